Source: an optimization exercise on an open RTL-to-GDS flow (aim: small area). Production flows keep margins and buffers that such runs may drop. At most, simulation tests tie the RTL to the original design; equivalence was not proved. Runs are listed by start time; runs that overlapped did not see each other's results, and the first one shown may already differ from the original design. Not every run is shown, and edits may drop behaviour that the tests do not exercise. The RTL of runs 4 and 11 was laid out without a check of its function. The clock cells of runs 17 to 22 come from the design's own scripts or RTL, not from TritonCTS. The clock input has no modelled driver; a real chip could not lean on it and would need a root buffer or a full tree.

`design/flow/run.sh`:
```
#!/bin/bash
# synth_recipe.tcl (not shown) runs the flow's synth.tcl, then flattens the netlist and writes it again
# the make line also repeats each setting of config.mk as NAME=value (left out here)
make -C /OpenROAD-flow-scripts/flow DESIGN_CONFIG=/design/flow/config.mk WORK_HOME=/design/flow/orfs CLKGATE_MAP_FILE= SYNTH_SCRIPT=/design/flow/synth_recipe.tcl finish
```
`design/flow/config.mk`:
```
export PLATFORM = sky130hd
export DESIGN_NAME = top
export DESIGN_NICKNAME = top
export VERILOG_FILES = /design/flow/design.v
export SDC_FILE = /design/flow/constraint.sdc
export NUM_CORES = 4
export LEC_CHECK = 0
export CAP_MARGIN = 20
export CORE_MARGIN = 2
export CORE_UTILIZATION = 40
export PLACE_DENSITY = 0.6
export SLEW_MARGIN = 20
```
`design/flow/design.v`:
```
module baud_tick_gen(
	input clk, rst, enable,
	output tick);
parameter clk_freq = 12000000;
parameter baud = 115200;
parameter oversampling = 1;
function integer log2(input integer v); begin log2=0; while(v >> log2) log2 = log2 + 1; end endfunction
localparam acc_width = log2(clk_freq / baud) + 8;  
reg [acc_width:0] acc;
localparam shiftlimiter = log2((baud * oversampling) >> (31 - acc_width));  
localparam inc = ((baud * oversampling << (acc_width - shiftlimiter)) + (clk_freq >> (shiftlimiter + 1))) / (clk_freq >> shiftlimiter);  
always @(posedge clk) if (rst) acc <= 0; else if (enable) acc <= acc[acc_width-1:0] + inc[acc_width:0]; else acc <= inc[acc_width:0];
assign tick = acc[acc_width];
endmodule
module uart_rx(
	input clk,
	input rst,
	input rx,
	output reg rx_ready,
	output reg [7:0] rx_data,  
	output rx_idle,  
	output reg rx_eop  
);
parameter clk_freq = 12000000;
parameter baud = 115200;
parameter oversampling = 8;  
localparam
	IDLE      = 4'b0000,
	BIT_START = 4'b0001,
	BIT0      = 4'b1000,
	BIT1      = 4'b1001,
	BIT2      = 4'b1010,
	BIT3      = 4'b1011,
	BIT4      = 4'b1100,
	BIT5      = 4'b1101,
	BIT6      = 4'b1110,
	BIT7      = 4'b1111,
	BIT_STOP  = 4'b0010;
reg [3:0] rx_state;
wire os_tick;
baud_tick_gen #(clk_freq, baud, oversampling) tickgen(.clk(clk), .rst(rst), .enable(1'b1), .tick(os_tick));
reg [1:0] rx_sync;
always @(posedge clk) if(rst) rx_sync <= 2'b11; else if(os_tick) rx_sync <= {rx_sync[0], rx};
reg [1:0] filter_cnt;
reg rx_bit;
always @(posedge clk)
	if(rst) begin
		filter_cnt <= 2'b11;
		rx_bit <= 1'b1;
	end else if(os_tick) begin
		if((rx_sync[1] == 1'b1) && (filter_cnt != 2'b11)) filter_cnt <= filter_cnt + 1'd1;
		if((rx_sync[1] == 1'b0) && (filter_cnt != 2'b00)) filter_cnt <= filter_cnt - 1'd1;
		if(filter_cnt == 2'b11) rx_bit <= 1'b1;
		else 
		if(filter_cnt == 2'b00) rx_bit <= 1'b0;
	end
function integer log2(input integer v); begin log2 = 0; while(v >> log2) log2 = log2 + 1; end endfunction
localparam l2o = log2(oversampling);
reg [l2o-2:0] os_cnt;
always @(posedge clk) if(rst) os_cnt <= 1'd0; else if(os_tick) os_cnt <= (rx_state == IDLE) ? 1'd0 : os_cnt + 1'd1;
wire sample_now = os_tick && (os_cnt == ((oversampling / 2) - 1));
always @(posedge clk)
	if(rst) rx_state <= IDLE; else
	case(rx_state)
		IDLE:      if(~rx_bit) rx_state <= BIT_START;
		BIT_START: if(sample_now) rx_state <= BIT0;
		BIT0:      if(sample_now) rx_state <= BIT1;
		BIT1:      if(sample_now) rx_state <= BIT2;
		BIT2:      if(sample_now) rx_state <= BIT3;
		BIT3:      if(sample_now) rx_state <= BIT4;
		BIT4:      if(sample_now) rx_state <= BIT5;
		BIT5:      if(sample_now) rx_state <= BIT6;
		BIT6:      if(sample_now) rx_state <= BIT7;
		BIT7:      if(sample_now) rx_state <= BIT_STOP;
		BIT_STOP:  if(sample_now) rx_state <= IDLE;
		default:   rx_state <= IDLE;
	endcase
always @(posedge clk) begin
	if(sample_now && rx_state[3]) begin
		rx_data <= {rx_bit, rx_data[7:1]};
	end
end
always @(posedge clk)
begin
	if(rst) rx_ready <= 1'b0; else
	rx_ready <= (sample_now && (rx_state == BIT_STOP) && rx_bit);  
end
reg [l2o+1:0] gap_cnt;
always @(posedge clk)
	if (rst || rx_state != IDLE) 
		gap_cnt <= 0;
	else
		if(os_tick & ~gap_cnt[l2o+1]) gap_cnt <= gap_cnt + 1'd1;
assign rx_idle = gap_cnt[l2o+1];
always @(posedge clk) if(rst) rx_eop <= 1'b0; else rx_eop <= os_tick & ~gap_cnt[l2o+1] & &gap_cnt[l2o:0];
endmodule
module uart_tx(
	input clk,
	input rst,
	input tx_start,
	input [7:0] tx_data,
	output tx,
	output tx_busy);
parameter clk_freq = 12000000;
parameter baud = 115200;
wire bit_tick;
baud_tick_gen #(clk_freq, baud) tickgen(.clk(clk), .rst(rst), .enable(tx_busy), .tick(bit_tick));
localparam
	IDLE      = 4'b0000,  
	BIT_START = 4'b0100,  
	BIT0      = 4'b1000,  
	BIT1      = 4'b1001,  
	BIT2      = 4'b1010,  
	BIT3      = 4'b1011,  
	BIT4      = 4'b1100,  
	BIT5      = 4'b1101,  
	BIT6      = 4'b1110,  
	BIT7      = 4'b1111,  
	BIT_STOP1 = 4'b0010,  
	BIT_STOP2 = 4'b0011;  
reg [3:0] tx_state;
wire tx_ready = (tx_state == 0);
assign tx_busy = ~tx_ready;
reg [7:0] tx_shift;
always @(posedge clk)
begin
	if (tx_ready & tx_start)
		tx_shift <= tx_data;
	else
	if (tx_state[3] & bit_tick)
		tx_shift <= (tx_shift >> 1);
	case (tx_state)
		IDLE:      if(tx_start) tx_state <= BIT_START;
		BIT_START: if(bit_tick) tx_state <= BIT0;
		BIT0:      if(bit_tick) tx_state <= BIT1;
		BIT1:      if(bit_tick) tx_state <= BIT2;
		BIT2:      if(bit_tick) tx_state <= BIT3;
		BIT3:      if(bit_tick) tx_state <= BIT4;
		BIT4:      if(bit_tick) tx_state <= BIT5;
		BIT5:      if(bit_tick) tx_state <= BIT6;
		BIT6:      if(bit_tick) tx_state <= BIT7;
		BIT7:      if(bit_tick) tx_state <= BIT_STOP1;
		BIT_STOP1: if(bit_tick) tx_state <= BIT_STOP2;
		BIT_STOP2: if(bit_tick) tx_state <= IDLE;
		default:   if(bit_tick) tx_state <= IDLE;
	endcase
	if (rst) begin
		tx_state <= IDLE;
		tx_shift <= 8'b0;
	end
end
assign tx = (tx_state < 4) | (tx_state[3] & tx_shift[0]);
endmodule
module hilotof_io (
    input clock,
    input sys_reset,
    input uart_rx,
    output uart_tx,
    output reg dut_reset,
    output reg [31:0] dut_din,
    output reg dut_din_valid,
    input [31:0] dut_dout,
    output dut_dout_ready,
    input dut_dout_valid
);
    function [4:0] ascii_to_hex;
        input [7:0] i_ascii;
        case(i_ascii)
            "0": ascii_to_hex = 5'h10;
            "1": ascii_to_hex = 5'h11;
            "2": ascii_to_hex = 5'h12;
            "3": ascii_to_hex = 5'h13;
            "4": ascii_to_hex = 5'h14;
            "5": ascii_to_hex = 5'h15;
            "6": ascii_to_hex = 5'h16;
            "7": ascii_to_hex = 5'h17;
            "8": ascii_to_hex = 5'h18;
            "9": ascii_to_hex = 5'h19;
            "A": ascii_to_hex = 5'h1A;
            "B": ascii_to_hex = 5'h1B;
            "C": ascii_to_hex = 5'h1C;
            "D": ascii_to_hex = 5'h1D;
            "E": ascii_to_hex = 5'h1E;
            "F": ascii_to_hex = 5'h1F;
            default: ascii_to_hex = 5'h00;
        endcase
    endfunction
    function [7:0] hex_to_ascii;
        input [3:0] i_ascii;
        case(i_ascii)
            4'h0: hex_to_ascii = "0";
            4'h1: hex_to_ascii = "1";
            4'h2: hex_to_ascii = "2";
            4'h3: hex_to_ascii = "3";
            4'h4: hex_to_ascii = "4";
            4'h5: hex_to_ascii = "5";
            4'h6: hex_to_ascii = "6";
            4'h7: hex_to_ascii = "7";
            4'h8: hex_to_ascii = "8";
            4'h9: hex_to_ascii = "9";
            4'hA: hex_to_ascii = "A";
            4'hB: hex_to_ascii = "B";
            4'hC: hex_to_ascii = "C";
            4'hD: hex_to_ascii = "D";
            4'hE: hex_to_ascii = "E";
            4'hF: hex_to_ascii = "F";
        endcase
    endfunction
    wire uart_rx_valid;
    wire [7:0] uart_rx_data;
    wire [4:0] decoded_rx = ascii_to_hex(uart_rx_data);
    always @(posedge clock)
    begin
        dut_reset <= 1'b0;
        if (uart_rx_valid) begin
            dut_din_valid <= 1'b0;
            if (decoded_rx[4])
                dut_din <= {dut_din[27:0], decoded_rx[3:0]};
            else if (uart_rx_data == "R")
                dut_reset <= 1'b1;
            else if (uart_rx_data == "\r" || uart_rx_data == "\n")
                dut_din_valid <= 1'b1;
        end
        if (sys_reset) begin
            dut_reset <= 1'b1;
            dut_din <= 32'b0;
            dut_din_valid <= 1'b0;
        end
    end
    reg uart_tx_valid;
    reg [7:0] uart_tx_data;
    wire tx_busy;
    reg tx_in_progress;
    reg [11:0] tx_count;
    reg [31:0] tx_shiftreg;
    always @(posedge clock)
    begin
        uart_tx_valid <= 1'b0;
        if (dut_dout_valid && !tx_in_progress) begin
            tx_shiftreg <= dut_dout;
            tx_count <= 4'b0;
            tx_in_progress <= 1'b1;
        end else if (tx_in_progress && !uart_tx_valid && !tx_busy) begin
            if (tx_count < 8) begin
                uart_tx_valid <= 1'b1;
                uart_tx_data <= hex_to_ascii(tx_shiftreg[31:28]);
                tx_shiftreg <= {tx_shiftreg[27:0], 4'b0000};
            end else if (tx_count == 8) begin
                uart_tx_valid <= 1'b1;
                uart_tx_data <= "\r";
            end else if (tx_count == 9) begin
                uart_tx_valid <= 1'b1;
                uart_tx_data <= "\n";
            end else if (&tx_count) begin  
                tx_in_progress <= 1'b0;
            end
            tx_count <= tx_count + 1'b1;
        end
        if (sys_reset) begin
            uart_tx_valid <= 1'b0;
            uart_tx_data <= 8'b0;
            tx_in_progress <= 1'b0;
            tx_count <= 4'b0;
        end
    end
    assign dut_dout_ready = !tx_in_progress;
    uart_rx #(
        .clk_freq(100000000),
        .baud(1000000)
    ) uart_rx_i (
        .clk(clock),
        .rst(sys_reset),
        .rx(uart_rx),
        .rx_ready(uart_rx_valid),
        .rx_data(uart_rx_data)
    );
    uart_tx #(
        .clk_freq(100000000),
        .baud(1000000)
    ) uart_tx_i (
        .clk(clock),
        .rst(sys_reset),
        .tx_start(uart_tx_valid),
        .tx_data(uart_tx_data),
        .tx_busy(tx_busy),
        .tx(uart_tx)
    );
endmodule
module dut(
	input clock, reset,
	input din_valid,
	input [31:0] din,
	input dout_ready,
	output dout_valid,
	output [31:0] dout
);
	assign dout = din[15:0] * din[31:16];
	assign dout_valid = din_valid;
endmodule
module top(
    input clock,
    input rst,
    output uart_tx,
    input uart_rx
);
    wire sys_reset, dut_reset;
    reg [5:0] reset_cnt;
    always @(posedge clock) begin
        if (rst)
            reset_cnt <= 6'd0;
        else
            reset_cnt <= reset_cnt + sys_reset;
    end
    assign sys_reset = !(&reset_cnt);
    wire dut_din_valid, dut_dout_ready, dut_dout_valid;
    wire [31:0] dut_din, dut_dout;
    hilotof_io ctrl_i (
        .clock(clock),
        .sys_reset(sys_reset),
        .uart_tx(uart_tx),
        .uart_rx(uart_rx),
        .dut_reset(dut_reset),
        .dut_din_valid(dut_din_valid),
        .dut_din(dut_din),
        .dut_dout_ready(dut_dout_ready),
        .dut_dout_valid(dut_dout_valid),
        .dut_dout(dut_dout)
    );
    dut dut_i (
        .clock(clock),
        .reset(dut_reset),
        .din_valid(dut_din_valid),
        .din(dut_din),
        .dout_ready(dut_dout_ready),
        .dout_valid(dut_dout_valid),
        .dout(dut_dout)
    );
endmodule
```
`design/flow/constraint.sdc`:
```
create_clock -name core_clock -period 10.0 [get_ports {clock}]
set_input_delay 2.0000 -clock core_clock [delete_from_list [all_inputs] [get_ports {clock}]]
set_output_delay 2.0000 -clock core_clock [all_outputs]
set_load 0.01 [all_outputs]
```
==> results of run 1 <==
## cell type report
cell class	count	area [sq um]
timing repair buffer	10	82.6
sequential	158	3560
fill	3756	21400
multi-input combinational	1253	10500
tap	511	639
clock inverter	13	133
clock buffer	19	433
inverter	256	961
## worst min-delay path: stages (launching register included)
cell                      delay, ns
sky130_fd_sc_hd__dfxtp_1       0.31
sky130_fd_sc_hd__nand2_1       0.05
sky130_fd_sc_hd__a21oi_1       0.05
## per-stage QoR
| step | cells | setup WS (ns) | cell area (sq um) | utilization (%) | hold slack (ns) |
|---|---|---|---|---|---|
| floorplan | 1753 | 3.49 | 15400 | - | 0.424 |
| global placement | 2188 | 2.73 | 15800 | 41.7 | 0.444 |
| detailed placement | 2188 | 2.63 | 15800 | 41.7 | 0.447 |
| CTS | 2220 | 2.61 | 16300 | 43.2 | 0.460 |
| global route | 2220 | 2.19 | 16300 | 43.2 | 0.481 |
| finish | 2220 | 2.55 | 16300 | 43.2 | 0.460 |
## worst min-delay path by stage
| stage | from | end | cells past startpoint |
|---|---|---|---|
| floorplan | ctrl_i.uart_rx_i.rx_data[1] | ctrl_i.uart_rx_i.rx_data[0] | 0 |
| global placement | ctrl_i.uart_rx_i.tickgen.acc[0] | ctrl_i.uart_rx_i.tickgen.acc[0] | 1 |
| detailed placement | register | ctrl_i.uart_tx_data[3] | 2 |
| CTS | ctrl_i.uart_tx_i.tickgen.acc[3] | ctrl_i.uart_tx_i.tickgen.acc[3] | 1 |
| global route | ctrl_i.uart_tx_i.tx_shift[2] | ctrl_i.uart_tx_i.tx_shift[2] | 2 |
| finish | ctrl_i.uart_tx_i.tx_shift[3] | ctrl_i.uart_tx_i.tx_shift[3] | 2 |
## synthesized netlist by cell type, types with 7 or more instances
cell type,instances
sky130_fd_sc_hd__mux2i_1,9
sky130_fd_sc_hd__inv_1,256
sky130_fd_sc_hd__nand4_1,11
sky130_fd_sc_hd__and2_1,130
sky130_fd_sc_hd__buf_2,8
sky130_fd_sc_hd__fa_1,194
sky130_fd_sc_hd__clkbuf_1,68
sky130_fd_sc_hd__o21a_1,9
sky130_fd_sc_hd__nand3_1,17
sky130_fd_sc_hd__dfxtp_1,118
sky130_fd_sc_hd__or3_1,9
sky130_fd_sc_hd__a21o_1,8
sky130_fd_sc_hd__a22oi_1,9
sky130_fd_sc_hd__nand2_1,292
sky130_fd_sc_hd__a21oi_1,93
sky130_fd_sc_hd__xor2_1,27
sky130_fd_sc_hd__nor2_1,98
sky130_fd_sc_hd__xnor2_1,29
sky130_fd_sc_hd__and3_1,11
sky130_fd_sc_hd__nor3_1,18
sky130_fd_sc_hd__buf_1,7
sky130_fd_sc_hd__a211oi_1,8
sky130_fd_sc_hd__nor2b_1,9
sky130_fd_sc_hd__ha_1,117
sky130_fd_sc_hd__o21ai_0,60
sky130_fd_sc_hd__edfxtp_1,40
## routing by layer
metal  part of all wire, %  vias up
met5                     0        -
met4                   2.8        0
met2                    48      209
li1                      -     5469
met3                   3.7       55
met1                    45     5619
## cell families (layout without fill, tap and decap cells)
family                   Yosys count  after routing  synth area share (%)
AO/OA/AOI/OAI                    243            243                  9.97
flip-flops                       158            158                  23.2
multiplexers                      12             12                 0.806
buffers and inverters            342            298                  8.51
XOR/XNOR                          56             56                  3.19
AND/OR/NAND/NOR                  631            631                  19.6
adder cells (fa/ha/maj)          311            311                  34.8
## state kept, by name, summed over array words and instances (netlist names), 2 cells and up, named ones only
| signal | cells |
|---|---|
| ctrl_i.dut_din | 32 |
| ctrl_i.tx_count | 12 |
| ctrl_i.tx_shiftreg | 32 |
| ctrl_i.uart_rx_i.filter_cnt | 2 |
| ctrl_i.uart_rx_i.os_cnt | 3 |
| ctrl_i.uart_rx_i.rx_data | 8 |
| ctrl_i.uart_rx_i.rx_state | 4 |
| ctrl_i.uart_rx_i.rx_sync | 2 |
| ctrl_i.uart_rx_i.tickgen.acc | 16 |
| ctrl_i.uart_tx_data | 6 |
| ctrl_i.uart_tx_i.tickgen.acc | 13 |
| ctrl_i.uart_tx_i.tx_shift | 7 |
| ctrl_i.uart_tx_i.tx_state | 4 |
| reset_cnt | 6 |
==> out/summary.txt, run 1 <==
================================================================================
Core Footprint .................................................... 0.0378 sq mm
Final hold violation count ........................................            0
Worst-margin pin slew .............................................     0.972 ns
Initial core utilization ..........................................        40.7%
Fraction of final layout cells sized beyond drive strength 1 ......        3.98%
Required @ worst endpoint .........................................     10.33 ns
Area enclosed by the die boundary ................................. 0.0400 sq mm
Routability-driven placement congestion ratio .....................        0.847
Die Ht ............................................................       200 um
Beginning of the critical path .................................... ctrl_i.dut_din[25]
Ratio of final minimum period to clock period .....................        74.5%
Met2 track demand over resource in global routing .................        31.8%
Number of nets with antenna violations after routing ..............            0
Post-synthesis async set-or-reset flop share ......................           0%
Path depth of the worst reg2reg path ..............................           23
TritonCTS clock tree ..............................................          yes
Grt ovf ...........................................................            0
Number of antenna violations at the first check in global routing .            0
Cell at the root of the clock tree ................................ sky130_fd_sc_hd__clkbuf_16
Nets in the synthesized netlist ...................................         2067
Most used routing layer in global routing .........................         met2
Synth Cell Area ................................................... 0.0154 sq mm
I/O pin cnt .......................................................            4
Max Clock Freq ....................................................      134 MHz
Distinct cell type count after synthesis ..........................           75
Fraction of post-synthesis cell area in the top cell type by area .        25.3%
Final slew viol count .............................................            0
Clk buf depth .....................................................            2
Reg2reg setup slack ...............................................      2.55 ns
Via count .........................................................        11400
Prevailing post-synth register cell ............................... sky130_fd_sc_hd__dfxtp_1
Dominant cell type by area after synthesis ........................ sky130_fd_sc_hd__fa_1
Kind of cell adding the most delay to the critical path ...........  adder cells
# Max-Cap Violations ..............................................            0
Worst reg2reg startpoint .......................................... ctrl_i.dut_din[25]
Type of the tightest min-delay check ..............................      reg2reg
Total length of routed wires ......................................     35500 um
Number of clock sinks seen by CTS .................................          158
CTS Hold Buffers Added ............................................            0
Average routed wire per standard cell .............................      16.0 um
Area added between synthesis and finish ...........................        6.16%
Most area-consuming cells after synthesis ......................... sky130_fd_sc_hd__fa_1 25%, sky130_fd_sc_hd__dfxtp_1 15%, sky130_fd_sc_hd__ha_1 9.5%
Type of element capturing the critical path .......................     register
Post-synth EDFFs ..................................................           40
Largest net degree at the start of global routing .................           75
Most used cells in the layout excluding fill and tap cells ........ 292 x sky130_fd_sc_hd__nand2_1, 255 x sky130_fd_sc_hd__inv_1, 194 x sky130_fd_sc_hd__fa_1
Post-layout nets ..................................................         2010
Post-synthesis average cell area ..................................   8.77 sq um
HPWL after detailed placement .....................................     26400 um
Number of global-route vias before repair .........................        11600
Count of standard-cell rows .......................................           71
Flip-flop and latch count after synthesis .........................          158
Delay contributed by the slowest stage of the critical path .......      0.96 ns
Total Neg Setup Slack .............................................         0 ns
Status ............................................................ complete, no violations
Die width .........................................................       200 um
Worst slew slack as a fraction of its limit .......................        35.1%
Post_cts resized ..................................................            0
Sequential element share of the synthesized area ..................        23.2%
Critical path depth in cells ......................................           23
Global-route track usage on met3 ..................................        2.47%
Number of buffers inserted by post-CTS setup repair ...............            0
Global-route wire length before repair ............................     59200 um
Startpoint types ..................................................     register
Clock tree skew after final layout ................................    0.0135 ns
Drt first pass iters ..............................................            5
Critical Setup Path Class .........................................      reg2reg
Leading cell type in the layout, fill and taps excluded ........... sky130_fd_sc_hd__nand2_1
Overall routing resource usage ....................................        18.9%
Number of instances in the synthesized netlist ....................         1753
# H-tree levels ...................................................            4
Arrival time of the worst setup path ..............................      7.78 ns
IO Port Bufs ......................................................            3
DRC ...............................................................            0
Yosys warnings ....................................................            6
Met1 layer usage reported by global route .........................        25.3%
Critical path buffers and inverters ...............................            6
Slowest library cell on the worst path ............................ sky130_fd_sc_hd__dfxtp_1
Number of clock buffers inserted by TritonCTS .....................           17
Vias per cell .....................................................         5.11
Worst-path cell chain ............................................. nand2_1 -> fa_1 -> inv_1 -> fa_1 -> inv_1 -> fa_1 -> inv_1 -> fa_1 -> fa_1 -> inv_1 -> fa_1 -> inv_1 -> ha_1 -> nand2_1 -> a2111oi_0 -> o21ba_2 -> o211ai_1 -> and4b_1 -> nor3b_2 -> inv_1 -> ha_1 -> nor2_1 -> o31a_1
Max FO, Critical Path .............................................           18
Number of diodes added for antenna fixing .........................            0
Setup repair after global routing missed its margin ...............        false
Final critical delay including setup and external delays ..........      7.45 ns
Number of DRC markers after the initial detailed-route iteration ..          606
Number of setup violations in the final report ....................            0
Clock-pin slew on the worst setup and hold paths ..................      0.07 ns
Later-pin clock latency in the skew report ........................      0.43 ns
================================================================================
Power of run 1 is not shown: the default activity estimate is doubtful for this run.
==> run 2: changes to the inputs <==
==> design/flow/design.v (replaced) <==
module top(
    input clock,
    input rst,
    output uart_tx,
    input uart_rx
);
    reg [3:0] ph;
    always @(posedge clock) ph <= ph + 1'b1;
    reg [6:0] rt;        
    reg [3:0] rs;        
    reg [7:0] rd;
    reg       valid;
    wire rtick = (rt == 7'd99);
    wire [3:0] hi = rd[7:4];
    wire [3:0] lo = rd[3:0];
    wire is_num = (hi == 4'h3) && (lo <= 4'd9);
    wire is_let = (hi == 4'h4) && (lo >= 4'd1) && (lo <= 4'd6);
    wire is_hex = is_num || is_let;
    wire is_eol = (rd == 8'h0a) || (rd == 8'h0d);
    wire [3:0] dig = rd[6] ? lo + 4'd9 : lo;
    reg [1:0] q;         
    wire win = (rs == 4'd11) && (ph[3:2] == q - 2'd1);
    always @(posedge clock) begin
        if (rst || rs == 4'd0) rt <= 7'd50;
        else if (rtick) rt <= 7'd0;
        else rt <= rt + 1'b1;
        if (rtick && rs >= 4'd2 && rs <= 4'd9) rd <= {uart_rx, rd[7:1]};
        if (rst) rs <= 4'd13;
        else case (rs)
            4'd0:  if (!uart_rx) rs <= 4'd1;
            4'd10: if (ph[1:0] == 2'd3) rs <= is_hex ? 4'd11 : 4'd12;
            4'd11: if (win && ph[1:0] == 2'd3) rs <= 4'd12;
            4'd12: if (uart_rx) rs <= 4'd0;
            4'd13: if (rtick) rs <= 4'd0;
            4'd14, 4'd15: rs <= 4'd0;
            default: if (rtick) rs <= rs + 1'b1;
        endcase
        if (rst) valid <= 1'b0;
        else if (rs == 4'd10 && ph[1:0] == 2'd3) valid <= is_eol;
        if (win && ph[1:0] == 2'd3) q <= q - 2'd1;
    end
    reg [15:0] ra, rb;
    wire clr = (rs == 4'd13);
    wire ain = clr ? 1'b0 : win ? dig[ph[1:0]] : ra[0];
    wire bin = clr ? 1'b0 : win ? ra[0] : rb[0];
    always @(posedge clock) begin
        ra <= {ain, ra[15:1]};
        rb <= {bin, rb[15:1]};
    end
    localparam IDLE = 2'd0, MULT = 2'd1, SEND = 2'd2;
    reg [1:0]  st;
    reg [6:0]  t;
    reg [3:0]  k;
    reg [3:0]  c;
    reg [32:0] p;
    reg        cy, bf;
    reg [3:0]  nib;
    wire [3:0] idx = ph - {q, 2'b00};
    wire mult = (st == MULT);
    wire m31  = (t[4:0] == 5'd31);
    wire load = (k == 4'd0) && (t[6:5] == 2'd0);
    wire last = k[2];
    wire x   = (mult && load) ? (t[4] & rb[0]) : p[0];
    wire ad  = mult && !load && !t[4] && bf && ra[0];
    wire s   = x ^ ad ^ cy;
    wire co  = (x & ad) | (x & cy) | (ad & cy);
    wire pin = (st == IDLE) ? 1'b0 : (mult && m31 && !last) ? 1'b0 : s;
    reg [4:0] dl;
    always @* case (c[2:0])
        3'd0: dl = 5'd29;
        3'd1: dl = 5'd15;
        3'd2: dl = 5'd1;
        3'd3: dl = 5'd20;
        3'd4: dl = 5'd6;
        3'd5: dl = 5'd25;
        3'd6: dl = 5'd11;
        default: dl = 5'd30;
    endcase
    always @(posedge clock) begin
        p  <= {pin, p[32:1]};
        cy <= mult && !m31 && co;
        if (mult && m31) bf <= s;
        if (st == SEND && k == 4'd0 && !c[3] && t == {2'b00, dl}) nib <= p[3:0];
        case (st)
            IDLE: if (valid && idx == 4'd15) begin
                st <= MULT; t <= 7'd0; k <= 4'd0;
            end
            MULT: if (!valid) st <= IDLE;
            else if (last && m31) begin
                st <= SEND; t <= 7'd0; k <= 4'd0; c <= 4'd0;
            end else begin
                t <= t + 1'b1;
                if (t == 7'd127) k <= k + 1'b1;
            end
            default: if (t == 7'd99) begin
                t <= 7'd0;
                if (k == 4'd9) begin
                    k <= 4'd0;
                    c <= c + 1'b1;
                    if (c == 4'd9) st <= IDLE;
                end else k <= k + 1'b1;
            end else t <= t + 1'b1;
        endcase
        if (rst) st <= IDLE;
    end
    wire lt = nib[3] & (nib[2] | nib[1]);
    wire [3:0] nl = lt ? nib + 4'd7 : nib;
    wire [7:0] ch = c[3] ? (c[0] ? 8'h0a : 8'h0d) : {1'b0, lt, ~lt, ~lt, nl};
    wire [3:0] bi = k - 1'b1;
    assign uart_tx = (st != SEND) || (k == 4'd9) || (k != 4'd0 && ch[bi[2:0]]);
endmodule
==> run 2 against run 1 <==
Net effect:
- still clean on timing, DRC and antenna
- die area is 70% lower
- synthesized cell count shrank 77%
- area after synthesis fell by 71%
- register-to-register slack gained 4.9 ns
- cell count decreased by 75%
==> out/summary.txt, run 2 <==
================================================================================
Drt first pass iters ..............................................            4
Worst-margin pin slew .............................................     0.776 ns
Post-synth EDFFs ..................................................           30
Max Clock Freq ....................................................      197 MHz
Ratio of final minimum period to clock period .....................        50.8%
Post_cts resized ..................................................            0
Max FO, Critical Path .............................................            9
Die width .........................................................       110 um
I/O pin cnt .......................................................            4
Setup repair after global routing missed its margin ...............        false
List of most frequent post-synthesis cells ........................ 84 x sky130_fd_sc_hd__dfxtp_1, 31 x sky130_fd_sc_hd__nor2_1, 30 x sky130_fd_sc_hd__edfxtp_1, 25 x sky130_fd_sc_hd__inv_1, 22 x sky130_fd_sc_hd__ha_1
Vias per cell .....................................................         5.08
Number of instances in the synthesized netlist ....................          400
Die Ht ............................................................       110 um
Post-synthesis async set-or-reset flop share ......................           0%
Number of buffers inserted by post-CTS setup repair ...............            0
Number of clock sinks seen by CTS .................................          114
Fraction of post-synthesis cell area in the top cell type by area .        37.7%
Number of clock buffers inserted by TritonCTS .....................           17
TritonCTS clock tree ..............................................          yes
Area added between synthesis and finish ...........................        17.5%
Final slew viol count .............................................            0
Prevailing post-synth register cell ............................... sky130_fd_sc_hd__dfxtp_1
Initial core utilization ..........................................        41.1%
Core Footprint .................................................... 0.0108 sq mm
Status ............................................................ complete, no violations
# H-tree levels ...................................................            4
Most used cells in the layout excluding fill and tap cells ........ 84 x sky130_fd_sc_hd__dfxtp_1, 31 x sky130_fd_sc_hd__nor2_1, 30 x sky130_fd_sc_hd__edfxtp_1
Count of standard-cell rows .......................................           38
Post-synthesis average cell area ..................................   11.1 sq um
Type of element capturing the critical path ....................... primary output
Global-route wire length before repair ............................     13200 um
HPWL after detailed placement .....................................      5180 um
# Max-Cap Violations ..............................................            0
Reg2reg setup slack ...............................................      7.43 ns
Clock tree skew after final layout ................................   0.00569 ns
Number of setup violations in the final report ....................            0
Overall routing resource usage ....................................        14.4%
Number of nets with antenna violations after routing ..............            0
Clk buf depth .....................................................            2
Most area-consuming cells after synthesis ......................... sky130_fd_sc_hd__dfxtp_1 38%, sky130_fd_sc_hd__edfxtp_1 20%, sky130_fd_sc_hd__ha_1 6.2%
Largest net degree at the start of global routing .................           17
Number of diodes added for antenna fixing .........................            0
Final hold violation count ........................................            0
Biggest registers after layout .................................... p (33), ra (16), rb (16)
Via count .........................................................         2864
DRC ...............................................................            0
Distinct cell type count after synthesis ..........................           60
Synth Cell Area ................................................... 0.00446 sq mm
Type of the tightest min-delay check ..............................      reg2reg
Grt ovf ...........................................................            0
Routability-driven placement congestion ratio .....................        0.840
Sequential element share of the synthesized area ..................        58.0%
Arrival time of the worst setup path ..............................      3.08 ns
Number of antenna violations at the first check in global routing .            0
Cell at the root of the clock tree ................................ sky130_fd_sc_hd__clkbuf_8
Required @ worst endpoint .........................................      8.00 ns
Max FFs per register ..............................................           33
Worst slew slack as a fraction of its limit .......................        48.3%
Area enclosed by the die boundary ................................. 0.0120 sq mm
Average routed wire per standard cell .............................      13.5 um
IO Port Bufs ......................................................            3
Biggest register ..................................................            p
Flip-flop and latch count after synthesis .........................          114
Nets in the synthesized netlist ...................................          426
Yosys warnings ....................................................            1
Number of global-route vias before repair .........................         2798
Startpoint types ..................................................     register
Final critical delay including setup and external delays ..........      5.08 ns
Number of DRC markers after the initial detailed-route iteration ..          137
Post-layout nets ..................................................          437
Dominant cell type by area after synthesis ........................ sky130_fd_sc_hd__dfxtp_1
Critical Setup Path Class .........................................      reg2out
Total length of routed wires ......................................      7630 um
Fraction of final layout cells sized beyond drive strength 1 ......        9.20%
Leading cell type in the layout, fill and taps excluded ........... sky130_fd_sc_hd__dfxtp_1
Most frequent cell after synthesis ................................ sky130_fd_sc_hd__dfxtp_1
Later-pin clock latency in the skew report ........................      0.51 ns
Total Neg Setup Slack .............................................         0 ns
Clock-pin slew on the worst setup and hold paths ..................      0.06 ns
CTS Hold Buffers Added ............................................            0
================================================================================
run 2: cell types whose count changed after synthesis, moves of 18 or more:
cell,before,now
sky130_fd_sc_hd__a21oi_1,93,19
sky130_fd_sc_hd__and2_1,130,5
sky130_fd_sc_hd__clkbuf_1,68,9
sky130_fd_sc_hd__dfxtp_1,118,84
sky130_fd_sc_hd__fa_1,194,1
sky130_fd_sc_hd__ha_1,117,22
sky130_fd_sc_hd__inv_1,256,25
sky130_fd_sc_hd__nand2_1,292,18
sky130_fd_sc_hd__nor2_1,98,31
sky130_fd_sc_hd__o21ai_0,60,19
sky130_fd_sc_hd__xor2_1,27,9
run 2: worst max-delay path, stage by stage (launching register included):
cell and delay [ns]:
sky130_fd_sc_hd__edfxtp_1 0.49, sky130_fd_sc_hd__inv_1 0.13, sky130_fd_sc_hd__ha_1 0.42, sky130_fd_sc_hd__nand2b_1 0.11, sky130_fd_sc_hd__o22ai_1 0.08, sky130_fd_sc_hd__a2111o_1 0.41, sky130_fd_sc_hd__a311oi_1 0.28, sky130_fd_sc_hd__o2111ai_1 0.14
sky130_fd_sc_hd__clkdlybuf4s50_1 0.51
run 2: logic make-up (layout without fill, tap and decap cells):
logic type               count (synthesis)  after routing  synth area share (%)
XOR/XNOR                                22             22                  4.63
buffers and inverters                   36             60                  3.09
AND/OR/NAND/NOR                        120            120                  14.4
flip-flops                             114            114                  58.0
adder cells (fa/ha/maj)                 23             23                  6.63
multiplexers                             3              3                 0.674
AO/OA/AOI/OAI                           82             82                  12.6
run 2: per-stage QoR:
stage | hold WS, ns | area [sq um] | std cells | worst slack [ns] | utilization [%]
after detailed placement | 0.312 | 4620 | 532 | 5.47 | 42.6
after global routing | 0.328 | 5240 | 564 | 4.74 | 48.3
after global placement | 0.312 | 4620 | 532 | 5.56 | 42.6
after CTS | 0.325 | 5240 | 564 | 4.92 | 48.3
final | 0.323 | 5240 | 564 | 4.92 | 48.3
after floorplan | 0.310 | 4460 | 400 | 6.04 | -
run 2: worst paths after layout:
path	from	endpoint	cells after the start
max	k[0]	uart_tx	8
min	p[23]	p[22]	0
max reg2reg	k[0]	nib[0]	6
min reg2reg	p[23]	p[22]	0
run 2: layout make-up:
| cell class | instances | area [sq um] |
|---|---|---|
| tap | 140 | 175 |
| clock inverter | 12 | 129 |
| timing repair buffer | 3 | 30.0 |
| clock buffer | 20 | 489 |
| multi-input combinational | 250 | 1740 |
| sequential | 114 | 2580 |
| fill | 989 | 5610 |
| inverter | 25 | 93.8 |
run 2: layer usage:
metal  vias to the layer above  share of wire, %  global-route usage (%)
li1                       1438                 -                       -
met1                      1358                47                    17.8
met2                        53                48                    23.1
met3                        15               3.5                    4.62
met4                         0               1.8                    5.97
met5                         -                 0                       0
Power of run 2 is not shown: the default activity estimate is doubtful for this run.
==> run 3: changes to the inputs <==
--- a/design/flow/config.mk
+++ b/design/flow/config.mk
@@ -9,4 +9,7 @@
 export CORE_MARGIN = 2
 export CORE_UTILIZATION = 40
+export CTS_BUF_LIST = sky130_fd_sc_hd__clkbuf_4
+export CTS_CLUSTER_DIAMETER = 100
+export CTS_CLUSTER_SIZE = 30
 export PLACE_DENSITY = 0.6
 export SLEW_MARGIN = 20
==> run 3 against run 2 <==
Net effect:
- worst hold slack better by 0.0062 ns
- sequential cell count stayed put
- via count is 0.45% lower
- routed wire length is 2.1% lower
- worst setup slack worse by 0.0033 ns
- utilization is 2.5 points lower
- synthesized cell count stayed put
- non-clock buffer count stayed put
- register-to-register slack hardly changed
- sequential share of layout area is 2.7 points higher
- first-iteration DRC count is 7.3% higher
- largest cell class unchanged
==> out/summary.txt, run 3 <==
================================================================================
Status ............................................................ complete, no violations
Type of the tightest min-delay check ..............................      reg2reg
Number of instances in the synthesized netlist ....................          400
Largest net degree at the start of global routing .................           17
Overall routing resource usage ....................................        14.0%
Number of buffers inserted by post-CTS setup repair ...............            0
Nets in the synthesized netlist ...................................          426
Final hold violation count ........................................            0
I/O pin cnt .......................................................            4
Post-synth EDFFs ..................................................           30
Average routed wire per standard cell .............................      13.2 um
Total Neg Setup Slack .............................................         0 ns
Dominant cell type by area after synthesis ........................ sky130_fd_sc_hd__dfxtp_1
Clock tree skew after final layout ................................    0.0158 ns
Synth Cell Area ................................................... 0.00446 sq mm
Vias per cell .....................................................         5.05
Post_cts resized ..................................................            0
Area added between synthesis and finish ...........................        11.4%
Ratio of final minimum period to clock period .....................        50.9%
Number of DRC markers after the initial detailed-route iteration ..          147
Global-route wire length before repair ............................     12900 um
Count of standard-cell rows .......................................           38
Clock-pin slew on the worst setup and hold paths ..................      0.12 ns
Startpoint types ..................................................     register
Number of antenna violations at the first check in global routing .            0
Setup repair after global routing missed its margin ...............        false
Number of setup violations in the final report ....................            0
Leading cell type in the layout, fill and taps excluded ........... sky130_fd_sc_hd__dfxtp_1
Number of nets with antenna violations after routing ..............            0
Drt first pass iters ..............................................            4
Hold path startpoint ..............................................        p[17]
Type of element capturing the critical path ....................... primary output
Post-layout nets ..................................................          437
Count of fill cells added during filler insertion .................         1022
Worst reg2reg startpoint ..........................................         k[0]
Die width .........................................................       110 um
Arrival time of the worst setup path ..............................      3.09 ns
Initial core utilization ..........................................        41.1%
Most used cells in the layout excluding fill and tap cells ........ 84 x sky130_fd_sc_hd__dfxtp_1, 31 x sky130_fd_sc_hd__nor2_1, 30 x sky130_fd_sc_hd__edfxtp_1
Flip-flop and latch count after synthesis .........................          114
# Max-Cap Violations ..............................................            0
Distinct cell type count after synthesis ..........................           60
Area enclosed by the die boundary ................................. 0.0120 sq mm
DRC ...............................................................            0
Fraction of final layout cells sized beyond drive strength 1 ......        9.20%
Final slew viol count .............................................            0
Die Ht ............................................................       110 um
TritonCTS clock tree ..............................................          yes
Sequential element share of the synthesized area ..................        58.0%
Max FO, Critical Path .............................................            9
Core Footprint .................................................... 0.0108 sq mm
Prevailing post-synth register cell ............................... sky130_fd_sc_hd__dfxtp_1
Post-synthesis average cell area ..................................   11.1 sq um
Fraction of post-synthesis cell area in the top cell type by area .        37.7%
Max FFs per register ..............................................           33
Critical Setup Path Class .........................................      reg2out
Max Clock Freq ....................................................      197 MHz
Count of cells along the worst hold path ..........................            0
Yosys warnings ....................................................            1
Path depth of the worst reg2reg path ..............................            7
Grt ovf ...........................................................            0
Number of global-route vias before repair .........................         2766
Number of clock buffers inserted by TritonCTS .....................           17
Total area of multi-input combinational cells ..................... 0.00174 sq mm
HPWL after detailed placement .....................................      5180 um
Required @ worst endpoint .........................................      8.00 ns
Later-pin clock latency in the skew report ........................      0.49 ns
Worst Hold Endpoint ...............................................        p[16]
Clk buf depth .....................................................            2
Final critical delay including setup and external delays ..........      5.09 ns
Most frequent cell after synthesis ................................ sky130_fd_sc_hd__dfxtp_1
Number of diodes added for antenna fixing .........................            0
Worst reg2reg path endpoint .......................................           bf
Cell at the root of the clock tree ................................ sky130_fd_sc_hd__clkbuf_4
Worst slew slack as a fraction of its limit .......................        48.3%
Reg2reg setup slack ...............................................      7.42 ns
Via count .........................................................         2851
Biggest register ..................................................            p
CTS Hold Buffers Added ............................................            0
Worst-margin pin slew .............................................     0.776 ns
Number of clock sinks seen by CTS .................................          114
IO Port Bufs ......................................................            3
Biggest registers after layout .................................... p (33), ra (16), rb (16)
# H-tree levels ...................................................            4
Total length of routed wires ......................................      7470 um
Most area-consuming cells after synthesis ......................... sky130_fd_sc_hd__dfxtp_1 38%, sky130_fd_sc_hd__edfxtp_1 20%, sky130_fd_sc_hd__ha_1 6.2%
Routability-driven placement congestion ratio .....................        0.840
Register area ..................................................... 0.00258 sq mm
Post-synthesis async set-or-reset flop share ......................           0%
List of most frequent post-synthesis cells ........................ 84 x sky130_fd_sc_hd__dfxtp_1, 31 x sky130_fd_sc_hd__nor2_1, 30 x sky130_fd_sc_hd__edfxtp_1, 25 x sky130_fd_sc_hd__inv_1, 22 x sky130_fd_sc_hd__ha_1
================================================================================
## run 3: cell counts after synthesis
Identical to the previous run, type by type.
## run 3: kinds of logic after synthesis
logic type | count (synthesis) | share of synthesized area [%]
XOR/XNOR | 22 | 4.63
buffers and inverters | 36 | 3.09
AND/OR/NAND/NOR | 120 | 14.4
AO/OA/AOI/OAI | 82 | 12.6
flip-flops | 114 | 58.0
multiplexers | 3 | 0.674
adder cells (fa/ha/maj) | 23 | 6.63
## run 3: layer usage
layer / GRT usage [%] / part of all wire (%) / vias up
li1: - / - / 1448
met1: 17.5 / 48 / 1350
met2: 22.2 / 48 / 47
met3: 4.98 / 3.2 / 6
met4: 5.15 / 0.92 / 0
met5: 0 / 0 / -
## run 3: how the worst max path moves through the flow
stage	from	endpoint	depth (start not counted)
global placement	k[0]	uart_tx	8
CTS	k[0]	uart_tx	8
finish	k[0]	uart_tx	8
floorplan	k[0]	uart_tx	8
detailed placement	k[0]	uart_tx	8
global route	k[0]	uart_tx	8
## run 3: worst max-delay path: stages (launching register included)
cell	delay [ns]
sky130_fd_sc_hd__edfxtp_1	0.51
sky130_fd_sc_hd__inv_1	0.13
sky130_fd_sc_hd__ha_1	0.42
sky130_fd_sc_hd__nand2b_1	0.11
sky130_fd_sc_hd__o22ai_1	0.08
sky130_fd_sc_hd__a2111o_1	0.41
sky130_fd_sc_hd__a311oi_1	0.28
sky130_fd_sc_hd__o2111ai_1	0.14
sky130_fd_sc_hd__clkdlybuf4s50_1	0.51
## run 3: area by class of cell
class	count	area share, %
Multi-Input combinational cell	250	35.0
Clock buffer	17	2.57
Sequential cell	114	52.0
Timing Repair Buffer	3	0.605
Tap cell	140	3.53
Inverter	25	1.89
Clock inverter	15	4.41
## run 3: metrics by stage
step	hold slack, ns	cells	setup WS (ns)	utilization, %	area (sq um)
2_1_floorplan	0.310	400	6.04	-	4460
3_3_place_gp	0.312	532	5.56	42.6	4620
3_5_place_dp	0.312	532	5.47	42.6	4620
4_1_cts	0.331	564	4.88	45.8	4960
5_1_grt	0.331	564	4.69	45.8	4960
6_report	0.329	564	4.91	45.8	4960
Power of run 3 is not shown: the default activity estimate is doubtful for this run.
==> run 4: changes to the inputs <==
==> design/flow/design.v (replaced) <==
module top(
    input clock,
    input rst,
    output uart_tx,
    input uart_rx
);
    reg [3:0] ph;
    always @(posedge clock) ph <= ph + 1'b1;
    wire q4 = (ph[1:0] == 2'd3);
    reg [4:0] rt;        
    reg [3:0] rs;        
    reg [7:0] rd;
    reg       valid;
    wire rtick = q4 && (rt == 5'd24);
    wire [3:0] hi = rd[7:4];
    wire [3:0] lo = rd[3:0];
    wire is_num = (hi == 4'h3) && (lo <= 4'd9);
    wire is_let = (hi == 4'h4) && (lo >= 4'd1) && (lo <= 4'd6);
    wire is_hex = is_num || is_let;
    wire is_eol = (rd == 8'h0a) || (rd == 8'h0d);
    reg dbit;
    always @* case (ph[1:0])
        2'd0: dbit = rd[6] ? ~lo[0] : lo[0];
        2'd1: dbit = rd[6] ? (lo[1] ^ lo[0]) : lo[1];
        2'd2: dbit = rd[6] ? (lo[2] ^ (lo[1] & lo[0])) : lo[2];
        default: dbit = rd[6] | lo[3];
    endcase
    reg [1:0] q;         
    wire w   = (ph[3:2] == q - 2'd1);    
    wire win = (rs == 4'd11) && w;
    always @(posedge clock) begin
        if (rst || rs == 4'd0) rt <= 5'd12;
        else if (q4) rt <= (rt == 5'd24) ? 5'd0 : rt + 1'b1;
        if (rtick && rs >= 4'd2 && rs <= 4'd9) rd <= {uart_rx, rd[7:1]};
        if (rst) rs <= 4'd13;
        else case (rs)
            4'd0:  if (!uart_rx) rs <= 4'd1;
            4'd10: if (rtick) rs <= is_hex ? 4'd11 : 4'd0;
            4'd11: if (win && q4) rs <= 4'd0;
            4'd12, 4'd14, 4'd15: rs <= 4'd0;
            4'd13: if (rtick) rs <= 4'd0;
            default: if (rtick) rs <= rs + 1'b1;
        endcase
        if (rst) valid <= 1'b0;
        else if (rs == 4'd10 && rtick) valid <= is_eol;
        if (win && q4) q <= q - 2'd1;
    end
    reg [15:0] ra, rb;
    wire clr = (rs == 4'd13);
    wire ain = clr ? 1'b0 : win ? dbit : ra[0];
    wire bin = clr ? 1'b0 : win ? ra[0] : rb[0];
    always @(posedge clock) begin
        ra <= {ain, ra[15:1]};
        rb <= {bin, rb[15:1]};
    end
    localparam IDLE = 2'd0, MULT = 2'd1, SEND = 2'd2;
    reg [1:0]  st;
    reg [4:0]  t;        
    reg [3:0]  k;
    reg [3:0]  c;
    reg [32:0] p;
    reg        cy, bf;
    reg [3:0]  nib;
    wire mult = (st == MULT);
    wire m31  = q4 && (t[2:0] == 3'd7);
    wire load = (k == 4'd0) && (t[4:3] == 2'd0);
    wire last = k[2];
    wire x   = (mult && load) ? (t[2] & rb[0]) : p[0];
    wire ad  = mult && !load && !t[2] && bf && ra[0];
    wire s   = x ^ ad ^ cy;
    wire co  = (x & ad) | (x & cy) | (ad & cy);
    wire pin = (st == IDLE) ? 1'b0 : (mult && m31 && !last) ? 1'b0 : s;
    reg [4:0] dl;
    always @* case (c[2:0])
        3'd0: dl = 5'd29;
        3'd1: dl = 5'd15;
        3'd2: dl = 5'd1;
        3'd3: dl = 5'd20;
        3'd4: dl = 5'd6;
        3'd5: dl = 5'd25;
        3'd6: dl = 5'd11;
        default: dl = 5'd30;
    endcase
    always @(posedge clock) begin
        p  <= {pin, p[32:1]};
        cy <= mult && !m31 && co;
        if (mult && m31) bf <= s;
        if (st == SEND && k == 4'd0 && !c[3] && {t, ph[1:0]} == {2'b00, dl}) nib <= p[3:0];
        case (st)
            IDLE: if (valid && w && q4) begin
                st <= MULT; t <= 5'd0; k <= 4'd0;
            end
            MULT: if (!valid) st <= IDLE;
            else if (last && m31) begin
                st <= SEND; t <= 5'd0; k <= 4'd0; c <= 4'd0;
            end else if (q4) begin
                t <= t + 1'b1;
                if (t == 5'd31) k <= k + 1'b1;
            end
            default: if (q4) begin
                if (t == 5'd24) begin
                    t <= 5'd0;
                    if (k == 4'd9) begin
                        k <= 4'd0;
                        c <= c + 1'b1;
                        if (c == 4'd9) st <= IDLE;
                    end else k <= k + 1'b1;
                end else t <= t + 1'b1;
            end
        endcase
        if (rst) st <= IDLE;
    end
    wire lt = nib[3] & (nib[2] | nib[1]);
    wire [3:0] nl;
    assign nl[0] = nib[0] ^ lt;
    assign nl[1] = lt ? (nib[1] ~^ nib[0]) : nib[1];
    assign nl[2] = lt ? (nib[2] & (nib[1] | nib[0])) : nib[2];
    assign nl[3] = nib[3] & ~lt;
    wire [7:0] ch = c[3] ? {5'h01, ~c[0], c[0], ~c[0]} : {1'b0, lt, ~lt, ~lt, nl};
    reg fb;
    always @* case (k)
        4'd0: fb = 1'b0;
        4'd1: fb = ch[0];
        4'd2: fb = ch[1];
        4'd3: fb = ch[2];
        4'd4: fb = ch[3];
        4'd5: fb = ch[4];
        4'd6: fb = ch[5];
        4'd7: fb = ch[6];
        4'd8: fb = ch[7];
        default: fb = 1'b1;
    endcase
    assign uart_tx = (st != SEND) || fb;
endmodule
==> design/flow/flow/run.sh (new file) <==
#!/bin/bash
# Standard flow, with clock tree synthesis told not to add dummy balancing loads
# and to use mid-size clock buffers.
set -euo pipefail
export CTS_ARGS="-sink_clustering_enable -repair_clock_nets -dont_use_dummy_load -buf_list sky130_fd_sc_hd__clkbuf_8 -root_buf sky130_fd_sc_hd__clkbuf_8 -sink_clustering_size 30 -sink_clustering_max_diameter 100"
bash standard.sh finish > standard_flow.log 2>&1
==> design/flow/standard.sh (new file) <==
#!/bin/bash
# synth_recipe.tcl (not shown) runs the flow's synth.tcl, then flattens the netlist and writes it again
# the make line also repeats each setting of config.mk as NAME=value (left out here)
make -C /OpenROAD-flow-scripts/flow DESIGN_CONFIG=/design/flow/config.mk WORK_HOME=/design/flow/orfs CLKGATE_MAP_FILE= SYNTH_SCRIPT=/design/flow/synth_recipe.tcl "${@:-finish}"
--- a/design/flow/config.mk
+++ b/design/flow/config.mk
@@ -9,7 +9,4 @@
 export CORE_MARGIN = 2
 export CORE_UTILIZATION = 40
-export CTS_BUF_LIST = sky130_fd_sc_hd__clkbuf_4
-export CTS_CLUSTER_DIAMETER = 100
-export CTS_CLUSTER_SIZE = 30
 export PLACE_DENSITY = 0.6
 export SLEW_MARGIN = 20
removed: design/flow/run.sh
==> run 4 against run 3 <==
Net effect:
- fmax increased by 12%
- worst setup slack improved by 0.56 ns
- critical path depth decreased by 2
- die area decreased by 4.9%
- largest cell class unchanged
==> out/summary.txt, run 4 <==
================================================================================
Initial core utilization ..........................................        41.1%
Number of clock sinks seen by CTS .................................          110
Final hold violation count ........................................            0
Post-layout nets ..................................................          405
Reg2reg setup slack ...............................................      7.30 ns
Most frequent cell after synthesis ................................ sky130_fd_sc_hd__dfxtp_1
Total Neg Setup Slack .............................................         0 ns
Average routed wire per standard cell .............................      13.4 um
Required @ worst endpoint .........................................      8.00 ns
Most area-consuming cells after synthesis ......................... sky130_fd_sc_hd__dfxtp_1 39%, sky130_fd_sc_hd__edfxtp_1 20%, sky130_fd_sc_hd__ha_1 8.3%
Max FFs per register ..............................................           33
Total area of multi-input combinational cells ..................... 0.00160 sq mm
Global-route wire length before repair ............................     11700 um
Total length of routed wires ......................................      6780 um
IO Port Bufs ......................................................            3
Final critical delay including setup and external delays ..........      4.53 ns
Distinct cell type count after synthesis ..........................           53
Routability-driven placement congestion ratio .....................        0.793
Leading cell type in the layout, fill and taps excluded ........... sky130_fd_sc_hd__dfxtp_1
Worst-margin pin slew .............................................     0.930 ns
Type of element capturing the critical path ....................... primary output
Number of buffers inserted by post-CTS setup repair ...............            0
I/O pin cnt .......................................................            4
Arrival time of the worst setup path ..............................      2.53 ns
Vias per cell .....................................................         5.04
# Max-Cap Violations ..............................................            0
Largest net degree at the start of global routing .................           21
Biggest registers after layout .................................... p (33), ra (16), rb (16)
Most used cells in the layout excluding fill and tap cells ........ 82 x sky130_fd_sc_hd__dfxtp_1, 28 x sky130_fd_sc_hd__ha_1, 28 x sky130_fd_sc_hd__edfxtp_1
Prevailing post-synth register cell ............................... sky130_fd_sc_hd__dfxtp_1
Number of setup violations in the final report ....................            0
Yosys warnings ....................................................            1
Post_cts resized ..................................................            0
Ratio of final minimum period to clock period .....................        45.3%
Count of fill cells added during filler insertion .................          986
WHS ...............................................................     0.320 ns
Register area ..................................................... 0.00248 sq mm
Via count .........................................................         2553
Final slew viol count .............................................            0
Biggest register ..................................................            p
Overall routing resource usage ....................................        13.1%
Grt ovf ...........................................................            0
Fraction of post-synthesis cell area in the top cell type by area .        38.8%
CTS Hold Buffers Added ............................................            0
Clock-pin slew on the worst setup and hold paths ..................      0.11 ns
Cell at the root of the clock tree ................................ sky130_fd_sc_hd__clkbuf_8
Area enclosed by the die boundary ................................. 0.0114 sq mm
Drt first pass iters ..............................................            4
Fraction of final layout cells sized beyond drive strength 1 ......        3.23%
Nets in the synthesized netlist ...................................          400
List of most frequent post-synthesis cells ........................ 82 x sky130_fd_sc_hd__dfxtp_1, 28 x sky130_fd_sc_hd__edfxtp_1, 28 x sky130_fd_sc_hd__ha_1, 27 x sky130_fd_sc_hd__nor2_1, 26 x sky130_fd_sc_hd__inv_1
Synth Cell Area ................................................... 0.00423 sq mm
Flip-flop and latch count after synthesis .........................          110
Post-synth EDFFs ..................................................           28
Count of cells along the worst hold path ..........................            0
Clock tree skew after final layout ................................    0.0282 ns
Sequential element share of the synthesized area ..................        58.7%
Clk buf depth .....................................................            2
Later-pin clock latency in the skew report ........................      0.37 ns
Type of the tightest min-delay check ..............................      reg2reg
Number of diodes added for antenna fixing .........................            0
Critical Setup Path Class .........................................      reg2out
Number of clock buffers inserted by TritonCTS .....................            9
Worst slew slack as a fraction of its limit .......................        37.2%
Post-synthesis average cell area ..................................   11.5 sq um
Max Clock Freq ....................................................      221 MHz
Number of instances in the synthesized netlist ....................          368
Die width .........................................................       107 um
Status ............................................................ complete, no violations
HPWL after detailed placement .....................................      4700 um
# H-tree levels ...................................................            3
Dominant cell type by area after synthesis ........................ sky130_fd_sc_hd__dfxtp_1
TritonCTS clock tree ..............................................          yes
Path depth of the worst reg2reg path ..............................            7
Die Ht ............................................................       107 um
Number of global-route vias before repair .........................         2444
DRC ...............................................................            0
Area added between synthesis and finish ...........................        6.60%
Startpoint types ..................................................     register
Max FO, Critical Path .............................................            4
Count of standard-cell rows .......................................           37
Post-synthesis async set-or-reset flop share ......................           0%
Number of DRC markers after the initial detailed-route iteration ..          118
Core Footprint .................................................... 0.0103 sq mm
Number of antenna violations at the first check in global routing .            0
Setup repair after global routing missed its margin ...............        false
Number of nets with antenna violations after routing ..............            0
================================================================================
## run 4: cell count changes in the layout (fill, tap and decap cells not counted), moves of 4 or more
cell                        delta
sky130_fd_sc_hd__a21oi_1       -7
sky130_fd_sc_hd__bufinv_16     -4
sky130_fd_sc_hd__clkbuf_4     -17
sky130_fd_sc_hd__clkbuf_8      +9
sky130_fd_sc_hd__ha_1          +6
sky130_fd_sc_hd__inv_6         -5
sky130_fd_sc_hd__mux2i_1       +4
sky130_fd_sc_hd__nand2b_1      -4
sky130_fd_sc_hd__nand3_1       -6
sky130_fd_sc_hd__nor2_1        -4
sky130_fd_sc_hd__nor2b_1       -4
sky130_fd_sc_hd__o21ai_0       -4
sky130_fd_sc_hd__o21bai_1      -4
## run 4: kinds of logic (layout without fill, tap and decap cells)
group,count (synthesis),after routing,share of synthesized area [%]
xor+xnor,19,19,3.93
mux,7,7,1.66
buf+inv,35,38,3.37
fa+ha+maj,29,29,8.76
flops,110,110,58.7
compound gates,61,61,10.4
simple gates,107,107,13.2
## run 4: final timing paths
| kind | end | from |
|---|---|---|
| hold reg to reg | rb[1] | rb[2] |
| setup reg to reg | nib[0] | c[0] |
| setup / recovery | uart_tx | nib[1] |
| hold / removal | rb[1] | rb[2] |
## run 4: area by class of cell
type,instances,share of cell area [%]
Multi-Input combinational cell,223,35.6
Clock buffer,9,2.75
Timing Repair Buffer,3,0.666
Tap cell,136,3.77
Inverter,26,2.16
Sequential cell,110,55.1
## run 4: worst max-delay path, stage by stage (launching register included)
cell and delay, ns:
sky130_fd_sc_hd__edfxtp_1 0.44, sky130_fd_sc_hd__o21ai_0 0.38, sky130_fd_sc_hd__xnor2_1 0.17, sky130_fd_sc_hd__o211a_1 0.15, sky130_fd_sc_hd__a211oi_1 0.04, sky130_fd_sc_hd__o311ai_0 0.37
sky130_fd_sc_hd__clkdlybuf4s50_1 0.60
## run 4: routing by layer
layer | track usage, % | part of all wire, % | vias to the layer above
met5 | 0 | 0 | -
met4 | 6.68 | 2.0 | 0
met3 | 3.10 | 3.4 | 12
met2 | 19.5 | 43 | 48
met1 | 17.8 | 52 | 1204
li1 | - | - | 1289
## run 4: stage by stage
stage               cells  setup WS (ns)  util (%)  area [sq um]
floorplan             368           6.39         -          4230
global placement      498           5.98      42.7          4380
detailed placement    498           5.88      42.7          4380
CTS                   507           5.44      43.9          4510
global route          507           5.28      43.9          4510
finish                507           5.47      43.9          4510
Power of run 4 is not shown: the default activity estimate is doubtful for this run.
==> run 5: changes to the inputs <==
--- a/design/flow/design.v
+++ b/design/flow/design.v
@@ -32,14 +32,11 @@
         if (rst || rs == 4'd0) rt <= 5'd12;
         else if (q4) rt <= (rt == 5'd24) ? 5'd0 : rt + 1'b1;
-        if (rtick && rs >= 4'd2 && rs <= 4'd9) rd <= {uart_rx, rd[7:1]};
-        if (rst) rs <= 4'd13;
-        else case (rs)
-            4'd0:  if (!uart_rx) rs <= 4'd1;
-            4'd10: if (rtick) rs <= is_hex ? 4'd11 : 4'd0;
-            4'd11: if (win && q4) rs <= 4'd0;
-            4'd12, 4'd14, 4'd15: rs <= 4'd0;
-            4'd13: if (rtick) rs <= 4'd0;
-            default: if (rtick) rs <= rs + 1'b1;
-        endcase
+        if (rtick && rs != 4'd10) rd <= {uart_rx, rd[7:1]};
+        if (rst) rs <= 4'd15;
+        else if (rs == 4'd0) begin
+            if (!uart_rx) rs <= 4'd1;
+        end else if (rs == 4'd11) begin
+            if (win && q4) rs <= 4'd0;
+        end else if (rtick) rs <= (rs == 4'd10) ? (is_hex ? 4'd11 : 4'd0) : rs + 1'b1;
         if (rst) valid <= 1'b0;
         else if (rs == 4'd10 && rtick) valid <= is_eol;
@@ -47,5 +44,5 @@
     end
     reg [15:0] ra, rb;
-    wire clr = (rs == 4'd13);
+    wire clr = (rs == 4'd15);
     wire ain = clr ? 1'b0 : win ? dbit : ra[0];
     wire bin = clr ? 1'b0 : win ? ra[0] : rb[0];
@@ -71,20 +68,9 @@
     wire co  = (x & ad) | (x & cy) | (ad & cy);
     wire pin = (st == IDLE) ? 1'b0 : (mult && m31 && !last) ? 1'b0 : s;
-    reg [4:0] dl;
-    always @* case (c[2:0])
-        3'd0: dl = 5'd29;
-        3'd1: dl = 5'd15;
-        3'd2: dl = 5'd1;
-        3'd3: dl = 5'd20;
-        3'd4: dl = 5'd6;
-        3'd5: dl = 5'd25;
-        3'd6: dl = 5'd11;
-        default: dl = 5'd30;
-    endcase
     always @(posedge clock) begin
         p  <= {pin, p[32:1]};
         cy <= mult && !m31 && co;
         if (mult && m31) bf <= s;
-        if (st == SEND && k == 4'd0 && !c[3] && {t, ph[1:0]} == {2'b00, dl}) nib <= p[3:0];
+        if (st == SEND && k == 4'd0 && !c[3] && t == 5'd7 && ph[1:0] == 2'd1) nib <= p[3:0];
         case (st)
             IDLE: if (valid && w && q4) begin
@@ -99,7 +85,7 @@
             end
             default: if (q4) begin
-                if (t == 5'd24) begin
+                if (t == (k[3] & k[1] ? 5'd12 : 5'd24)) begin    
                     t <= 5'd0;
-                    if (k == 4'd9) begin
+                    if (k == 4'd10) begin
                         k <= 4'd0;
                         c <= c + 1'b1;
==> run 5 against run 4 <==
Net effect:
- area after synthesis shrank 5.4%
- register-to-register slack is essentially flat
- critical path type unchanged
- critical path depth grew 2
- fmax grew 1.8%
- sequential cell count is the same
- global-route usage shrank 1.0 points
- die area shrank 5.2%
- clock skew shrank 0.010 ns
- via count shrank 7.7%
- count of clock-buffer cells in the layout is the same
- first-iteration DRC count shrank 27%
- still clean on timing, DRC and antenna
==> out/summary.txt, run 5 <==
================================================================================
Critical path depth in cells ......................................            8
Initial core utilization ..........................................        41.1%
Worst-margin pin slew .............................................     0.860 ns
Status ............................................................ complete, no violations
Post-place setup slack ............................................      5.94 ns
Critical Setup Path Class .........................................      reg2out
Global-route wire length before repair ............................     10600 um
Area fraction in compound gates after synthesis ...................        9.63%
Xor/xnor share of the synthesized area ............................        3.28%
Final slew viol count .............................................            0
Via count .........................................................         2357
Biggest register ..................................................            p
Number of clock sinks seen by CTS .................................          110
Vias per cell .....................................................         4.93
Post-synth EDFFs ..................................................           28
Number of nets with antenna violations after routing ..............            0
Type of the tightest min-delay check ..............................      reg2reg
CTS Hold Buffers Added ............................................            0
Number of instances in the synthesized netlist ....................          341
Number of setup violations in the final report ....................            0
Dominant cell type by area after synthesis ........................ sky130_fd_sc_hd__dfxtp_1
Clock tree skew after final layout ................................    0.0182 ns
Biggest registers after layout .................................... p (33), ra (16), rb (16)
Final critical delay including setup and external delays ..........      4.45 ns
Synth Area in Simple Gates ........................................        12.6%
Worst slew slack as a fraction of its limit .......................        42.1%
Total length of routed wires ......................................      6210 um
Flip-flop and latch count after synthesis .........................          110
Grt ovf ...........................................................            0
Most area-consuming cells after synthesis ......................... sky130_fd_sc_hd__dfxtp_1 41%, sky130_fd_sc_hd__edfxtp_1 21%, sky130_fd_sc_hd__ha_1 7.5%
Drt first pass iters ..............................................            4
Yosys warnings ....................................................            1
Synth Cell Area ................................................... 0.00400 sq mm
Max FO, Critical Path .............................................            5
Final hold violation count ........................................            0
Type of element capturing the critical path ....................... primary output
Clk buf depth .....................................................            2
Count of standard-cell rows .......................................           36
Average routed wire per standard cell .............................      13.0 um
Worst setup path endpoint .........................................      uart_tx
Number of global-route vias before repair .........................         2337
Path depth of the worst reg2reg path ..............................            5
Leading cell type in the layout, fill and taps excluded ........... sky130_fd_sc_hd__dfxtp_1
Number of clock buffers inserted by TritonCTS .....................            9
Startpoint types ..................................................     register
Number of antenna violations at the first check in global routing .            0
Clock-pin slew on the worst setup and hold paths ..................      0.10 ns
Routability-driven placement congestion ratio .....................        0.811
Prevailing post-synth register cell ............................... sky130_fd_sc_hd__dfxtp_1
HPWL after detailed placement .....................................      4370 um
Worst reg2reg startpoint ..........................................         q[1]
Multiplexer share of the synthesized area .........................        1.38%
Fraction of final layout cells sized beyond drive strength 1 ......        4.06%
Synth Area in Adders ..............................................        8.01%
# Max-Cap Violations ..............................................            0
Kind of cell adding the most delay to the critical path ........... buffers and inverters
Setup repair after global routing missed its margin ...............        false
I/O pin cnt .......................................................            4
Delay contributed by the slowest stage of the critical path .......      0.55 ns
Area added between synthesis and finish ...........................        7.23%
Dominant combinational cell family by area after synthesis ........ simple AND/OR/NAND/NOR gates
Most used cells in the layout excluding fill and tap cells ........ 82 x sky130_fd_sc_hd__dfxtp_1, 28 x sky130_fd_sc_hd__edfxtp_1, 24 x sky130_fd_sc_hd__inv_1, 24 x sky130_fd_sc_hd__ha_1, 23 x sky130_fd_sc_hd__nor2_1
# H-tree levels ...................................................            3
Cell at the root of the clock tree ................................ sky130_fd_sc_hd__clkbuf_8
IO Port Bufs ......................................................            3
Post-synthesis average cell area ..................................   11.7 sq um
Max Clock Freq ....................................................      225 MHz
Number of diodes added for antenna fixing .........................            0
Number of DRC markers after the initial detailed-route iteration ..           86
Most frequent cell after synthesis ................................ sky130_fd_sc_hd__dfxtp_1
Post_cts resized ..................................................            0
Die width .........................................................       104 um
Reg2reg setup slack ...............................................      7.30 ns
Critical path buffers and inverters ...............................            2
TritonCTS clock tree ..............................................          yes
Overall routing resource usage ....................................        12.1%
Required @ worst endpoint .........................................      8.00 ns
Area enclosed by the die boundary ................................. 0.0108 sq mm
DRC ...............................................................            0
Fraction of post-synthesis cell area in the top cell type by area .        41.0%
Max FFs per register ..............................................           33
List of most frequent post-synthesis cells ........................ 82 x sky130_fd_sc_hd__dfxtp_1, 28 x sky130_fd_sc_hd__edfxtp_1, 24 x sky130_fd_sc_hd__ha_1, 24 x sky130_fd_sc_hd__inv_1, 23 x sky130_fd_sc_hd__nor2_1
Sequential element share of the synthesized area ..................        62.1%
Total Neg Setup Slack .............................................         0 ns
Ratio of final minimum period to clock period .....................        44.5%
Post-layout nets ..................................................          375
Die Ht ............................................................       104 um
Distinct cell type count after synthesis ..........................           56
Beginning of the critical path ....................................         k[0]
Worst reg2reg path endpoint .......................................         k[1]
Nets in the synthesized netlist ...................................          369
Slowest library cell on the worst path ............................ sky130_fd_sc_hd__clkdlybuf4s50_1
Core Footprint .................................................... 0.00973 sq mm
Worst-case setup margin in the final layout .......................      5.55 ns
Number of buffers inserted by post-CTS setup repair ...............            0
Largest net degree at the start of global routing .................           18
Later-pin clock latency in the skew report ........................      0.36 ns
Worst-path cell chain ............................................. inv_1 -> ha_1 -> nor2_1 -> a31oi_1 -> o221ai_1 -> and3_1 -> o21ai_0 -> clkdlybuf4s50_1
Arrival time of the worst setup path ..............................      2.45 ns
Post-synthesis async set-or-reset flop share ......................           0%
================================================================================
-- run 5: changes by cell type after synthesis, moves of 3 or more --
cell,previous run,this run
sky130_fd_sc_hd__ha_1,28,24
sky130_fd_sc_hd__mux2i_1,7,4
sky130_fd_sc_hd__xor2_1,10,7
sky130_fd_sc_hd__nor4_1,5,1
sky130_fd_sc_hd__nor2_1,27,23
sky130_fd_sc_hd__a31oi_1,1,6
-- run 5: worst min path at each step --
stage	startpoint	to	slack [ns]	cells after the start
final	p[25]	p[24]	0.31	0
after global routing	p[25]	p[24]	0.33	0
after CTS	p[25]	p[24]	0.31	0
after detailed placement	p[29]	p[28]	0.31	0
after global placement	ra[12]	ra[11]	0.31	0
after floorplan	p[11]	p[10]	0.31	0
-- run 5: cells by family after synthesis --
logic type               Yosys count
AO/OA/AOI/OAI                     57
adder cells (fa/ha/maj)           25
XOR/XNOR                          15
flip-flops                       110
buffers and inverters             32
AND/OR/NAND/NOR                   97
multiplexers                       5
-- run 5: area by class of cell --
type / instances / area (sq um)
inverters: 24 / 90.1
multi-input cells: 199 / 1400
flip-flops and latches: 110 / 2480
well taps: 133 / 166
repair buffers: 3 / 30.0
clock buffers: 9 / 124
fillers: 922 / 5440
-- run 5: worst register-to-register path, cell delays in order (launching register included) --
cell and delay [ns]:
sky130_fd_sc_hd__edfxtp_1 0.43, sky130_fd_sc_hd__xnor2_1 0.30, sky130_fd_sc_hd__mux2i_1 0.44, sky130_fd_sc_hd__o21ai_0 0.14, sky130_fd_sc_hd__a21boi_0 0.71, sky130_fd_sc_hd__and3_1 0.39
-- run 5: through the flow --
step	area [sq um]	util, %	hold WS [ns]	cells
after floorplan	4000	-	0.310	341
after global placement	4170	42.8	0.311	469
after detailed placement	4170	42.8	0.312	469
after CTS	4290	44.1	0.315	478
after global routing	4290	44.1	0.326	478
final	4290	44.1	0.314	478
-- run 5: layer usage --
metal / share of wire (%) / track usage [%]
met1: 49 / 14.9
met2: 47 / 20.2
met3: 3.1 / 3.20
met4: 1.3 / 4.92
met5: 0 / 0
Power of run 5 is not shown: the default activity estimate is doubtful for this run.
==> run 6: changes to the inputs <==
==> design/flow/flow/run.sh (replaced) <==
#!/bin/bash
set -euo pipefail
export CTS_ARGS="-sink_clustering_enable -repair_clock_nets -dont_use_dummy_load -buf_list sky130_fd_sc_hd__clkbuf_8 -root_buf sky130_fd_sc_hd__clkbuf_8 -sink_clustering_size 60 -sink_clustering_max_diameter 300"
bash standard.sh finish > standard_flow.log 2>&1
==> run 6 against run 5 <==
Net effect:
- global-route usage unchanged
- worst setup slack unchanged
- non-clock buffer count did not move
- fmax unchanged
- register-to-register slack is essentially flat
- sequential cell count did not move
- cell area is the same
- clock skew unchanged
- via count unchanged
- worst hold slack is the same
- critical path type unchanged
- area after synthesis is the same
==> out/summary.txt, run 6 <==
================================================================================
Largest net degree at the start of global routing .................           18
Clock tree skew after final layout ................................    0.0182 ns
Count of fill cells added during filler insertion .................          922
Post-layout nets ..................................................          375
Type of element capturing the critical path ....................... primary output
# Max-Cap Violations ..............................................            0
Startpoint types ..................................................     register
Number of global-route vias before repair .........................         2337
Post_cts resized ..................................................            0
Arrival time of the worst setup path ..............................      2.45 ns
Fraction of final layout cells sized beyond drive strength 1 ......        4.06%
Core Footprint .................................................... 0.00973 sq mm
DRC ...............................................................            0
Drt first pass iters ..............................................            4
IO Port Bufs ......................................................            3
Via count .........................................................         2357
Total Neg Setup Slack .............................................         0 ns
Post-synthesis async set-or-reset flop share ......................           0%
Kind of cell adding the most delay to the critical path ........... buffers and inverters
Overall routing resource usage ....................................        12.1%
Ratio of final minimum period to clock period .....................        44.5%
I/O pin cnt .......................................................            4
Average routed wire per standard cell .............................      13.0 um
Placed insts ......................................................          469
Status ............................................................ complete, no violations
Critical Setup Path Class .........................................      reg2out
Required @ worst endpoint .........................................      8.00 ns
Total length of routed wires ......................................      6210 um
Area enclosed by the die boundary ................................. 0.0108 sq mm
Prevailing post-synth register cell ............................... sky130_fd_sc_hd__dfxtp_1
Biggest registers after layout .................................... p (33), ra (16), rb (16)
Leading cell type in the layout, fill and taps excluded ........... sky130_fd_sc_hd__dfxtp_1
Max Clock Freq ....................................................      225 MHz
Grt ovf ...........................................................            0
List of most frequent post-synthesis cells ........................ 82 x sky130_fd_sc_hd__dfxtp_1, 28 x sky130_fd_sc_hd__edfxtp_1, 24 x sky130_fd_sc_hd__ha_1, 24 x sky130_fd_sc_hd__inv_1, 23 x sky130_fd_sc_hd__nor2_1
Setup repair after global routing missed its margin ...............        false
Biggest register ..................................................            p
Worst slew slack as a fraction of its limit .......................        42.1%
Sequential element share of the synthesized area ..................        62.1%
Clk buf depth .....................................................            2
Yosys warnings ....................................................            1
Nets in the synthesized netlist ...................................          369
Number of antenna violations at the first check in global routing .            0
Number of setup violations in the final report ....................            0
Register area ..................................................... 0.00248 sq mm
Most used cells in the layout excluding fill and tap cells ........ 82 x sky130_fd_sc_hd__dfxtp_1, 28 x sky130_fd_sc_hd__edfxtp_1, 24 x sky130_fd_sc_hd__inv_1, 24 x sky130_fd_sc_hd__ha_1, 23 x sky130_fd_sc_hd__nor2_1
Cell at the root of the clock tree ................................ sky130_fd_sc_hd__clkbuf_8
Final cell count without fillers ..................................          478
Initial core utilization ..........................................        41.1%
Number of DRC markers after the initial detailed-route iteration ..           86
Final hold violation count ........................................            0
Most area-consuming cells after synthesis ......................... sky130_fd_sc_hd__dfxtp_1 41%, sky130_fd_sc_hd__edfxtp_1 21%, sky130_fd_sc_hd__ha_1 7.5%
Worst-path cell chain ............................................. inv_1 -> ha_1 -> nor2_1 -> a31oi_1 -> o221ai_1 -> and3_1 -> o21ai_0 -> clkdlybuf4s50_1
TritonCTS clock tree ..............................................          yes
# H-tree levels ...................................................            3
Max FO, Critical Path .............................................            5
Die width .........................................................       104 um
Clock-pin slew on the worst setup and hold paths ..................      0.10 ns
Flip-flop and latch count after synthesis .........................          110
Number of instances in the synthesized netlist ....................          341
Distinct cell type count after synthesis ..........................           56
Most frequent cell after synthesis ................................ sky130_fd_sc_hd__dfxtp_1
Number of nets with antenna violations after routing ..............            0
Max FFs per register ..............................................           33
Delay contributed by the slowest stage of the critical path .......      0.55 ns
Routability-driven placement congestion ratio .....................        0.811
Worst-margin pin slew .............................................     0.860 ns
HPWL after detailed placement .....................................      4370 um
Critical path buffers and inverters ...............................            2
Final slew viol count .............................................            0
Area added between synthesis and finish ...........................        7.23%
Final critical delay including setup and external delays ..........      4.45 ns
Slowest library cell on the worst path ............................ sky130_fd_sc_hd__clkdlybuf4s50_1
Vias per cell .....................................................         4.93
Number of clock buffers inserted by TritonCTS .....................            9
Number of buffers inserted by post-CTS setup repair ...............            0
Fraction of post-synthesis cell area in the top cell type by area .        41.0%
Total area of multi-input combinational cells ..................... 0.00140 sq mm
Type of the tightest min-delay check ..............................      reg2reg
Post-synth EDFFs ..................................................           28
Number of clock sinks seen by CTS .................................          110
Post-synthesis average cell area ..................................   11.7 sq um
Die Ht ............................................................       104 um
Count of standard-cell rows .......................................           36
Synth Cell Area ................................................... 0.00400 sq mm
Dominant cell type by area after synthesis ........................ sky130_fd_sc_hd__dfxtp_1
Later-pin clock latency in the skew report ........................      0.36 ns
Global-route wire length before repair ............................     10600 um
CTS Hold Buffers Added ............................................            0
Number of diodes added for antenna fixing .........................            0
================================================================================
-- run 6: cell counts after synthesis --
No cell type changed its count.
-- run 6: path summary, 6_finish.rpt --
kind,startpoint,slack (ns),cells past startpoint,endpoint
worst max-delay path,k[0],5.55,8,uart_tx
worst min-delay path,p[25],0.31,0,p[24]
worst max register to register,q[1],7.30,5,k[1]
worst min register to register,p[25],0.31,0,p[24]
-- run 6: logic make-up (layout without fill, tap and decap cells) --
group	Yosys count	in the layout	share of synthesized area, %
and+or+nand+nor	97	97	12.6
adders and majority gates	25	25	8.01
buffers and inverters	32	36	3.03
muxes	5	5	1.38
AOI/OAI and AO/OA	57	57	9.63
DFF	110	110	62.1
xor gates and xnor gates	15	15	3.28
-- run 6: area by class of cell --
| class | instances | share of cell area, % |
|---|---|---|
| Tap cell | 133 | 3.88 |
| Timing Repair Buffer | 3 | 0.700 |
| Sequential cell | 110 | 57.9 |
| Inverter | 24 | 2.10 |
| Clock buffer | 9 | 2.89 |
| Multi-Input combinational cell | 199 | 32.6 |
-- run 6: metrics by stage --
step	worst slack, ns	utilization, %	hold slack, ns	instance area (sq um)
4_1_cts	5.53	44.1	0.315	4290
3_3_place_gp	6.04	42.8	0.311	4170
5_1_grt	5.38	44.1	0.326	4290
2_1_floorplan	6.51	-	0.310	4000
3_5_place_dp	5.94	42.8	0.312	4170
6_report	5.55	44.1	0.314	4290
-- run 6: metal layers --
| layer | share of wire (%) | wire length [um] | global-route usage, % |
|---|---|---|---|
| met4 | 1.3 | 78 | 4.92 |
| met5 | 0 | 0 | 0 |
| met3 | 3.1 | 195 | 3.20 |
| met2 | 47 | 2910 | 20.2 |
| met1 | 49 | 3030 | 14.9 |
-- run 6: worst reg2reg max path: cells and delay by family, from the launching register on --
kind	cells	cell delay, ns
AO/OA/AOI/OAI	2	0.85
multiplexers	1	0.44
AND/OR/NAND/NOR	1	0.39
XOR/XNOR	1	0.30
flip-flops	1	0.43
Power of run 6 is not shown: the default activity estimate is doubtful for this run.
==> run 7: changes to the inputs <==
==> design/flow/flow/run.sh (replaced) <==
#!/bin/bash
set -euo pipefail
export CTS_ARGS="-sink_clustering_enable -repair_clock_nets -dont_use_dummy_load -buf_list sky130_fd_sc_hd__clkbuf_8 -root_buf sky130_fd_sc_hd__clkbuf_8 -sink_clustering_size 60 -sink_clustering_max_diameter 300 -sink_clustering_levels 1"
bash standard.sh finish > standard_flow.log 2>&1
==> run 7 against run 6 <==
Net effect:
- still clean on timing, DRC and antenna
- via count unchanged
- non-clock buffer count unchanged
- sequential share of layout area stayed put
- synthesized cell count is the same
- area after synthesis unchanged
- global-route usage is the same
- fmax unchanged
- die area is the same
- cell count is the same
- critical path depth unchanged
- critical path type unchanged
- largest cell class unchanged
- highest routed layer unchanged
==> out/summary.txt, run 7 <==
================================================================================
Status ............................................................ complete, no violations
Register area ..................................................... 0.00248 sq mm
Post-synthesis async set-or-reset flop share ......................           0%
Distinct cell type count after synthesis ..........................           56
Worst-margin pin slew .............................................     0.860 ns
Core Footprint .................................................... 0.00973 sq mm
Fraction of post-synthesis cell area in the top cell type by area .        41.0%
Via count .........................................................         2357
Total area of multi-input combinational cells ..................... 0.00140 sq mm
Synth Area in Adders ..............................................        8.01%
Area fraction in compound gates after synthesis ...................        9.63%
Global-route wire length before repair ............................     10600 um
Final critical delay including setup and external delays ..........      4.45 ns
Core Util, Final ..................................................        44.1%
Post-synthesis average cell area ..................................   11.7 sq um
Post-synth EDFFs ..................................................           28
Number of clock sinks seen by CTS .................................          110
Number of instances in the synthesized netlist ....................          341
Max FO, Critical Path .............................................            5
Post-layout nets ..................................................          375
Die width .........................................................       104 um
Number of global-route vias before repair .........................         2337
Flip-flop and latch count after synthesis .........................          110
Die Ht ............................................................       104 um
Initial core utilization ..........................................        41.1%
Cell at the root of the clock tree ................................ sky130_fd_sc_hd__clkbuf_8
Largest net degree at the start of global routing .................           18
Synth Area in Simple Gates ........................................        12.6%
Worst slew slack as a fraction of its limit .......................        42.1%
Arrival time of the worst setup path ..............................      2.45 ns
Most frequent cell after synthesis ................................ sky130_fd_sc_hd__dfxtp_1
IO Port Bufs ......................................................            3
Final hold violation count ........................................            0
Prevailing post-synth register cell ............................... sky130_fd_sc_hd__dfxtp_1
Slowest library cell on the worst path ............................ sky130_fd_sc_hd__clkdlybuf4s50_1
Dominant combinational cell family by area after synthesis ........ simple AND/OR/NAND/NOR gates
# H-tree levels ...................................................            3
Most used cells in the layout excluding fill and tap cells ........ 82 x sky130_fd_sc_hd__dfxtp_1, 28 x sky130_fd_sc_hd__edfxtp_1, 24 x sky130_fd_sc_hd__inv_1, 24 x sky130_fd_sc_hd__ha_1, 23 x sky130_fd_sc_hd__nor2_1
Biggest registers after layout .................................... p (33), ra (16), rb (16)
# Max-Cap Violations ..............................................            0
Number of DRC markers after the initial detailed-route iteration ..           86
Startpoint types ..................................................     register
Grt ovf ...........................................................            0
Number of buffers inserted by post-CTS setup repair ...............            0
Kind of cell adding the most delay to the critical path ........... buffers and inverters
Xor/xnor share of the synthesized area ............................        3.28%
Sequential element share of the synthesized area ..................        62.1%
Number of nets with antenna violations after routing ..............            0
Type of element capturing the critical path ....................... primary output
Total length of routed wires ......................................      6210 um
Critical path buffers and inverters ...............................            2
Max FFs per register ..............................................           33
Delay contributed by the slowest stage of the critical path .......      0.55 ns
Biggest register ..................................................            p
Critical Setup Path Class .........................................      reg2out
Most area-consuming cells after synthesis ......................... sky130_fd_sc_hd__dfxtp_1 41%, sky130_fd_sc_hd__edfxtp_1 21%, sky130_fd_sc_hd__ha_1 7.5%
Required @ worst endpoint .........................................      8.00 ns
Type of the tightest min-delay check ..............................      reg2reg
Clock tree skew after final layout ................................    0.0182 ns
DRC ...............................................................            0
Clock-pin slew on the worst setup and hold paths ..................      0.10 ns
List of most frequent post-synthesis cells ........................ 82 x sky130_fd_sc_hd__dfxtp_1, 28 x sky130_fd_sc_hd__edfxtp_1, 24 x sky130_fd_sc_hd__ha_1, 24 x sky130_fd_sc_hd__inv_1, 23 x sky130_fd_sc_hd__nor2_1
Drt first pass iters ..............................................            4
Area enclosed by the die boundary ................................. 0.0108 sq mm
Number of antenna violations at the first check in global routing .            0
Number of clock buffers inserted by TritonCTS .....................            9
Overall routing resource usage ....................................        12.1%
Count of fill cells added during filler insertion .................          922
Dominant cell type by area after synthesis ........................ sky130_fd_sc_hd__dfxtp_1
Nets in the synthesized netlist ...................................          369
TritonCTS clock tree ..............................................          yes
Synth Cell Area ................................................... 0.00400 sq mm
Routability-driven placement congestion ratio .....................        0.811
Clk buf depth .....................................................            2
Vias per cell .....................................................         4.93
Fraction of final layout cells sized beyond drive strength 1 ......        4.06%
Final slew viol count .............................................            0
Max Clock Freq ....................................................      225 MHz
Count of standard-cell rows .......................................           36
Multiplexer share of the synthesized area .........................        1.38%
Later-pin clock latency in the skew report ........................      0.36 ns
Worst-path cell chain ............................................. inv_1 -> ha_1 -> nor2_1 -> a31oi_1 -> o221ai_1 -> and3_1 -> o21ai_0 -> clkdlybuf4s50_1
Number of setup violations in the final report ....................            0
Average routed wire per standard cell .............................      13.0 um
I/O pin cnt .......................................................            4
HPWL after detailed placement .....................................      4370 um
CTS Hold Buffers Added ............................................            0
Number of diodes added for antenna fixing .........................            0
Post_cts resized ..................................................            0
Ratio of final minimum period to clock period .....................        44.5%
Yosys warnings ....................................................            1
Total Neg Setup Slack .............................................         0 ns
Leading cell type in the layout, fill and taps excluded ........... sky130_fd_sc_hd__dfxtp_1
Area added between synthesis and finish ...........................        7.23%
Setup repair after global routing missed its margin ...............        false
================================================================================
-- run 7: cell counts after synthesis --
No cell type changed its count.
-- run 7: final timing paths --
path,endpoint,start,slack (ns),depth (start not counted)
min,p[24],p[25],0.31,0
min reg2reg,p[24],p[25],0.31,0
max,uart_tx,k[0],5.55,8
max reg2reg,k[1],q[1],7.30,5
-- run 7: cell type report --
class,count,area share [%]
inverters,24,2.10
flip-flops and latches,110,57.9
multi-input cells,199,32.6
clock buffers,9,2.89
well taps,133,3.88
repair buffers,3,0.700
-- run 7: kinds of logic after synthesis --
group                    Yosys count
buffers and inverters             32
flip-flops                       110
XOR/XNOR                          15
adder cells (fa/ha/maj)           25
AND/OR/NAND/NOR                   97
AO/OA/AOI/OAI                     57
multiplexers                       5
-- run 7: layer usage --
| layer | global-route usage, % | vias to the layer above | routed length, um |
|---|---|---|---|
| met5 | 0 | - | 0 |
| met1 | 14.9 | 1126 | 3030 |
| met3 | 3.20 | 9 | 195 |
| met4 | 4.92 | 0 | 78 |
| met2 | 20.2 | 28 | 2910 |
| li1 | - | 1194 | - |
-- run 7: metrics by stage --
step / hold WS (ns) / cells / instance area (sq um) / worst slack (ns)
floorplan: 0.310 / 341 / 4000 / 6.51
global placement: 0.311 / 469 / 4170 / 6.04
detailed placement: 0.312 / 469 / 4170 / 5.94
CTS: 0.315 / 478 / 4290 / 5.53
global route: 0.326 / 478 / 4290 / 5.38
finish: 0.314 / 478 / 4290 / 5.55
-- run 7: worst reg2reg max path: cells and delay by family (launching register included) --
family / cells / cell delay (ns)
xor+xnor: 1 / 0.30
compound gates: 2 / 0.85
mux: 1 / 0.44
simple gates: 1 / 0.39
flops: 1 / 0.43
Power of run 7 is not shown: the default activity estimate is doubtful for this run.
==> run 8: changes to the inputs <==
==> design/flow/flow/run.sh (replaced) <==
#!/bin/bash
set -euo pipefail
export CTS_ARGS="-repair_clock_nets -dont_use_dummy_load -buf_list sky130_fd_sc_hd__clkbuf_16 -root_buf sky130_fd_sc_hd__clkbuf_16"
bash standard.sh finish > standard_flow.log 2>&1
==> run 8 against run 7 <==
Net effect:
- via count is essentially flat
- fmax grew 0.73%
- sequential share of layout area shrank 1.3 points
- worst hold slack gained 0.0013 ns
- first-iteration DRC count shrank 12%
- area after synthesis is the same
- register-to-register slack is essentially flat
- cell area grew 2.4%
- critical path type unchanged
- critical endpoint unchanged
==> out/summary.txt, run 8 <==
================================================================================
Setup repair after global routing missed its margin ...............        false
Met1 layer usage reported by global route .........................        14.9%
Die width .........................................................       104 um
Count of standard-cell rows .......................................           36
Dominant cell type by area after synthesis ........................ sky130_fd_sc_hd__dfxtp_1
I/O pin cnt .......................................................            4
Synth Cell Area ................................................... 0.00400 sq mm
Most area-consuming cells after synthesis ......................... sky130_fd_sc_hd__dfxtp_1 41%, sky130_fd_sc_hd__edfxtp_1 21%, sky130_fd_sc_hd__ha_1 7.5%
Leading cell type in the layout, fill and taps excluded ........... sky130_fd_sc_hd__dfxtp_1
Count of cells along the worst hold path ..........................            0
Reg2reg setup slack ...............................................      7.30 ns
Number of nets with antenna violations after routing ..............            0
Type of element capturing the critical path ....................... primary output
Ratio of final minimum period to clock period .....................        44.1%
TritonCTS clock tree ..............................................          yes
Number of instances in the synthesized netlist ....................          341
Global-route track usage on met3 ..................................        3.57%
HPWL after detailed placement .....................................      4370 um
Max FO, Critical Path .............................................            5
Arrival time of the worst setup path ..............................      2.41 ns
Worst Hold Endpoint ...............................................        p[24]
Die Ht ............................................................       104 um
Drt first pass iters ..............................................            4
Clk buf depth .....................................................            2
Later-pin clock latency in the skew report ........................      0.34 ns
CTS Hold Buffers Added ............................................            0
# H-tree levels ...................................................            3
Delay contributed by the slowest stage of the critical path .......      0.55 ns
Fraction of post-synthesis cell area in the top cell type by area .        41.0%
Worst reg2reg startpoint ..........................................         q[1]
Vias per cell .....................................................         4.93
Final cell count without fillers ..................................          478
Global-route wire length before repair ............................     10700 um
Fraction of final layout cells sized beyond drive strength 1 ......        4.06%
# Max-Cap Violations ..............................................            0
Grt ovf ...........................................................            0
Final critical delay including setup and external delays ..........      4.41 ns
Average routed wire per standard cell .............................      13.0 um
Final hold violation count ........................................            0
Overall routing resource usage ....................................        12.3%
Cell at the root of the clock tree ................................ sky130_fd_sc_hd__clkbuf_16
Status ............................................................ complete, no violations
Worst reg2reg path endpoint .......................................         k[1]
Most used routing layer in global routing .........................         met2
Max Clock Freq ....................................................      227 MHz
Critical Setup Path Class .........................................      reg2out
Startpoint types ..................................................     register
IO Port Bufs ......................................................            3
Number of setup violations in the final report ....................            0
Area added between synthesis and finish ...........................        9.76%
Required @ worst endpoint .........................................      8.00 ns
Initial core utilization ..........................................        41.1%
List of most frequent post-synthesis cells ........................ 82 x sky130_fd_sc_hd__dfxtp_1, 28 x sky130_fd_sc_hd__edfxtp_1, 24 x sky130_fd_sc_hd__ha_1, 24 x sky130_fd_sc_hd__inv_1, 23 x sky130_fd_sc_hd__nor2_1
Worst slew slack as a fraction of its limit .......................        42.1%
Post-synth EDFFs ..................................................           28
Core Footprint .................................................... 0.00973 sq mm
Number of global-route vias before repair .........................         2348
Final slew viol count .............................................            0
Total Neg Setup Slack .............................................         0 ns
Slowest library cell on the worst path ............................ sky130_fd_sc_hd__clkdlybuf4s50_1
Flip-flop and latch count after synthesis .........................          110
Post-layout nets ..................................................          375
Yosys warnings ....................................................            1
Number of clock buffers inserted by TritonCTS .....................            9
Distinct cell type count after synthesis ..........................           56
Area enclosed by the die boundary ................................. 0.0108 sq mm
Worst-margin pin slew .............................................     0.861 ns
Hold path startpoint ..............................................        p[25]
Post-synthesis average cell area ..................................   11.7 sq um
Clock-pin slew on the worst setup and hold paths ..................      0.07 ns
Routability-driven placement congestion ratio .....................        0.811
Post-synthesis async set-or-reset flop share ......................           0%
Number of buffers inserted by post-CTS setup repair ...............            0
Met2 track demand over resource in global routing .................        20.6%
Most used cells in the layout excluding fill and tap cells ........ 82 x sky130_fd_sc_hd__dfxtp_1, 28 x sky130_fd_sc_hd__edfxtp_1, 24 x sky130_fd_sc_hd__inv_1, 24 x sky130_fd_sc_hd__ha_1, 23 x sky130_fd_sc_hd__nor2_1
Type of the tightest min-delay check ..............................      reg2reg
Clock tree skew after final layout ................................    0.0100 ns
Number of clock sinks seen by CTS .................................          110
Number of antenna violations at the first check in global routing .            0
Sequential element share of the synthesized area ..................        62.1%
Total length of routed wires ......................................      6230 um
Nets in the synthesized netlist ...................................          369
Max FFs per register ..............................................           33
Biggest register ..................................................            p
Placed insts ......................................................          469
Number of DRC markers after the initial detailed-route iteration ..           76
Path depth of the worst reg2reg path ..............................            5
DRC ...............................................................            0
Via count .........................................................         2358
Number of diodes added for antenna fixing .........................            0
Worst-path cell chain ............................................. inv_1 -> ha_1 -> nor2_1 -> a31oi_1 -> o221ai_1 -> and3_1 -> o21ai_0 -> clkdlybuf4s50_1
Prevailing post-synth register cell ............................... sky130_fd_sc_hd__dfxtp_1
Post_cts resized ..................................................            0
Largest net degree at the start of global routing .................           18
Biggest registers after layout .................................... p (33), ra (16), rb (16)
Most frequent cell after synthesis ................................ sky130_fd_sc_hd__dfxtp_1
================================================================================
## run 8: cell counts after synthesis
Identical to the previous run, type by type.
## run 8: worst max-delay path, delay by kind of cell (launching register included)
family	cells	cell delay, ns
AOI/OAI and AO/OA	3	0.44
buffers and inverters	2	0.67
DFF	1	0.46
and+or+nand+nor	2	0.26
adders and majority gates	1	0.25
## run 8: through the flow
step | setup slack [ns] | utilization (%) | cell area (sq um) | hold slack (ns)
after floorplan | 6.51 | - | 4000 | 0.310
after global placement | 6.04 | 42.8 | 4170 | 0.311
after detailed placement | 5.94 | 42.8 | 4170 | 0.312
after CTS | 5.56 | 45.1 | 4390 | 0.315
final | 5.59 | 45.1 | 4390 | 0.315
after global routing | 5.42 | 45.1 | 4390 | 0.328
## run 8: cell families (layout without fill, tap and decap cells)
group	Yosys count	in the layout	share of synthesized area [%]
AO/OA/AOI/OAI	57	57	9.63
adder cells (fa/ha/maj)	25	25	8.01
multiplexers	5	5	1.38
flip-flops	110	110	62.1
XOR/XNOR	15	15	3.28
buffers and inverters	32	36	3.03
AND/OR/NAND/NOR	97	97	12.6
## run 8: layout make-up
class | count | area, sq um
clock buffers | 9 | 225
well taps | 133 | 166
multi-input cells | 199 | 1400
inverters | 24 | 90.1
repair buffers | 3 | 30.0
flip-flops and latches | 110 | 2480
fillers | 918 | 5340
## run 8: worst max path at each step
stage	start	endpoint
floorplan	k[0]	uart_tx
global placement	k[0]	uart_tx
detailed placement	k[0]	uart_tx
CTS	k[0]	uart_tx
global route	k[1]	uart_tx
finish	k[0]	uart_tx
## run 8: routing by layer
layer / wire [um] / vias up
met5: 0 / -
met4: 115 / 0
met3: 190 / 10
met2: 2960 / 24
met1: 2960 / 1130
li1: - / 1194
Power of run 8 is not shown: the default activity estimate is doubtful for this run.
==> run 9: changes to the inputs <==
--- a/design/flow/design.v
+++ b/design/flow/design.v
@@ -6,5 +6,6 @@
 );
     reg [3:0] ph;
-    always @(posedge clock) ph <= ph + 1'b1;
+    wire splice_end;
+    always @(posedge clock) ph <= (ph + 1'b1) | {1'b0, splice_end, 2'b00};
     wire q4 = (ph[1:0] == 2'd3);
     reg [4:0] rt;        
@@ -26,7 +27,7 @@
         default: dbit = rd[6] | lo[3];
     endcase
-    reg [1:0] q;         
-    wire w   = (ph[3:2] == q - 2'd1);    
+    wire w   = (ph[3:2] == 2'd3);    
     wire win = (rs == 4'd11) && w;
+    assign splice_end = win && q4;
     always @(posedge clock) begin
         if (rst || rs == 4'd0) rt <= 5'd12;
@@ -37,9 +38,8 @@
             if (!uart_rx) rs <= 4'd1;
         end else if (rs == 4'd11) begin
-            if (win && q4) rs <= 4'd0;
+            if (splice_end) rs <= 4'd0;
         end else if (rtick) rs <= (rs == 4'd10) ? (is_hex ? 4'd11 : 4'd0) : rs + 1'b1;
         if (rst) valid <= 1'b0;
         else if (rs == 4'd10 && rtick) valid <= is_eol;
-        if (win && q4) q <= q - 2'd1;
     end
     reg [15:0] ra, rb;
==> design/flow/flow/run.sh (replaced) <==
#!/bin/bash
# Standard flow, with clock tree synthesis told not to add dummy balancing loads
# and to use mid-size clock buffers.
set -euo pipefail
export CTS_ARGS="-sink_clustering_enable -repair_clock_nets -dont_use_dummy_load -buf_list sky130_fd_sc_hd__clkbuf_8 -root_buf sky130_fd_sc_hd__clkbuf_8 -sink_clustering_size 30 -sink_clustering_max_diameter 100"
bash standard.sh finish > standard_flow.log 2>&1
==> run 9 against run 8 <==
Net effect:
- critical endpoint unchanged
- sequential cell count fell by 2
- via count fell by 2.2%
- count of clock-buffer cells in the layout unchanged
- worst setup slack improved by 0.064 ns
- cell count down 0.63%
- non-clock buffer count increased by 1
- sequential share of layout area grew 0.91 points
- register-to-register slack improved by 0.15 ns
- synthesized cell count decreased by 1.8%
- critical path depth did not move
==> out/summary.txt, run 9 <==
================================================================================
Cell at the root of the clock tree ................................ sky130_fd_sc_hd__clkbuf_8
Fraction of final layout cells sized beyond drive strength 1 ......        6.43%
Sequential element share of the synthesized area ..................        61.8%
Count of standard-cell rows .......................................           36
Total Neg Setup Slack .............................................         0 ns
IO Port Bufs ......................................................            3
Number of diodes added for antenna fixing .........................            0
Prevailing post-synth register cell ............................... sky130_fd_sc_hd__dfxtp_1
Most area-consuming cells after synthesis ......................... sky130_fd_sc_hd__dfxtp_1 42%, sky130_fd_sc_hd__edfxtp_1 20%, sky130_fd_sc_hd__ha_1 7.7%
Later-pin clock latency in the skew report ........................      0.35 ns
Most used cells in the layout excluding fill and tap cells ........ 82 x sky130_fd_sc_hd__dfxtp_1, 30 x sky130_fd_sc_hd__nor2_1, 26 x sky130_fd_sc_hd__edfxtp_1
Initial core utilization ..........................................        40.7%
Number of clock buffers inserted by TritonCTS .....................            9
Clock-pin slew on the worst setup and hold paths ..................      0.10 ns
Fraction of post-synthesis cell area in the top cell type by area .        41.9%
CTS Hold Buffers Added ............................................            0
Final hold violation count ........................................            0
Max Clock Freq ....................................................      230 MHz
Total length of routed wires ......................................      6260 um
Hold path startpoint ..............................................        ra[2]
Number of global-route vias before repair .........................         2269
Worst reg2reg path endpoint .......................................           bf
Drt first pass iters ..............................................            4
Routability-driven placement congestion ratio .....................        0.860
Critical Setup Path Class .........................................      reg2out
Biggest registers after layout .................................... p (33), ra (16), rb (16)
Area added between synthesis and finish ...........................        7.50%
Post_cts resized ..................................................            0
Path depth of the worst reg2reg path ..............................            7
Reg2reg setup slack ...............................................      7.45 ns
Number of setup violations in the final report ....................            0
Average routed wire per standard cell .............................      13.2 um
List of most frequent post-synthesis cells ........................ 82 x sky130_fd_sc_hd__dfxtp_1, 30 x sky130_fd_sc_hd__nor2_1, 26 x sky130_fd_sc_hd__edfxtp_1, 25 x sky130_fd_sc_hd__inv_1, 24 x sky130_fd_sc_hd__ha_1
Post-layout nets ..................................................          372
Worst-path cell chain ............................................. inv_1 -> ha_1 -> mux2i_1 -> nor2_1 -> a31o_2 -> o41ai_1 -> nand3_1 -> clkdlybuf4s50_1
Beginning of the critical path ....................................         k[0]
Clock tree skew after final layout ................................    0.0218 ns
Max FFs per register ..............................................           33
Clk buf depth .....................................................            2
Largest net degree at the start of global routing .................           20
Leading cell type in the layout, fill and taps excluded ........... sky130_fd_sc_hd__dfxtp_1
DRC ...............................................................            0
Required @ worst endpoint .........................................      8.00 ns
Ratio of final minimum period to clock period .....................        43.5%
# Max-Cap Violations ..............................................            0
Most frequent cell after synthesis ................................ sky130_fd_sc_hd__dfxtp_1
Count of cells along the worst hold path ..........................            0
# H-tree levels ...................................................            3
Yosys warnings ....................................................            1
Final slew viol count .............................................            0
Area enclosed by the die boundary ................................. 0.0106 sq mm
Type of element capturing the critical path ....................... primary output
Number of DRC markers after the initial detailed-route iteration ..          109
Core Util, Final ..................................................        43.7%
Status ............................................................ complete, no violations
Post-synthesis average cell area ..................................   11.7 sq um
Die Ht ............................................................       103 um
Slowest library cell on the worst path ............................ sky130_fd_sc_hd__clkdlybuf4s50_1
Biggest register ..................................................            p
Number of buffers inserted by post-CTS setup repair ...............            0
Number of clock sinks seen by CTS .................................          108
Number of antenna violations at the first check in global routing .            0
Core Footprint .................................................... 0.00964 sq mm
Number of nets with antenna violations after routing ..............            0
Nets in the synthesized netlist ...................................          363
Flip-flop and latch count after synthesis .........................          108
Distinct cell type count after synthesis ..........................           59
Dominant cell type by area after synthesis ........................ sky130_fd_sc_hd__dfxtp_1
Startpoint types ..................................................     register
Final critical delay including setup and external delays ..........      4.35 ns
HPWL after detailed placement .....................................      4380 um
Die width .........................................................       103 um
Worst reg2reg startpoint ..........................................         k[1]
Post-synth EDFFs ..................................................           26
Worst-margin pin slew .............................................     0.708 ns
Arrival time of the worst setup path ..............................      2.35 ns
Type of the tightest min-delay check ..............................      reg2reg
Max FO, Critical Path .............................................            5
Vias per cell .....................................................         4.86
Post-synthesis async set-or-reset flop share ......................           0%
I/O pin cnt .......................................................            4
Worst Hold Endpoint ...............................................        ra[1]
Worst slew slack as a fraction of its limit .......................        52.5%
Count of fill cells added during filler insertion .................          939
Global-route wire length before repair ............................     10500 um
Synth Cell Area ................................................... 0.00392 sq mm
TritonCTS clock tree ..............................................          yes
Via count .........................................................         2307
Number of instances in the synthesized netlist ....................          335
Overall routing resource usage ....................................        13.0%
Setup repair after global routing missed its margin ...............        false
Delay contributed by the slowest stage of the critical path .......      0.50 ns
Grt ovf ...........................................................            0
================================================================================
run 9: cell types whose count changed after synthesis, sizes merged, moves of 2 or more:
cell,previous run,this run
and2,3,1
clkbuf,5,2
edfxtp,28,26
mux2i,4,6
nand2,21,23
nand2b,8,3
nand3,8,13
nand3b,4,2
nor2,23,30
o21bai,2,0
o31ai,2,0
xnor2,8,5
xor2,7,4
run 9: kinds of logic (layout without fill, tap and decap cells):
| group | Yosys count | after routing | synth area share [%] |
|---|---|---|---|
| AO/OA/AOI/OAI | 53 | 53 | 9.44 |
| AND/OR/NAND/NOR | 102 | 102 | 13.6 |
| flip-flops | 108 | 108 | 61.8 |
| adder cells (fa/ha/maj) | 25 | 25 | 8.17 |
| buffers and inverters | 31 | 38 | 3.25 |
| multiplexers | 7 | 7 | 1.82 |
| XOR/XNOR | 9 | 9 | 2.01 |
run 9: per-stage QoR:
stage	hold WS [ns]	std cells	setup slack, ns	instance area [sq um]
floorplan	0.310	335	6.58	3920
global placement	0.311	466	6.08	4090
detailed placement	0.312	466	6.06	4090
CTS	0.311	475	5.66	4220
global route	0.320	475	5.49	4220
finish	0.307	475	5.65	4220
run 9: area by class of cell:
class	count	area, sq um	share of cell area [%]
flip-flops and latches	108	2420	57.4
multi-input cells	196	1370	32.6
well taps	133	166	3.95
clock buffers	9	124	2.94
inverters	25	93.8	2.23
repair buffers	4	37.5	0.890
run 9: layer usage:
metal | wire length (um) | track usage [%] | up-vias
met1 | 3230 | 16.9 | 1107
met3 | 147 | 4.27 | 2
li1 | - | - | 1177
met4 | 35 | 3.64 | 0
met5 | 0 | 0 | -
met2 | 2850 | 20.8 | 21
run 9: worst max-delay path, delay by kind of cell, from the launching register on:
family | cells | cell delay [ns]
AND/OR/NAND/NOR | 2 | 0.17
flip-flops | 1 | 0.43
multiplexers | 1 | 0.14
adder cells (fa/ha/maj) | 1 | 0.22
AO/OA/AOI/OAI | 2 | 0.48
buffers and inverters | 2 | 0.59
run 9: worst max-delay path by stage:
stage                    to  slack, ns  cells past startpoint
floorplan           uart_tx       6.58                      7
global placement    uart_tx       6.08                      8
detailed placement  uart_tx       6.06                      8
CTS                 uart_tx       5.66                      8
global route        uart_tx       5.49                      8
finish              uart_tx       5.65                      8
Power of run 9 is not shown: the default activity estimate is doubtful for this run.
==> run 10: changes to the inputs <==
--- a/design/flow/design.v
+++ b/design/flow/design.v
@@ -58,5 +58,6 @@
     reg [32:0] p;
     reg        cy, bf;
-    reg [3:0]  nib;
+    reg        txo;      
+    reg        lt, cr;   
     wire mult = (st == MULT);
     wire m31  = q4 && (t[2:0] == 3'd7);
@@ -72,5 +73,11 @@
         cy <= mult && !m31 && co;
         if (mult && m31) bf <= s;
-        if (st == SEND && k == 4'd0 && !c[3] && t == 5'd7 && ph[1:0] == 2'd1) nib <= p[3:0];
+        if (tend) begin
+            txo <= nb;
+            if (k == 4'd0) begin
+                lt <= ltn;
+                cr <= p[29] & ltn;
+            end else cr <= (p[29] & lt) | (p[29] & cr) | (lt & cr);
+        end
         case (st)
             IDLE: if (valid && w && q4) begin
@@ -79,5 +86,5 @@
             MULT: if (!valid) st <= IDLE;
             else if (last && m31) begin
-                st <= SEND; t <= 5'd0; k <= 4'd0; c <= 4'd0;
+                st <= SEND; t <= 5'd0; k <= 4'd0; c <= 4'd0; txo <= 1'b0;
             end else if (q4) begin
                 t <= t + 1'b1;
@@ -85,5 +92,5 @@
             end
             default: if (q4) begin
-                if (t == (k[3] & k[1] ? 5'd12 : 5'd24)) begin    
+                if (tend) begin
                     t <= 5'd0;
                     if (k == 4'd10) begin
@@ -97,24 +104,20 @@
         if (rst) st <= IDLE;
     end
-    wire lt = nib[3] & (nib[2] | nib[1]);
-    wire [3:0] nl;
-    assign nl[0] = nib[0] ^ lt;
-    assign nl[1] = lt ? (nib[1] ~^ nib[0]) : nib[1];
-    assign nl[2] = lt ? (nib[2] & (nib[1] | nib[0])) : nib[2];
-    assign nl[3] = nib[3] & ~lt;
-    wire [7:0] ch = c[3] ? {5'h01, ~c[0], c[0], ~c[0]} : {1'b0, lt, ~lt, ~lt, nl};
-    reg fb;
+    wire tend = (st == SEND) && q4 && (t == (k[3] & k[1] ? 5'd12 : 5'd24));
+    wire ltn = p[32] & (p[31] | p[30]);
+    reg nb;
     always @* case (k)
-        4'd0: fb = 1'b0;
-        4'd1: fb = ch[0];
-        4'd2: fb = ch[1];
-        4'd3: fb = ch[2];
-        4'd4: fb = ch[3];
-        4'd5: fb = ch[4];
-        4'd6: fb = ch[5];
-        4'd7: fb = ch[6];
-        4'd8: fb = ch[7];
-        default: fb = 1'b1;
+        4'd0: nb = c[3] ? ~c[0] : p[29] ^ ltn;
+        4'd1: nb = c[3] ?  c[0] : p[29] ^ lt ^ cr;
+        4'd2: nb = c[3] ? ~c[0] : p[29] ^ lt ^ cr;
+        4'd3: nb = c[3] | (p[29] ^ cr);
+        4'd4: nb = ~c[3] & ~lt;
+        4'd5: nb = ~c[3] & ~lt;
+        4'd6: nb = ~c[3] & lt;
+        4'd7: nb = 1'b0;
+        4'd8: nb = 1'b1;
+        4'd9: nb = 1'b1;
+        default: nb = 1'b0;
     endcase
-    assign uart_tx = (st != SEND) || fb;
+    assign uart_tx = (st != SEND) || txo;
 endmodule
==> run 10 against run 9 <==
Net effect:
- via count fell by 1.4%
- global-route usage fell by 0.53 points
- worst setup slack improved by 0.69 ns
==> out/summary.txt, run 10 <==
================================================================================
Worst-path cell chain ............................................. nor2b_1 -> nand2b_1 -> clkdlybuf4s50_1
Number of clock buffers inserted by TritonCTS .....................            9
Area added between synthesis and finish ...........................        7.01%
DRC ...............................................................            0
Average routed wire per standard cell .............................      12.7 um
Worst reg2reg startpoint ..........................................        ph[1]
Number of global-route vias before repair .........................         2174
Number of DRC markers after the initial detailed-route iteration ..           62
# Max-Cap Violations ..............................................            0
Largest net degree at the start of global routing .................           26
Xor/xnor share of the synthesized area ............................        2.00%
Hold path startpoint ..............................................        p[15]
Met1 WL ...........................................................      3080 um
IO Port Bufs ......................................................            3
Count of cells along the worst hold path ..........................            0
Yosys warnings ....................................................            1
Setup repair after global routing missed its margin ...............        false
Dominant cell type by area after synthesis ........................ sky130_fd_sc_hd__dfxtp_1
Global-route wire length before repair ............................     10200 um
Leading cell type in the layout, fill and taps excluded ........... sky130_fd_sc_hd__dfxtp_1
Critical Setup Path Class .........................................      reg2out
Overall routing resource usage ....................................        12.5%
Number of setup violations in the final report ....................            0
Synth Cell Area ................................................... 0.00394 sq mm
Post-synth EDFFs ..................................................           24
Required @ worst endpoint .........................................      8.00 ns
Vias per cell .....................................................         4.87
Clock tree skew after final layout ................................    0.0236 ns
Initial core utilization ..........................................        40.7%
Number of diodes added for antenna fixing .........................            0
Number of buffers inserted by post-CTS setup repair ...............            0
Final critical delay including setup and external delays ..........      3.66 ns
Post-synthesis average cell area ..................................   11.9 sq um
Uppermost metal layer occupied by signal nets .....................         met4
TritonCTS clock tree ..............................................          yes
Most used cells in the layout excluding fill and tap cells ........ 83 x sky130_fd_sc_hd__dfxtp_1, 27 x sky130_fd_sc_hd__nor2_1, 25 x sky130_fd_sc_hd__ha_1
Worst reg2reg path endpoint .......................................         c[3]
Biggest registers after layout .................................... p (33), ra (16), rb (16)
Final slew viol count .............................................            0
Nets in the synthesized netlist ...................................          361
Die Ht ............................................................       103 um
Clk buf depth .....................................................            2
Number of nets with antenna violations after routing ..............            0
Post-layout nets ..................................................          366
Number of instances in the synthesized netlist ....................          331
Final hold violation count ........................................            0
Most area-consuming cells after synthesis ......................... sky130_fd_sc_hd__dfxtp_1 42%, sky130_fd_sc_hd__edfxtp_1 18%, sky130_fd_sc_hd__ha_1 7.9%
Most frequent cell after synthesis ................................ sky130_fd_sc_hd__dfxtp_1
List of most frequent post-synthesis cells ........................ 83 x sky130_fd_sc_hd__dfxtp_1, 27 x sky130_fd_sc_hd__nor2_1, 25 x sky130_fd_sc_hd__ha_1, 24 x sky130_fd_sc_hd__edfxtp_1, 20 x sky130_fd_sc_hd__inv_1
Count of standard-cell rows .......................................           36
Worst-margin pin slew .............................................     0.889 ns
Area fraction in compound gates after synthesis ...................        9.36%
Total Neg Setup Slack .............................................         0 ns
Sequential element share of the synthesized area ..................        60.4%
Slowest library cell on the worst path ............................ sky130_fd_sc_hd__dfxtp_1
Cell at the root of the clock tree ................................ sky130_fd_sc_hd__clkbuf_8
Die width .........................................................       103 um
Path depth of the worst reg2reg path ..............................            4
Clock-pin slew on the worst setup and hold paths ..................      0.11 ns
Later-pin clock latency in the skew report ........................      0.37 ns
Worst Hold Endpoint ...............................................        p[14]
Type of the tightest min-delay check ..............................      reg2reg
Multiplexer share of the synthesized area .........................        2.44%
Routability-driven placement congestion ratio .....................        0.825
Grt ovf ...........................................................            0
Area enclosed by the die boundary ................................. 0.0107 sq mm
Fraction of post-synthesis cell area in the top cell type by area .        42.1%
I/O pin cnt .......................................................            4
Reg2reg setup slack ...............................................      7.48 ns
Number of clock sinks seen by CTS .................................          107
Total length of routed wires ......................................      5950 um
Critical path buffers and inverters ...............................            1
Status ............................................................ complete, no violations
Kind of cell adding the most delay to the critical path ...........   flip-flops
Number of antenna violations at the first check in global routing .            0
Startpoint types ..................................................     register
Post-synthesis async set-or-reset flop share ......................           0%
Via count .........................................................         2274
Prevailing post-synth register cell ............................... sky130_fd_sc_hd__dfxtp_1
Core Footprint .................................................... 0.00968 sq mm
Synth Area in Simple Gates ........................................        13.8%
Core Util, Final ..................................................        43.6%
Ratio of final minimum period to clock period .....................        36.6%
Drt first pass iters ..............................................            4
Synth Area in Adders ..............................................        8.95%
Max Clock Freq ....................................................      274 MHz
Worst slew slack as a fraction of its limit .......................        40.7%
Dominant combinational cell family by area after synthesis ........ simple AND/OR/NAND/NOR gates
Max FO, Critical Path .............................................           13
Arrival time of the worst setup path ..............................      1.66 ns
Max FFs per register ..............................................           33
Biggest register ..................................................            p
# H-tree levels ...................................................            3
Flip-flop and latch count after synthesis .........................          107
Wire length on met3 ...............................................       170 um
WL met2 ...........................................................      2620 um
Distinct cell type count after synthesis ..........................           55
CTS Hold Buffers Added ............................................            0
Post_cts resized ..................................................            0
Delay contributed by the slowest stage of the critical path .......      0.52 ns
Type of element capturing the critical path ....................... primary output
Fraction of final layout cells sized beyond drive strength 1 ......        5.39%
HPWL after detailed placement .....................................      4140 um
================================================================================
-- run 10: cell count changes after synthesis, moves of 3 or more --
cell,previous run,this run
sky130_fd_sc_hd__o21ai_0,14,8
sky130_fd_sc_hd__a211o_1,1,4
sky130_fd_sc_hd__inv_1,25,20
sky130_fd_sc_hd__and4_1,0,3
sky130_fd_sc_hd__mux2_2,1,5
sky130_fd_sc_hd__nand2_1,23,16
sky130_fd_sc_hd__a21oi_1,10,7
sky130_fd_sc_hd__o21a_1,1,5
sky130_fd_sc_hd__nand3b_1,2,6
sky130_fd_sc_hd__and3b_1,0,3
sky130_fd_sc_hd__nor2_1,30,27
sky130_fd_sc_hd__a31oi_1,5,1
-- run 10: worst register-to-register path, delay by kind of cell, from the launching register on --
family	cells	cell delay [ns]
fa+ha+maj	1	0.76
compound gates	2	0.73
flops	1	0.38
simple gates	1	0.31
-- run 10: per-stage QoR --
stage	std cells	hold WS, ns	instance area (sq um)	setup slack, ns
floorplan	331	0.310	3940	7.42
global placement	458	0.311	4100	6.71
detailed placement	458	0.312	4100	6.72
CTS	467	0.306	4220	6.34
global route	467	0.295	4220	6.22
finish	467	0.306	4220	6.34
-- run 10: cell type report --
type | instances | area (sq um)
inverter | 20 | 75.1
sequential | 107 | 2380
tap | 133 | 166
timing repair buffer | 3 | 30.0
clock buffer | 9 | 124
multi-input combinational | 195 | 1440
fill | 905 | 5460
-- run 10: cells by family (layout without fill, tap and decap cells) --
| logic type | after synthesis | after routing |
|---|---|---|
| flip-flops | 107 | 107 |
| multiplexers | 9 | 9 |
| AND/OR/NAND/NOR | 100 | 100 |
| AO/OA/AOI/OAI | 50 | 50 |
| XOR/XNOR | 9 | 9 |
| buffers and inverters | 29 | 32 |
| adder cells (fa/ha/maj) | 27 | 27 |
-- run 10: how the worst max path moves through the flow --
stage / endpoint / startpoint / cells after the start / slack, ns
2_1_floorplan: uart_tx / st[0] / 2 / 7.42
3_3_place_gp: uart_tx / st[1] / 3 / 6.71
3_5_place_dp: uart_tx / st[1] / 3 / 6.72
4_1_cts: uart_tx / st[1] / 3 / 6.34
5_1_grt: uart_tx / st[1] / 3 / 6.22
6_report: uart_tx / st[1] / 3 / 6.34
-- run 10: per-layer routing --
metal  global-route usage (%)  vias up
met1                     17.2     1082
met2                     18.3       22
met4                     4.55        0
met3                     4.03       10
met5                        0        -
li1                         -     1160
Power of run 10 is not shown: the default activity estimate is doubtful for this run.
==> run 11: changes to the inputs <==
--- a/design/flow/design.v
+++ b/design/flow/design.v
@@ -13,5 +13,5 @@
     reg [7:0] rd;
     reg       valid;
-    wire rtick = q4 && (rt == 5'd24);
+    wire rtick = q4 && (rt == 5'd16);    
     wire [3:0] hi = rd[7:4];
     wire [3:0] lo = rd[3:0];
@@ -31,6 +31,6 @@
     assign splice_end = win && q4;
     always @(posedge clock) begin
-        if (rst || rs == 4'd0) rt <= 5'd12;
-        else if (q4) rt <= (rt == 5'd24) ? 5'd0 : rt + 1'b1;
+        if (rst || rs == 4'd0) rt <= 5'd3;                   
+        else if (q4) rt <= (rt == 5'd16) ? 5'd11 : {rt[3:0], rt[4] ^ rt[2]};    
         if (rtick && rs != 4'd10) rd <= {uart_rx, rd[7:1]};
         if (rst) rs <= 4'd15;
==> design/flow/flow/run.sh (replaced) <==
#!/bin/bash
# Standard flow with two changes:
#  - synthesis and repair do not use the half/full adder cells (the platform's
#    don't-use list plus ha/fa), so Yosys's extract_fa does not turn small
#    decoders into half-adder cells;
#  - clock tree synthesis adds no dummy balancing loads and uses mid-size buffers.
set -euo pipefail
DU=$(sed -n '/export DONT_USE_CELLS += /,/^$/p' "$FLOW_HOME/platforms/sky130hd/config.mk" | tr -d '\\' | sed 's/export DONT_USE_CELLS += //' | tr '\n' ' ' | tr -s ' ')
export CTS_ARGS="-sink_clustering_enable -repair_clock_nets -dont_use_dummy_load -buf_list sky130_fd_sc_hd__clkbuf_8 -root_buf sky130_fd_sc_hd__clkbuf_8 -sink_clustering_size 30 -sink_clustering_max_diameter 100"
bash standard.sh "DONT_USE_CELLS=$DU sky130_fd_sc_hd__ha_1 sky130_fd_sc_hd__fa_1" finish > standard_flow.log 2>&1
==> run 11 against run 10 <==
Net effect:
- sequential share of layout area rose by 4.0 points
- non-clock buffer count stayed put
- area after synthesis shrank 5.7%
- register-to-register slack better by 0.04 ns
- highest routed layer unchanged
==> out/summary.txt, run 11 <==
================================================================================
Status ............................................................ complete, no violations
Nets in the synthesized netlist ...................................          324
Number of clock sinks seen by CTS .................................          107
Area enclosed by the die boundary ................................. 0.0101 sq mm
Kind of cell adding the most delay to the critical path ...........   flip-flops
Prevailing post-synth register cell ............................... sky130_fd_sc_hd__dfxtp_1
Delay contributed by the slowest stage of the critical path .......      0.52 ns
Initial core utilization ..........................................        40.8%
Clock-pin slew on the worst setup and hold paths ..................      0.09 ns
Cell at the root of the clock tree ................................ sky130_fd_sc_hd__clkbuf_8
Total Neg Setup Slack .............................................         0 ns
Overall routing resource usage ....................................        13.3%
Yosys warnings ....................................................            1
Sequential element share of the synthesized area ..................        64.1%
Routability-driven placement congestion ratio .....................        0.800
Final critical delay including setup and external delays ..........      3.74 ns
Startpoint types ..................................................     register
Type of the tightest min-delay check ..............................      reg2reg
Critical Setup Path Class .........................................      reg2out
Worst-path cell chain ............................................. nand2b_1 -> or2_2 -> clkdlybuf4s50_1
Die Ht ............................................................       100 um
Post_cts resized ..................................................            0
Final hold violation count ........................................            0
Drt first pass iters ..............................................            4
Biggest registers after layout .................................... p (33), ra (16), rb (16)
Later-pin clock latency in the skew report ........................      0.36 ns
Max FFs per register ..............................................           33
Setup repair after global routing missed its margin ...............        false
Total length of routed wires ......................................      6030 um
Area added between synthesis and finish ...........................        6.02%
# H-tree levels ...................................................            3
Post-layout nets ..................................................          327
Number of nets with antenna violations after routing ..............            0
Clock tree skew after final layout ................................    0.0188 ns
Most frequent cell after synthesis ................................ sky130_fd_sc_hd__dfxtp_1
Most used cells in the layout excluding fill and tap cells ........ 83 x sky130_fd_sc_hd__dfxtp_1, 33 x sky130_fd_sc_hd__nor2_1, 26 x sky130_fd_sc_hd__nand2_1
Via count .........................................................         2272
Worst-margin pin slew .............................................     0.703 ns
Critical path buffers and inverters ...............................            1
DRC ...............................................................            0
Dominant cell type by area after synthesis ........................ sky130_fd_sc_hd__dfxtp_1
Post-synthesis async set-or-reset flop share ......................           0%
Biggest register ..................................................            p
Post-place setup slack ............................................      6.63 ns
Vias per cell .....................................................         5.25
Core Footprint .................................................... 0.00911 sq mm
Number of antenna violations at the first check in global routing .            0
Number of setup violations in the final report ....................            0
Number of clock buffers inserted by TritonCTS .....................            9
Average routed wire per standard cell .............................      13.9 um
Number of global-route vias before repair .........................         2185
Final slew viol count .............................................            0
Synth Cell Area ................................................... 0.00372 sq mm
Worst-case setup margin in the final layout .......................      6.26 ns
Number of diodes added for antenna fixing .........................            0
Required @ worst endpoint .........................................      8.00 ns
Largest net degree at the start of global routing .................           19
List of most frequent post-synthesis cells ........................ 83 x sky130_fd_sc_hd__dfxtp_1, 33 x sky130_fd_sc_hd__nor2_1, 26 x sky130_fd_sc_hd__nand2_1, 24 x sky130_fd_sc_hd__edfxtp_1, 14 x sky130_fd_sc_hd__a21oi_1
Arrival time of the worst setup path ..............................      1.74 ns
Number of buffers inserted by post-CTS setup repair ...............            0
Count of standard-cell rows .......................................           35
HPWL after detailed placement .....................................      4090 um
CTS Hold Buffers Added ............................................            0
WHS ...............................................................     0.313 ns
Max Clock Freq ....................................................      267 MHz
Worst slew slack as a fraction of its limit .......................        52.7%
Number of DRC markers after the initial detailed-route iteration ..           85
Fraction of final layout cells sized beyond drive strength 1 ......        7.14%
Ratio of final minimum period to clock period .....................        37.4%
# Max-Cap Violations ..............................................            0
Flip-flop and latch count after synthesis .........................          107
Clk buf depth .....................................................            2
Core Util, Final ..................................................        43.3%
Grt ovf ...........................................................            0
Most area-consuming cells after synthesis ......................... sky130_fd_sc_hd__dfxtp_1 45%, sky130_fd_sc_hd__edfxtp_1 19%, sky130_fd_sc_hd__nor2_1 3.3%
IO Port Bufs ......................................................            3
Slowest library cell on the worst path ............................ sky130_fd_sc_hd__dfxtp_1
Type of element capturing the critical path ....................... primary output
Number of instances in the synthesized netlist ....................          321
TritonCTS clock tree ..............................................          yes
I/O pin cnt .......................................................            4
Max FO, Critical Path .............................................           12
Leading cell type in the layout, fill and taps excluded ........... sky130_fd_sc_hd__dfxtp_1
Post-synth EDFFs ..................................................           24
Distinct cell type count after synthesis ..........................           63
Die width .........................................................       100 um
Post-synthesis average cell area ..................................   11.6 sq um
Global-route wire length before repair ............................     10400 um
Fraction of post-synthesis cell area in the top cell type by area .        44.7%
================================================================================
-- run 11: cell count changes after synthesis, sizes merged, moves of 6 or more --
cell   before  now
a21oi       7   14
ha         25    0
inv        20   11
nand2      16   27
nor2       27   33
nor2b       8    2
nor4        2    8
xor2        4   10
-- run 11: path summary, 6_finish.rpt --
check                           startpoint  cells past startpoint  slack (ns)      end
worst max register to register       ph[0]                      5        7.52     c[2]
worst min register to register       p[20]                      0        0.31    p[19]
worst max-delay path                 st[1]                      3        6.26  uart_tx
worst min-delay path                 p[20]                      0        0.31    p[19]
-- run 11: stage by stage --
stage / area [sq um] / cells
5_1_grt: 3940 / 433
3_3_place_gp: 3820 / 424
3_5_place_dp: 3820 / 424
4_1_cts: 3940 / 433
2_1_floorplan: 3720 / 321
6_report: 3940 / 433
-- run 11: cells by family after synthesis --
| group | count (synthesis) | synth area share, % |
|---|---|---|
| AOI/OAI and AO/OA | 59 | 11.5 |
| xor gates and xnor gates | 17 | 4.01 |
| DFF | 107 | 64.1 |
| muxes | 1 | 0.269 |
| buffers and inverters | 22 | 2.96 |
| adders and majority gates | 2 | 0.572 |
| and+or+nand+nor | 113 | 16.6 |
-- run 11: routing by layer --
layer | global-route usage (%) | up-vias | wire length [um]
li1 | - | 1142 | -
met1 | 17.4 | 1079 | 2860
met2 | 20.5 | 42 | 2820
met3 | 4.18 | 9 | 245
met4 | 5.48 | 0 | 108
met5 | 0 | - | 0
-- run 11: layout make-up --
type                    count  area, sq um
multi-input cells         192         1220
flip-flops and latches    107         2380
inverters                  11         41.3
well taps                 111          139
fillers                   864         5170
clock buffers               9          124
repair buffers              3         30.0
Power of run 11 is not shown: the default activity estimate is doubtful for this run.
==> run 12: changes to the inputs <==
--- a/design/flow/design.v
+++ b/design/flow/design.v
@@ -58,6 +58,5 @@
     reg [32:0] p;
     reg        cy, bf;
-    reg        txo;      
-    reg        lt, cr;   
+    reg [3:0]  nib;
     wire mult = (st == MULT);
     wire m31  = q4 && (t[2:0] == 3'd7);
@@ -73,11 +72,5 @@
         cy <= mult && !m31 && co;
         if (mult && m31) bf <= s;
-        if (tend) begin
-            txo <= nb;
-            if (k == 4'd0) begin
-                lt <= ltn;
-                cr <= p[29] & ltn;
-            end else cr <= (p[29] & lt) | (p[29] & cr) | (lt & cr);
-        end
+        if (st == SEND && k == 4'd0 && !c[3] && t == 5'd7 && ph[1:0] == 2'd1) nib <= p[3:0];
         case (st)
             IDLE: if (valid && w && q4) begin
@@ -86,5 +79,5 @@
             MULT: if (!valid) st <= IDLE;
             else if (last && m31) begin
-                st <= SEND; t <= 5'd0; k <= 4'd0; c <= 4'd0; txo <= 1'b0;
+                st <= SEND; t <= 5'd0; k <= 4'd0; c <= 4'd0;
             end else if (q4) begin
                 t <= t + 1'b1;
@@ -92,5 +85,5 @@
             end
             default: if (q4) begin
-                if (tend) begin
+                if (t == (k[3] & k[1] ? 5'd12 : 5'd24)) begin    
                     t <= 5'd0;
                     if (k == 4'd10) begin
@@ -104,20 +97,24 @@
         if (rst) st <= IDLE;
     end
-    wire tend = (st == SEND) && q4 && (t == (k[3] & k[1] ? 5'd12 : 5'd24));
-    wire ltn = p[32] & (p[31] | p[30]);
-    reg nb;
+    wire lt = nib[3] & (nib[2] | nib[1]);
+    wire [3:0] nl;
+    assign nl[0] = nib[0] ^ lt;
+    assign nl[1] = lt ? (nib[1] ~^ nib[0]) : nib[1];
+    assign nl[2] = lt ? (nib[2] & (nib[1] | nib[0])) : nib[2];
+    assign nl[3] = nib[3] & ~lt;
+    wire [7:0] ch = c[3] ? {5'h01, ~c[0], c[0], ~c[0]} : {1'b0, lt, ~lt, ~lt, nl};
+    reg fb;
     always @* case (k)
-        4'd0: nb = c[3] ? ~c[0] : p[29] ^ ltn;
-        4'd1: nb = c[3] ?  c[0] : p[29] ^ lt ^ cr;
-        4'd2: nb = c[3] ? ~c[0] : p[29] ^ lt ^ cr;
-        4'd3: nb = c[3] | (p[29] ^ cr);
-        4'd4: nb = ~c[3] & ~lt;
-        4'd5: nb = ~c[3] & ~lt;
-        4'd6: nb = ~c[3] & lt;
-        4'd7: nb = 1'b0;
-        4'd8: nb = 1'b1;
-        4'd9: nb = 1'b1;
-        default: nb = 1'b0;
+        4'd0: fb = 1'b0;
+        4'd1: fb = ch[0];
+        4'd2: fb = ch[1];
+        4'd3: fb = ch[2];
+        4'd4: fb = ch[3];
+        4'd5: fb = ch[4];
+        4'd6: fb = ch[5];
+        4'd7: fb = ch[6];
+        4'd8: fb = ch[7];
+        default: fb = 1'b1;
     endcase
-    assign uart_tx = (st != SEND) || txo;
+    assign uart_tx = (st != SEND) || fb;
 endmodule
==> run 12 against run 11 <==
Net effect:
- synthesized cell count is 2.2% lower
- register-to-register slack better by 0.22 ns
- critical endpoint unchanged
- clock skew is 0.026 ns higher
- area after synthesis down 2.2%
- largest cell class unchanged
- critical path depth is 3 higher
- critical path type unchanged
- cell count decreased by 2.3%
==> out/summary.txt, run 12 <==
================================================================================
Number of buffers inserted by post-CTS setup repair ...............            0
Core Footprint .................................................... 0.00876 sq mm
Largest net degree at the start of global routing .................           23
Die Ht ............................................................      99.3 um
Required @ worst endpoint .........................................      8.00 ns
Total length of routed wires ......................................      5800 um
Post_cts resized ..................................................            0
Fraction of post-synthesis cell area in the top cell type by area .        45.2%
Post-synth EDFFs ..................................................           26
Status ............................................................ complete, no violations
# H-tree levels ...................................................            3
Final cell count without fillers ..................................          423
Biggest registers after layout .................................... p (33), ra (16), rb (16)
Biggest register ..................................................            p
Count of standard-cell rows .......................................           34
Type of the tightest min-delay check ..............................      reg2reg
DRC ...............................................................            0
Post-place setup slack ............................................      5.82 ns
Clk buf depth .....................................................            2
Number of instances in the synthesized netlist ....................          314
Distinct cell type count after synthesis ..........................           53
Number of clock buffers inserted by TritonCTS .....................            9
Post-synthesis average cell area ..................................   11.6 sq um
Post-layout nets ..................................................          320
Most frequent cell after synthesis ................................ sky130_fd_sc_hd__dfxtp_1
Type of element capturing the critical path ....................... primary output
Placed insts ......................................................          414
Die width .........................................................      99.3 um
Cell at the root of the clock tree ................................ sky130_fd_sc_hd__clkbuf_8
I/O pin cnt .......................................................            4
Max FO, Critical Path .............................................           13
Final critical delay including setup and external delays ..........      4.56 ns
Count of fill cells added during filler insertion .................          834
Number of antenna violations at the first check in global routing .            0
Number of DRC markers after the initial detailed-route iteration ..           75
Number of clock sinks seen by CTS .................................          108
Area added between synthesis and finish ...........................        6.61%
Via count .........................................................         2253
Fraction of final layout cells sized beyond drive strength 1 ......        4.76%
Number of nets with antenna violations after routing ..............            0
Worst slew slack as a fraction of its limit .......................        55.8%
Worst-path cell chain ............................................. or4_1 -> o31ai_1 -> a221oi_1 -> nor3b_1 -> a311o_1 -> clkdlybuf4s50_1
Average routed wire per standard cell .............................      13.7 um
Initial core utilization ..........................................        41.5%
Worst-margin pin slew .............................................     0.657 ns
Later-pin clock latency in the skew report ........................      0.36 ns
Ratio of final minimum period to clock period .....................        45.6%
Area enclosed by the die boundary ................................. 0.00987 sq mm
Sequential element share of the synthesized area ..................        66.6%
Max Clock Freq ....................................................      219 MHz
Synth Cell Area ................................................... 0.00363 sq mm
Number of global-route vias before repair .........................         2136
Arrival time of the worst setup path ..............................      2.56 ns
Yosys warnings ....................................................            1
HPWL after detailed placement .....................................      3990 um
Worst-case setup margin in the final layout .......................      5.44 ns
Grt ovf ...........................................................            0
Final slew viol count .............................................            0
Global-route wire length before repair ............................      9870 um
CTS Hold Buffers Added ............................................            0
Most used cells in the layout excluding fill and tap cells ........ 82 x sky130_fd_sc_hd__dfxtp_1, 28 x sky130_fd_sc_hd__nor2_1, 26 x sky130_fd_sc_hd__nand2_1, 26 x sky130_fd_sc_hd__edfxtp_1, 15 x sky130_fd_sc_hd__a21oi_1
Vias per cell .....................................................         5.33
TritonCTS clock tree ..............................................          yes
Drt first pass iters ..............................................            4
Setup repair after global routing missed its margin ...............        false
Kind of cell adding the most delay to the critical path ........... simple AND/OR/NAND/NOR gates
Max FFs per register ..............................................           33
Leading cell type in the layout, fill and taps excluded ........... sky130_fd_sc_hd__dfxtp_1
List of most frequent post-synthesis cells ........................ 82 x sky130_fd_sc_hd__dfxtp_1, 28 x sky130_fd_sc_hd__nor2_1, 26 x sky130_fd_sc_hd__edfxtp_1, 26 x sky130_fd_sc_hd__nand2_1, 15 x sky130_fd_sc_hd__a21oi_1
Flip-flop and latch count after synthesis .........................          108
Routability-driven placement congestion ratio .....................        0.781
Startpoint types ..................................................     register
Delay contributed by the slowest stage of the critical path .......      0.57 ns
Clock tree skew after final layout ................................    0.0450 ns
WHS ...............................................................     0.296 ns
Critical Setup Path Class .........................................      reg2out
Prevailing post-synth register cell ............................... sky130_fd_sc_hd__dfxtp_1
IO Port Bufs ......................................................            3
Clock-pin slew on the worst setup and hold paths ..................      0.11 ns
Total Neg Setup Slack .............................................         0 ns
# Max-Cap Violations ..............................................            0
Critical path buffers and inverters ...............................            1
Dominant cell type by area after synthesis ........................ sky130_fd_sc_hd__dfxtp_1
Overall routing resource usage ....................................        12.5%
Slowest library cell on the worst path ............................ sky130_fd_sc_hd__edfxtp_1
Nets in the synthesized netlist ...................................          317
Post-synthesis async set-or-reset flop share ......................           0%
Final hold violation count ........................................            0
Most area-consuming cells after synthesis ......................... sky130_fd_sc_hd__dfxtp_1 45%, sky130_fd_sc_hd__edfxtp_1 21%, sky130_fd_sc_hd__nor2_1 2.9%
Number of diodes added for antenna fixing .........................            0
Number of setup violations in the final report ....................            0
================================================================================
run 12: worst register-to-register path, cell delays in order (launching register included):
cell and delay (ns):
sky130_fd_sc_hd__edfxtp_1 0.60, sky130_fd_sc_hd__and4b_1 0.26, sky130_fd_sc_hd__a21oi_1 0.06, sky130_fd_sc_hd__o21ai_0 0.56, sky130_fd_sc_hd__nand2_1 0.10, sky130_fd_sc_hd__a21oi_1 0.36
run 12: final timing paths:
path          from  endpoint  slack [ns]  depth (start not counted)
max           k[1]   uart_tx        5.44                          6
min          p[30]     p[29]        0.30                          0
max reg2reg   k[1]      k[0]        7.74                          5
min reg2reg  p[30]     p[29]        0.30                          0
run 12: final cells by class:
cell class,instances,area [sq um],area share [%]
timing repair buffer,3,30.0,0.775
multi-input combinational,189,1140,29.4
inverter,6,22.5,0.581
sequential,108,2420,62.5
tap,108,135,3.49
clock buffer,9,124,3.20
run 12: logic make-up (layout without fill, tap and decap cells):
family	after synthesis	count (layout)	share of synthesized area (%)
compound gates	56	56	10.0
xor+xnor	16	16	3.86
fa+ha+maj	1	1	0.275
buf+inv	17	18	1.96
flops	108	108	66.6
mux	3	3	0.895
simple gates	113	113	16.4
run 12: per-layer routing:
layer	share of wire, %	up-vias	global-route usage, %
li1	-	1123	-
met1	50	1082	16.9
met2	45	44	19.1
met3	4.4	4	4.01
met4	0.72	0	4.21
met5	0	-	0
run 12: per-stage QoR:
stage | utilization (%) | area [sq um]
after floorplan | - | 3630
after global placement | 42.8 | 3750
after detailed placement | 42.8 | 3750
after CTS | 44.2 | 3870
after global routing | 44.2 | 3870
final | 44.2 | 3870
Power of run 12 is not shown: the default activity estimate is doubtful for this run.
==> run 13: changes to the inputs <==
--- a/design/flow/design.v
+++ b/design/flow/design.v
@@ -9,9 +9,11 @@
     always @(posedge clock) ph <= (ph + 1'b1) | {1'b0, splice_end, 2'b00};
     wire q4 = (ph[1:0] == 2'd3);
-    reg [4:0] rt;        
+    wire w   = (ph[3:2] == 2'd3);    
+    reg [2:0] rt;        
     reg [3:0] rs;        
     reg [7:0] rd;
     reg       valid;
-    wire rtick = q4 && (rt == 5'd16);    
+    wire q16   = w && q4;
+    wire rtick = q16 && (rt == {1'b1, rs[1:0] == 2'd2, rs[1:0] != 2'd2});
     wire [3:0] hi = rd[7:4];
     wire [3:0] lo = rd[3:0];
@@ -27,10 +29,9 @@
         default: dbit = rd[6] | lo[3];
     endcase
-    wire w   = (ph[3:2] == 2'd3);    
     wire win = (rs == 4'd11) && w;
     assign splice_end = win && q4;
     always @(posedge clock) begin
-        if (rst || rs == 4'd0) rt <= 5'd3;                   
-        else if (q4) rt <= (rt == 5'd16) ? 5'd11 : {rt[3:0], rt[4] ^ rt[2]};    
+        if (rst || rs == 4'd0) rt <= 3'd3;
+        else if (q16) rt <= rtick ? 3'd0 : rt + 1'b1;
         if (rtick && rs != 4'd10) rd <= {uart_rx, rd[7:1]};
         if (rst) rs <= 4'd15;
==> design/flow/flow/run.sh (replaced) <==
#!/bin/bash
# Standard flow with these changes:
#  - synthesis: the standard flow's own script (synth_recipe.tcl), but ABC maps the logic with
#    an area-oriented script (flow/abc_area.script: one choice-network pass and
#    &nf with relaxed delay), and the half/full adder cells are left out (added
#    to the platform's don't-use list) so Yosys's extract_fa does not turn small
#    decoders into half-adder cells;
#  - clock tree synthesis adds no dummy balancing loads and uses mid-size buffers.
# Every tool's output stays in the ORFS logs under orfs/logs; make's own output
# goes to standard_flow.log.
set -euo pipefail
HERE=$(pwd)
DU=$(sed -n '/export DONT_USE_CELLS += /,/^$/p' "$FLOW_HOME/platforms/sky130hd/config.mk" | tr -d '\\' | sed 's/export DONT_USE_CELLS += //' | tr '\n' ' ' | tr -s ' ')
{
  echo 'proc abc {args} {'
  echo '  set i [lsearch -exact $args -script]'
  echo '  if {$i >= 0} { lset args [expr {$i + 1}] $::env(MY_ABC_SCRIPT) }'
  echo '  yosys abc {*}$args'
  echo '}'
  cat synth_recipe.tcl
} > my_synth.tcl
export MY_ABC_SCRIPT="$HERE/flow/abc_area.script"
export CTS_ARGS="-sink_clustering_enable -repair_clock_nets -dont_use_dummy_load -buf_list sky130_fd_sc_hd__clkbuf_8 -root_buf sky130_fd_sc_hd__clkbuf_8 -sink_clustering_size 30 -sink_clustering_max_diameter 100"
bash standard.sh "DONT_USE_CELLS=$DU sky130_fd_sc_hd__ha_1 sky130_fd_sc_hd__fa_1" "SYNTH_SCRIPT=$HERE/my_synth.tcl" finish > standard_flow.log 2>&1
==> design/flow/flow/abc_area.script (new file) <==
&get -n
&st
&dch
&nf -R 1000
&put
==> run 13 against run 12 <==
Net effect:
- global-route usage rose by 0.75 points
- cell count down 4.5%
- fmax fell by 0.82%
- utilization rose by 0.74 points
- cell area is 4.2% lower
- via count is 6.5% lower
- count of clock-buffer cells in the layout did not move
- clock skew down 0.019 ns
- first-iteration DRC count up 25%
- non-clock buffer count stayed put
- critical endpoint unchanged
- synthesized cell count decreased by 8.6%
==> out/summary.txt, run 13 <==
================================================================================
Status ............................................................ complete, no violations
Most used cells in the layout excluding fill and tap cells ........ 80 x sky130_fd_sc_hd__dfxtp_1, 30 x sky130_fd_sc_hd__nor2_1, 26 x sky130_fd_sc_hd__edfxtp_1
Count of cells along the worst hold path ..........................            0
Post-synthesis async set-or-reset flop share ......................           0%
Post-synthesis average cell area ..................................   11.9 sq um
Later-pin clock latency in the skew report ........................      0.36 ns
Final non-filler cell area ........................................ 0.00371 sq mm
Count of fill cells added during filler insertion .................          792
Slowest library cell on the worst path ............................ sky130_fd_sc_hd__o21ai_0
Register area ..................................................... 0.00238 sq mm
Worst-margin pin slew .............................................     0.936 ns
Nets in the synthesized netlist ...................................          290
Critical path buffers and inverters ...............................            1
Total length of routed wires ......................................      5330 um
Worst slew slack as a fraction of its limit .......................        37.2%
Met2 track demand over resource in global routing .................        20.2%
Ratio of final minimum period to clock period .....................        46.0%
Overall routing resource usage ....................................        13.3%
Met1 layer usage reported by global route .........................        17.3%
Arrival time of the worst setup path ..............................      2.60 ns
Count of standard-cell rows .......................................           33
Number of instances in the synthesized netlist ....................          287
Biggest register ..................................................            p
Initial core utilization ..........................................        41.5%
HPWL after detailed placement .....................................      3540 um
Number of global-route vias before repair .........................         2019
Core Footprint .................................................... 0.00826 sq mm
CTS Hold Buffers Added ............................................            0
Final slew viol count .............................................            0
Number of clock buffers inserted by TritonCTS .....................            9
# Max-Cap Violations ..............................................            0
Prevailing post-synth register cell ............................... sky130_fd_sc_hd__dfxtp_1
Clock-pin slew on the worst setup and hold paths ..................      0.10 ns
TritonCTS clock tree ..............................................          yes
I/O pin cnt .......................................................            4
Setup repair after global routing missed its margin ...............        false
Clock tree skew after final layout ................................    0.0256 ns
Core Util, Final ..................................................        45.0%
Yosys warnings ....................................................            1
# H-tree levels ...................................................            3
Clk buf depth .....................................................            2
Number of setup violations in the final report ....................            0
Type of the tightest min-delay check ..............................      reg2reg
Number of buffers inserted by post-CTS setup repair ...............            0
Critical Setup Path Class .........................................      reg2out
Sequential element share of the synthesized area ..................        69.5%
Die width .........................................................      96.6 um
Area added between synthesis and finish ...........................        8.32%
Total Neg Setup Slack .............................................         0 ns
Total area of multi-input combinational cells ..................... 0.00104 sq mm
Post-synth EDFFs ..................................................           26
Global-route wire length before repair ............................      9360 um
Synth Cell Area ................................................... 0.00343 sq mm
Most used routing layer in global routing .........................         met2
Flip-flop and latch count after synthesis .........................          106
Post_cts resized ..................................................            0
List of most frequent post-synthesis cells ........................ 80 x sky130_fd_sc_hd__dfxtp_1, 30 x sky130_fd_sc_hd__nor2_1, 26 x sky130_fd_sc_hd__edfxtp_1, 22 x sky130_fd_sc_hd__a21oi_1, 16 x sky130_fd_sc_hd__o21ai_0
Most frequent cell after synthesis ................................ sky130_fd_sc_hd__dfxtp_1
Most area-consuming cells after synthesis ......................... sky130_fd_sc_hd__dfxtp_1 47%, sky130_fd_sc_hd__edfxtp_1 23%, sky130_fd_sc_hd__nor2_1 3.3%
Delay contributed by the slowest stage of the critical path .......      0.48 ns
Post-layout nets ..................................................          304
Grt ovf ...........................................................            0
Drt first pass iters ..............................................            4
Average routed wire per standard cell .............................      13.2 um
Number of nets with antenna violations after routing ..............            0
IO Port Bufs ......................................................            3
Kind of cell adding the most delay to the critical path ........... compound AO/OA/AOI/OAI gates
Cell at the root of the clock tree ................................ sky130_fd_sc_hd__clkbuf_8
Die Ht ............................................................      96.6 um
Startpoint types ..................................................     register
Number of clock sinks seen by CTS .................................          106
Critical path depth in cells ......................................            9
Fraction of final layout cells sized beyond drive strength 1 ......        3.01%
Routability-driven placement congestion ratio .....................        0.758
Number of antenna violations at the first check in global routing .            0
Dominant cell type by area after synthesis ........................ sky130_fd_sc_hd__dfxtp_1
Max FO, Critical Path .............................................            5
Biggest registers after layout .................................... p (33), ra (16), rb (16)
Area enclosed by the die boundary ................................. 0.00932 sq mm
Required @ worst endpoint .........................................      8.00 ns
Worst-path cell chain ............................................. o21ai_0 -> nor3_1 -> nor2_1 -> a21oi_1 -> nand4b_1 -> nand4b_1 -> a211oi_1 -> o21ai_0 -> clkdlybuf4s50_1
Path depth of the worst reg2reg path ..............................            6
Type of element capturing the critical path ....................... primary output
Number of DRC markers after the initial detailed-route iteration ..           94
Leading cell type in the layout, fill and taps excluded ........... sky130_fd_sc_hd__dfxtp_1
Distinct cell type count after synthesis ..........................           35
Largest net degree at the start of global routing .................           20
Via count .........................................................         2107
Number of diodes added for antenna fixing .........................            0
Global-route track usage on met3 ..................................        4.89%
DRC ...............................................................            0
Placed cell area .................................................. 0.00359 sq mm
Max Clock Freq ....................................................      217 MHz
Final hold violation count ........................................            0
Vias per cell .....................................................         5.22
Final critical delay including setup and external delays ..........      4.60 ns
Max FFs per register ..............................................           33
Fraction of post-synthesis cell area in the top cell type by area .        46.7%
================================================================================
==> run 13: worst reg2reg max path: stages (launching register included) <==
cell and delay (ns):
sky130_fd_sc_hd__edfxtp_1 0.54, sky130_fd_sc_hd__or3_1 0.45, sky130_fd_sc_hd__nor4_1 0.55, sky130_fd_sc_hd__a21boi_0 0.21, sky130_fd_sc_hd__a41oi_1 0.29, sky130_fd_sc_hd__xor2_1 0.20
sky130_fd_sc_hd__nor3b_1 0.24
==> run 13: path summary, 6_finish.rpt <==
| kind | startpoint | endpoint | slack (ns) |
|---|---|---|---|
| setup / recovery | nib[2] | uart_tx | 5.40 |
| hold / removal | p[17] | p[16] | 0.31 |
| setup reg to reg | k[1] | p[32] | 7.43 |
| hold reg to reg | p[17] | p[16] | 0.31 |
==> run 13: cell type report <==
class / instances / share of cell area, %
tap: 105 / 3.54
multi-input combinational: 179 / 27.9
inverter: 2 / 0.202
sequential: 106 / 64.2
clock buffer: 9 / 3.34
timing repair buffer: 3 / 0.809
==> run 13: per-layer routing <==
layer / routed length [um] / up-vias
li1: - / 1064
met1: 2730 / 1012
met2: 2360 / 21
met3: 175 / 10
met4: 62 / 0
met5: 0 / -
==> run 13: cell families after synthesis <==
kind of cell    count (synthesis)  share of synthesized area [%]
simple gates                  106                           16.2
buf+inv                         2                          0.219
mux                             2                          0.584
flops                         106                           69.5
compound gates                 57                           9.86
xor+xnor                       14                           3.58
==> run 13: per-stage QoR <==
step | setup slack [ns] | hold slack [ns] | std cells
final | 5.40 | 0.313 | 404
after CTS | 5.40 | 0.318 | 404
after floorplan | 6.44 | 0.310 | 287
after global placement | 5.91 | 0.311 | 395
after detailed placement | 5.81 | 0.312 | 395
after global routing | 5.11 | 0.319 | 404
Power of run 13 is not shown: the default activity estimate is doubtful for this run.
==> run 14: changes to the inputs <==
--- a/design/flow/flow/run.sh
+++ b/design/flow/flow/run.sh
@@ -6,4 +6,5 @@
 #    to the platform's don't-use list) so Yosys's extract_fa does not turn small
 #    decoders into half-adder cells;
+#  - the port buffers are the smallest buffer, buf_1;
 #  - clock tree synthesis adds no dummy balancing loads and uses mid-size buffers.
 # Every tool's output stays in the ORFS logs under orfs/logs; make's own output
@@ -21,4 +22,5 @@
 } > my_synth.tcl
 export MY_ABC_SCRIPT="$HERE/flow/abc_area.script"
+export BUFFER_PORTS_ARGS="-buffer_cell sky130_fd_sc_hd__buf_1"
 export CTS_ARGS="-sink_clustering_enable -repair_clock_nets -dont_use_dummy_load -buf_list sky130_fd_sc_hd__clkbuf_8 -root_buf sky130_fd_sc_hd__clkbuf_8 -sink_clustering_size 30 -sink_clustering_max_diameter 100"
 bash standard.sh "DONT_USE_CELLS=$DU sky130_fd_sc_hd__ha_1 sky130_fd_sc_hd__fa_1" "SYNTH_SCRIPT=$HERE/my_synth.tcl" finish > standard_flow.log 2>&1
==> run 14 against run 13 <==
Net effect:
- global-route usage decreased by 0.54 points
- fmax increased by 8.4%
- area after synthesis did not move
- cell area down 0.51%
- via count fell by 0.24%
- clock skew fell by 0.010 ns
- count of clock-buffer cells in the layout did not move
- sequential cell count stayed put
- worst setup slack better by 0.36 ns
- non-clock buffer count unchanged
- die area stayed put
==> out/summary.txt, run 14 <==
================================================================================
Clk buf depth .....................................................            2
Post-synthesis async set-or-reset flop share ......................           0%
Final slew viol count .............................................            0
Critical path buffers and inverters ...............................            1
Post-synthesis average cell area ..................................   11.9 sq um
Sequential element share of the synthesized area ..................        69.5%
Clock tree skew after final layout ................................    0.0154 ns
Slowest library cell on the worst path ............................ sky130_fd_sc_hd__o21ai_0
Yosys warnings ....................................................            1
Type of element capturing the critical path ....................... primary output
Biggest register ..................................................            p
Total length of routed wires ......................................      5220 um
Via count .........................................................         2102
List of most frequent post-synthesis cells ........................ 80 x sky130_fd_sc_hd__dfxtp_1, 30 x sky130_fd_sc_hd__nor2_1, 26 x sky130_fd_sc_hd__edfxtp_1, 22 x sky130_fd_sc_hd__a21oi_1, 16 x sky130_fd_sc_hd__o21ai_0
Clock-pin slew on the worst setup and hold paths ..................      0.09 ns
Core Footprint .................................................... 0.00826 sq mm
Synth Cell Area ................................................... 0.00343 sq mm
Die width .........................................................      96.6 um
Grt ovf ...........................................................            0
Ratio of final minimum period to clock period .....................        42.4%
# H-tree levels ...................................................            3
Post-place setup slack ............................................      6.17 ns
Fraction of post-synthesis cell area in the top cell type by area .        46.7%
Average routed wire per standard cell .............................      12.9 um
Most area-consuming cells after synthesis ......................... sky130_fd_sc_hd__dfxtp_1 47%, sky130_fd_sc_hd__edfxtp_1 23%, sky130_fd_sc_hd__nor2_1 3.3%
Number of clock buffers inserted by TritonCTS .....................            9
Required @ worst endpoint .........................................      8.00 ns
Count of standard-cell rows .......................................           33
Kind of cell adding the most delay to the critical path ........... compound AO/OA/AOI/OAI gates
Leading cell type in the layout, fill and taps excluded ........... sky130_fd_sc_hd__dfxtp_1
Max FFs per register ..............................................           33
Final non-filler cell area ........................................ 0.00369 sq mm
Final critical delay including setup and external delays ..........      4.24 ns
Nets in the synthesized netlist ...................................          290
Final hold violation count ........................................            0
Number of setup violations in the final report ....................            0
Post-synth EDFFs ..................................................           26
Type of the tightest min-delay check ..............................      reg2reg
CTS Hold Buffers Added ............................................            0
Largest net degree at the start of global routing .................           18
Initial core utilization ..........................................        41.5%
Register area ..................................................... 0.00238 sq mm
Number of DRC markers after the initial detailed-route iteration ..           70
Multiplexer share of the synthesized area .........................       0.584%
I/O pin cnt .......................................................            4
WHS ...............................................................     0.322 ns
Number of antenna violations at the first check in global routing .            0
Post-layout nets ..................................................          304
Count of fill cells added during filler insertion .................          784
Xor/xnor share of the synthesized area ............................        3.58%
Area added between synthesis and finish ...........................        7.78%
Synth Area in Adders ..............................................           0%
HPWL after detailed placement .....................................      3520 um
Overall routing resource usage ....................................        12.7%
Critical Setup Path Class .........................................      reg2out
Reg2reg setup slack ...............................................      7.49 ns
Drt first pass iters ..............................................            5
Worst-case setup margin in the final layout .......................      5.76 ns
Distinct cell type count after synthesis ..........................           35
IO Port Bufs ......................................................            3
# Max-Cap Violations ..............................................            0
Vias per cell .....................................................         5.20
Number of buffers inserted by post-CTS setup repair ...............            0
Global-route wire length before repair ............................      8970 um
Synth Area in Simple Gates ........................................        16.2%
Most used cells in the layout excluding fill and tap cells ........ 80 x sky130_fd_sc_hd__dfxtp_1, 30 x sky130_fd_sc_hd__nor2_1, 26 x sky130_fd_sc_hd__edfxtp_1
Delay contributed by the slowest stage of the critical path .......      0.47 ns
Arrival time of the worst setup path ..............................      2.24 ns
Prevailing post-synth register cell ............................... sky130_fd_sc_hd__dfxtp_1
Total Neg Setup Slack .............................................         0 ns
Number of clock sinks seen by CTS .................................          106
Max FO, Critical Path .............................................            5
Number of nets with antenna violations after routing ..............            0
Number of global-route vias before repair .........................         1941
Startpoint types ..................................................     register
Number of diodes added for antenna fixing .........................            0
Area fraction in compound gates after synthesis ...................        9.86%
Status ............................................................ complete, no violations
Post_cts resized ..................................................            0
Total area of multi-input combinational cells ..................... 0.00104 sq mm
Dominant combinational cell family by area after synthesis ........ simple AND/OR/NAND/NOR gates
Placed cell area .................................................. 0.00357 sq mm
Setup repair after global routing missed its margin ...............        false
Max Clock Freq ....................................................      236 MHz
TritonCTS clock tree ..............................................          yes
Worst slew slack as a fraction of its limit .......................        33.6%
Fraction of final layout cells sized beyond drive strength 1 ......        3.01%
DRC ...............................................................            0
Die Ht ............................................................      96.6 um
Worst-path cell chain ............................................. o21ai_0 -> nor3_1 -> nor2_1 -> a21oi_1 -> nand4b_1 -> nand4b_1 -> a211oi_1 -> o21ai_0 -> buf_1
Number of instances in the synthesized netlist ....................          287
Cell at the root of the clock tree ................................ sky130_fd_sc_hd__clkbuf_8
Dominant cell type by area after synthesis ........................ sky130_fd_sc_hd__dfxtp_1
Most frequent cell after synthesis ................................ sky130_fd_sc_hd__dfxtp_1
Routability-driven placement congestion ratio .....................        0.737
Biggest registers after layout .................................... p (33), ra (16), rb (16)
Area enclosed by the die boundary ................................. 0.00932 sq mm
Worst-margin pin slew .............................................     0.990 ns
Later-pin clock latency in the skew report ........................      0.34 ns
Flip-flop and latch count after synthesis .........................          106
================================================================================
run 14: cell counts after synthesis:
No cell type changed its count.
run 14: final cells by class:
| cell class | instances | area share, % |
|---|---|---|
| multi-input combinational | 179 | 28.1 |
| inverter | 2 | 0.203 |
| tap | 105 | 3.56 |
| clock buffer | 9 | 3.35 |
| timing repair buffer | 3 | 0.305 |
| sequential | 106 | 64.5 |
run 14: worst register-to-register path: stages, from the launching register on:
cell,delay (ns)
sky130_fd_sc_hd__edfxtp_1,0.55
sky130_fd_sc_hd__or3_1,0.45
sky130_fd_sc_hd__nor4_1,0.50
sky130_fd_sc_hd__a21boi_0,0.20
sky130_fd_sc_hd__a41oi_1,0.29
sky130_fd_sc_hd__xor2_1,0.21
sky130_fd_sc_hd__nor3b_1,0.23
run 14: cell families after synthesis:
group | after synthesis
buffers and inverters | 2
DFF | 106
AOI/OAI and AO/OA | 57
muxes | 2
and+or+nand+nor | 106
xor gates and xnor gates | 14
run 14: final timing paths:
| check | start | end | cells after the start |
|---|---|---|---|
| hold reg to reg | p[13] | p[12] | 0 |
| hold / removal | p[13] | p[12] | 0 |
| setup reg to reg | k[1] | p[32] | 6 |
| setup / recovery | nib[1] | uart_tx | 9 |
run 14: through the flow:
step	utilization [%]	cells
2_1_floorplan	-	287
3_3_place_gp	43.2	395
3_5_place_dp	43.2	395
4_1_cts	44.7	404
5_1_grt	44.7	404
6_report	44.7	404
run 14: metal layers:
metal	track usage, %	vias up	routed length [um]
met3	3.96	8	185
met1	16.9	1003	2630
met4	4.58	0	68
met5	0	-	0
li1	-	1067	-
met2	19.6	24	2340
Power of run 14 is not shown: the default activity estimate is doubtful for this run.
==> run 15: changes to the inputs <==
--- a/design/flow/flow/run.sh
+++ b/design/flow/flow/run.sh
@@ -2,5 +2,5 @@
 # Standard flow with these changes:
 #  - synthesis: the standard flow's own script (synth_recipe.tcl), but ABC maps the logic with
-#    an area-oriented script (flow/abc_area.script: one choice-network pass and
+#    an area-oriented script (flow/abc_area.script: two rounds of a choice-network pass and
 #    &nf with relaxed delay), and the half/full adder cells are left out (added
 #    to the platform's don't-use list) so Yosys's extract_fa does not turn small
==> design/flow/flow/abc_area.script (replaced) <==
&get -n
&st
&dch
&nf -R 1000
&put
strash
&get -n
&st
&dch
&nf -R 1000
&put
==> run 15 against run 14 <==
Net effect:
- still clean
- sequential cell count did not move
- register-to-register slack gained 0.19 ns
- utilization is 0.14 points lower
- worst setup slack worse by 0.095 ns
- routed wire length shrank 0.57%
- first-iteration DRC count shrank 4.3%
==> out/summary.txt, run 15 <==
================================================================================
Total Neg Setup Slack .............................................         0 ns
Leading cell type in the layout, fill and taps excluded ........... sky130_fd_sc_hd__dfxtp_1
Clk buf depth .....................................................            2
Clock-pin slew on the worst setup and hold paths ..................      0.10 ns
Synth Cell Area ................................................... 0.00339 sq mm
Core Util, Final ..................................................        44.6%
Vias per cell .....................................................         5.08
Core Footprint .................................................... 0.00822 sq mm
Sequential element share of the synthesized area ..................        70.3%
Final slew viol count .............................................            0
Count of fill cells added during filler insertion .................          769
Worst slew slack as a fraction of its limit .......................        56.1%
Overall routing resource usage ....................................        12.6%
Final non-filler cell area ........................................ 0.00366 sq mm
Biggest register ..................................................            p
Type of the tightest min-delay check ..............................      reg2reg
Area enclosed by the die boundary ................................. 0.00923 sq mm
# H-tree levels ...................................................            3
Via count .........................................................         2099
Yosys warnings ....................................................            1
Dominant cell type by area after synthesis ........................ sky130_fd_sc_hd__dfxtp_1
Total length of routed wires ......................................      5190 um
Die width .........................................................      96.1 um
Largest net degree at the start of global routing .................           20
I/O pin cnt .......................................................            4
Max FO, Critical Path .............................................            5
Arrival time of the worst setup path ..............................      2.34 ns
Number of antenna violations at the first check in global routing .            0
Drt first pass iters ..............................................            4
Nets in the synthesized netlist ...................................          298
Status ............................................................ complete, no violations
Post-synth EDFFs ..................................................           26
Fraction of post-synthesis cell area in the top cell type by area .        47.2%
Number of clock buffers inserted by TritonCTS .....................            9
Number of buffers inserted by post-CTS setup repair ...............            0
Routability-driven placement congestion ratio .....................        0.800
Global-route wire length before repair ............................      8800 um
Cell at the root of the clock tree ................................ sky130_fd_sc_hd__clkbuf_8
Most frequent cell after synthesis ................................ sky130_fd_sc_hd__dfxtp_1
TritonCTS clock tree ..............................................          yes
Worst setup path endpoint .........................................      uart_tx
Worst-margin pin slew .............................................     0.657 ns
Reg2reg setup slack ...............................................      7.68 ns
Count of standard-cell rows .......................................           33
Number of nets with antenna violations after routing ..............            0
Post-synthesis async set-or-reset flop share ......................           0%
Later-pin clock latency in the skew report ........................      0.36 ns
Number of diodes added for antenna fixing .........................            0
Distinct cell type count after synthesis ..........................           31
Placed cell area .................................................. 0.00354 sq mm
Worst reg2reg path endpoint .......................................        rd[2]
Critical Setup Path Class .........................................      reg2out
Final hold violation count ........................................            0
Flip-flop and latch count after synthesis .........................          106
Startpoint types ..................................................     register
Biggest registers after layout .................................... p (33), ra (16), rb (16)
Beginning of the critical path ....................................       nib[1]
Prevailing post-synth register cell ............................... sky130_fd_sc_hd__dfxtp_1
Final critical delay including setup and external delays ..........      4.34 ns
Number of DRC markers after the initial detailed-route iteration ..           67
Max FFs per register ..............................................           33
Path depth of the worst reg2reg path ..............................            4
Ratio of final minimum period to clock period .....................        43.4%
HPWL after detailed placement .....................................      3570 um
Post_cts resized ..................................................            0
Type of element capturing the critical path ....................... primary output
Max Clock Freq ....................................................      231 MHz
Grt ovf ...........................................................            0
Post-layout nets ..................................................          313
Required @ worst endpoint .........................................      8.00 ns
Fraction of final layout cells sized beyond drive strength 1 ......        3.25%
Average routed wire per standard cell .............................      12.6 um
Clock tree skew after final layout ................................    0.0249 ns
CTS Hold Buffers Added ............................................            0
Most area-consuming cells after synthesis ......................... sky130_fd_sc_hd__dfxtp_1 47%, sky130_fd_sc_hd__edfxtp_1 23%, sky130_fd_sc_hd__a21oi_1 4.0%
Setup repair after global routing missed its margin ...............        false
Most used cells in the layout excluding fill and tap cells ........ 80 x sky130_fd_sc_hd__dfxtp_1, 35 x sky130_fd_sc_hd__nor2_1, 27 x sky130_fd_sc_hd__a21oi_1
Number of clock sinks seen by CTS .................................          106
IO Port Bufs ......................................................            3
Worst reg2reg startpoint ..........................................        ph[0]
DRC ...............................................................            0
Number of instances in the synthesized netlist ....................          295
List of most frequent post-synthesis cells ........................ 80 x sky130_fd_sc_hd__dfxtp_1, 35 x sky130_fd_sc_hd__nor2_1, 27 x sky130_fd_sc_hd__a21oi_1, 26 x sky130_fd_sc_hd__edfxtp_1, 25 x sky130_fd_sc_hd__nand2_1
Post-synthesis average cell area ..................................   11.5 sq um
# Max-Cap Violations ..............................................            0
Area added between synthesis and finish ...........................        8.08%
Die Ht ............................................................      96.1 um
Initial core utilization ..........................................        41.3%
Number of global-route vias before repair .........................         1884
Number of setup violations in the final report ....................            0
WHS ...............................................................     0.303 ns
================================================================================
[run 15: changes by cell type after synthesis, moves of 3 or more]
cell	delta
sky130_fd_sc_hd__xnor2_1	-4
sky130_fd_sc_hd__nor2_1	+5
sky130_fd_sc_hd__a211oi_1	-3
sky130_fd_sc_hd__nor3b_1	-3
sky130_fd_sc_hd__and2_0	+3
sky130_fd_sc_hd__a2111oi_0	+4
sky130_fd_sc_hd__nand2_1	+13
sky130_fd_sc_hd__a21oi_1	+5
[run 15: metal layers]
metal | global-route usage (%) | wire (um) | vias up
li1 | - | - | 1079
met1 | 17.5 | 2680 | 980
met2 | 18.3 | 2220 | 33
met3 | 4.70 | 238 | 7
met4 | 3.57 | 61 | 0
met5 | 0 | 0 | -
[run 15: stage by stage]
| stage | setup slack, ns | instances |
|---|---|---|
| floorplan | 6.41 | 295 |
| global placement | 6.23 | 404 |
| detailed placement | 6.02 | 404 |
| CTS | 5.62 | 413 |
| global route | 5.37 | 413 |
| finish | 5.66 | 413 |
[run 15: how the worst min path moves through the flow]
stage | from | end | slack, ns | cells past startpoint
2_1_floorplan | p[11] | p[10] | 0.31 | 0
3_3_place_gp | rb[1] | rb[0] | 0.31 | 0
3_5_place_dp | p[13] | p[12] | 0.31 | 0
4_1_cts | p[29] | p[28] | 0.31 | 0
5_1_grt | p[29] | p[28] | 0.30 | 0
6_report | p[29] | p[28] | 0.30 | 0
[run 15: cells by family (layout without fill, tap and decap cells)]
group	Yosys count	after routing	synth area share, %
compound gates	64	64	11.1
xor+xnor	8	8	2.07
buf+inv	3	16	0.332
flops	106	106	70.3
mux	1	1	0.295
simple gates	113	113	15.9
[run 15: worst max-delay path, cell delays in order (launching register included)]
cell and delay, ns:
sky130_fd_sc_hd__edfxtp_1 0.43, sky130_fd_sc_hd__o21ai_0 0.49, sky130_fd_sc_hd__xnor2_1 0.12, sky130_fd_sc_hd__nor2_1 0.11, sky130_fd_sc_hd__a2111oi_0 0.08, sky130_fd_sc_hd__a2111oi_0 0.44, sky130_fd_sc_hd__o2111ai_1 0.16, sky130_fd_sc_hd__buf_1 0.16
[run 15: final cells by class]
class / count / area [sq um] / area share [%]
Timing Repair Buffer: 4 / 18.8 / 0.512
Sequential cell: 106 / 2380 / 65.0
Clock buffer: 9 / 124 / 3.38
Tap cell: 105 / 131 / 3.59
Inverter: 3 / 11.3 / 0.307
Multi-Input combinational cell: 186 / 996 / 27.2
Power of run 15 is not shown: the default activity estimate is doubtful for this run.
==> run 16: changes to the inputs <==
--- a/design/flow/design.v
+++ b/design/flow/design.v
@@ -12,14 +12,15 @@
     reg [2:0] rt;        
     reg [3:0] rs;        
-    reg [7:0] rd;
+    reg [6:0] rd;        
     reg       valid;
     wire q16   = w && q4;
-    wire rtick = q16 && (rt == {1'b1, rs[1:0] == 2'd2, rs[1:0] != 2'd2});
-    wire [3:0] hi = rd[7:4];
+    wire rtick = q16 && (rt == {1'b1, rs[3] | (rs[2:0] == 3'd7), ~(rs[3] | (rs[2:0] == 3'd7))});
+    wire [7:0] byte_in = {uart_rx, rd};
+    wire [3:0] hi = byte_in[7:4];
     wire [3:0] lo = rd[3:0];
     wire is_num = (hi == 4'h3) && (lo <= 4'd9);
     wire is_let = (hi == 4'h4) && (lo >= 4'd1) && (lo <= 4'd6);
     wire is_hex = is_num || is_let;
-    wire is_eol = (rd == 8'h0a) || (rd == 8'h0d);
+    wire is_eol = (byte_in == 8'h0a) || (byte_in == 8'h0d);
     reg dbit;
     always @* case (ph[1:0])
@@ -29,18 +30,20 @@
         default: dbit = rd[6] | lo[3];
     endcase
-    wire win = (rs == 4'd11) && w;
+    wire win = (rs == 4'd10) && w;
     assign splice_end = win && q4;
     always @(posedge clock) begin
-        if (rst || rs == 4'd0) rt <= 3'd3;
+        if (rst || rs == 4'd0) rt <= 3'd2;
         else if (q16) rt <= rtick ? 3'd0 : rt + 1'b1;
-        if (rtick && rs != 4'd10) rd <= {uart_rx, rd[7:1]};
+        if (rtick && rs != 4'd9) rd <= {uart_rx, rd[6:1]};
         if (rst) rs <= 4'd15;
         else if (rs == 4'd0) begin
             if (!uart_rx) rs <= 4'd1;
+        end else if (rs == 4'd10) begin
+            if (splice_end) rs <= 4'd11;
         end else if (rs == 4'd11) begin
-            if (splice_end) rs <= 4'd0;
-        end else if (rtick) rs <= (rs == 4'd10) ? (is_hex ? 4'd11 : 4'd0) : rs + 1'b1;
+            if (uart_rx) rs <= 4'd0;
+        end else if (rtick) rs <= (rs == 4'd9) ? (is_hex ? 4'd10 : 4'd11) : rs + 1'b1;
         if (rst) valid <= 1'b0;
-        else if (rs == 4'd10 && rtick) valid <= is_eol;
+        else if (rs == 4'd9 && rtick) valid <= is_eol;
     end
     reg [15:0] ra, rb;
@@ -69,9 +72,10 @@
     wire co  = (x & ad) | (x & cy) | (ad & cy);
     wire pin = (st == IDLE) ? 1'b0 : (mult && m31 && !last) ? 1'b0 : s;
+    wire tend = (st == SEND) && q4 && (t == (k[3] & k[1] ? 5'd12 : 5'd24));
     always @(posedge clock) begin
         p  <= {pin, p[32:1]};
         cy <= mult && !m31 && co;
         if (mult && m31) bf <= s;
-        if (st == SEND && k == 4'd0 && !c[3] && t == 5'd7 && ph[1:0] == 2'd1) nib <= p[3:0];
+        if (tend && k == 4'd0) nib <= p[32:29];
         case (st)
             IDLE: if (valid && w && q4) begin
@@ -86,5 +90,5 @@
             end
             default: if (q4) begin
-                if (t == (k[3] & k[1] ? 5'd12 : 5'd24)) begin    
+                if (tend) begin
                     t <= 5'd0;
                     if (k == 4'd10) begin
==> run 16 against run 15 <==
Net effect:
- synthesized cell count is 2.0% lower
- cell area is 0.72% lower
- largest cell class unchanged
- sequential share of layout area is 0.36 points lower
- highest routed layer unchanged
- global-route usage hardly changed
- worst hold slack better by 0.012 ns
- sequential cell count is 1 lower
- first-iteration DRC count is 110% higher
- routed wire length is 1.4% lower
- still clean on timing, DRC and antenna
- area after synthesis is 0.55% lower
- die area is 0.53% lower
- register-to-register slack worse by 0.17 ns
==> out/summary.txt, run 16 <==
================================================================================
Status ............................................................ complete, no violations
Arrival time of the worst setup path ..............................      2.29 ns
Number of global-route vias before repair .........................         1846
Clock tree skew after final layout ................................    0.0206 ns
Type of element capturing the critical path ....................... primary output
Post-synthesis async set-or-reset flop share ......................           0%
Drt first pass iters ..............................................            4
Die Ht ............................................................      95.8 um
Worst slew slack as a fraction of its limit .......................        48.0%
Max Clock Freq ....................................................      233 MHz
Reg2reg setup slack ...............................................      7.51 ns
Post-layout nets ..................................................          306
# Max-Cap Violations ..............................................            0
Max FFs per register ..............................................           33
Fraction of final layout cells sized beyond drive strength 1 ......        2.99%
Biggest registers after layout .................................... p (33), ra (16), rb (16)
IO Port Bufs ......................................................            3
Grt ovf ...........................................................            0
Average routed wire per standard cell .............................      12.6 um
Path depth of the worst reg2reg path ..............................            7
Post-synthesis average cell area ..................................   11.7 sq um
Number of buffers inserted by post-CTS setup repair ...............            0
Cell at the root of the clock tree ................................ sky130_fd_sc_hd__clkbuf_8
Ratio of final minimum period to clock period .....................        42.9%
Number of nets with antenna violations after routing ..............            0
Biggest register ..................................................            p
Synth Cell Area ................................................... 0.00337 sq mm
Yosys warnings ....................................................            1
Core Util, Final ..................................................        44.5%
Clock-pin slew on the worst setup and hold paths ..................      0.10 ns
Number of antenna violations at the first check in global routing .            0
HPWL after detailed placement .....................................      3460 um
TritonCTS clock tree ..............................................          yes
List of most frequent post-synthesis cells ........................ 80 x sky130_fd_sc_hd__dfxtp_1, 38 x sky130_fd_sc_hd__nor2_1, 26 x sky130_fd_sc_hd__a21oi_1, 25 x sky130_fd_sc_hd__edfxtp_1, 17 x sky130_fd_sc_hd__o21ai_0
Largest net degree at the start of global routing .................           22
Most used cells in the layout excluding fill and tap cells ........ 80 x sky130_fd_sc_hd__dfxtp_1, 38 x sky130_fd_sc_hd__nor2_1, 26 x sky130_fd_sc_hd__a21oi_1
Number of DRC markers after the initial detailed-route iteration ..          142
Type of the tightest min-delay check ..............................      reg2reg
Worst reg2reg path endpoint .......................................        rs[0]
Most area-consuming cells after synthesis ......................... sky130_fd_sc_hd__dfxtp_1 48%, sky130_fd_sc_hd__edfxtp_1 22%, sky130_fd_sc_hd__nor2_1 4.2%
Die width .........................................................      95.8 um
Leading cell type in the layout, fill and taps excluded ........... sky130_fd_sc_hd__dfxtp_1
Vias per cell .....................................................         5.04
Total length of routed wires ......................................      5120 um
Prevailing post-synth register cell ............................... sky130_fd_sc_hd__dfxtp_1
CTS Hold Buffers Added ............................................            0
Area enclosed by the die boundary ................................. 0.00918 sq mm
Hold path startpoint ..............................................        p[15]
Post-synth EDFFs ..................................................           25
Count of standard-cell rows .......................................           33
Sequential element share of the synthesized area ..................        69.8%
Final slew viol count .............................................            0
Required @ worst endpoint .........................................      8.00 ns
Post_cts resized ..................................................            0
# H-tree levels ...................................................            3
Dominant cell type by area after synthesis ........................ sky130_fd_sc_hd__dfxtp_1
Final critical delay including setup and external delays ..........      4.29 ns
Beginning of the critical path ....................................       nib[1]
Number of clock sinks seen by CTS .................................          105
Fraction of post-synthesis cell area in the top cell type by area .        47.5%
Initial core utilization ..........................................        41.2%
Total Neg Setup Slack .............................................         0 ns
Worst setup path endpoint .........................................      uart_tx
Via count .........................................................         2046
Overall routing resource usage ....................................        12.6%
Later-pin clock latency in the skew report ........................      0.34 ns
Clk buf depth .....................................................            2
Final hold violation count ........................................            0
Worst reg2reg startpoint ..........................................        rs[0]
DRC ...............................................................            0
Critical Setup Path Class .........................................      reg2out
Number of clock buffers inserted by TritonCTS .....................            9
Routability-driven placement congestion ratio .....................        0.798
Area added between synthesis and finish ...........................        7.91%
Most frequent cell after synthesis ................................ sky130_fd_sc_hd__dfxtp_1
Core Footprint .................................................... 0.00818 sq mm
Setup repair after global routing missed its margin ...............        false
I/O pin cnt .......................................................            4
Worst-margin pin slew .............................................     0.772 ns
Flip-flop and latch count after synthesis .........................          105
Max FO, Critical Path .............................................            5
Global-route wire length before repair ............................      8650 um
Distinct cell type count after synthesis ..........................           37
Startpoint types ..................................................     register
Nets in the synthesized netlist ...................................          292
Number of setup violations in the final report ....................            0
Number of diodes added for antenna fixing .........................            0
Number of instances in the synthesized netlist ....................          289
================================================================================
## run 16: cell count changes in the layout (fill, tap and decap cells not counted), sizes merged, moves of 3 or more
cell / change
nand2: -10
nor3: -4
a2111oi: -3
nand4: +3
nor2: +3
nor3b: +3
or3: -3
## run 16: cell type report
| class | instances | area (sq um) |
|---|---|---|
| fill | 778 | 4540 |
| sequential | 105 | 2350 |
| multi-input combinational | 182 | 1010 |
| tap | 105 | 131 |
| clock buffer | 9 | 124 |
| timing repair buffer | 3 | 11.3 |
| inverter | 2 | 7.51 |
## run 16: cells by family after synthesis
family,Yosys count,share of synthesized area [%]
mux,1,0.297
buf+inv,2,0.223
simple gates,101,14.4
xor+xnor,12,3.12
flops,105,69.8
compound gates,68,12.1
## run 16: worst max-delay path, stage by stage (launching register included)
cell and delay (ns):
sky130_fd_sc_hd__edfxtp_1 0.44, sky130_fd_sc_hd__o21ai_0 0.50, sky130_fd_sc_hd__nor2_1 0.11, sky130_fd_sc_hd__xnor2_1 0.15, sky130_fd_sc_hd__o21ai_0 0.14, sky130_fd_sc_hd__a31oi_1 0.10
sky130_fd_sc_hd__a31oi_1 0.17, sky130_fd_sc_hd__o2bb2ai_1 0.11, sky130_fd_sc_hd__nand3b_1 0.09, sky130_fd_sc_hd__buf_1 0.15
## run 16: worst min-delay path by stage
stage / endpoint / slack (ns) / cells past startpoint
CTS: p[14] / 0.31 / 0
global route: rb[7] / 0.33 / 0
finish: p[14] / 0.31 / 0
floorplan: p[0] / 0.31 / 0
global placement: ra[9] / 0.31 / 0
detailed placement: p[3] / 0.31 / 0
## run 16: through the flow
step | std cells | hold slack, ns | instance area [sq um] | worst slack [ns]
global route | 406 | 0.326 | 3640 | 5.46
floorplan | 289 | 0.310 | 3370 | 6.42
detailed placement | 397 | 0.313 | 3510 | 6.08
CTS | 406 | 0.314 | 3640 | 5.68
finish | 406 | 0.315 | 3640 | 5.71
global placement | 397 | 0.312 | 3510 | 6.16
## run 16: per-layer routing
metal	wire length [um]	up-vias	track usage, %
met3	149	8	4.46
met5	0	-	0
met4	85	0	5.36
li1	-	1058	-
met2	2290	17	18.2
met1	2600	963	17.1
Power of run 16 is not shown: the default activity estimate is doubtful for this run.
==> run 17: changes to the inputs <==
==> design/flow/flow/run.sh (replaced) <==
#!/bin/bash
# Standard flow with these changes:
#  - synthesis: the standard flow's own script (synth_recipe.tcl), but ABC maps the logic with
#    an area-oriented script (flow/abc_area.script: two rounds of a choice-network
#    pass and &nf with relaxed delay), and the half/full adder cells are left out
#    (added to the platform's don't-use list) so Yosys's extract_fa does not turn
#    small decoders into half-adder cells;
#  - the port buffers are the smallest buffer, buf_1;
#  - after ORFS's clock tree synthesis, flow/rects.tcl replaces the tree with four
#    clkbuf_16, each driving one cluster of flip-flops, fed from the clock port.
# Every tool's output stays in the ORFS logs under orfs/logs; make's own output
# goes to standard_flow.log and the tree rebuild's to rects.log.
set -euo pipefail
HERE=$(pwd)
DU=$(sed -n '/export DONT_USE_CELLS += /,/^$/p' "$FLOW_HOME/platforms/sky130hd/config.mk" | tr -d '\\' | sed 's/export DONT_USE_CELLS += //' | tr '\n' ' ' | tr -s ' ')
{
  echo 'proc abc {args} {'
  echo '  set i [lsearch -exact $args -script]'
  echo '  if {$i >= 0} { lset args [expr {$i + 1}] $::env(MY_ABC_SCRIPT) }'
  echo '  yosys abc {*}$args'
  echo '}'
  cat synth_recipe.tcl
} > my_synth.tcl
export MY_ABC_SCRIPT="$HERE/flow/abc_area.script"
export BUFFER_PORTS_ARGS="-buffer_cell sky130_fd_sc_hd__buf_1"
export CTS_ARGS="-sink_clustering_enable -repair_clock_nets -dont_use_dummy_load -buf_list sky130_fd_sc_hd__clkbuf_8 -root_buf sky130_fd_sc_hd__clkbuf_8 -sink_clustering_size 30 -sink_clustering_max_diameter 100"
ARGS=("DONT_USE_CELLS=$DU sky130_fd_sc_hd__ha_1 sky130_fd_sc_hd__fa_1" "SYNTH_SCRIPT=$HERE/my_synth.tcl")
bash standard.sh "${ARGS[@]}" cts > standard_flow.log 2>&1
RES="$HERE/orfs/results/$FLOW_PLATFORM/top/base"
RESULTS="$RES" PLATFORM_DIR="$FLOW_HOME/platforms/$FLOW_PLATFORM" OUT_DB="$RES/4_cts.odb" \
  openroad -no_init -exit "$HERE/flow/rects.tcl" > rects.log 2>&1
bash standard.sh "${ARGS[@]}" finish >> standard_flow.log 2>&1
==> design/flow/flow/mycts.tcl (new file) <==
# Replace the clock net's direct sinks with NB clock buffers, one per k-means cluster of flip-flops.
proc my_cts {nb bufm} {
  set db [ord::get_db]
  set block [ord::get_db_block]
  set master [$db findMaster $bufm]
  set clk [$block findNet clock]
  set sinks {}
  foreach it [$clk getITerms] {
    set inst [$it getInst]
    if {[[$inst getMaster] isSequential] || [string match "*df*" [[$inst getMaster] getName]]} {
      set b [$inst getBBox]
      lappend sinks [list $it [expr {([$b xMin]+[$b xMax])/2}] [expr {([$b yMin]+[$b yMax])/2}]]
    }
  }
  set n [llength $sinks]
  # k-means init: spread along sorted x+y
  set sorted [lsort -real -index 1 $sinks]
  set cent {}
  for {set i 0} {$i < $nb} {incr i} {
    set s [lindex $sorted [expr {int(($i + 0.5) * $n / $nb)}]]
    lappend cent [list [lindex $s 1] [lindex $s 2]]
  }
  for {set iter 0} {$iter < 30} {incr iter} {
    set assign {}
    set sx {}; set sy {}; set cnt {}
    for {set i 0} {$i < $nb} {incr i} { lappend sx 0; lappend sy 0; lappend cnt 0 }
    foreach s $sinks {
      set best 0; set bd 1e18
      for {set i 0} {$i < $nb} {incr i} {
        set c [lindex $cent $i]
        set d [expr {abs([lindex $s 1]-[lindex $c 0]) + abs([lindex $s 2]-[lindex $c 1])}]
        if {$d < $bd} { set bd $d; set best $i }
      }
      lappend assign $best
      lset sx $best [expr {[lindex $sx $best] + [lindex $s 1]}]
      lset sy $best [expr {[lindex $sy $best] + [lindex $s 2]}]
      lset cnt $best [expr {[lindex $cnt $best] + 1}]
    }
    for {set i 0} {$i < $nb} {incr i} {
      if {[lindex $cnt $i] > 0} {
        lset cent $i [list [expr {[lindex $sx $i] / [lindex $cnt $i]}] [expr {[lindex $sy $i] / [lindex $cnt $i]}]]
      }
    }
  }
  puts "MYCTS cluster sizes: $cnt"
  for {set i 0} {$i < $nb} {incr i} {
    set inst [odb::dbInst_create $block $master "myclkbuf_$i"]
    set net [odb::dbNet_create $block "myclknet_$i"]
    $net setSigType CLOCK
    [$inst findITerm A] connect $clk
    [$inst findITerm X] connect $net
    set c [lindex $cent $i]
    $inst setLocation [expr {int([lindex $c 0])}] [expr {int([lindex $c 1])}]
    $inst setPlacementStatus PLACED
    set nets($i) $net
  }
  set j 0
  foreach s $sinks {
    set it [lindex $s 0]
    $it disconnect
    $it connect $nets([lindex $assign $j])
    incr j
  }
}
==> design/flow/flow/rects.tcl (new file) <==
# Rebuild the clock tree that ORFS's CTS made: four clkbuf_16, each driving one
# k-means cluster of flip-flops, fed straight from the clock port.
set R $::env(RESULTS)
set P $::env(PLATFORM_DIR)
read_lef $P/lef/sky130_fd_sc_hd.tlef
read_lef $P/lef/sky130_fd_sc_hd_merged.lef
read_liberty $P/lib/sky130_fd_sc_hd__tt_025C_1v80.lib
read_db $R/4_cts.odb
read_sdc $R/4_cts.sdc
source $P/setRC.tcl
source [file dirname [info script]]/mycts.tcl

set block [ord::get_db_block]
set clk [$block findNet clock]
# undo the tree: every clock-tree buffer and dummy load goes, its sinks move to the port net
set removed 0
foreach inst [$block getInsts] {
  set m [[$inst getMaster] getName]
  set n [$inst getName]
  if {[string match "clkbuf_*" $n] || [string match "clkload*" $n]} {
    set out [$inst findITerm X]
    if {$out == "NULL"} { set out [$inst findITerm Y] }
    set onet [$out getNet]
    if {$onet != "NULL"} {
      foreach it [$onet getITerms] {
        if {[$it getInst] != $inst} { $it disconnect; $it connect $clk }
      }
      odb::dbNet_destroy $onet
    }
    odb::dbInst_destroy $inst
    incr removed
  }
}
puts "RECTS removed $removed clock tree cells"
# nets left without a driver after the removal
foreach net [$block getNets] {
  if {[string match "clknet_*" [$net getName]] && [llength [$net getITerms]] == 0} { odb::dbNet_destroy $net }
}
my_cts 4 sky130_fd_sc_hd__clkbuf_16
detailed_placement
check_placement -verbose
set_propagated_clock [all_clocks]
estimate_parasitics -placement
set ws 0
foreach pin [get_pins -hierarchical */CLK] { set s [get_property $pin slew_max]; if {$s > $ws} {set ws $s} }
puts "RECTS worst clock pin slew $ws"
report_worst_slack -max
report_worst_slack -min
set nport 0
foreach it [$clk getITerms] { incr nport }
puts "RECTS clock port drives $nport cell pins"
write_db $::env(OUT_DB)
==> run 17 against run 16 <==
Net effect:
- critical path depth unchanged
- still clean
- sequential cell count unchanged
- worst hold slack better by 0.0053 ns
- worst setup slack better by 0.19 ns
- global-route usage down 0.67 points
==> out/summary.txt, run 17 <==
================================================================================
Prevailing post-synth register cell ............................... sky130_fd_sc_hd__dfxtp_1
Post-synthesis async set-or-reset flop share ......................           0%
Most area-consuming cells after synthesis ......................... sky130_fd_sc_hd__dfxtp_1 48%, sky130_fd_sc_hd__edfxtp_1 22%, sky130_fd_sc_hd__nor2_1 4.2%
Post-layout nets ..................................................          301
Beginning of the critical path ....................................       nib[1]
Post_cts resized ..................................................            0
Post-synth EDFFs ..................................................           25
Path depth of the worst reg2reg path ..............................            7
Most used cells in the layout excluding fill and tap cells ........ 80 x sky130_fd_sc_hd__dfxtp_1, 38 x sky130_fd_sc_hd__nor2_1, 26 x sky130_fd_sc_hd__a21oi_1
Leading cell type in the layout, fill and taps excluded ........... sky130_fd_sc_hd__dfxtp_1
Max FO, Critical Path .............................................            5
Average routed wire per standard cell .............................      12.5 um
Grt ovf ...........................................................            0
Setup repair after global routing missed its margin ...............        false
Count of standard-cell rows .......................................           33
Clock tree skew after final layout ................................    0.0174 ns
Final hold violation count ........................................            0
Die width .........................................................      95.8 um
Largest net degree at the start of global routing .................           33
Reg2reg setup slack ...............................................      7.50 ns
Flip-flop and latch count after synthesis .........................          105
Routability-driven placement congestion ratio .....................        0.798
Final slew viol count .............................................            0
Total Neg Setup Slack .............................................         0 ns
Number of global-route vias before repair .........................         1780
Biggest registers after layout .................................... p (33), ra (16), rb (16)
Global-route track usage on met3 ..................................        3.52%
Total length of routed wires ......................................      5030 um
Area added between synthesis and finish ...........................        7.20%
Type of element capturing the critical path ....................... primary output
Register area ..................................................... 0.00235 sq mm
Arrival time of the worst setup path ..............................      2.10 ns
IO Port Bufs ......................................................            3
Number of instances in the synthesized netlist ....................          289
Fraction of final layout cells sized beyond drive strength 1 ......        1.35%
Number of clock sinks seen by CTS .................................          105
Number of setup violations in the final report ....................            0
Die Ht ............................................................      95.8 um
Placed cell area .................................................. 0.00351 sq mm
Most frequent cell after synthesis ................................ sky130_fd_sc_hd__dfxtp_1
Via count .........................................................         2054
Number of buffers inserted by post-CTS setup repair ...............            0
Sequential element share of the synthesized area ..................        69.8%
Post-synthesis average cell area ..................................   11.7 sq um
List of most frequent post-synthesis cells ........................ 80 x sky130_fd_sc_hd__dfxtp_1, 38 x sky130_fd_sc_hd__nor2_1, 26 x sky130_fd_sc_hd__a21oi_1, 25 x sky130_fd_sc_hd__edfxtp_1, 17 x sky130_fd_sc_hd__o21ai_0
Worst-margin pin slew .............................................     0.773 ns
Required @ worst endpoint .........................................      8.00 ns
Number of DRC markers after the initial detailed-route iteration ..          133
Clock-pin slew on the worst setup and hold paths ..................      0.10 ns
Drt first pass iters ..............................................            4
I/O pin cnt .......................................................            4
Worst reg2reg path endpoint .......................................        rs[0]
Worst slew slack as a fraction of its limit .......................        47.9%
Later-pin clock latency in the skew report ........................      0.16 ns
Count of fill cells added during filler insertion .................          773
Number of nets with antenna violations after routing ..............            0
Placed insts ......................................................          397
# Max-Cap Violations ..............................................            0
Global-route wire length before repair ............................      8420 um
Startpoint types ..................................................     register
Dominant cell type by area after synthesis ........................ sky130_fd_sc_hd__dfxtp_1
Critical Setup Path Class .........................................      reg2out
Final critical delay including setup and external delays ..........      4.10 ns
Met1 layer usage reported by global route .........................        17.1%
HPWL after detailed placement .....................................      3460 um
Final cell count without fillers ..................................          401
Area enclosed by the die boundary ................................. 0.00918 sq mm
Number of antenna violations at the first check in global routing .            0
DRC ...............................................................            0
Distinct cell type count after synthesis ..........................           37
Worst setup path endpoint .........................................      uart_tx
Biggest register ..................................................            p
Type of the tightest min-delay check ..............................      reg2reg
Number of diodes added for antenna fixing .........................            0
Vias per cell .....................................................         5.12
Status ............................................................ complete, no violations
Most used routing layer in global routing .........................         met2
Core Footprint .................................................... 0.00818 sq mm
Fraction of post-synthesis cell area in the top cell type by area .        47.5%
Worst reg2reg startpoint ..........................................        rs[0]
Met2 track demand over resource in global routing .................        17.7%
Ratio of final minimum period to clock period .....................        41.0%
Total area of multi-input combinational cells ..................... 0.00101 sq mm
Synth Cell Area ................................................... 0.00337 sq mm
CTS Hold Buffers Added ............................................            0
Yosys warnings ....................................................            1
Overall routing resource usage ....................................        11.9%
Initial core utilization ..........................................        41.2%
Nets in the synthesized netlist ...................................          292
Final non-filler cell area ........................................ 0.00361 sq mm
Max FFs per register ..............................................           33
Max Clock Freq ....................................................      244 MHz
================================================================================
-- run 17: cell types whose count changed in the layout (fill, tap and decap cells not counted), sizes merged --
cell / change
clkbuf: -5
-- run 17: cells by family (layout without fill, tap and decap cells) --
| family | Yosys count | in the layout | share of synthesized area, % |
|---|---|---|---|
| simple gates | 101 | 101 | 14.4 |
| flops | 105 | 105 | 69.8 |
| xor+xnor | 12 | 12 | 3.12 |
| mux | 1 | 1 | 0.297 |
| compound gates | 68 | 68 | 12.1 |
| buf+inv | 2 | 9 | 0.223 |
-- run 17: worst max-delay path: stages, from the launching register on --
cell,delay (ns)
sky130_fd_sc_hd__edfxtp_1,0.44
sky130_fd_sc_hd__o21ai_0,0.51
sky130_fd_sc_hd__nor2_1,0.11
sky130_fd_sc_hd__xnor2_1,0.15
sky130_fd_sc_hd__o21ai_0,0.14
sky130_fd_sc_hd__a31oi_1,0.10
sky130_fd_sc_hd__a31oi_1,0.17
sky130_fd_sc_hd__o2bb2ai_1,0.11
sky130_fd_sc_hd__nand3b_1,0.09
sky130_fd_sc_hd__buf_1,0.15
-- run 17: final cells by class --
type	instances	area share, %
Buffer	4	2.77
Inverter	2	0.208
Multi-Input combinational cell	182	28.0
Sequential cell	105	65.1
Tap cell	105	3.64
Timing Repair Buffer	3	0.312
-- run 17: how the worst min path moves through the flow --
stage / startpoint / to / slack, ns / cells past startpoint
2_1_floorplan: p[1] / p[0] / 0.31 / 0
3_3_place_gp: ra[10] / ra[9] / 0.31 / 0
3_5_place_dp: p[4] / p[3] / 0.31 / 0
4_1_cts: p[15] / p[14] / 0.31 / 0
5_1_grt: ra[10] / ra[9] / 0.34 / 0
6_report: p[15] / p[14] / 0.32 / 0
-- run 17: metrics by stage --
stage | utilization [%] | setup WS (ns) | hold WS (ns)
after CTS | 44.5 | 5.68 | 0.314
final | 44.2 | 5.90 | 0.320
after global placement | 43.0 | 6.16 | 0.312
after floorplan | - | 6.42 | 0.310
after detailed placement | 43.0 | 6.08 | 0.313
after global routing | 44.2 | 5.68 | 0.336
-- run 17: metal layers --
| metal | part of all wire [%] | up-vias |
|---|---|---|
| met3 | 3.4 | 4 |
| met1 | 50 | 975 |
| li1 | - | 1053 |
| met4 | 1.2 | 0 |
| met2 | 45 | 22 |
| met5 | 0 | - |
Power of run 17 is not shown: the default activity estimate is doubtful for this run.
==> run 18: changes to the inputs <==
--- a/design/flow/design.v
+++ b/design/flow/design.v
@@ -55,13 +55,13 @@
         rb <= {bin, rb[15:1]};
     end
-    localparam IDLE = 2'd0, MULT = 2'd1, SEND = 2'd2;
-    reg [1:0]  st;
     reg [4:0]  t;        
     reg [3:0]  k;
-    reg [3:0]  c;
+    reg [3:0]  c;        
     reg [32:0] p;
     reg        cy, bf;
     reg [3:0]  nib;
-    wire mult = (st == MULT);
+    wire mult = (c == 4'd14);
+    wire idle = (c == 4'd15);
+    wire send = !(c[3] & (c[2] | c[1]));
     wire m31  = q4 && (t[2:0] == 3'd7);
     wire load = (k == 4'd0) && (t[4:3] == 2'd0);
@@ -71,6 +71,6 @@
     wire s   = x ^ ad ^ cy;
     wire co  = (x & ad) | (x & cy) | (ad & cy);
-    wire pin = (st == IDLE) ? 1'b0 : (mult && m31 && !last) ? 1'b0 : s;
-    wire tend = (st == SEND) && q4 && (t == (k[3] & k[1] ? 5'd12 : 5'd24));
+    wire pin = idle ? 1'b0 : (mult && m31 && !last) ? 1'b0 : s;
+    wire tend = send && q4 && (t == (k[3] & k[1] ? 5'd12 : 5'd24));
     always @(posedge clock) begin
         p  <= {pin, p[32:1]};
@@ -78,27 +78,28 @@
         if (mult && m31) bf <= s;
         if (tend && k == 4'd0) nib <= p[32:29];
-        case (st)
-            IDLE: if (valid && w && q4) begin
-                st <= MULT; t <= 5'd0; k <= 4'd0;
+        if (idle) begin
+            if (valid && w && q4) begin
+                c <= 4'd14; t <= 5'd0; k <= 4'd0;
             end
-            MULT: if (!valid) st <= IDLE;
+        end else if (mult) begin
+            if (!valid) c <= 4'd15;
             else if (last && m31) begin
-                st <= SEND; t <= 5'd0; k <= 4'd0; c <= 4'd0;
+                c <= 4'd0; t <= 5'd0; k <= 4'd0;
             end else if (q4) begin
                 t <= t + 1'b1;
                 if (t == 5'd31) k <= k + 1'b1;
             end
-            default: if (q4) begin
+        end else if (send) begin
+            if (q4) begin
                 if (tend) begin
                     t <= 5'd0;
                     if (k == 4'd10) begin
                         k <= 4'd0;
-                        c <= c + 1'b1;
-                        if (c == 4'd9) st <= IDLE;
+                        c <= (c == 4'd9) ? 4'd15 : c + 1'b1;
                     end else k <= k + 1'b1;
                 end else t <= t + 1'b1;
             end
-        endcase
-        if (rst) st <= IDLE;
+        end else c <= 4'd15;
+        if (rst) c <= 4'd15;
     end
     wire lt = nib[3] & (nib[2] | nib[1]);
@@ -122,4 +123,4 @@
         default: fb = 1'b1;
     endcase
-    assign uart_tx = (st != SEND) || fb;
+    assign uart_tx = !send || fb;
 endmodule
--- a/design/flow/flow/run.sh
+++ b/design/flow/flow/run.sh
@@ -2,5 +2,5 @@
 # Standard flow with these changes:
 #  - synthesis: the standard flow's own script (synth_recipe.tcl), but ABC maps the logic with
-#    an area-oriented script (flow/abc_area.script: two rounds of a choice-network
+#    an area-oriented script (flow/abc_area.script: four rounds of a choice-network
 #    pass and &nf with relaxed delay), and the half/full adder cells are left out
 #    (added to the platform's don't-use list) so Yosys's extract_fa does not turn
@@ -8,5 +8,6 @@
 #  - the port buffers are the smallest buffer, buf_1;
 #  - after ORFS's clock tree synthesis, flow/rects.tcl replaces the tree with four
-#    clkbuf_16, each driving one cluster of flip-flops, fed from the clock port.
+#    clkbuf_16, each driving a quarter of the flip-flops (split by x, then y),
+#    fed from the clock port.
 # Every tool's output stays in the ORFS logs under orfs/logs; make's own output
 # goes to standard_flow.log and the tree rebuild's to rects.log.
@@ -28,5 +29,6 @@
 bash standard.sh "${ARGS[@]}" cts > standard_flow.log 2>&1
 RES="$HERE/orfs/results/$FLOW_PLATFORM/top/base"
+# if the rebuild fails or misses its slew target, 4_cts.odb keeps ORFS's tree
 RESULTS="$RES" PLATFORM_DIR="$FLOW_HOME/platforms/$FLOW_PLATFORM" OUT_DB="$RES/4_cts.odb" \
-  openroad -no_init -exit "$HERE/flow/rects.tcl" > rects.log 2>&1
+  openroad -no_init -exit "$HERE/flow/rects.tcl" > rects.log 2>&1 || echo "rects.tcl failed; keeping ORFS's tree" >> rects.log
 bash standard.sh "${ARGS[@]}" finish >> standard_flow.log 2>&1
==> design/flow/flow/abc_area.script (replaced) <==
&get -n
&st
&dch
&nf -R 1000
&put
strash
&get -n
&st
&dch
&nf -R 1000
&put
strash
&get -n
&st
&dch
&nf -R 1000
&put
strash
&get -n
&st
&dch
&nf -R 1000
&put
==> design/flow/flow/mycts.tcl (replaced) <==
# Replace the clock net's direct sinks with NB clock buffers, one per k-means cluster of flip-flops.
proc my_cts {nb bufm} {
  set db [ord::get_db]
  set block [ord::get_db_block]
  set master [$db findMaster $bufm]
  set clk [$block findNet clock]
  set sinks {}
  foreach it [$clk getITerms] {
    set inst [$it getInst]
    if {[[$inst getMaster] isSequential] || [string match "*df*" [[$inst getMaster] getName]]} {
      set b [$inst getBBox]
      lappend sinks [list $it [expr {([$b xMin]+[$b xMax])/2}] [expr {([$b yMin]+[$b yMax])/2}]]
    }
  }
  set n [llength $sinks]
  if {$n < 2 * $nb} { error "my_cts: only $n clock sinks found" }
  # balanced split: halves by x, then each half into nb/2 parts by y
  set sorted [lsort -real -index 1 $sinks]
  set half [expr {$n / 2}]
  set groups [list [lrange $sorted 0 [expr {$half - 1}]] [lrange $sorted $half end]]
  set parts {}
  set per [expr {$nb / 2}]
  foreach g $groups {
    set gs [lsort -real -index 2 $g]
    set m [llength $gs]
    for {set i 0} {$i < $per} {incr i} {
      lappend parts [lrange $gs [expr {$i * $m / $per}] [expr {($i + 1) * $m / $per - 1}]]
    }
  }
  set cent {}
  set cnt {}
  set assign_map [dict create]
  set idx 0
  foreach part $parts {
    set sx 0; set sy 0
    foreach s $part { set sx [expr {$sx + [lindex $s 1]}]; set sy [expr {$sy + [lindex $s 2]}]; dict set assign_map [lindex $s 0] $idx }
    set m [llength $part]
    lappend cent [list [expr {$sx / $m}] [expr {$sy / $m}]]
    lappend cnt $m
    incr idx
  }
  set assign {}
  foreach s $sinks { lappend assign [dict get $assign_map [lindex $s 0]] }
  puts "MYCTS cluster sizes: $cnt"
  for {set i 0} {$i < $nb} {incr i} {
    set inst [odb::dbInst_create $block $master "myclkbuf_$i"]
    set net [odb::dbNet_create $block "myclknet_$i"]
    $net setSigType CLOCK
    [$inst findITerm A] connect $clk
    [$inst findITerm X] connect $net
    set c [lindex $cent $i]
    $inst setLocation [expr {int([lindex $c 0])}] [expr {int([lindex $c 1])}]
    $inst setPlacementStatus PLACED
    set nets($i) $net
  }
  set j 0
  foreach s $sinks {
    set it [lindex $s 0]
    $it disconnect
    $it connect $nets([lindex $assign $j])
    incr j
  }
}
--- a/design/flow/flow/rects.tcl
+++ b/design/flow/flow/rects.tcl
@@ -50,3 +50,7 @@
 foreach it [$clk getITerms] { incr nport }
 puts "RECTS clock port drives $nport cell pins"
-write_db $::env(OUT_DB)
+if {$ws > 0.120 || $nport > 4} {
+  puts "RECTS the rebuilt tree misses its slew target; keeping the tree ORFS made"
+} else {
+  write_db $::env(OUT_DB)
+}
==> run 18 against run 17 <==
Net effect:
- worst setup slack improved by 0.042 ns
- critical path depth up 1
- die area down 1.6%
- fmax is 1.0% higher
- worst hold slack got worse by 0.0039 ns
- critical path type unchanged
==> out/summary.txt, run 18 <==
================================================================================
Later-pin clock latency in the skew report ........................      0.16 ns
Required @ worst endpoint .........................................      8.00 ns
Initial core utilization ..........................................        40.8%
Sequential element share of the synthesized area ..................        68.5%
Total length of routed wires ......................................      5100 um
DRC ...............................................................            0
I/O pin cnt .......................................................            4
Slowest library cell on the worst path ............................ sky130_fd_sc_hd__edfxtp_1
Delay contributed by the slowest stage of the critical path .......      0.39 ns
Overall routing resource usage ....................................        12.3%
Global-route wire length before repair ............................      8800 um
HPWL after detailed placement .....................................      3460 um
Max FO, Critical Path .............................................            4
Leading cell type in the layout, fill and taps excluded ........... sky130_fd_sc_hd__dfxtp_1
Most used cells in the layout excluding fill and tap cells ........ 82 x sky130_fd_sc_hd__dfxtp_1, 36 x sky130_fd_sc_hd__a21oi_1, 30 x sky130_fd_sc_hd__nor2_1
Dominant cell type by area after synthesis ........................ sky130_fd_sc_hd__dfxtp_1
Fraction of post-synthesis cell area in the top cell type by area .        49.5%
Number of instances in the synthesized netlist ....................          293
Number of antenna violations at the first check in global routing .            0
Type of the tightest min-delay check ..............................      reg2reg
Nets in the synthesized netlist ...................................          296
Type of element capturing the critical path ....................... primary output
Biggest register ..................................................            p
Flip-flop and latch count after synthesis .........................          103
Routability-driven placement congestion ratio .....................        0.776
Die width .........................................................      95.0 um
Die Ht ............................................................      95.0 um
Biggest registers after layout .................................... p (33), ra (16), rb (16)
Core Footprint .................................................... 0.00813 sq mm
Count of standard-cell rows .......................................           33
Total Neg Setup Slack .............................................         0 ns
Number of nets with antenna violations after routing ..............            0
Post-synthesis async set-or-reset flop share ......................           0%
Clock-pin slew on the worst setup and hold paths ..................      0.10 ns
Number of global-route vias before repair .........................         1866
Final slew viol count .............................................            0
Distinct cell type count after synthesis ..........................           37
Prevailing post-synth register cell ............................... sky130_fd_sc_hd__dfxtp_1
Fraction of final layout cells sized beyond drive strength 1 ......        1.67%
Max FFs per register ..............................................           33
Clock tree skew after final layout ................................    0.0144 ns
Yosys warnings ....................................................            1
Library cell appearing most often on the critical path ............ sky130_fd_sc_hd__nor2_1
Number of buffers inserted by post-CTS setup repair ...............            0
Synth Cell Area ................................................... 0.00332 sq mm
List of most frequent post-synthesis cells ........................ 82 x sky130_fd_sc_hd__dfxtp_1, 36 x sky130_fd_sc_hd__a21oi_1, 30 x sky130_fd_sc_hd__nor2_1, 21 x sky130_fd_sc_hd__edfxtp_1, 21 x sky130_fd_sc_hd__nand2_1
Most area-consuming cells after synthesis ......................... sky130_fd_sc_hd__dfxtp_1 50%, sky130_fd_sc_hd__edfxtp_1 19%, sky130_fd_sc_hd__a21oi_1 5.4%
Setup repair after global routing missed its margin ...............        false
Number of setup violations in the final report ....................            0
Most frequent cell after synthesis ................................ sky130_fd_sc_hd__dfxtp_1
Grt ovf ...........................................................            0
Number of DRC markers after the initial detailed-route iteration ..          120
Worst slew slack as a fraction of its limit .......................        46.0%
Worst-margin pin slew .............................................     0.801 ns
Number of diodes added for antenna fixing .........................            0
Drt first pass iters ..............................................            4
Max Clock Freq ....................................................      246 MHz
Number of clock sinks seen by CTS .................................          103
Via count .........................................................         2081
Startpoint types ..................................................     register
# Max-Cap Violations ..............................................            0
Post-layout nets ..................................................          305
Average routed wire per standard cell .............................      12.6 um
CTS Hold Buffers Added ............................................            0
Post-synthesis average cell area ..................................   11.3 sq um
Critical Setup Path Class .........................................      reg2out
IO Port Bufs ......................................................            3
Post_cts resized ..................................................            0
Worst-path cell chain ............................................. o21ai_0 -> or2_0 -> nor2_1 -> nor2_1 -> a21boi_0 -> o31a_1 -> nor4_1 -> a31oi_1 -> nand2_1 -> buf_1
Final critical delay including setup and external delays ..........      4.06 ns
Critical path buffers and inverters ...............................            1
Post-synth EDFFs ..................................................           21
Area enclosed by the die boundary ................................. 0.00903 sq mm
Final hold violation count ........................................            0
Status ............................................................ complete, no violations
Area added between synthesis and finish ...........................        7.51%
Vias per cell .....................................................         5.14
Largest net degree at the start of global routing .................           27
Kind of cell adding the most delay to the critical path ........... simple AND/OR/NAND/NOR gates
Arrival time of the worst setup path ..............................      2.06 ns
Ratio of final minimum period to clock period .....................        40.6%
================================================================================
-- run 18: kinds of logic (layout without fill, tap and decap cells) --
group	count (synthesis)	in the layout	share of synthesized area (%)
AOI/OAI and AO/OA	79	79	13.9
xor gates and xnor gates	10	10	2.64
muxes	1	1	0.302
DFF	103	103	68.5
and+or+nand+nor	98	98	14.4
buffers and inverters	2	9	0.226
-- run 18: final cells by class --
type	instances	area, sq um
Inverter	2	7.51
Fill cell	753	4570
Sequential cell	103	2270
Buffer	4	100
Tap cell	105	131
Timing Repair Buffer	3	11.3
Multi-Input combinational cell	188	1040
-- run 18: final timing paths --
path,startpoint,to,slack [ns],cells past startpoint
hold reg to reg,ra[5],ra[4],0.32,0
hold / removal,ra[5],ra[4],0.32,0
setup / recovery,nib[1],uart_tx,5.94,10
setup reg to reg,ph[0],k[1],7.12,6
-- run 18: metal layers --
metal  GRT usage, %  vias to the layer above  share of wire (%)
li1               -                     1081                  -
met1           18.6                      978                 53
met2           17.7                       16                 43
met3           1.66                        6                1.7
met4           5.19                        0                1.6
met5              0                        -                  0
-- run 18: through the flow --
step	std cells	instance area, sq um	utilization, %	setup WS (ns)	hold slack, ns
4_1_cts	410	3590	44.1	5.71	0.314
3_5_place_dp	401	3460	42.6	6.13	0.312
3_3_place_gp	401	3460	42.5	6.18	0.310
6_report	405	3560	43.8	5.94	0.316
2_1_floorplan	293	3320	-	6.38	0.310
5_1_grt	405	3560	43.8	5.70	0.334
-- run 18: worst register-to-register path, cell delays in order, from the launching register on --
cell,delay [ns]
sky130_fd_sc_hd__dfxtp_1,0.45
sky130_fd_sc_hd__and2_0,0.38
sky130_fd_sc_hd__and3_1,0.40
sky130_fd_sc_hd__a21oi_1,0.16
sky130_fd_sc_hd__nor4_2,0.67
sky130_fd_sc_hd__nand2_1,0.11
sky130_fd_sc_hd__a21oi_1,0.38
Power of run 18 is not shown: the default activity estimate is doubtful for this run.
==> run 19: changes to the inputs <==
--- a/design/flow/design.v
+++ b/design/flow/design.v
@@ -59,6 +59,7 @@
     reg [3:0]  c;        
     reg [32:0] p;
-    reg        cy, bf;
-    reg [3:0]  nib;
+    reg [3:0]  nib;      
+    wire cy = nib[1];
+    wire bf = nib[0];
     wire mult = (c == 4'd14);
     wire idle = (c == 4'd15);
@@ -75,7 +76,10 @@
     always @(posedge clock) begin
         p  <= {pin, p[32:1]};
-        cy <= mult && !m31 && co;
-        if (mult && m31) bf <= s;
         if (tend && k == 4'd0) nib <= p[32:29];
+        else begin
+            if (mult) nib[1] <= !m31 && co;
+            else if (idle) nib[1] <= 1'b0;
+            if (mult && m31) nib[0] <= s;
+        end
         if (idle) begin
             if (valid && w && q4) begin
--- a/design/flow/flow/mycts.tcl
+++ b/design/flow/flow/mycts.tcl
@@ -1,3 +1,3 @@
-# Replace the clock net's direct sinks with NB clock buffers, one per k-means cluster of flip-flops.
+# Replace the clock net's direct sinks with NB clock buffers, each driving an equal share of the flip-flops.
 proc my_cts {nb bufm} {
   set db [ord::get_db]
==> run 19 against run 18 <==
Net effect:
- cell area decreased by 2.0%
- sequential share of layout area down 0.15 points
- clock skew fell by 0.0033 ns
- first-iteration DRC count decreased by 18%
- routed wire length rose by 0.71%
- critical path depth unchanged
- worst setup slack improved by 0.039 ns
- critical path type unchanged
- area after synthesis is 1.8% lower
==> out/summary.txt, run 19 <==
================================================================================
Post-synthesis average cell area ..................................   11.1 sq um
Met1 WL ...........................................................      2730 um
Initial core utilization ..........................................        41.7%
Placed insts ......................................................          397
Max FFs per register ..............................................           33
Later-pin clock latency in the skew report ........................      0.16 ns
Overall routing resource usage ....................................        12.5%
CTS Hold Buffers Added ............................................            0
Grt ovf ...........................................................            0
I/O pin cnt .......................................................            4
Worst reg2reg path endpoint .......................................         k[3]
Most used cells in the layout excluding fill and tap cells ........ 81 x sky130_fd_sc_hd__dfxtp_1, 33 x sky130_fd_sc_hd__a21oi_1, 30 x sky130_fd_sc_hd__nor2_1
Number of buffers inserted by post-CTS setup repair ...............            0
Required @ worst endpoint .........................................      8.00 ns
# Max-Cap Violations ..............................................            0
Path depth of the worst reg2reg path ..............................            6
Wire length on met3 ...............................................       142 um
Synth Cell Area ................................................... 0.00326 sq mm
Type of element capturing the critical path ....................... primary output
Count of standard-cell rows .......................................           32
Die width .........................................................      94.2 um
Worst reg2reg startpoint ..........................................        ph[0]
Max Clock Freq ....................................................      249 MHz
Critical Setup Path Class .........................................      reg2out
Number of diodes added for antenna fixing .........................            0
Count of cells along the worst hold path ..........................            0
Number of antenna violations at the first check in global routing .            0
Type of the tightest min-delay check ..............................      reg2reg
Number of instances in the synthesized netlist ....................          292
Number of clock sinks seen by CTS .................................          101
Biggest register ..................................................            p
Post-synth EDFFs ..................................................           20
Number of setup violations in the final report ....................            0
Die Ht ............................................................      94.2 um
Via count .........................................................         2066
Final critical delay including setup and external delays ..........      4.02 ns
Final slew viol count .............................................            0
Hold path startpoint ..............................................        ra[5]
Number of DRC markers after the initial detailed-route iteration ..           99
Area enclosed by the die boundary ................................. 0.00888 sq mm
Leading cell type in the layout, fill and taps excluded ........... sky130_fd_sc_hd__dfxtp_1
Core Footprint .................................................... 0.00781 sq mm
Uppermost metal layer occupied by signal nets .....................         met4
Distinct cell type count after synthesis ..........................           37
Clock tree skew after final layout ................................    0.0111 ns
Most frequent cell after synthesis ................................ sky130_fd_sc_hd__dfxtp_1
Worst Hold Endpoint ...............................................        ra[4]
Biggest registers after layout .................................... p (33), ra (16), rb (16)
Clock-pin slew on the worst setup and hold paths ..................      0.10 ns
Sequential element share of the synthesized area ..................        68.3%
Post-synthesis async set-or-reset flop share ......................           0%
Status ............................................................ complete, no violations
Vias per cell .....................................................         5.15
Average routed wire per standard cell .............................      12.8 um
Final cell count without fillers ..................................          401
Prevailing post-synth register cell ............................... sky130_fd_sc_hd__dfxtp_1
Total Neg Setup Slack .............................................         0 ns
Fraction of final layout cells sized beyond drive strength 1 ......        1.34%
HPWL after detailed placement .....................................      3480 um
WL met2 ...........................................................      2220 um
Final hold violation count ........................................            0
Post-layout nets ..................................................          304
Number of global-route vias before repair .........................         1832
Flip-flop and latch count after synthesis .........................          101
Max FO, Critical Path .............................................            5
Worst-margin pin slew .............................................     0.831 ns
IO Port Bufs ......................................................            3
Setup repair after global routing missed its margin ...............        false
Post_cts resized ..................................................            0
Total length of routed wires ......................................      5130 um
Yosys warnings ....................................................            1
Nets in the synthesized netlist ...................................          295
DRC ...............................................................            0
Drt first pass iters ..............................................            4
Ratio of final minimum period to clock period .....................        40.2%
Fraction of post-synthesis cell area in the top cell type by area .        49.8%
Reg2reg setup slack ...............................................      7.22 ns
Dominant cell type by area after synthesis ........................ sky130_fd_sc_hd__dfxtp_1
Area added between synthesis and finish ...........................        7.34%
List of most frequent post-synthesis cells ........................ 81 x sky130_fd_sc_hd__dfxtp_1, 33 x sky130_fd_sc_hd__a21oi_1, 30 x sky130_fd_sc_hd__nor2_1, 25 x sky130_fd_sc_hd__nand2_1, 22 x sky130_fd_sc_hd__o21ai_0
Most area-consuming cells after synthesis ......................... sky130_fd_sc_hd__dfxtp_1 50%, sky130_fd_sc_hd__edfxtp_1 18%, sky130_fd_sc_hd__a21oi_1 5.1%
Global-route wire length before repair ............................      8690 um
Arrival time of the worst setup path ..............................      2.02 ns
Routability-driven placement congestion ratio .....................        0.807
Largest net degree at the start of global routing .................           27
Worst slew slack as a fraction of its limit .......................        44.2%
Number of nets with antenna violations after routing ..............            0
Startpoint types ..................................................     register
================================================================================
==> run 19: cell types whose count changed in the layout (fill, tap and decap cells not counted), moves of 3 or more <==
cell | before | now
sky130_fd_sc_hd__a211o_1 | 4 | 1
sky130_fd_sc_hd__a21oi_1 | 36 | 33
sky130_fd_sc_hd__a221o_1 | 0 | 3
sky130_fd_sc_hd__nand2_1 | 21 | 25
sky130_fd_sc_hd__xor2_1 | 1 | 4
==> run 19: kinds of logic after synthesis <==
kind of cell           count (synthesis)  synth area share [%]
AO/OA/AOI/OAI                         75                  13.4
XOR/XNOR                              11                  2.96
buffers and inverters                  3                 0.346
flip-flops                           101                  68.3
multiplexers                           1                 0.307
AND/OR/NAND/NOR                      101                  14.8
==> run 19: per-layer routing <==
| layer | up-vias | track usage (%) |
|---|---|---|
| met2 | 17 | 18.6 |
| met3 | 4 | 3.37 |
| li1 | 1062 | - |
| met4 | 0 | 2.78 |
| met1 | 983 | 18.1 |
| met5 | - | 0 |
==> run 19: how the worst max path moves through the flow <==
stage | end | depth (start not counted) | from | slack (ns)
floorplan | uart_tx | 9 | nib[1] | 6.49
global placement | uart_tx | 10 | nib[1] | 6.29
detailed placement | uart_tx | 10 | nib[1] | 6.19
CTS | uart_tx | 10 | nib[1] | 5.79
global route | uart_tx | 10 | nib[1] | 5.81
finish | uart_tx | 10 | nib[1] | 5.98
==> run 19: critical path: stages (launching register included) <==
cell and delay (ns):
sky130_fd_sc_hd__edfxtp_1 0.46, sky130_fd_sc_hd__o21ai_0 0.40, sky130_fd_sc_hd__or2_0 0.23, sky130_fd_sc_hd__nor2_1 0.06
sky130_fd_sc_hd__nor2_1 0.12, sky130_fd_sc_hd__a21oi_1 0.08, sky130_fd_sc_hd__a21oi_1 0.11, sky130_fd_sc_hd__o21ai_0 0.10
sky130_fd_sc_hd__nand2_1 0.07, sky130_fd_sc_hd__nand4_1 0.08, sky130_fd_sc_hd__buf_1 0.17
==> run 19: layout make-up <==
cell class                      count  area (sq um)
Inverter                            3          11.3
Fill cell                         746          4310
Sequential cell                   101          2220
Buffer                              4           100
Multi-Input combinational cell    188          1020
Timing Repair Buffer                3          11.3
Tap cell                          102           128
==> run 19: stage by stage <==
step | utilization [%] | worst slack [ns] | hold WS (ns) | cell area [sq um]
after floorplan | - | 6.49 | 0.310 | 3260
after global placement | 43.5 | 6.29 | 0.311 | 3390
after detailed placement | 43.5 | 6.19 | 0.312 | 3390
after CTS | 45.1 | 5.79 | 0.305 | 3520
after global routing | 44.8 | 5.81 | 0.337 | 3490
final | 44.8 | 5.98 | 0.324 | 3490
Power of run 19 is not shown: the default activity estimate is doubtful for this run.
==> run 20: changes to the inputs <==
--- a/design/flow/flow/run.sh
+++ b/design/flow/flow/run.sh
@@ -8,5 +8,5 @@
 #  - the port buffers are the smallest buffer, buf_1;
 #  - after ORFS's clock tree synthesis, flow/rects.tcl replaces the tree with four
-#    clkbuf_16, each driving a quarter of the flip-flops (split by x, then y),
+#    buf_12, each driving a quarter of the flip-flops (split by x, then y),
 #    fed from the clock port.
 # Every tool's output stays in the ORFS logs under orfs/logs; make's own output
--- a/design/flow/flow/rects.tcl
+++ b/design/flow/flow/rects.tcl
@@ -1,3 +1,3 @@
-# Rebuild the clock tree that ORFS's CTS made: four clkbuf_16, each driving one
+# Rebuild the clock tree that ORFS's CTS made: four buf_12, each driving one
 # k-means cluster of flip-flops, fed straight from the clock port.
 set R $::env(RESULTS)
@@ -37,5 +37,5 @@
   if {[string match "clknet_*" [$net getName]] && [llength [$net getITerms]] == 0} { odb::dbNet_destroy $net }
 }
-my_cts 4 sky130_fd_sc_hd__clkbuf_16
+my_cts 4 sky130_fd_sc_hd__buf_12
 detailed_placement
 check_placement -verbose
==> run 20 against run 19 <==
Net effect:
- still clean
- routed wire length barely moved
- register-to-register slack is essentially flat
- critical path depth did not move
- sequential cell count stayed put
- via count fell by 0.48%
- global-route usage is essentially flat
- worst setup slack improved by 0.023 ns
- clock skew increased by 0.0026 ns
- utilization shrank 0.26 points
- area after synthesis did not move
- sequential share of layout area grew 0.37 points
- die area stayed put
- critical endpoint unchanged
- highest routed layer unchanged
==> out/summary.txt, run 20 <==
================================================================================
Status ............................................................ complete, no violations
Average routed wire per standard cell .............................      12.8 um
Number of global-route vias before repair .........................         1828
I/O pin cnt .......................................................            4
Global-route wire length before repair ............................      8680 um
Number of antenna violations at the first check in global routing .            0
Placed insts ......................................................          397
CTS Hold Buffers Added ............................................            0
Dominant combinational cell family by area after synthesis ........ simple AND/OR/NAND/NOR gates
Sequential element share of the synthesized area ..................        68.3%
Area fraction in compound gates after synthesis ...................        13.4%
Required @ worst endpoint .........................................      8.00 ns
Prevailing post-synth register cell ............................... sky130_fd_sc_hd__dfxtp_1
Biggest register ..................................................            p
Max FO, Critical Path .............................................            5
Type of the tightest min-delay check ..............................      reg2reg
Later-pin clock latency in the skew report ........................      0.13 ns
Number of setup violations in the final report ....................            0
Arrival time of the worst setup path ..............................      2.00 ns
Area enclosed by the die boundary ................................. 0.00888 sq mm
Most frequent cell after synthesis ................................ sky130_fd_sc_hd__dfxtp_1
Path depth of the worst reg2reg path ..............................            6
Fraction of final layout cells sized beyond drive strength 1 ......        1.34%
Yosys warnings ....................................................            1
Max FFs per register ..............................................           33
Drt first pass iters ..............................................            4
Initial core utilization ..........................................        41.7%
IO Port Bufs ......................................................            3
Placed cell area .................................................. 0.00339 sq mm
# Max-Cap Violations ..............................................            0
Synth Area in Adders ..............................................           0%
Most area-consuming cells after synthesis ......................... sky130_fd_sc_hd__dfxtp_1 50%, sky130_fd_sc_hd__edfxtp_1 18%, sky130_fd_sc_hd__a21oi_1 5.1%
Max Clock Freq ....................................................      250 MHz
Type of element capturing the critical path ....................... primary output
Critical Setup Path Class .........................................      reg2out
Count of cells along the worst hold path ..........................            0
Leading cell type in the layout, fill and taps excluded ........... sky130_fd_sc_hd__dfxtp_1
Multiplexer share of the synthesized area .........................       0.307%
Post-synth EDFFs ..................................................           20
Biggest registers after layout .................................... p (33), ra (16), rb (16)
Count of standard-cell rows .......................................           32
Synth Area in Simple Gates ........................................        14.8%
Flip-flop and latch count after synthesis .........................          101
Grt ovf ...........................................................            0
Post_cts resized ..................................................            0
DRC ...............................................................            0
Post-layout nets ..................................................          304
Total length of routed wires ......................................      5140 um
Synth Cell Area ................................................... 0.00326 sq mm
Xor/xnor share of the synthesized area ............................        2.96%
Clock tree skew after final layout ................................    0.0137 ns
Number of nets with antenna violations after routing ..............            0
Final cell count without fillers ..................................          401
HPWL after detailed placement .....................................      3480 um
Ratio of final minimum period to clock period .....................        40.0%
Number of diodes added for antenna fixing .........................            0
Overall routing resource usage ....................................        12.4%
Number of clock sinks seen by CTS .................................          101
Fraction of post-synthesis cell area in the top cell type by area .        49.8%
Clock-pin slew on the worst setup and hold paths ..................      0.10 ns
Nets in the synthesized netlist ...................................          295
Number of DRC markers after the initial detailed-route iteration ..          116
Startpoint types ..................................................     register
Vias per cell .....................................................         5.13
Most used cells in the layout excluding fill and tap cells ........ 81 x sky130_fd_sc_hd__dfxtp_1, 33 x sky130_fd_sc_hd__a21oi_1, 30 x sky130_fd_sc_hd__nor2_1
Core Footprint .................................................... 0.00781 sq mm
Final critical delay including setup and external delays ..........      4.00 ns
Area added between synthesis and finish ...........................        6.73%
Count of fill cells added during filler insertion .................          748
List of most frequent post-synthesis cells ........................ 81 x sky130_fd_sc_hd__dfxtp_1, 33 x sky130_fd_sc_hd__a21oi_1, 30 x sky130_fd_sc_hd__nor2_1, 25 x sky130_fd_sc_hd__nand2_1, 22 x sky130_fd_sc_hd__o21ai_0
Post-synthesis async set-or-reset flop share ......................           0%
Final hold violation count ........................................            0
Number of instances in the synthesized netlist ....................          292
Setup repair after global routing missed its margin ...............        false
Post-synthesis average cell area ..................................   11.1 sq um
Die Ht ............................................................      94.2 um
Via count .........................................................         2056
Dominant cell type by area after synthesis ........................ sky130_fd_sc_hd__dfxtp_1
Total Neg Setup Slack .............................................         0 ns
Number of buffers inserted by post-CTS setup repair ...............            0
Final non-filler cell area ........................................ 0.00347 sq mm
Final slew viol count .............................................            0
Distinct cell type count after synthesis ..........................           37
Worst slew slack as a fraction of its limit .......................        42.7%
Worst-margin pin slew .............................................     0.854 ns
Routability-driven placement congestion ratio .....................        0.807
Die width .........................................................      94.2 um
Largest net degree at the start of global routing .................           27
================================================================================
## run 20: cell counts after synthesis
Identical to the previous run, type by type.
## run 20: stage by stage
| stage | hold slack [ns] | utilization, % | setup WS (ns) |
|---|---|---|---|
| 6_report | 0.321 | 44.5 | 6.00 |
| 5_1_grt | 0.338 | 44.5 | 5.83 |
| 4_1_cts | 0.305 | 45.1 | 5.79 |
| 3_5_place_dp | 0.312 | 43.5 | 6.19 |
| 3_3_place_gp | 0.311 | 43.5 | 6.29 |
| 2_1_floorplan | 0.310 | - | 6.49 |
## run 20: path summary, 6_finish.rpt
kind | slack [ns] | start | end
min reg2reg | 0.32 | ra[5] | ra[4]
max reg2reg | 7.23 | ph[0] | k[3]
max | 6.00 | nib[1] | uart_tx
min | 0.32 | ra[5] | ra[4]
## run 20: area by class of cell
| class | count | area, sq um | share of cell area [%] |
|---|---|---|---|
| Buffer | 4 | 80.1 | 2.30 |
| Multi-Input combinational cell | 188 | 1020 | 29.4 |
| Timing Repair Buffer | 3 | 11.3 | 0.324 |
| Sequential cell | 101 | 2220 | 64.0 |
| Inverter | 3 | 11.3 | 0.324 |
| Tap cell | 102 | 128 | 3.67 |
## run 20: logic make-up after synthesis
family / after synthesis
DFF: 101
AOI/OAI and AO/OA: 75
xor gates and xnor gates: 11
and+or+nand+nor: 101
buffers and inverters: 3
muxes: 1
## run 20: routing by layer
layer,part of all wire [%],up-vias,track usage [%]
li1,-,1063,-
met1,53,972,18.1
met2,43,18,18.6
met3,3.2,3,3.37
met4,0.84,0,2.78
met5,0,-,0
## run 20: critical path, cell delays in order (launching register included)
cell and delay, ns:
sky130_fd_sc_hd__edfxtp_1 0.46, sky130_fd_sc_hd__o21ai_0 0.40, sky130_fd_sc_hd__or2_0 0.23, sky130_fd_sc_hd__nor2_1 0.06, sky130_fd_sc_hd__nor2_1 0.12, sky130_fd_sc_hd__a21oi_1 0.08
sky130_fd_sc_hd__a21oi_1 0.11, sky130_fd_sc_hd__o21ai_0 0.10, sky130_fd_sc_hd__nand2_1 0.08, sky130_fd_sc_hd__nand4_1 0.08, sky130_fd_sc_hd__buf_1 0.17
Power of run 20 is not shown: the default activity estimate is doubtful for this run.
==> run 21: changes to the inputs <==
--- a/design/flow/flow/run.sh
+++ b/design/flow/flow/run.sh
@@ -8,8 +8,8 @@
 #  - the port buffers are the smallest buffer, buf_1;
 #  - after ORFS's clock tree synthesis, flow/rects.tcl replaces the tree with four
-#    buf_12, each driving a quarter of the flip-flops (split by x, then y),
-#    fed from the clock port.
+#    buffers (buf_8, or buf_12 or clkbuf_16 if the slew needs it), each driving
+#    a quarter of the flip-flops (split by x, then y), fed from the clock port.
 # Every tool's output stays in the ORFS logs under orfs/logs; make's own output
-# goes to standard_flow.log and the tree rebuild's to rects.log.
+# goes to standard_flow.log and the tree rebuild's to rects_*.log.
 set -euo pipefail
 HERE=$(pwd)
@@ -29,6 +29,10 @@
 bash standard.sh "${ARGS[@]}" cts > standard_flow.log 2>&1
 RES="$HERE/orfs/results/$FLOW_PLATFORM/top/base"
-# if the rebuild fails or misses its slew target, 4_cts.odb keeps ORFS's tree
-RESULTS="$RES" PLATFORM_DIR="$FLOW_HOME/platforms/$FLOW_PLATFORM" OUT_DB="$RES/4_cts.odb" \
-  openroad -no_init -exit "$HERE/flow/rects.tcl" > rects.log 2>&1 || echo "rects.tcl failed; keeping ORFS's tree" >> rects.log
+# try the smaller buffer first; if no rebuild meets its slew target, 4_cts.odb
+# keeps ORFS's tree
+for b in buf_8 buf_12 clkbuf_16; do
+  CLK_BUF=sky130_fd_sc_hd__$b RESULTS="$RES" PLATFORM_DIR="$FLOW_HOME/platforms/$FLOW_PLATFORM" OUT_DB="$RES/4_cts.odb" \
+    openroad -no_init -exit "$HERE/flow/rects.tcl" > rects_$b.log 2>&1 || echo "rects.tcl failed" >> rects_$b.log
+  if grep -q "RECTS wrote" rects_$b.log; then break; fi
+done
 bash standard.sh "${ARGS[@]}" finish >> standard_flow.log 2>&1
--- a/design/flow/flow/rects.tcl
+++ b/design/flow/flow/rects.tcl
@@ -1,3 +1,3 @@
-# Rebuild the clock tree that ORFS's CTS made: four buf_12, each driving one
+# Rebuild the clock tree that ORFS's CTS made: four CLK_BUF buffers, each driving one
 # k-means cluster of flip-flops, fed straight from the clock port.
 set R $::env(RESULTS)
@@ -37,5 +37,5 @@
   if {[string match "clknet_*" [$net getName]] && [llength [$net getITerms]] == 0} { odb::dbNet_destroy $net }
 }
-my_cts 4 sky130_fd_sc_hd__buf_12
+my_cts 4 $::env(CLK_BUF)
 detailed_placement
 check_placement -verbose
@@ -54,3 +54,4 @@
 } else {
   write_db $::env(OUT_DB)
+  puts "RECTS wrote the rebuilt tree"
 }
--- a/design/flow/config.mk
+++ b/design/flow/config.mk
@@ -8,5 +8,5 @@
 export CAP_MARGIN = 20
 export CORE_MARGIN = 2
-export CORE_UTILIZATION = 40
-export PLACE_DENSITY = 0.6
+export CORE_UTILIZATION = 60
+export PLACE_DENSITY = 0.85
 export SLEW_MARGIN = 20
==> run 21 against run 20 <==
Net effect:
- still clean on timing, DRC and antenna
- global-route usage is 4.7 points higher
- worst setup slack worse by 0.034 ns
- first-iteration DRC count is 28% higher
- clock skew is 0.0043 ns lower
- cell area is 1.2% lower
- area after synthesis stayed put
- via count is 1.2% higher
- synthesized cell count stayed put
- sequential share of layout area is 0.75 points higher
- highest routed layer unchanged
==> out/summary.txt, run 21 <==
================================================================================
Fraction of final layout cells sized beyond drive strength 1 ......        1.34%
Post-synthesis async set-or-reset flop share ......................           0%
Clock tree skew after final layout ................................   0.00943 ns
Final slew viol count .............................................            0
Final hold violation count ........................................            0
Initial core utilization ..........................................        62.9%
Grt ovf ...........................................................            0
Number of nets with antenna violations after routing ..............            0
WHS ...............................................................     0.326 ns
Startpoint types ..................................................     register
Number of diodes added for antenna fixing .........................            0
Final critical delay including setup and external delays ..........      4.03 ns
Synth Cell Area ................................................... 0.00326 sq mm
Prevailing post-synth register cell ............................... sky130_fd_sc_hd__dfxtp_1
Nets in the synthesized netlist ...................................          295
Count of standard-cell rows .......................................           26
Area enclosed by the die boundary ................................. 0.00603 sq mm
Max Clock Freq ....................................................      248 MHz
Number of instances in the synthesized netlist ....................          292
Post-synthesis average cell area ..................................   11.1 sq um
Setup repair after global routing missed its margin ...............        false
Most frequent cell after synthesis ................................ sky130_fd_sc_hd__dfxtp_1
Via count .........................................................         2081
Die width .........................................................      77.7 um
List of most frequent post-synthesis cells ........................ 81 x sky130_fd_sc_hd__dfxtp_1, 33 x sky130_fd_sc_hd__a21oi_1, 30 x sky130_fd_sc_hd__nor2_1, 25 x sky130_fd_sc_hd__nand2_1, 22 x sky130_fd_sc_hd__o21ai_0
CTS Hold Buffers Added ............................................            0
Type of element capturing the critical path ....................... primary output
IO Port Bufs ......................................................            3
Worst slew slack as a fraction of its limit .......................        44.5%
Critical Setup Path Class .........................................      reg2out
Type of the tightest min-delay check ..............................      reg2reg
HPWL after detailed placement .....................................      3280 um
Required @ worst endpoint .........................................      8.00 ns
Max FO, Critical Path .............................................            5
Largest net degree at the start of global routing .................           27
Max FFs per register ..............................................           33
Worst-margin pin slew .............................................     0.827 ns
Post-synth EDFFs ..................................................           20
Post-layout nets ..................................................          304
Die Ht ............................................................      77.7 um
DRC ...............................................................            0
Area added between synthesis and finish ...........................        5.50%
Number of clock sinks seen by CTS .................................          101
Average routed wire per standard cell .............................      13.6 um
Biggest registers after layout .................................... p (33), ra (16), rb (16)
Arrival time of the worst setup path ..............................      2.03 ns
Number of global-route vias before repair .........................         1843
Routability-driven placement congestion ratio .....................        0.818
Total length of routed wires ......................................      5020 um
Clock-pin slew on the worst setup and hold paths ..................      0.10 ns
Core Footprint .................................................... 0.00517 sq mm
# Max-Cap Violations ..............................................            0
Global-route wire length before repair ............................      8260 um
Number of antenna violations at the first check in global routing .            0
Number of setup violations in the final report ....................            0
Number of buffers inserted by post-CTS setup repair ...............            0
Yosys warnings ....................................................            1
Most used cells in the layout excluding fill and tap cells ........ 81 x sky130_fd_sc_hd__dfxtp_1, 33 x sky130_fd_sc_hd__a21oi_1, 30 x sky130_fd_sc_hd__nor2_1
Number of DRC markers after the initial detailed-route iteration ..          149
Most area-consuming cells after synthesis ......................... sky130_fd_sc_hd__dfxtp_1 50%, sky130_fd_sc_hd__edfxtp_1 18%, sky130_fd_sc_hd__a21oi_1 5.1%
Drt first pass iters ..............................................            4
Later-pin clock latency in the skew report ........................      0.13 ns
Post_cts resized ..................................................            0
Total Neg Setup Slack .............................................         0 ns
Sequential element share of the synthesized area ..................        68.3%
Biggest register ..................................................            p
Leading cell type in the layout, fill and taps excluded ........... sky130_fd_sc_hd__dfxtp_1
Flip-flop and latch count after synthesis .........................          101
Fraction of post-synthesis cell area in the top cell type by area .        49.8%
Dominant cell type by area after synthesis ........................ sky130_fd_sc_hd__dfxtp_1
Vias per cell .....................................................         5.64
Overall routing resource usage ....................................        17.1%
Status ............................................................ complete, no violations
Ratio of final minimum period to clock period .....................        40.3%
I/O pin cnt .......................................................            4
Distinct cell type count after synthesis ..........................           37
================================================================================
## run 21: cell type report
| cell class | instances | area, sq um |
|---|---|---|
| Fill cell | 390 | 1740 |
| Timing Repair Buffer | 3 | 11.3 |
| Tap cell | 70 | 87.6 |
| Multi-Input combinational cell | 188 | 1020 |
| Inverter | 3 | 11.3 |
| Buffer | 4 | 80.1 |
| Sequential cell | 101 | 2220 |
## run 21: critical path, stage by stage (launching register included)
cell                       delay (ns)
sky130_fd_sc_hd__edfxtp_1        0.45
sky130_fd_sc_hd__o21ai_0         0.42
sky130_fd_sc_hd__or2_0           0.23
sky130_fd_sc_hd__nor2_1          0.06
sky130_fd_sc_hd__nor2_1          0.14
sky130_fd_sc_hd__a21oi_1         0.09
sky130_fd_sc_hd__a21oi_1         0.11
sky130_fd_sc_hd__o21ai_0         0.09
sky130_fd_sc_hd__nand2_1         0.07
sky130_fd_sc_hd__nand4_1         0.07
sky130_fd_sc_hd__buf_1           0.17
## run 21: cells by family (layout without fill, tap and decap cells)
kind of cell	Yosys count	in the layout	synth area share (%)
AOI/OAI and AO/OA	75	75	13.4
xor gates and xnor gates	11	11	2.96
buffers and inverters	3	10	0.346
DFF	101	101	68.3
muxes	1	1	0.307
and+or+nand+nor	101	101	14.8
## run 21: through the flow
| stage | cell area (sq um) | cells | utilization, % | worst slack [ns] |
|---|---|---|---|---|
| 2_1_floorplan | 3260 | 292 | - | 6.49 |
| 4_1_cts | 3480 | 374 | 67.2 | 5.80 |
| 5_1_grt | 3430 | 369 | 66.4 | 5.79 |
| 3_3_place_gp | 3350 | 365 | 64.9 | 6.31 |
| 3_5_place_dp | 3350 | 365 | 64.9 | 6.18 |
| 6_report | 3430 | 369 | 66.4 | 5.97 |
## run 21: routing by layer
layer | routed length, um | track usage [%]
met3 | 239 | 4.42
met5 | 0 | 0
met1 | 2510 | 24.5
met2 | 2190 | 25.9
met4 | 79 | 4.82
## run 21: final timing paths
check | from | to | slack (ns) | depth (start not counted)
worst max-delay path | nib[1] | uart_tx | 5.97 | 10
worst min-delay path | rb[3] | rb[2] | 0.33 | 0
worst max register to register | ph[0] | k[1] | 7.23 | 6
worst min register to register | rb[3] | rb[2] | 0.33 | 0
Power of run 21 is not shown: the default activity estimate is doubtful for this run.
==> run 22: changes to the inputs <==
--- a/design/flow/design.v
+++ b/design/flow/design.v
@@ -59,10 +59,12 @@
     reg [3:0]  c;        
     reg [32:0] p;
-    reg [3:0]  nib;      
-    wire cy = nib[1];
-    wire bf = nib[0];
+    reg        txo;      
+    reg        ltr;      
+    reg        crr;      
     wire mult = (c == 4'd14);
     wire idle = (c == 4'd15);
     wire send = !(c[3] & (c[2] | c[1]));
+    wire cy = crr & mult;
+    wire bf = ltr;
     wire m31  = q4 && (t[2:0] == 3'd7);
     wire load = (k == 4'd0) && (t[4:3] == 2'd0);
@@ -74,11 +76,31 @@
     wire pin = idle ? 1'b0 : (mult && m31 && !last) ? 1'b0 : s;
     wire tend = send && q4 && (t == (k[3] & k[1] ? 5'd12 : 5'd24));
+    wire ltn = p[32] & (p[31] | p[30]);
+    reg nb;
+    always @* case (k)
+        4'd0: nb = c[3] ? ~c[0] : p[29] ^ ltn;
+        4'd1: nb = c[3] ?  c[0] : p[29] ^ ltr ^ crr;
+        4'd2: nb = c[3] ? ~c[0] : p[29] ^ ltr ^ crr;
+        4'd3: nb = c[3] | (p[29] ^ crr);
+        4'd4: nb = ~c[3] & ~ltr;
+        4'd5: nb = ~c[3] & ~ltr;
+        4'd6: nb = ~c[3] & ltr;
+        4'd7: nb = 1'b0;
+        4'd8: nb = 1'b1;
+        4'd9: nb = 1'b1;
+        default: nb = 1'b0;
+    endcase
     always @(posedge clock) begin
         p  <= {pin, p[32:1]};
-        if (tend && k == 4'd0) nib <= p[32:29];
-        else begin
-            if (mult) nib[1] <= !m31 && co;
-            else if (idle) nib[1] <= 1'b0;
-            if (mult && m31) nib[0] <= s;
+        if (tend) begin
+            txo <= nb;
+            if (k == 4'd0) begin
+                ltr <= ltn;
+                crr <= p[29] & ltn;
+            end else crr <= (p[29] & ltr) | (p[29] & crr) | (ltr & crr);
+        end else begin
+            if (mult) crr <= !m31 && co;
+            else if (idle) crr <= 1'b0;
+            if (mult && m31) ltr <= s;
         end
         if (idle) begin
@@ -89,5 +111,5 @@
             if (!valid) c <= 4'd15;
             else if (last && m31) begin
-                c <= 4'd0; t <= 5'd0; k <= 4'd0;
+                c <= 4'd0; t <= 5'd0; k <= 4'd0; txo <= 1'b0;
             end else if (q4) begin
                 t <= t + 1'b1;
@@ -107,24 +129,4 @@
         if (rst) c <= 4'd15;
     end
-    wire lt = nib[3] & (nib[2] | nib[1]);
-    wire [3:0] nl;
-    assign nl[0] = nib[0] ^ lt;
-    assign nl[1] = lt ? (nib[1] ~^ nib[0]) : nib[1];
-    assign nl[2] = lt ? (nib[2] & (nib[1] | nib[0])) : nib[2];
-    assign nl[3] = nib[3] & ~lt;
-    wire [7:0] ch = c[3] ? {5'h01, ~c[0], c[0], ~c[0]} : {1'b0, lt, ~lt, ~lt, nl};
-    reg fb;
-    always @* case (k)
-        4'd0: fb = 1'b0;
-        4'd1: fb = ch[0];
-        4'd2: fb = ch[1];
-        4'd3: fb = ch[2];
-        4'd4: fb = ch[3];
-        4'd5: fb = ch[4];
-        4'd6: fb = ch[5];
-        4'd7: fb = ch[6];
-        4'd8: fb = ch[7];
-        default: fb = 1'b1;
-    endcase
-    assign uart_tx = !send || fb;
+    assign uart_tx = !send || txo;
 endmodule
--- a/design/flow/flow/run.sh
+++ b/design/flow/flow/run.sh
@@ -8,8 +8,8 @@
 #  - the port buffers are the smallest buffer, buf_1;
 #  - after ORFS's clock tree synthesis, flow/rects.tcl replaces the tree with four
-#    buffers (buf_8, or buf_12 or clkbuf_16 if the slew needs it), each driving
-#    a quarter of the flip-flops (split by x, then y), fed from the clock port.
+#    buf_12, each driving a quarter of the flip-flops (split by x, then y),
+#    fed from the clock port.
 # Every tool's output stays in the ORFS logs under orfs/logs; make's own output
-# goes to standard_flow.log and the tree rebuild's to rects_*.log.
+# goes to standard_flow.log and the tree rebuild's to rects.log.
 set -euo pipefail
 HERE=$(pwd)
@@ -29,10 +29,6 @@
 bash standard.sh "${ARGS[@]}" cts > standard_flow.log 2>&1
 RES="$HERE/orfs/results/$FLOW_PLATFORM/top/base"
-# try the smaller buffer first; if no rebuild meets its slew target, 4_cts.odb
-# keeps ORFS's tree
-for b in buf_8 buf_12 clkbuf_16; do
-  CLK_BUF=sky130_fd_sc_hd__$b RESULTS="$RES" PLATFORM_DIR="$FLOW_HOME/platforms/$FLOW_PLATFORM" OUT_DB="$RES/4_cts.odb" \
-    openroad -no_init -exit "$HERE/flow/rects.tcl" > rects_$b.log 2>&1 || echo "rects.tcl failed" >> rects_$b.log
-  if grep -q "RECTS wrote" rects_$b.log; then break; fi
-done
+# if the rebuild fails or misses its slew target, 4_cts.odb keeps ORFS's tree
+RESULTS="$RES" PLATFORM_DIR="$FLOW_HOME/platforms/$FLOW_PLATFORM" OUT_DB="$RES/4_cts.odb" \
+  openroad -no_init -exit "$HERE/flow/rects.tcl" > rects.log 2>&1 || echo "rects.tcl failed; keeping ORFS's tree" >> rects.log
 bash standard.sh "${ARGS[@]}" finish >> standard_flow.log 2>&1
--- a/design/flow/flow/rects.tcl
+++ b/design/flow/flow/rects.tcl
@@ -1,3 +1,3 @@
-# Rebuild the clock tree that ORFS's CTS made: four CLK_BUF buffers, each driving one
+# Rebuild the clock tree that ORFS's CTS made: four buf_12, each driving one
 # k-means cluster of flip-flops, fed straight from the clock port.
 set R $::env(RESULTS)
@@ -37,5 +37,5 @@
   if {[string match "clknet_*" [$net getName]] && [llength [$net getITerms]] == 0} { odb::dbNet_destroy $net }
 }
-my_cts 4 $::env(CLK_BUF)
+my_cts 4 sky130_fd_sc_hd__buf_12
 detailed_placement
 check_placement -verbose
@@ -54,4 +54,3 @@
 } else {
   write_db $::env(OUT_DB)
-  puts "RECTS wrote the rebuilt tree"
 }
--- a/design/flow/config.mk
+++ b/design/flow/config.mk
@@ -8,5 +8,5 @@
 export CAP_MARGIN = 20
 export CORE_MARGIN = 2
-export CORE_UTILIZATION = 60
-export PLACE_DENSITY = 0.85
+export CORE_UTILIZATION = 40
+export PLACE_DENSITY = 0.6
 export SLEW_MARGIN = 20
==> run 22 against run 21 <==
Net effect:
- still clean
- worst setup slack improved by 0.65 ns
- first-iteration DRC count rose by 15%
- clock skew rose by 0.0029 ns
- utilization fell by 22 points
- sequential cell count fell by 1
- via count fell by 1.5%
- worst hold slack got worse by 0.0082 ns
- global-route usage fell by 4.3 points
- critical path type unchanged
- critical endpoint unchanged
- largest cell class unchanged
- highest routed layer unchanged
==> out/summary.txt, run 22 <==
================================================================================
Area fraction in compound gates after synthesis ...................        12.0%
Worst Hold Endpoint ...............................................        ra[2]
Path depth of the worst reg2reg path ..............................            6
Total Neg Setup Slack .............................................         0 ns
Final critical delay including setup and external delays ..........      3.39 ns
Number of DRC markers after the initial detailed-route iteration ..          172
Required @ worst endpoint .........................................      8.00 ns
Flip-flop and latch count after synthesis .........................          100
Die Ht ............................................................      94.1 um
Fraction of post-synthesis cell area in the top cell type by area .        50.6%
# Max-Cap Violations ..............................................            0
Final slew viol count .............................................            0
Worst reg2reg path endpoint .......................................         k[2]
Biggest registers after layout .................................... p (33), ra (16), rb (16)
Synth Area in Simple Gates ........................................        15.0%
Setup repair after global routing missed its margin ...............        false
Sequential element share of the synthesized area ..................        67.3%
Biggest register ..................................................            p
Via count .........................................................         2050
Count of fill cells added during filler insertion .................          741
Total length of routed wires ......................................      5230 um
CTS Hold Buffers Added ............................................            0
Synth Area in Adders ..............................................       0.617%
Initial core utilization ..........................................        41.6%
I/O pin cnt .......................................................            4
List of most frequent post-synthesis cells ........................ 82 x sky130_fd_sc_hd__dfxtp_1, 28 x sky130_fd_sc_hd__nor2_1, 27 x sky130_fd_sc_hd__nand2_1, 24 x sky130_fd_sc_hd__a21oi_1
Worst slew slack as a fraction of its limit .......................        52.6%
Post_cts resized ..................................................            0
Post-synthesis average cell area ..................................   11.1 sq um
Largest net degree at the start of global routing .................           26
Final hold violation count ........................................            0
Dominant cell type by area after synthesis ........................ sky130_fd_sc_hd__dfxtp_1
Most area-consuming cells after synthesis ......................... sky130_fd_sc_hd__dfxtp_1 51%, sky130_fd_sc_hd__edfxtp_1 17%, sky130_fd_sc_hd__a21oi_1 3.7%
Nets in the synthesized netlist ...................................          296
Routability-driven placement congestion ratio .....................        0.807
Fraction of final layout cells sized beyond drive strength 1 ......        1.67%
Average routed wire per standard cell .............................      13.0 um
Die width .........................................................      94.1 um
Type of element capturing the critical path ....................... primary output
Area added between synthesis and finish ...........................        6.94%
Number of antenna violations at the first check in global routing .            0
Area enclosed by the die boundary ................................. 0.00885 sq mm
DRC ...............................................................            0
Number of setup violations in the final report ....................            0
Multiplexer share of the synthesized area .........................       0.617%
Number of buffers inserted by post-CTS setup repair ...............            0
IO Port Bufs ......................................................            3
Max Clock Freq ....................................................      295 MHz
Arrival time of the worst setup path ..............................      1.39 ns
Most frequent cell after synthesis ................................ sky130_fd_sc_hd__dfxtp_1
Drt first pass iters ..............................................            4
Yosys warnings ....................................................            1
Vias per cell .....................................................         5.10
Grt ovf ...........................................................            0
Number of diodes added for antenna fixing .........................            0
Critical Setup Path Class .........................................      reg2out
Worst-margin pin slew .............................................     0.712 ns
Max FFs per register ..............................................           33
Prevailing post-synth register cell ............................... sky130_fd_sc_hd__dfxtp_1
Leading cell type in the layout, fill and taps excluded ........... sky130_fd_sc_hd__dfxtp_1
Xor/xnor share of the synthesized area ............................        3.78%
Number of global-route vias before repair .........................         1872
Post-synthesis async set-or-reset flop share ......................           0%
Later-pin clock latency in the skew report ........................      0.14 ns
Post-layout nets ..................................................          305
Post-synth EDFFs ..................................................           18
Type of the tightest min-delay check ..............................      reg2reg
Max FO, Critical Path .............................................           13
HPWL after detailed placement .....................................      3650 um
Ratio of final minimum period to clock period .....................        33.9%
Most used cells in the layout excluding fill and tap cells ........ 82 x sky130_fd_sc_hd__dfxtp_1, 28 x sky130_fd_sc_hd__nor2_1, 27 x sky130_fd_sc_hd__nand2_1
Number of clock sinks seen by CTS .................................          100
Worst reg2reg startpoint ..........................................        ph[0]
Clock tree skew after final layout ................................    0.0123 ns
Reg2reg setup slack ...............................................      7.31 ns
Hold path startpoint ..............................................        ra[3]
Number of nets with antenna violations after routing ..............            0
Number of instances in the synthesized netlist ....................          293
Count of cells along the worst hold path ..........................            0
Global-route wire length before repair ............................      8890 um
Clock-pin slew on the worst setup and hold paths ..................      0.10 ns
Synth Cell Area ................................................... 0.00324 sq mm
Overall routing resource usage ....................................        12.8%
Count of standard-cell rows .......................................           32
Distinct cell type count after synthesis ..........................           40
Dominant combinational cell family by area after synthesis ........ simple AND/OR/NAND/NOR gates
Startpoint types ..................................................     register
Core Footprint .................................................... 0.00781 sq mm
Status ............................................................ complete, no violations
================================================================================
run 22: cell count changes in the layout (fill, tap and decap cells not counted), moves of 3 or more:
cell,before,now
sky130_fd_sc_hd__a21oi_1,33,24
sky130_fd_sc_hd__a221o_1,3,0
sky130_fd_sc_hd__a31oi_1,3,6
sky130_fd_sc_hd__clkinv_1,3,7
sky130_fd_sc_hd__nor2b_1,1,4
sky130_fd_sc_hd__nor3_1,8,11
sky130_fd_sc_hd__o21ai_0,22,18
sky130_fd_sc_hd__xor2_1,4,7
run 22: kinds of logic (layout without fill, tap and decap cells):
family | count (synthesis) | count (layout)
buf+inv | 7 | 14
simple gates | 102 | 102
flops | 100 | 100
xor+xnor | 14 | 14
mux | 2 | 2
compound gates | 66 | 66
fa+ha+maj | 2 | 2
run 22: layer usage:
metal  vias to the layer above  GRT usage, %  routed length, um
met5                         -             0                  0
met4                         0          5.07                 90
met3                         6          2.17                159
met2                        29          18.9               2280
met1                       948          18.7               2700
li1                       1067             -                  -
run 22: stage by stage:
step	instances	hold slack (ns)	utilization (%)	cell area [sq um]	worst slack, ns
after floorplan	293	0.310	-	3240	7.09
after global placement	398	0.310	43.3	3380	6.86
after detailed placement	398	0.312	43.3	3380	6.79
after CTS	407	0.306	44.9	3510	6.39
after global routing	402	0.330	44.4	3470	6.52
final	402	0.318	44.4	3470	6.61
run 22: worst max-delay path by stage:
stage	end	cells after the start	startpoint	slack, ns
5_1_grt	uart_tx	3	c[3]	6.52
3_3_place_gp	uart_tx	3	c[3]	6.86
6_report	uart_tx	3	c[3]	6.61
4_1_cts	uart_tx	3	c[1]	6.39
3_5_place_dp	uart_tx	3	c[1]	6.79
2_1_floorplan	uart_tx	2	c[1]	7.09
run 22: area by class of cell:
cell class,instances,area (sq um),area share [%]
flip-flops and latches,100,2180,62.9
plain buffers,4,80.1,2.31
multi-input cells,186,1040,30.0
repair buffers,3,11.3,0.325
well taps,102,128,3.68
inverters,7,26.3,0.757
run 22: critical path, stage by stage (launching register included):
cell and delay (ns):
sky130_fd_sc_hd__dfxtp_1 0.57, sky130_fd_sc_hd__o21ai_0 0.37, sky130_fd_sc_hd__nand2_1 0.16, sky130_fd_sc_hd__buf_1 0.16
Power of run 22 is not shown: the default activity estimate is doubtful for this run.

## separate check: timing with driven ports
No port has a modelled driver above. Below, the same layouts with a new extraction and two added sets of constraints.
Step 1 sets driving cells, clkbuf_16 on the clock port and buf_2 on the other inputs (assumed; they add their load-dependent delay and slew).
Step 2 times the ports against the registers' clock, not the clock port: input delays grow and output delays shrink by t, the midpoint of the rising clock arrivals with the driver on.
Slacks: ideal / step 1 / step 2; pairs: ideal / step 1.
run	t (ns)	setup WS [ns]	slew at the worst register clock pin (ns)
run 1	0.472	2.548 / 2.548 / 2.548	0.07 / 0.07
run 2	0.533	4.916 / 4.889 / 5.422	0.06 / 0.06
run 3	0.508	4.913 / 4.886 / 5.394	0.12 / 0.12
run 4	0.381	5.472 / 5.440 / 5.821	0.11 / 0.11
run 5	0.383	5.553 / 5.522 / 5.904	0.10 / 0.10
run 6	0.383	5.553 / 5.522 / 5.904	0.10 / 0.10
run 7	0.383	5.553 / 5.522 / 5.904	0.10 / 0.10
run 8	0.368	5.585 / 5.551 / 5.919	0.07 / 0.07
run 9	0.368	5.649 / 5.618 / 5.986	0.10 / 0.10
run 10	0.383	6.344 / 6.315 / 6.698	0.11 / 0.11
run 11	0.379	6.260 / 6.228 / 6.606	0.09 / 0.09
run 12	0.367	5.440 / 5.413 / 5.780	0.11 / 0.11
run 13	0.371	5.402 / 5.377 / 5.748	0.10 / 0.10
run 14	0.365	5.759 / 5.729 / 6.094	0.09 / 0.09
run 15	0.368	5.664 / 5.636 / 6.004	0.10 / 0.10
run 16	0.371	5.705 / 5.674 / 6.045	0.10 / 0.10
run 17	0.229	5.895 / 5.820 / 6.049	0.10 / 0.10
run 18	0.226	5.937 / 5.865 / 6.092	0.10 / 0.10
run 19	0.227	5.977 / 5.902 / 6.129	0.10 / 0.10
run 20	0.209	5.999 / 5.917 / 6.126	0.10 / 0.10
run 21	0.207	5.965 / 5.886 / 6.093	0.10 / 0.10
run 22	0.210	6.613 / 6.531 / 6.741	0.10 / 0.10
After both steps every run listed still meets setup and hold.
